What follows belongs to an exercise in optimizing a design on an open flow for small area; a production flow would make more cautious choices. Where RTL was checked, it was by simulation tests only, not by an equivalence proof against the original. The runs stand in the order in which they began. Some may have run side by side, so a run need not build on the results above it, and the first need not be the original design. The series may have gaps, and a smaller design here may also do less where the tests do not look. Function not checked in runs 3 to 6: the RTL went through the layout flow alone.

[flow/map.dat]
1111111111111111111111111111111111111111111111111111111111111111
1111111111111111111111111111111111111111111111111111111111111111
1110000000000000000000000000000000000000000000000000000000000111
1110000000000000000000000000000000000000000000000000000000000111
1110000000000000000000000000000000000000000000000000000000000111
1110000000000000000000000000000000000000000000000000000000000111
1110000000000000000000000000000000000000000000000000000000000111
1110000000000000000000000000011111111111100000000000000000000111
1110000000000000000000000000011111111111100000000000000000000111
1110000000000000000000000000000000011111100000000000000000000111
1110000000000000000000000000000000011111100000000000000000000111
1110000000000000000000000000000000011111100000000000000000000111
1110000000000000000000000000000000011111100000000000000000000111
1110000000000000000000000000000000011111100000000000000000000111
1110000001111111111111100000000000011111111111111111100000000111
1110000001111111111111100000000000011111111111111111100000000111
1110000000000000000000000000000000000000000000000000000000000111
1110000000000000000000000000000000000000000000000000000000000111
1110000000000000000000000000000000000000000000000000000000000111
1110000000000000000000000000000000000000000000000000000000000111
1110000000000000000000000000000000000000000000000000000000000111
1110000000000000000000000000000000000000000000000000000000000111
1110000000000000000000000000000000000000000000000000000000000111
1110000001111111111111100000000000011111111111111111100000000111
1110000001111111111111100000000000011111111111111111100000000111
1110000000000000000000000000000000000000000000000000000000000111
1110000000000000000000000000000000000000000000000000000000000111
1110000000000000000000000000000000000000000000000000000000000111
1110000000000000000000000000000000000000000000000000000000000111
1110000000000000000000000000000000000000000000000000000000000111
1110000000000000000000000011111100000000000000000000000000000111
1110000000000000000000000011111100000000000000000000000000000111
1110000000000000000000000011111100000000000000000000000000000111
1110000000000000000000000011111100000000000000000000000000000111
1110000000000000000000000011111100000000000000000000000000000111
1110000000000000000000000011111111111100000000000000000000000111
1110000000000000000000000011111111111100000000000000000000000111
1110000000000000000000000000000000000000000000000000000000000111
1110000000000000000000000000000000000000000000000000000000000111
1110000000000000000000000000000000000000000000000000000000000111
1110000000000000000000000000000000000000000000000000000000000111
1110000000000000000000000000000000000000000000000000000000000111
1111111111111111111111111111111111111111111111111111111111111111
1111111111111111111111111111111111111111111111111111111111111111
[flow/run.sh]
#!/bin/bash
# synth_recipe.tcl (not shown) runs the flow's synth.tcl, then flattens the netlist and writes it again
# the make line also repeats each setting of config.mk as NAME=value (left out here)
make -C /OpenROAD-flow-scripts/flow DESIGN_CONFIG=/design/flow/config.mk WORK_HOME=/design/flow/orfs CLKGATE_MAP_FILE= SYNTH_SCRIPT=/design/flow/synth_recipe.tcl finish
[flow/config.mk]
export PLATFORM = sky130hd
export DESIGN_NAME = tank_game
export DESIGN_NICKNAME = tank_game
export VERILOG_FILES = /design/flow/design.v
export SDC_FILE = /design/flow/constraint.sdc
export NUM_CORES = 4
export LEC_CHECK = 0
export CAP_MARGIN = 20
export CORE_MARGIN = 2
export CORE_UTILIZATION = 35
export PLACE_DENSITY = 0.5
export SLEW_MARGIN = 20
[flow/constraint.sdc]
create_clock -name core_clock -period 40.0 [get_ports {clk}]
set_input_delay 8.0000 -clock core_clock [delete_from_list [all_inputs] [get_ports {clk}]]
set_output_delay 8.0000 -clock core_clock [all_outputs]
set_load 0.01 [all_outputs]
[flow/design.v]
module state(
    input clk,
    input rst_n,
    input press_up_1,    
    input press_down_1,
    input press_left_1,
    input press_right_1,
    input press_fire_1,
    input press_up_2,
    input press_down_2,
    input press_left_2,
    input press_right_2,
    input press_fire_2,
    input[5:0] tank_1_pos_x,
    input[5:0] tank_1_pos_y,
    input[5:0] tank_2_pos_x,
    input[5:0] tank_2_pos_y,
    input[1:0] tank_1_dir,
    input[1:0] tank_2_dir,
    input[2:0] tank_1_life,
    input[2:0] tank_2_life,
    output[5:0] o_init_tank_1_pos_x,
    output[5:0] o_init_tank_1_pos_y,
    output[5:0] o_init_tank_2_pos_x,
    output[5:0] o_init_tank_2_pos_y,
    output logic o_tank_1_hurt,
    output logic o_tank_2_hurt,
    input[4:0] i_valid_shell_1,    
    input[4:0] i_valid_shell_2,
    input[5:0] shell_1_0_pos_x,      
    input[5:0] shell_1_0_pos_y,
    input[5:0] shell_1_1_pos_x,      
    input[5:0] shell_1_1_pos_y,
    input[5:0] shell_1_2_pos_x,      
    input[5:0] shell_1_2_pos_y,
    input[5:0] shell_1_3_pos_x,      
    input[5:0] shell_1_3_pos_y, 
    input[5:0] shell_1_4_pos_x,      
    input[5:0] shell_1_4_pos_y,
    input[5:0] shell_2_0_pos_x,      
    input[5:0] shell_2_0_pos_y,
    input[5:0] shell_2_1_pos_x,      
    input[5:0] shell_2_1_pos_y,     
    input[5:0] shell_2_2_pos_x,      
    input[5:0] shell_2_2_pos_y,
    input[5:0] shell_2_3_pos_x,      
    input[5:0] shell_2_3_pos_y,
    input[5:0] shell_2_4_pos_x,      
    input[5:0] shell_2_4_pos_y,
    output[4:0] o_shell_vanish_1,      
    output[4:0] o_shell_vanish_2,
    output      o_valid_frame_1,   
    output      o_valid_frame_2,
    output[2:0] o_dir_1,       
    output[2:0] o_dir_2,       
    output o_fire_1,
    output o_fire_2,           
    input[5:0]  i_x_pos,   
    input[5:0]  i_y_pos, 
    input       i_busy,     
    output      o_is_map,      
    output[1:0] o_state,      
    output[1:0] o_who_wins     
);
    parameter START = 2'b00;
    parameter GAME = 2'b01;
    parameter END = 2'b10;
    reg   [63:0]   map_mem    [0:43];
    logic          valid_frame_1, next_valid_frame_1;
    logic          valid_frame_2, next_valid_frame_2;
    logic [2:0]    dir_1, next_dir_1;
    logic [2:0]    dir_2, next_dir_2;
    logic          fire_1, next_fire_1;
    logic          fire_2, next_fire_2;
    logic          save_fire_1, save_next_fire_1;
    logic          save_fire_2, save_next_fire_2;
    logic [4:0]    shell_vanish_1, next_shell_vanish_1;
    logic [4:0]    shell_vanish_2, next_shell_vanish_2;
    logic [4:0]    shell_hit_1, next_shell_hit_1;
    logic [4:0]    shell_hit_2, next_shell_hit_2;
    logic          next_tank_1_hurt, next_tank_2_hurt;
    logic          is_map, next_is_map;
    logic [1:0]    state, next_state;
    logic [1:0]    who_wins, next_who_wins;
    assign o_init_tank_1_pos_y = 6'd38;
    assign o_init_tank_1_pos_x = 6'd6;
    assign o_init_tank_2_pos_y = 6'd6;
    assign o_init_tank_2_pos_x = 6'd57;
    assign o_valid_frame_1 = valid_frame_1;
    assign o_valid_frame_2 = valid_frame_2;
    assign o_dir_1 = dir_1;
    assign o_dir_2 = dir_2;
    assign o_fire_1 = fire_1;
    assign o_fire_2 = fire_2;
    assign o_shell_vanish_1 = shell_vanish_1;
    assign o_shell_vanish_2 = shell_vanish_2;
    assign o_is_map = is_map;
    assign o_state = state;
    assign o_who_wins = who_wins;
    initial $readmemb ("map.dat",  map_mem);    
    always_comb begin
        next_tank_1_hurt = 1'b0;
        next_tank_2_hurt = 1'b0;
        case(state)
            default: begin
                next_state = state;
                next_valid_frame_1 = valid_frame_1;
                next_valid_frame_2 = valid_frame_2;
                next_dir_1 = dir_1;
                next_dir_2 = dir_2;
                next_fire_1 = fire_1;
                next_fire_2 = fire_2;
                next_shell_vanish_1 = shell_vanish_1;
                next_shell_vanish_2 = shell_vanish_2;
                next_shell_hit_1 = shell_hit_1;
                next_shell_hit_2 = shell_hit_2;
                next_is_map = is_map;
                next_who_wins = who_wins;
            end
            START: begin
                if( (~press_left_1)& (~press_left_2) ) next_state = GAME;
                else next_state = state;
                next_valid_frame_1  = 5'b0;
                next_valid_frame_2  = 5'b0;
                next_dir_1          = 3'b100;
                next_dir_2          = 3'b100;
                next_fire_1         = 1'b0;
                next_fire_2         = 1'b0;
                next_shell_vanish_1 = 5'b0;
                next_shell_vanish_2 = 5'b0;
                next_shell_hit_1    = 5'b0;
                next_shell_hit_2    = 5'b0;
                next_is_map         = 1'b0;
                next_who_wins       = 2'b00;
            end
            GAME: begin
                if( ~i_busy ) begin
                    next_valid_frame_1 = 1'b1;
                    next_valid_frame_2 = 1'b1;
                end
                else begin
                    next_valid_frame_1 = 1'b0;
                    next_valid_frame_2 = 1'b0;
                end
                if( ~fire_1 ) next_fire_1 = ~press_fire_1;
                else next_fire_1 = ~valid_frame_1;
                if( ~press_up_1 ) begin
                    if(tank_1_dir != 2'd0)next_dir_1 = 3'd0;
                    else if( tank_1_pos_y <= 2  
                      | map_mem[tank_1_pos_y - 3][63 - (tank_1_pos_x - 2)] 
                      | map_mem[tank_1_pos_y - 3][63 - (tank_1_pos_x - 1)]
                      | map_mem[tank_1_pos_y - 3][63 - (tank_1_pos_x)]
                      | map_mem[tank_1_pos_y - 3][63 - (tank_1_pos_x + 1)]
                      | map_mem[tank_1_pos_y - 3][63 - (tank_1_pos_x + 2)]      
                      | (( tank_1_pos_y < 7 + tank_2_pos_y )&&(tank_2_pos_y < tank_1_pos_y)
                        &&((tank_2_pos_x + 6 > tank_1_pos_x) && (tank_2_pos_x < tank_1_pos_x + 6))) )    
                        next_dir_1 = 3'b100;
                    else next_dir_1 = 3'b000;
                end
                else if( ~press_down_1 ) begin
                    if(tank_1_dir != 2'd1)next_dir_1 = 3'd1;
                    else if( tank_1_pos_y >= 41  
                      | map_mem[tank_1_pos_y + 3][63 - (tank_1_pos_x - 2)] 
                      | map_mem[tank_1_pos_y + 3][63 - (tank_1_pos_x - 1)]
                      | map_mem[tank_1_pos_y + 3][63 - (tank_1_pos_x)]
                      | map_mem[tank_1_pos_y + 3][63 - (tank_1_pos_x + 1)]
                      | map_mem[tank_1_pos_y + 3][63 - (tank_1_pos_x + 2)]      
                      | (( tank_2_pos_y < 7 + tank_1_pos_y)&&(tank_1_pos_y < tank_2_pos_y)
                     &&((tank_2_pos_x + 6> tank_1_pos_x) && (tank_2_pos_x < tank_1_pos_x + 6))) )    
                        next_dir_1 = 3'b100;
                    else next_dir_1 = 3'b001;
                end
                else if( ~press_left_1 ) begin
                    if(tank_1_dir != 2'd2)next_dir_1 = 3'd2;
                    else if( tank_1_pos_x <= 2  
                      | map_mem[tank_1_pos_y - 2][63 - (tank_1_pos_x - 3)]
                      | map_mem[tank_1_pos_y - 1][63 - (tank_1_pos_x - 3)]
                      | map_mem[tank_1_pos_y][63 - (tank_1_pos_x - 3)]
                      | map_mem[tank_1_pos_y + 1][63 - (tank_1_pos_x - 3)]
                      | map_mem[tank_1_pos_y + 2][63 - (tank_1_pos_x - 3)]     
                      | (( tank_1_pos_x < 7 + tank_2_pos_x )&&(tank_2_pos_x < tank_1_pos_x)
                        &&((tank_2_pos_y < tank_1_pos_y + 6) && (tank_2_pos_y + 6 > tank_1_pos_y))) )    
                        next_dir_1 = 3'b100;
                    else next_dir_1 = 3'b010;
                end
                else if( ~press_right_1 ) begin
                    if(tank_1_dir != 2'd3)next_dir_1 = 3'd3;
                    else if( tank_1_pos_x >= 61  
                      | map_mem[tank_1_pos_y - 2][63 - (tank_1_pos_x + 3)]
                      | map_mem[tank_1_pos_y - 1][63 - (tank_1_pos_x + 3)]
                      | map_mem[tank_1_pos_y][63 - (tank_1_pos_x + 3)]
                      | map_mem[tank_1_pos_y + 1][63 - (tank_1_pos_x + 3)]
                      | map_mem[tank_1_pos_y + 2][63 - (tank_1_pos_x + 3)]     
                      | (( tank_2_pos_x < 7 + tank_1_pos_x)&&(tank_1_pos_x < tank_2_pos_x)
                        &&((tank_2_pos_y < tank_1_pos_y + 6) && (tank_2_pos_y + 6 > tank_1_pos_y))) )    
                        next_dir_1 = 3'b100;
                    else next_dir_1 = 3'b011;
                end
                else begin
                    next_dir_1 = 3'b100;
                end
                if( ~fire_2 ) next_fire_2 = ~press_fire_2;
                else next_fire_2 = ~valid_frame_2;
                if( ~press_up_2 ) begin
                    if(tank_2_dir != 2'd0)next_dir_2 = 3'd0;
                    else if( tank_2_pos_y <= 2  
                      | map_mem[tank_2_pos_y - 3][63 - (tank_2_pos_x - 2)] 
                      | map_mem[tank_2_pos_y - 3][63 - (tank_2_pos_x - 1)]
                      | map_mem[tank_2_pos_y - 3][63 - (tank_2_pos_x)]
                      | map_mem[tank_2_pos_y - 3][63 - (tank_2_pos_x + 1)]
                      | map_mem[tank_2_pos_y - 3][63 - (tank_2_pos_x + 2)]     
                      | (( tank_2_pos_y  < 7 + tank_1_pos_y)&&(tank_1_pos_y < tank_2_pos_y)
                        &&((tank_1_pos_x +6 > tank_2_pos_x ) && (tank_1_pos_x < tank_2_pos_x + 6))) )    
                        next_dir_2 = 3'b100;
                    else next_dir_2 = 3'b000;
                end
                else if( ~press_down_2 ) begin
                    if(tank_2_dir != 2'd1)next_dir_2 = 3'd1;
                    else if( tank_2_pos_y >= 41  
                      | map_mem[tank_2_pos_y + 3][63 - (tank_2_pos_x - 2)] 
                      | map_mem[tank_2_pos_y + 3][63 - (tank_2_pos_x - 1)]
                      | map_mem[tank_2_pos_y + 3][63 - (tank_2_pos_x)]
                      | map_mem[tank_2_pos_y + 3][63 - (tank_2_pos_x + 1)]
                      | map_mem[tank_2_pos_y + 3][63 - (tank_2_pos_x + 2)]     
                      | (( tank_1_pos_y < 7 + tank_2_pos_y)&&(tank_2_pos_y < tank_1_pos_y)
                        &&((tank_1_pos_x +6 > tank_2_pos_x) && (tank_1_pos_x < tank_2_pos_x + 6))) )    
                        next_dir_2 = 3'b100;
                    else next_dir_2 = 3'b001;
                end
                else if( ~press_left_2 ) begin
                    if(tank_2_dir != 2'd2)next_dir_2 = 3'd2;
                    else if( tank_2_pos_x <= 2  
                      | map_mem[tank_2_pos_y - 2][63 - (tank_2_pos_x - 3)]
                      | map_mem[tank_2_pos_y - 1][63 - (tank_2_pos_x - 3)]
                      | map_mem[tank_2_pos_y][63 - (tank_2_pos_x - 3)]
                      | map_mem[tank_2_pos_y + 1][63 - (tank_2_pos_x - 3)]
                      | map_mem[tank_2_pos_y + 2][63 - (tank_2_pos_x - 3)]    
                      | (( tank_2_pos_x < 7 + tank_1_pos_x)&&(tank_1_pos_x < tank_2_pos_x)
                        &&((tank_1_pos_y < tank_2_pos_y + 6) && (tank_1_pos_y + 6 > tank_2_pos_y))) )    
                        next_dir_2 = 3'b100;
                    else next_dir_2 = 3'b010;
                end
                else if( ~press_right_2 ) begin
                    if(tank_2_dir != 2'd3)next_dir_2 = 3'd3;
                    else if( tank_2_pos_x >= 61  
                      | map_mem[tank_2_pos_y - 2][63 - (tank_2_pos_x + 3)]
                      | map_mem[tank_2_pos_y - 1][63 - (tank_2_pos_x + 3)]
                      | map_mem[tank_2_pos_y][63 - (tank_2_pos_x + 3)]
                      | map_mem[tank_2_pos_y + 1][63 - (tank_2_pos_x + 3)]
                      | map_mem[tank_2_pos_y + 2][63 - (tank_2_pos_x + 3)]     
                      | (( tank_1_pos_x < 7 + tank_2_pos_x)&&(tank_2_pos_x < tank_1_pos_x)
                        &&((tank_1_pos_y < tank_2_pos_y + 6) && (tank_1_pos_y + 6 > tank_2_pos_y))) )    
                        next_dir_2 = 3'b100;
                    else next_dir_2 = 3'b011;
                end
                else begin
                    next_dir_2 = 3'b100;
                end
                if( ~i_valid_shell_1[0] & ~shell_vanish_1[0]) begin
                    if( map_mem[shell_1_0_pos_y][63 - shell_1_0_pos_x] || 
                    shell_1_0_pos_x == 6'd0 || shell_1_0_pos_x == 6'd63 || 
                    shell_1_0_pos_y == 6'd0 || shell_1_0_pos_y == 6'd43) begin
                        next_shell_vanish_1[0] = 1'b1;
                    end 
                    else next_shell_vanish_1[0] = 1'b0;
                    if(( shell_1_0_pos_x >= (tank_2_pos_x - 2)
                      & shell_1_0_pos_x <= (tank_2_pos_x + 2)
                      & shell_1_0_pos_y >= tank_2_pos_y - 2
                      & shell_1_0_pos_y <= tank_2_pos_y + 2 )) begin
                        next_shell_hit_1[0] = 1'b1;
                        next_shell_vanish_1[0] = 1'b1;
                    end
                    else begin
                        next_shell_hit_1[0] = 1'b0;
                    end
                end
                else begin
                    next_shell_vanish_1[0] = 1'b0;
                    next_shell_hit_1[0] = 1'b0;
                end
                if( ~i_valid_shell_1[1] & ~shell_vanish_1[1]) begin
                    if( map_mem[shell_1_1_pos_y][63 - shell_1_1_pos_x] || 
                    shell_1_1_pos_x == 6'd0 || shell_1_1_pos_x == 6'd63 || 
                    shell_1_1_pos_y == 6'd0 || shell_1_1_pos_y == 6'd43 ) begin
                        next_shell_vanish_1[1] = 1'b1;
                    end 
                    else next_shell_vanish_1[1] = 1'b0;
                    if(( shell_1_1_pos_x >= (tank_2_pos_x - 2)
                      & shell_1_1_pos_x <= (tank_2_pos_x + 2)
                      & shell_1_1_pos_y >= tank_2_pos_y - 2
                      & shell_1_1_pos_y <= tank_2_pos_y + 2 )) begin
                        next_shell_hit_1[1] = 1'b1;
                        next_shell_vanish_1[1] = 1'b1;
                    end
                    else begin
                        next_shell_hit_1[1] = 1'b0;
                    end
                end
                else begin
                    next_shell_vanish_1[1] = 1'b0;
                    next_shell_hit_1[1] = 1'b0;
                end
                if( ~i_valid_shell_1[2] & ~shell_vanish_1[2]) begin
                    if( map_mem[shell_1_2_pos_y][63 - shell_1_2_pos_x] || 
                    shell_1_2_pos_x == 6'd0 || shell_1_2_pos_x == 6'd63 || 
                    shell_1_2_pos_y == 6'd0 || shell_1_2_pos_y == 6'd43 ) begin
                        next_shell_vanish_1[2] = 1'b1;
                    end
                    else next_shell_vanish_1[2] = 1'b0;
                    if(( shell_1_2_pos_x >= (tank_2_pos_x - 2)
                      & shell_1_2_pos_x <= (tank_2_pos_x + 2)
                      & shell_1_2_pos_y >= tank_2_pos_y - 2
                      & shell_1_2_pos_y <= tank_2_pos_y + 2 )) begin
                        next_shell_hit_1[2] = 1'b1;
                        next_shell_vanish_1[2] = 1'b1;
                    end
                    else begin
                        next_shell_hit_1[2] = 1'b0;
                    end
                end
                else begin
                    next_shell_vanish_1[2] = 1'b0;
                    next_shell_hit_1[2] = 1'b0;
                end
                if( ~i_valid_shell_1[3] & ~shell_vanish_1[3]) begin
                    if( map_mem[shell_1_3_pos_y][63 - shell_1_3_pos_x] || 
                    shell_1_3_pos_x == 6'd0 || shell_1_3_pos_x == 6'd63 || 
                    shell_1_3_pos_y == 6'd0 || shell_1_3_pos_y == 6'd43 ) begin
                        next_shell_vanish_1[3] = 1'b1;
                    end
                    else next_shell_vanish_1[3] = 1'b0;
                    if(( shell_1_3_pos_x >= (tank_2_pos_x - 2)
                      & shell_1_3_pos_x <= (tank_2_pos_x + 2)
                      & shell_1_3_pos_y >= tank_2_pos_y - 2
                      & shell_1_3_pos_y <= tank_2_pos_y + 2 )) begin
                        next_shell_hit_1[3] = 1'b1;
                        next_shell_vanish_1[3] = 1'b1;
                    end
                    else begin
                        next_shell_hit_1[3] = 1'b0;
                    end
                end
                else begin
                    next_shell_vanish_1[3] = 1'b0;
                    next_shell_hit_1[3] = 1'b0;
                end
                if( ~i_valid_shell_1[4] & ~shell_vanish_1[4]) begin
                    if( map_mem[shell_1_4_pos_y][63 - shell_1_4_pos_x] || 
                    shell_1_4_pos_x == 6'd0 || shell_1_4_pos_x == 6'd63 || 
                    shell_1_4_pos_y == 6'd0 || shell_1_4_pos_y == 6'd43 ) begin
                        next_shell_vanish_1[4] = 1'b1;
                    end
                    else next_shell_vanish_1[4] = 1'b0;
                    if(( shell_1_4_pos_x >= (tank_2_pos_x - 2)
                      & shell_1_4_pos_x <= (tank_2_pos_x + 2)
                      & shell_1_4_pos_y >= tank_2_pos_y - 2
                      & shell_1_4_pos_y <= tank_2_pos_y + 2 )) begin
                        next_shell_hit_1[4] = 1'b1;
                        next_shell_vanish_1[4] = 1'b1;
                    end
                    else begin
                        next_shell_hit_1[4] = 1'b0;
                    end
                end
                else begin
                    next_shell_vanish_1[4] = 1'b0;
                    next_shell_hit_1[4] = 1'b0;
                end
                if( ~i_valid_shell_2[0] & ~shell_vanish_2[0]) begin
                    if( map_mem[shell_2_0_pos_y][63 - shell_2_0_pos_x] || 
                    shell_2_0_pos_x == 6'd0 || shell_2_0_pos_x == 6'd63 || 
                    shell_2_0_pos_y == 6'd0 || shell_2_0_pos_y == 6'd43 ) begin
                        next_shell_vanish_2[0] = 1'b1;
                    end
                    else next_shell_vanish_2[0] = 1'b0;
                    if(( shell_2_0_pos_x >= (tank_1_pos_x - 2) 
                      & shell_2_0_pos_x <= (tank_1_pos_x + 2)  
                      & shell_2_0_pos_y >= tank_1_pos_y - 2
                      & shell_2_0_pos_y <= tank_1_pos_y + 2 )) begin
                        next_shell_hit_2[0] = 1'b1;
                        next_shell_vanish_2[0] = 1'b1;
                    end
                    else begin
                        next_shell_hit_2[0] = 1'b0;
                    end
                end
                else begin
                    next_shell_vanish_2[0] = 1'b0;
                    next_shell_hit_2[0] = 1'b0;
                end
                if( ~i_valid_shell_2[1] & ~shell_vanish_2[1]) begin
                    if( map_mem[shell_2_1_pos_y][63 - shell_2_1_pos_x] || 
                    shell_2_1_pos_x == 6'd0 || shell_2_1_pos_x == 6'd63 || 
                    shell_2_1_pos_y == 6'd0 || shell_2_1_pos_y == 6'd43 ) begin
                        next_shell_vanish_2[1] = 1'b1;
                    end
                    else next_shell_vanish_2[1] = 1'b0;
                    if(( shell_2_1_pos_x >= (tank_1_pos_x - 2) 
                      & shell_2_1_pos_x <= (tank_1_pos_x + 2)  
                      & shell_2_1_pos_y >= tank_1_pos_y - 2
                      & shell_2_1_pos_y <= tank_1_pos_y + 2 )) begin
                        next_shell_hit_2[1] = 1'b1;
                        next_shell_vanish_2[1] = 1'b1;
                    end
                    else begin
                        next_shell_hit_2[1] = 1'b0;
                    end
                end
                else begin
                    next_shell_vanish_2[1] = 1'b0;
                    next_shell_hit_2[1] = 1'b0;
                end
                if( ~i_valid_shell_2[2] & ~shell_vanish_2[2]) begin
                    if( map_mem[shell_2_2_pos_y][63 - shell_2_2_pos_x] || 
                    shell_2_2_pos_x == 6'd0 || shell_2_2_pos_x == 6'd63 || 
                    shell_2_2_pos_y == 6'd0 || shell_2_2_pos_y == 6'd43 ) begin
                        next_shell_vanish_2[2] = 1'b1;
                    end
                    else next_shell_vanish_2[2] = 1'b0;
                    if(( shell_2_2_pos_x >= (tank_1_pos_x - 2) 
                      & shell_2_2_pos_x <= (tank_1_pos_x + 2)  
                      & shell_2_2_pos_y >= tank_1_pos_y - 2
                      & shell_2_2_pos_y <= tank_1_pos_y + 2 )) begin
                        next_shell_hit_2[2] = 1'b1;
                        next_shell_vanish_2[2] = 1'b1;
                    end
                    else begin
                        next_shell_hit_2[2] = 1'b0;
                    end
                end
                else begin
                    next_shell_vanish_2[2] = 1'b0;
                    next_shell_hit_2[2] = 1'b0;
                end
                if( ~i_valid_shell_2[3] & ~shell_vanish_2[3]) begin
                    if( map_mem[shell_2_3_pos_y][63 - shell_2_3_pos_x] || 
                    shell_2_3_pos_x == 6'd0 || shell_2_3_pos_x == 6'd63 || 
                    shell_2_3_pos_y == 6'd0 || shell_2_3_pos_y == 6'd43 ) begin
                        next_shell_vanish_2[3] = 1'b1;
                    end
                    else next_shell_vanish_2[3] = 1'b0;
                    if(( shell_2_3_pos_x >= (tank_1_pos_x - 2) 
                      & shell_2_3_pos_x <= (tank_1_pos_x + 2)  
                      & shell_2_3_pos_y >= tank_1_pos_y - 2
                      & shell_2_3_pos_y <= tank_1_pos_y + 2 )) begin
                        next_shell_hit_2[3] = 1'b1;
                        next_shell_vanish_2[3] = 1'b1;
                    end
                    else begin
                        next_shell_hit_2[3] = 1'b0;
                    end
                end
                else begin
                    next_shell_vanish_2[3] = 1'b0;
                    next_shell_hit_2[3] = 1'b0;
                end
                if( ~i_valid_shell_2[4] & ~shell_vanish_2[4]) begin
                    if( map_mem[shell_2_4_pos_y][63 - shell_2_4_pos_x] || 
                    shell_2_4_pos_x == 6'd0 || shell_2_4_pos_x == 6'd63 || 
                    shell_2_4_pos_y == 6'd0 || shell_2_4_pos_y == 6'd43 ) begin
                        next_shell_vanish_2[4] = 1'b1;
                    end
                    else next_shell_vanish_2[4] = 1'b0;
                    if(( shell_2_4_pos_x >= (tank_1_pos_x - 2) 
                      & shell_2_4_pos_x <= (tank_1_pos_x + 2)  
                      & shell_2_4_pos_y >= tank_1_pos_y - 2
                      & shell_2_4_pos_y <= tank_1_pos_y + 2 )) begin
                        next_shell_hit_2[4] = 1'b1;
                        next_shell_vanish_2[4] = 1'b1;
                    end
                    else begin
                        next_shell_hit_2[4] = 1'b0;
                    end
                end
                else begin
                    next_shell_vanish_2[4] = 1'b0;
                    next_shell_hit_2[4] = 1'b0;
                end
                next_state = state;
                next_who_wins = 2'b00;
                if( shell_hit_1 ) begin
                    if(tank_2_life > 3'd1) next_tank_2_hurt = 1'b1;
                    else begin
                        next_state = END;
                        next_who_wins = 2'b01;
                    end
                end
                if( shell_hit_2 ) begin 
                    if(tank_1_life > 3'd1) next_tank_1_hurt = 1'b1;
                    else begin
                        next_state = END;
                        next_who_wins = 2'b10;
                    end
                end
                if( map_mem[i_y_pos][63 - i_x_pos] ) next_is_map = 1'b1;
                else next_is_map = 1'b0;
            end
            END: begin
                if( ~press_left_1 & ~press_left_2 ) next_state = GAME;
                else next_state = state;
                next_valid_frame_1  = 5'b0;
                next_valid_frame_2  = 5'b0;
                next_dir_1          = 3'b100;
                next_dir_2          = 3'b100;
                next_fire_1         = 1'b0;
                next_fire_2         = 1'b0;
                next_shell_vanish_1 = 5'b0;
                next_shell_vanish_2 = 5'b0;
                next_shell_hit_1    = 5'b0;
                next_shell_hit_2    = 5'b0;
                next_is_map         = 1'b0;
                next_who_wins       = who_wins;
            end
        endcase
    end
    always_ff@(posedge clk or negedge rst_n) begin
        if(~rst_n)begin
            valid_frame_1      <= 1'b0;
            valid_frame_2      <= 1'b0;
            dir_1            <= 3'b100;
            dir_2            <= 3'b100;
            fire_1           <= 1'b0;
            fire_2           <= 1'b0;
            shell_vanish_1   <= 5'b0;
            shell_vanish_2   <= 5'b0;
            shell_hit_1      <= 5'b0;
            shell_hit_2      <= 5'b0;
            o_tank_1_hurt    <= 1'b0;
            o_tank_2_hurt    <= 1'b0;
            is_map    <= 1'b0;
            state     <= START;
            who_wins  <= 2'b00;	
		end
		else begin
            valid_frame_1    <= next_valid_frame_1;
            valid_frame_2    <= next_valid_frame_2;
            dir_1          <= next_dir_1;
            dir_2          <= next_dir_2;
            fire_1         <= next_fire_1;
            fire_2         <= next_fire_2;
            shell_vanish_1 <= next_shell_vanish_1;
            shell_vanish_2 <= next_shell_vanish_2;
            shell_hit_1    <= next_shell_hit_1;
            shell_hit_2    <= next_shell_hit_2;
            o_tank_1_hurt    <= next_tank_1_hurt;
            o_tank_2_hurt    <= next_tank_2_hurt;
            is_map    <= next_is_map;
            state     <= next_state;
            who_wins  <= next_who_wins;	
		end
    end
endmodule
module tank(
	input clk,
	input rst_n,
    input [5:0] initial_x,
    input [5:0] initial_y,
    input [2:0] initial_direction,
    input [2:0] direction_in,  
    input valid_take_direction,
    input [1:0] game_state,
    input is_hurt,
    output logic [5:0] tank_x_pos, 
    output logic [5:0] tank_y_pos, 
    output logic [2:0] tank_life,
    output logic [1:0] direction_out
);
	localparam UP = 0;
	localparam DOWN = 1;
	localparam LEFT = 2;
	localparam RIGHT = 3;
	localparam STAND = 4;
	localparam STATE_0 = 0;
	localparam STATE_1 = 1;
	localparam STATE_2 = 2;
	localparam STATE_3 = 3;
	localparam STATE_4 = 4;
	localparam LIFE_MAX = 5;
	reg [2:0] state, state_n;
	reg [5:0] tank_x_pos_n, tank_y_pos_n;
	reg [2:0] direction_last, direction_last_n;  
	reg [1:0] direction_out_n;
	reg [2:0] tank_life_n;
	always_comb begin
		direction_out_n = direction_out;
		tank_life_n = is_hurt ? tank_life -3'd1 : tank_life;
		case(state)
			STATE_0: begin
				if (~valid_take_direction) begin
					state_n = state;
					tank_x_pos_n = tank_x_pos;
					tank_y_pos_n = tank_y_pos;
					direction_last_n = direction_last;
				end
				else begin
					if(direction_in != 3'd4)direction_out_n = direction_in[1:0];
					if (direction_last != direction_in) begin
						state_n = STATE_0;
						tank_x_pos_n = tank_x_pos;
						tank_y_pos_n = tank_y_pos;
						direction_last_n = direction_in;
					end
					else begin
						state_n = STATE_1;
						tank_x_pos_n = tank_x_pos;
						tank_y_pos_n = tank_y_pos;
						direction_last_n = direction_in;
					end
				end
			end
			STATE_1: begin
				if (~valid_take_direction) begin
					state_n = state;
					tank_x_pos_n = tank_x_pos;
					tank_y_pos_n = tank_y_pos;
					direction_last_n = direction_last;
				end
				else begin
					if (direction_last != direction_in) begin
						state_n = STATE_0;
						tank_x_pos_n = tank_x_pos;
						tank_y_pos_n = tank_y_pos;
						direction_last_n = direction_in;
					end
					else begin
						state_n = STATE_2;
						tank_x_pos_n = tank_x_pos;
						tank_y_pos_n = tank_y_pos;
						direction_last_n = direction_last;
					end
				end
			end
			STATE_2: begin
				if (~valid_take_direction) begin
					state_n = state;
					tank_x_pos_n = tank_x_pos;
					tank_y_pos_n = tank_y_pos;
					direction_last_n = direction_last;
				end
				else begin
					if (direction_last != direction_in) begin
						state_n = STATE_0;
						tank_x_pos_n = tank_x_pos;
						tank_y_pos_n = tank_y_pos;
						direction_last_n = direction_in;
					end
					else begin
						state_n = STATE_3;
						tank_x_pos_n = tank_x_pos;
						tank_y_pos_n = tank_y_pos;
						direction_last_n = direction_in;
					end
				end
			end
			STATE_3: begin
				if (~valid_take_direction) begin
					state_n = state;
					tank_x_pos_n = tank_x_pos;
					tank_y_pos_n = tank_y_pos;
					direction_last_n = direction_last;
				end
				else begin
					if (direction_last != direction_in) begin
						state_n = STATE_0;
						tank_x_pos_n = tank_x_pos;
						tank_y_pos_n = tank_y_pos;
						direction_last_n = direction_in;
					end
					else begin
						state_n = STATE_0;
						direction_last_n = direction_in;
						tank_x_pos_n = tank_x_pos;
						tank_y_pos_n = tank_y_pos;
						if (direction_last == UP) begin
							tank_y_pos_n = tank_y_pos - 1;
							direction_out_n = direction_last [1:0];
						end
						else if (direction_last == DOWN) begin
							tank_y_pos_n = tank_y_pos + 1;
							direction_out_n = direction_last [1:0];
						end
						else if (direction_last == LEFT) begin
							tank_x_pos_n = tank_x_pos - 1;
							direction_out_n = direction_last [1:0];
						end
						else if (direction_last == RIGHT) begin
							tank_x_pos_n = tank_x_pos + 1;
							direction_out_n = direction_last [1:0];
						end
					end
				end
			end
			default : begin
				state_n = state;
				tank_x_pos_n = tank_x_pos;
				tank_y_pos_n = tank_y_pos;
				direction_last_n = direction_last;
			end
		endcase  
		if (game_state == 2'b10) begin
			tank_x_pos_n = initial_x;
			tank_y_pos_n = initial_y;
			tank_life_n = LIFE_MAX;
		end
	end
	always_ff @(posedge clk or negedge rst_n) begin
		if (~rst_n) begin
			state <= STATE_0;
			tank_x_pos <= initial_x;
			tank_y_pos <= initial_y;
			direction_last <= STAND;
			direction_out <= initial_direction;
			tank_life <= LIFE_MAX;
		end
		else begin
			state <= state_n;
			tank_x_pos <= tank_x_pos_n;
			tank_y_pos <= tank_y_pos_n;
			direction_last <= direction_last_n;
			direction_out <= direction_out_n;
			tank_life <= tank_life_n;
		end
	end
endmodule  
module shell(
    input clk,
    input rst_n,
    input fire_1,
    input fire_2,
    input valid_give_shell_1,
    input valid_give_shell_2,
    input [4:0] vanish_1,
    input [4:0] vanish_2,
    input [1:0] game_state,
    input [1:0] direction_1_in,  
    input [1:0] direction_2_in,  
    input [5:0] tank_1_x_pos,
    input [5:0] tank_1_y_pos,
    input [5:0] tank_2_x_pos,
    input [5:0] tank_2_y_pos,
    output logic [5:0] shell_1_0_x_pos, 
    output logic [5:0] shell_1_0_y_pos, 
    output logic [5:0] shell_1_1_x_pos, 
    output logic [5:0] shell_1_1_y_pos, 
    output logic [5:0] shell_1_2_x_pos, 
    output logic [5:0] shell_1_2_y_pos, 
    output logic [5:0] shell_1_3_x_pos, 
    output logic [5:0] shell_1_3_y_pos, 
    output logic [5:0] shell_1_4_x_pos, 
    output logic [5:0] shell_1_4_y_pos, 
    output logic [5:0] shell_2_0_x_pos, 
    output logic [5:0] shell_2_0_y_pos, 
    output logic [5:0] shell_2_1_x_pos, 
    output logic [5:0] shell_2_1_y_pos, 
    output logic [5:0] shell_2_2_x_pos, 
    output logic [5:0] shell_2_2_y_pos, 
    output logic [5:0] shell_2_3_x_pos, 
    output logic [5:0] shell_2_3_y_pos, 
    output logic [5:0] shell_2_4_x_pos, 
    output logic [5:0] shell_2_4_y_pos, 
    output logic [4:0] valid_1_shell,  
    output logic [4:0] valid_2_shell  
    );
    logic [4:0] fire_1_out, fire_2_out;
    select_shell select_shell_1(.fire(fire_1), .valid_give_shell(valid_give_shell_1),
                                .valid_shell(valid_1_shell), .fire_out(fire_1_out));
    select_shell select_shell_2(.fire(fire_2), .valid_give_shell(valid_give_shell_2),
                                .valid_shell(valid_2_shell), .fire_out(fire_2_out));
    single_shell single_shell_1_0(.clk(clk), .rst_n(rst_n), .vanish(vanish_1[0]), 
                                  .fire(fire_1_out[0]), .direction_in(direction_1_in), 
                                  .tank_x_pos(tank_1_x_pos), .tank_y_pos(tank_1_y_pos),
                                  .game_state(game_state), 
                                  .shell_x_pos(shell_1_0_x_pos), .shell_y_pos(shell_1_0_y_pos), 
                                  .valid_shell(valid_1_shell[0]));
    single_shell single_shell_1_1(.clk(clk), .rst_n(rst_n), .vanish(vanish_1[1]), 
                                  .fire(fire_1_out[1]), .direction_in(direction_1_in), 
                                  .tank_x_pos(tank_1_x_pos), .tank_y_pos(tank_1_y_pos),
                                  .game_state(game_state), 
                                  .shell_x_pos(shell_1_1_x_pos), .shell_y_pos(shell_1_1_y_pos), 
                                  .valid_shell(valid_1_shell[1]));
    single_shell single_shell_1_2(.clk(clk), .rst_n(rst_n), .vanish(vanish_1[2]), 
                                  .fire(fire_1_out[2]), .direction_in(direction_1_in), 
                                  .tank_x_pos(tank_1_x_pos), .tank_y_pos(tank_1_y_pos),
                                  .game_state(game_state), 
                                  .shell_x_pos(shell_1_2_x_pos), .shell_y_pos(shell_1_2_y_pos), 
                                  .valid_shell(valid_1_shell[2]));
    single_shell single_shell_1_3(.clk(clk), .rst_n(rst_n), .vanish(vanish_1[3]), 
                                  .fire(fire_1_out[3]), .direction_in(direction_1_in), 
                                  .tank_x_pos(tank_1_x_pos), .tank_y_pos(tank_1_y_pos),
                                  .game_state(game_state), 
                                  .shell_x_pos(shell_1_3_x_pos), .shell_y_pos(shell_1_3_y_pos), 
                                  .valid_shell(valid_1_shell[3]));
    single_shell single_shell_1_4(.clk(clk), .rst_n(rst_n), .vanish(vanish_1[4]), 
                                  .fire(fire_1_out[4]), .direction_in(direction_1_in), 
                                  .tank_x_pos(tank_1_x_pos), .tank_y_pos(tank_1_y_pos),
                                  .game_state(game_state), 
                                  .shell_x_pos(shell_1_4_x_pos), .shell_y_pos(shell_1_4_y_pos), 
                                  .valid_shell(valid_1_shell[4]));
    single_shell single_shell_2_0(.clk(clk), .rst_n(rst_n), .vanish(vanish_2[0]), 
                                  .fire(fire_2_out[0]), .direction_in(direction_2_in), 
                                  .tank_x_pos(tank_2_x_pos), .tank_y_pos(tank_2_y_pos),
                                  .game_state(game_state), 
                                  .shell_x_pos(shell_2_0_x_pos), .shell_y_pos(shell_2_0_y_pos), 
                                  .valid_shell(valid_2_shell[0]));
    single_shell single_shell_2_1(.clk(clk), .rst_n(rst_n), .vanish(vanish_2[1]), 
                                  .fire(fire_2_out[1]), .direction_in(direction_2_in), 
                                  .tank_x_pos(tank_2_x_pos), .tank_y_pos(tank_2_y_pos),
                                  .game_state(game_state), 
                                  .shell_x_pos(shell_2_1_x_pos), .shell_y_pos(shell_2_1_y_pos), 
                                  .valid_shell(valid_2_shell[1]));
    single_shell single_shell_2_2(.clk(clk), .rst_n(rst_n), .vanish(vanish_2[2]), 
                                  .fire(fire_2_out[2]), .direction_in(direction_2_in), 
                                  .tank_x_pos(tank_2_x_pos), .tank_y_pos(tank_2_y_pos),
                                  .game_state(game_state), 
                                  .shell_x_pos(shell_2_2_x_pos), .shell_y_pos(shell_2_2_y_pos), 
                                  .valid_shell(valid_2_shell[2]));
    single_shell single_shell_2_3(.clk(clk), .rst_n(rst_n), .vanish(vanish_2[3]), 
                                  .fire(fire_2_out[3]), .direction_in(direction_2_in), 
                                  .tank_x_pos(tank_2_x_pos), .tank_y_pos(tank_2_y_pos),
                                  .game_state(game_state), 
                                  .shell_x_pos(shell_2_3_x_pos), .shell_y_pos(shell_2_3_y_pos), 
                                  .valid_shell(valid_2_shell[3]));
    single_shell single_shell_2_4(.clk(clk), .rst_n(rst_n), .vanish(vanish_2[4]), 
                                  .fire(fire_2_out[4]), .direction_in(direction_2_in), 
                                  .tank_x_pos(tank_2_x_pos), .tank_y_pos(tank_2_y_pos),
                                  .game_state(game_state), 
                                  .shell_x_pos(shell_2_4_x_pos), .shell_y_pos(shell_2_4_y_pos), 
                                  .valid_shell(valid_2_shell[4]));
endmodule
module select_shell(
    input fire,
    input valid_give_shell,
    input [4:0] valid_shell,
    output logic [4:0] fire_out 
    );
    assign fire_out = (fire == 0) ? 5'b00000 :
                      (valid_give_shell == 0) ? 5'b00000:
                      (valid_shell == 5'b11111) ? 5'b00001 :
                      (valid_shell == 5'b11110) ? 5'b00010 :
                      (valid_shell == 5'b11101) ? 5'b00001 :
                      (valid_shell == 5'b11100) ? 5'b00100 :
                      (valid_shell == 5'b11011) ? 5'b00001 :
                      (valid_shell == 5'b11010) ? 5'b00010 :
                      (valid_shell == 5'b11001) ? 5'b00001 :
                      (valid_shell == 5'b11000) ? 5'b01000 :
                      (valid_shell == 5'b10111) ? 5'b00001 :
                      (valid_shell == 5'b10110) ? 5'b00010 :
                      (valid_shell == 5'b10101) ? 5'b00001 :
                      (valid_shell == 5'b10100) ? 5'b00100 :
                      (valid_shell == 5'b10011) ? 5'b00001 :
                      (valid_shell == 5'b10010) ? 5'b00010 :
                      (valid_shell == 5'b10001) ? 5'b00001 :
                      (valid_shell == 5'b10000) ? 5'b10000 :
                      (valid_shell == 5'b01111) ? 5'b00001 :
                      (valid_shell == 5'b01110) ? 5'b00010 :
                      (valid_shell == 5'b01101) ? 5'b00001 :
                      (valid_shell == 5'b01100) ? 5'b00100 :
                      (valid_shell == 5'b01011) ? 5'b00001 :
                      (valid_shell == 5'b01010) ? 5'b00010 :
                      (valid_shell == 5'b01001) ? 5'b00001 :
                      (valid_shell == 5'b01000) ? 5'b01000 :
                      (valid_shell == 5'b00111) ? 5'b00001 :
                      (valid_shell == 5'b00110) ? 5'b00010 :
                      (valid_shell == 5'b00101) ? 5'b00001 :
                      (valid_shell == 5'b00100) ? 5'b00100 :
                      (valid_shell == 5'b00011) ? 5'b00001 :
                      (valid_shell == 5'b00010) ? 5'b00010 :
                      (valid_shell == 5'b00001) ? 5'b00001 :
                      (valid_shell == 5'b00000) ? 5'b00000 : 5'b00000;  
endmodule
module single_shell(
    input clk,
    input rst_n,
    input vanish,
    input fire,
    input [1:0] direction_in,  
    input [5:0] tank_x_pos,
    input [5:0] tank_y_pos,
    input [1:0] game_state,
    output logic [5:0] shell_x_pos, 
    output logic [5:0] shell_y_pos, 
    output logic valid_shell  
);
    reg [19:0] count;
    reg [19:0] count_n;
    reg state, state_n;
    reg [5:0] shell_x_pos_n, shell_y_pos_n;
    reg [2:0] record_direction, record_direction_n;
    localparam IDLE = 0;
    localparam SHOOT = 1;
    localparam UP = 0;
    localparam DOWN = 1;
    localparam LEFT = 2;
    localparam RIGHT = 3;
    localparam STAND = 4;
    always_comb begin
        case(state) 
            IDLE: begin
                count_n = 0;
                shell_x_pos_n = tank_x_pos; 
                shell_y_pos_n = tank_y_pos; 
                state_n = state;
                valid_shell = 1;
                record_direction_n = STAND;
                if (fire) begin
                    state_n = SHOOT;
                    valid_shell = 1; 
                    record_direction_n = direction_in;
                end
            end
            SHOOT: begin
                count_n = count + 1;
                shell_x_pos_n = shell_x_pos;
                shell_y_pos_n = shell_y_pos;
                state_n = SHOOT;
                valid_shell = 0;
                record_direction_n = record_direction;
                if (count == 20'd15) begin
                    count_n = 0;
                    if (record_direction == UP) begin
                        shell_y_pos_n = shell_y_pos - 1;
                    end
                    else if (record_direction == DOWN) begin
                        shell_y_pos_n = shell_y_pos + 1;
                    end
                    else if (record_direction == LEFT) begin
                        shell_x_pos_n = shell_x_pos - 1;
                    end
                    else if (record_direction == RIGHT) begin
                        shell_x_pos_n = shell_x_pos + 1;
                    end
                end
                if (vanish) begin
                    count_n = 0;
                    valid_shell = 1;
                    state_n = IDLE;
                end
            end
        endcase  
        if(game_state == 2'b10) begin
        valid_shell = 1;
        state_n = IDLE;
        count_n = 0;
        shell_x_pos_n = tank_x_pos;
        shell_y_pos_n = tank_y_pos;
      end
    end
    always_ff @(posedge clk) begin
        if (~rst_n) begin
            state <= IDLE;
            count <= 0;
            shell_x_pos <= tank_x_pos;
            shell_y_pos <= tank_y_pos;
            record_direction <= STAND;
        end
        else begin
            state <= state_n;
            count <= count_n;
            shell_x_pos <= shell_x_pos_n;
            shell_y_pos <= shell_y_pos_n;
            record_direction <= record_direction_n;
        end
    end
endmodule  
module tank_game(
    input        clk,
    input        rst_n,
    input        press_up_1,
    input        press_down_1,
    input        press_left_1,
    input        press_right_1,
    input        press_fire_1,
    input        press_up_2,
    input        press_down_2,
    input        press_left_2,
    input        press_right_2,
    input        press_fire_2,
    input        vga_busy,
    input  [5:0] vga_x,
    input  [5:0] vga_y,
    output       is_map,
    output [1:0] game_state,
    output [1:0] who_wins,
    output [5:0] tank_1_x,
    output [5:0] tank_1_y,
    output [1:0] tank_1_dir,
    output [2:0] tank_1_life,
    output [5:0] tank_2_x,
    output [5:0] tank_2_y,
    output [1:0] tank_2_dir,
    output [2:0] tank_2_life,
    output [4:0] valid_1_shell,
    output [4:0] valid_2_shell,
    output [5:0] shell_1_0_x, output [5:0] shell_1_0_y,
    output [5:0] shell_1_1_x, output [5:0] shell_1_1_y,
    output [5:0] shell_1_2_x, output [5:0] shell_1_2_y,
    output [5:0] shell_1_3_x, output [5:0] shell_1_3_y,
    output [5:0] shell_1_4_x, output [5:0] shell_1_4_y,
    output [5:0] shell_2_0_x, output [5:0] shell_2_0_y,
    output [5:0] shell_2_1_x, output [5:0] shell_2_1_y,
    output [5:0] shell_2_2_x, output [5:0] shell_2_2_y,
    output [5:0] shell_2_3_x, output [5:0] shell_2_3_y,
    output [5:0] shell_2_4_x, output [5:0] shell_2_4_y
);
logic tank_1_hurt, tank_2_hurt;
logic [5:0] init_1_x, init_1_y, init_2_x, init_2_y;
logic [4:0] shell_vanish_1, shell_vanish_2;
logic valid_frame_1, valid_frame_2;
logic [2:0] dir_1_cmd, dir_2_cmd;
logic fire_1, fire_2;
state state_1(.clk(clk), .rst_n(rst_n),
    .press_up_1(press_up_1), .press_down_1(press_down_1),
    .press_left_1(press_left_1), .press_right_1(press_right_1), .press_fire_1(press_fire_1),
    .press_up_2(press_up_2), .press_down_2(press_down_2),
    .press_left_2(press_left_2), .press_right_2(press_right_2), .press_fire_2(press_fire_2),
    .tank_1_pos_x(tank_1_x), .tank_1_pos_y(tank_1_y),
    .tank_2_pos_x(tank_2_x), .tank_2_pos_y(tank_2_y),
    .tank_1_dir(tank_1_dir), .tank_2_dir(tank_2_dir),
    .tank_1_life(tank_1_life), .tank_2_life(tank_2_life),
    .o_init_tank_1_pos_x(init_1_x), .o_init_tank_1_pos_y(init_1_y),
    .o_init_tank_2_pos_x(init_2_x), .o_init_tank_2_pos_y(init_2_y),
    .o_tank_1_hurt(tank_1_hurt), .o_tank_2_hurt(tank_2_hurt),
    .i_valid_shell_1(valid_1_shell), .i_valid_shell_2(valid_2_shell),
    .shell_1_0_pos_x(shell_1_0_x), .shell_1_0_pos_y(shell_1_0_y),
    .shell_1_1_pos_x(shell_1_1_x), .shell_1_1_pos_y(shell_1_1_y),
    .shell_1_2_pos_x(shell_1_2_x), .shell_1_2_pos_y(shell_1_2_y),
    .shell_1_3_pos_x(shell_1_3_x), .shell_1_3_pos_y(shell_1_3_y),
    .shell_1_4_pos_x(shell_1_4_x), .shell_1_4_pos_y(shell_1_4_y),
    .shell_2_0_pos_x(shell_2_0_x), .shell_2_0_pos_y(shell_2_0_y),
    .shell_2_1_pos_x(shell_2_1_x), .shell_2_1_pos_y(shell_2_1_y),
    .shell_2_2_pos_x(shell_2_2_x), .shell_2_2_pos_y(shell_2_2_y),
    .shell_2_3_pos_x(shell_2_3_x), .shell_2_3_pos_y(shell_2_3_y),
    .shell_2_4_pos_x(shell_2_4_x), .shell_2_4_pos_y(shell_2_4_y),
    .o_shell_vanish_1(shell_vanish_1), .o_shell_vanish_2(shell_vanish_2),
    .o_valid_frame_1(valid_frame_1), .o_valid_frame_2(valid_frame_2),
    .o_dir_1(dir_1_cmd), .o_dir_2(dir_2_cmd),
    .o_fire_1(fire_1), .o_fire_2(fire_2),
    .i_x_pos(vga_x), .i_y_pos(vga_y), .i_busy(vga_busy),
    .o_is_map(is_map), .o_state(game_state), .o_who_wins(who_wins));
shell shell_1(.clk(clk), .rst_n(rst_n), .fire_1(fire_1), .fire_2(fire_2),
    .valid_give_shell_1(valid_frame_1), .valid_give_shell_2(valid_frame_2),
    .vanish_1(shell_vanish_1), .vanish_2(shell_vanish_2),
    .game_state(game_state),
    .direction_1_in(tank_1_dir), .direction_2_in(tank_2_dir),
    .tank_1_x_pos(tank_1_x), .tank_1_y_pos(tank_1_y),
    .tank_2_x_pos(tank_2_x), .tank_2_y_pos(tank_2_y),
    .shell_1_0_x_pos(shell_1_0_x), .shell_1_0_y_pos(shell_1_0_y),
    .shell_1_1_x_pos(shell_1_1_x), .shell_1_1_y_pos(shell_1_1_y),
    .shell_1_2_x_pos(shell_1_2_x), .shell_1_2_y_pos(shell_1_2_y),
    .shell_1_3_x_pos(shell_1_3_x), .shell_1_3_y_pos(shell_1_3_y),
    .shell_1_4_x_pos(shell_1_4_x), .shell_1_4_y_pos(shell_1_4_y),
    .shell_2_0_x_pos(shell_2_0_x), .shell_2_0_y_pos(shell_2_0_y),
    .shell_2_1_x_pos(shell_2_1_x), .shell_2_1_y_pos(shell_2_1_y),
    .shell_2_2_x_pos(shell_2_2_x), .shell_2_2_y_pos(shell_2_2_y),
    .shell_2_3_x_pos(shell_2_3_x), .shell_2_3_y_pos(shell_2_3_y),
    .shell_2_4_x_pos(shell_2_4_x), .shell_2_4_y_pos(shell_2_4_y),
    .valid_1_shell(valid_1_shell), .valid_2_shell(valid_2_shell));
tank tank_1(.clk(clk), .rst_n(rst_n), .initial_x(init_1_x), .initial_y(init_1_y),
    .initial_direction(3'd3), .direction_in(dir_1_cmd), .valid_take_direction(valid_frame_1),
    .game_state(game_state), .is_hurt(tank_1_hurt),
    .tank_x_pos(tank_1_x), .tank_y_pos(tank_1_y), .tank_life(tank_1_life),
    .direction_out(tank_1_dir));
tank tank_2(.clk(clk), .rst_n(rst_n), .initial_x(init_2_x), .initial_y(init_2_y),
    .initial_direction(3'd2), .direction_in(dir_2_cmd), .valid_take_direction(valid_frame_2),
    .game_state(game_state), .is_hurt(tank_2_hurt),
    .tank_x_pos(tank_2_x), .tank_y_pos(tank_2_y), .tank_life(tank_2_life),
    .direction_out(tank_2_dir));
endmodule
==> reports/qor.csv, run 1 <==
stage;metric;value;unit
status;outcome;finished clean;
floorplanning;core area;137700;um2
setup_path;reg2reg setup slack;33.30;ns
setup_path;CP top delay family;buffers and inverters;
setup_path;WP data arrival;3.09;ns
finish;final-stage net count;6776;
setup_path;CP max stage delay;0.59;ns
synth;number of flops mapped to enable cells by yosys;120;
floorplanning;Core Rows;136;
setup_path;Setup crit start kind;register;
floorplanning;IO Count;194;
placed_design;I/O Buffers;193;
global_routing;initial antenna violation count;9;
hold_path;hold depth;1;
floorplanning;Initial Util;35.31;%
placed_design;Routability Congestion;0.9975;
clock_tree;number of CTS-inserted buffers;68;
finish;sequential cell area;11850;um2
detailed_routing;Vias;48720;
hold_path;Min-Delay Endpoint;shell_1.single_shell_1_4.count[0]$_SDFF_PP0_;
finish;synthesis-to-layout area growth;12.34;%
clock_tree;H-tree Lvls;3;
timing;RSZ-0062 raised after global routing;no;
setup_path;CP Cell Sequence;nand2b_2 > buf_4 > nand2_1 > clkdlybuf4s50_1;
timing;Fmax;90.20;MHz
global_routing;vias in the first global route;45660;
clock_tree;post_cts resized;0;
clock_tree;root buf cell;clkbuf_16;
setup_path;Slowest-stage cell, CP;clkdlybuf4s50_1;
timing;period utilisation layout;27.72;%
setup_path;crit-path max FO;22;
floorplanning;die area;141900;um2
setup_path;reg-to-reg endpoint;state_1.dir_1[1]$_DFFE_PN0P_;
clock_tree;clk buf depth;3;
clock_tree;CTS tree;done;
timing;worst clock skew;0.03376;ns
synth;FF+latch count, synth;510;
synth;Synth Warn #;6;
hold_path;Worst Hold Class;reg2reg;
detailed_routing;remaining antenna violation count after routing;0;
timing;max-slew violations;0;
finish;Fill cells;14140;
synth;mapped cell area;48610;um2
setup_path;crit path kind;reg2out;
run;# Max-Cap Violations;0;
detailed_routing;DR iter-0 viols;4771;
synth;post-synth net total;6751;
clock_tree;clock latency (worst-skew pair);0.68;ns
global_routing;Total Routing Usage GR;26.40;%
timing;Hold Violations, Final;0;
floorplanning;Die Y;376.7;um
synth;cells after synthesis;6285;
setup_path;WP buf/inv;2;
synth;Seq/Total Area, Yosys;24.35;%
clock_tree;Post-CTS Setup Inserts;0;
setup_path;CP Capture Type;output pin;
global_routing;largest net degree at the start of global routing;57;
setup_path;Reg2Reg Depth;18;
clock_tree;Clk pin slew, worst setup/hold paths;0.06;ns
timing;worst slew pin tran;1.184;ns
clock_tree;clock sink count;510;
timing;setup tns final;0;ns
timing;Slew headroom;21.04;%
placed_design;post-DP HPWL;139.7;mm
hold_path;min-delay src;shell_1.single_shell_1_4.count[0]$_SDFF_PP0_;
floorplanning;die span in x;376.7;um
setup_path;required time worst endpoint;32.00;ns
clock_tree;CTS Hold Buffers Added;0;
finish;share of layout cells above drive strength 1;6.505;%
detailed_routing;vias per cell;5.970;
timing;# setup viols final;0;
detailed_routing;residual DRC count;0;
finish;multi-input logic area;34580;um2
finish;final instance area;54610;um2
setup_path;reg2reg start;tank_1.tank_y_pos[2]$_DFFE_PN1P_;
synth;Synth cell types;112;
global_routing;global-route wire length before repair;289.9;mm
synth;top_reg_cell synth;dfxtp_1;
global_routing;GRT overflow;0;
detailed_routing;Total Routed Length;193.6;mm
synth;Syn Area/Cell;7.734;um2
synth;async set-reset flop share out of synthesis;15.69;%
placed_design;Placed Area;52240;um2
timing;crit path time final;11.09;ns
detailed_routing;wire length per cell;23.73;um
detailed_routing;Pre-antenna DRT Iters;8;
==> stage by stage <==
stage	hold WS, ns	setup slack (ns)	utilization [%]	std cells
floorplan	0.4130	29.70	-	6285
global placement	0.4285	28.46	37.94	8033
detailed placement	0.4323	28.47	37.95	8033
CTS	0.4405	28.89	39.65	8157
global route	0.4596	28.79	39.67	8158
finish	0.4383	28.91	39.67	8160
==> cell type report <==
type | instances | share of cell area, %
multi-input combinational | 5198 | 63.31
sequential | 510 | 21.71
timing repair buffer | 293 | 4.915
tap | 1794 | 4.110
clock buffer | 107 | 3.888
inverter | 239 | 1.643
clock inverter | 17 | 0.4147
antenna | 2 | 0.009165
==> cell families (layout without fill, tap and decap cells) <==
logic type,count (synthesis),after routing,synth area share [%]
and+or+nand+nor,2355,2355,23.55
AOI/OAI and AO/OA,1817,1817,24.02
buffers and inverters,577,656,4.703
DFF,510,510,24.35
adders and majority gates,442,442,11.68
xor gates and xnor gates,391,391,7.153
muxes,193,193,4.533
other,0,2,0
==> worst max-delay path by stage <==
| stage | slack [ns] | cells after the start | startpoint | end |
|---|---|---|---|---|
| floorplan | 29.70 | 10 | rst_n | register |
| global placement | 28.46 | 12 | rst_n | register |
| detailed placement | 28.47 | 12 | rst_n | register |
| CTS | 28.89 | 4 | state_1.state[1]$_DFFE_PN0P_ | valid_1_shell[1] |
| global route | 28.79 | 12 | rst_n | register |
| finish | 28.91 | 4 | state_1.state[1]$_DFFE_PN0P_ | valid_1_shell[1] |
==> routing by layer <==
| metal | vias up | track usage [%] | wire length, um |
|---|---|---|---|
| li1 | 23070 | - | - |
| met5 | - | 0 | 21 |
| met2 | 1990 | 39.72 | 82390 |
| met4 | 4 | 9.992 | 7075 |
| met3 | 344 | 5.429 | 16610 |
| met1 | 23320 | 36.87 | 87520 |
==> synthesized netlist by cell type (all sizes together), types with 25 or more instances <==
cell type  instances  area share, %
nand2b           139            1.8
nand2            588            4.5
inv              231            1.8
nor4              72           0.94
ha               421             11
a311oi            30           0.59
a21o              92            1.4
nand4            102            1.3
nor2             642            5.0
nor2b            143            1.8
nand3b            25           0.39
o21bai            36           0.56
dfrtp             58            3.0
and2              43           0.55
o31ai             47           0.82
o21ai            491            5.1
clkbuf           248            1.9
xnor2            229            4.2
o22ai             54           0.69
mux2              57            1.3
o21a              63           0.97
a211oi            59           0.91
or3               50           0.64
o221ai            35           0.64
nand3            242            2.5
dfxtp            310             13
mux2i            120            2.5
a31oi             60           0.80
xor2             162            2.9
a21oi            490            5.1
edfxtp           120            7.4
nor3             112            1.2
buf               90           0.94
o211ai            76            1.2
and3              90            1.2
a221oi            32           0.59
==> cell usage in the layout (no fill, tap or decap), drive strengths merged, types with 57 or more instances in the layout <==
cell and instances:
clkdlybuf4s50 192, mux2i 120, clkbuf 107, nand2b 139
dfrtp 58, nand4 102, ha 421, o21ai 491
nor2b 143, mux2 57, and3 90, xnor2 229
nor2 642, xor2 162, nand2 588, inv 235
nand3 242, buf 101, nor4 72, dfxtp 310
o21a 63, a31oi 60, nor3 112, edfxtp 120
a21oi 490, a211oi 59, a21o 92, o211ai 76
Power of run 1 is not shown: the default activity estimate is doubtful for this run.
==> inputs of run 2 (changes only) <==
==> flow/design.v (replaced) <==
module tg_wall(
    input  [5:0] x,
    input  [5:0] y,
    output       wall
);
    wire y_a = (y >= 6'd7)  & (y <= 6'd8);
    wire y_b = (y >= 6'd7)  & (y <= 6'd15);
    wire y_c = ((y >= 6'd14) & (y <= 6'd15)) | ((y >= 6'd23) & (y <= 6'd24));
    wire y_d = (y >= 6'd30) & (y <= 6'd36);
    wire y_e = (y >= 6'd35) & (y <= 6'd36);
    assign wall = (y <= 6'd1) | (y >= 6'd42) | (x <= 6'd2) | (x >= 6'd61)
                | (y_a & (x >= 6'd29) & (x <= 6'd40))
                | (y_b & (x >= 6'd35) & (x <= 6'd40))
                | (y_c & (((x >= 6'd9) & (x <= 6'd22)) | ((x >= 6'd35) & (x <= 6'd52))))
                | (y_d & (x >= 6'd26) & (x <= 6'd31))
                | (y_e & (x >= 6'd26) & (x <= 6'd37));
endmodule
module tg_strip_h #(parameter integer OFF = 3) (
    input  [5:0] tx,
    input  [5:0] ty,
    output       wall
);
    function automatic rin(input [5:0] v, input integer lo, input integer hi);
        integer t;
        begin
            t = v;
            rin = (t >= lo) && (t <= hi);
        end
    endfunction
    wire y_a = rin(ty, 7 - OFF, 8 - OFF);
    wire y_b = rin(ty, 7 - OFF, 15 - OFF);
    wire y_c = rin(ty, 14 - OFF, 15 - OFF) | rin(ty, 23 - OFF, 24 - OFF);
    wire y_d = rin(ty, 30 - OFF, 36 - OFF);
    wire y_e = rin(ty, 35 - OFF, 36 - OFF);
    assign wall = rin(ty, -64, 1 - OFF) | rin(ty, 42 - OFF, 127)
                | (tx <= 6'd4) | (tx >= 6'd59)
                | (y_a & rin(tx, 27, 42))
                | (y_b & rin(tx, 33, 42))
                | (y_c & (rin(tx, 7, 24) | rin(tx, 33, 54)))
                | (y_d & rin(tx, 24, 33))
                | (y_e & rin(tx, 24, 39));
endmodule
module tg_strip_v #(parameter integer OFF = 3) (
    input  [5:0] tx,
    input  [5:0] ty,
    output       wall
);
    function automatic rin(input [5:0] v, input integer lo, input integer hi);
        integer t;
        begin
            t = v;
            rin = (t >= lo) && (t <= hi);
        end
    endfunction
    wire x_a = rin(tx, 29 - OFF, 40 - OFF);
    wire x_b = rin(tx, 35 - OFF, 40 - OFF);
    wire x_c = rin(tx, 9 - OFF, 22 - OFF);
    wire x_d = rin(tx, 35 - OFF, 52 - OFF);
    wire x_e = rin(tx, 26 - OFF, 31 - OFF);
    wire x_f = rin(tx, 26 - OFF, 37 - OFF);
    assign wall = rin(tx, -64, 2 - OFF) | rin(tx, 61 - OFF, 127)
                | (ty <= 6'd3) | (ty >= 6'd40)
                | (x_a & rin(ty, 5, 10))
                | (x_b & rin(ty, 5, 17))
                | ((x_c | x_d) & (rin(ty, 12, 17) | rin(ty, 21, 26)))
                | (x_e & rin(ty, 28, 38))
                | (x_f & rin(ty, 33, 38));
endmodule
module tg_tank #(
    parameter [5:0] INIT_X = 6'd6,
    parameter [5:0] INIT_Y = 6'd38,
    parameter [1:0] INIT_DIR = 2'd3
) (
    input            clk,
    input            rst_n,
    input      [2:0] dir_in,       
    input            frame,
    input            end_screen,
    input            hurt,
    output reg [5:0] x,
    output reg [5:0] y,
    output reg [2:0] life,
    output reg [1:0] dir
);
    reg [1:0] cnt;
    reg [2:0] last;
    wire same = (last == dir_in);
    wire move = frame & same & (cnt == 2'd3) & ~last[2];
    wire turn = frame & ~dir_in[2] & ((cnt == 2'd0) | move);
    wire [5:0] c  = last[1] ? x : y;
    wire [5:0] cn = c + {{5{~last[0]}}, 1'b1};
    always @(posedge clk or negedge rst_n) begin
        if (~rst_n) begin
            cnt  <= 2'd0;
            last <= 3'd4;
            dir  <= INIT_DIR;
            x    <= INIT_X;
            y    <= INIT_Y;
            life <= 5;
        end else begin
            if (frame) begin
                cnt  <= same ? cnt + 2'd1 : 2'd0;
                last <= dir_in;
            end
            if (turn) dir <= dir_in[1:0];
            if (end_screen) begin
                x    <= INIT_X;
                y    <= INIT_Y;
                life <= 5;
            end else begin
                if (move &  last[1]) x <= cn;
                if (move & ~last[1]) y <= cn;
                if (hurt) life <= life - 3'd1;
            end
        end
    end
endmodule
module tg_shell(
    input            clk,
    input            rst_n,
    input            fire,
    input            game,         
    input            end_screen,
    input      [1:0] dir_in,
    input      [5:0] tank_x,       
    input      [5:0] tank_y,
    input      [5:0] hx,           
    input      [5:0] hy,
    output reg [5:0] x,
    output reg [5:0] y,
    output           valid,
    output           hit
);
    reg       fly;
    reg       vanish;
    reg [3:0] count;
    reg [1:0] rdir;
    wire wall;
    tg_wall u_wall(.x(x), .y(y), .wall(wall));
    wire [5:0] dx = x + hx;
    wire [5:0] dy = y + hy;
    wire in_x = (dx[5:3] == 3'd0) & ~(dx[2] & (dx[1] | dx[0]));
    wire in_y = (dy[5:3] == 3'd0) & ~(dy[2] & (dy[1] | dy[0]));
    wire live = fly & ~vanish;
    assign hit = live & in_x & in_y;
    assign valid = ~fly | vanish | end_screen;
    wire step = (count == 4'd15);
    wire [5:0] c  = rdir[1] ? x : y;
    wire [5:0] cn = c + {{5{~rdir[0]}}, 1'b1};
    wire load = ~fly | end_screen;
    always @(posedge clk) begin
        if (~rst_n) fly <= 1'b0;
        else if (end_screen) fly <= 1'b0;
        else if (fly) fly <= ~vanish;
        else fly <= fire;
        vanish <= game & live & (wall | in_x & in_y);
        count <= fly ? count + 4'd1 : 4'd0;
        if (~fly) rdir <= dir_in;
        if (load) begin
            x <= tank_x;
            y <= tank_y;
        end else if (step) begin
            if (rdir[1]) x <= cn;
            else y <= cn;
        end
    end
endmodule
module tank_game(
    input        clk,
    input        rst_n,
    input        press_up_1,
    input        press_down_1,
    input        press_left_1,
    input        press_right_1,
    input        press_fire_1,
    input        press_up_2,
    input        press_down_2,
    input        press_left_2,
    input        press_right_2,
    input        press_fire_2,
    input        vga_busy,
    input  [5:0] vga_x,
    input  [5:0] vga_y,
    output       is_map,
    output [1:0] game_state,
    output [1:0] who_wins,
    output [5:0] tank_1_x,
    output [5:0] tank_1_y,
    output [1:0] tank_1_dir,
    output [2:0] tank_1_life,
    output [5:0] tank_2_x,
    output [5:0] tank_2_y,
    output [1:0] tank_2_dir,
    output [2:0] tank_2_life,
    output [4:0] valid_1_shell,
    output [4:0] valid_2_shell,
    output [5:0] shell_1_0_x, output [5:0] shell_1_0_y,
    output [5:0] shell_1_1_x, output [5:0] shell_1_1_y,
    output [5:0] shell_1_2_x, output [5:0] shell_1_2_y,
    output [5:0] shell_1_3_x, output [5:0] shell_1_3_y,
    output [5:0] shell_1_4_x, output [5:0] shell_1_4_y,
    output [5:0] shell_2_0_x, output [5:0] shell_2_0_y,
    output [5:0] shell_2_1_x, output [5:0] shell_2_1_y,
    output [5:0] shell_2_2_x, output [5:0] shell_2_2_y,
    output [5:0] shell_2_3_x, output [5:0] shell_2_3_y,
    output [5:0] shell_2_4_x, output [5:0] shell_2_4_y
);
localparam [1:0] START = 2'd0, GAME = 2'd1, END = 2'd2;
reg  [1:0] state;
reg  [1:0] wins;
reg        map_q;
reg        frame;
reg  [2:0] cmd_1, cmd_2;
reg        fire_q_1, fire_q_2;
reg        hit_1, hit_2;           
reg        hurt_1, hurt_2;
wire game = (state == GAME);
wire end_screen = (state == END);
assign game_state = state;
assign who_wins = wins;
assign is_map = map_q;
tg_tank #(.INIT_X(6'd6), .INIT_Y(6'd38), .INIT_DIR(2'd3)) u_tank_1(
    .clk(clk), .rst_n(rst_n), .dir_in(cmd_1), .frame(frame), .end_screen(end_screen),
    .hurt(hurt_1), .x(tank_1_x), .y(tank_1_y), .life(tank_1_life), .dir(tank_1_dir));
tg_tank #(.INIT_X(6'd57), .INIT_Y(6'd6), .INIT_DIR(2'd2)) u_tank_2(
    .clk(clk), .rst_n(rst_n), .dir_in(cmd_2), .frame(frame), .end_screen(end_screen),
    .hurt(hurt_2), .x(tank_2_x), .y(tank_2_y), .life(tank_2_life), .dir(tank_2_dir));
wire [6:0] ddx = {1'b0, tank_1_x} - {1'b0, tank_2_x};
wire [6:0] ddy = {1'b0, tank_1_y} - {1'b0, tank_2_y};
wire dx_pos = ~ddx[6] & (ddx[5:0] != 6'd0) & (ddx[5:0] <= 6'd6);      
wire dx_neg = ddx[6] & (ddx[5:0] >= 6'd58);                           
wire dx_near = ~ddx[6] ? (ddx[5:0] <= 6'd5) : (ddx[5:0] >= 6'd59);     
wire dy_pos = ~ddy[6] & (ddy[5:0] != 6'd0) & (ddy[5:0] <= 6'd6);
wire dy_neg = ddy[6] & (ddy[5:0] >= 6'd58);
wire dy_near = ~ddy[6] ? (ddy[5:0] <= 6'd5) : (ddy[5:0] >= 6'd59);
wire wu_1, wd_1, wl_1, wr_1, wu_2, wd_2, wl_2, wr_2;
tg_strip_h #(.OFF(-3)) u_su_1(.tx(tank_1_x), .ty(tank_1_y), .wall(wu_1));
tg_strip_h #(.OFF(3))  u_sd_1(.tx(tank_1_x), .ty(tank_1_y), .wall(wd_1));
tg_strip_v #(.OFF(-3)) u_sl_1(.tx(tank_1_x), .ty(tank_1_y), .wall(wl_1));
tg_strip_v #(.OFF(3))  u_sr_1(.tx(tank_1_x), .ty(tank_1_y), .wall(wr_1));
tg_strip_h #(.OFF(-3)) u_su_2(.tx(tank_2_x), .ty(tank_2_y), .wall(wu_2));
tg_strip_h #(.OFF(3))  u_sd_2(.tx(tank_2_x), .ty(tank_2_y), .wall(wd_2));
tg_strip_v #(.OFF(-3)) u_sl_2(.tx(tank_2_x), .ty(tank_2_y), .wall(wl_2));
tg_strip_v #(.OFF(3))  u_sr_2(.tx(tank_2_x), .ty(tank_2_y), .wall(wr_2));
wire bu_1 = (tank_1_y <= 6'd2)  | wu_1 | (dy_pos & dx_near);
wire bd_1 = (tank_1_y >= 6'd41) | wd_1 | (dy_neg & dx_near);
wire bl_1 = (tank_1_x <= 6'd2)  | wl_1 | (dx_pos & dy_near);
wire br_1 = (tank_1_x >= 6'd61) | wr_1 | (dx_neg & dy_near);
wire bu_2 = (tank_2_y <= 6'd2)  | wu_2 | (dy_neg & dx_near);
wire bd_2 = (tank_2_y >= 6'd41) | wd_2 | (dy_pos & dx_near);
wire bl_2 = (tank_2_x <= 6'd2)  | wl_2 | (dx_neg & dy_near);
wire br_2 = (tank_2_x >= 6'd61) | wr_2 | (dx_pos & dy_near);
function automatic [2:0] command(input up, input down, input left, input right,
                                 input [1:0] facing,
                                 input bu, input bd, input bl, input br);
    reg [1:0] p;
    reg b;
    begin
        if (~up)         begin p = 2'd0; b = bu; end
        else if (~down)  begin p = 2'd1; b = bd; end
        else if (~left)  begin p = 2'd2; b = bl; end
        else             begin p = 2'd3; b = br; end
        if (up & down & left & right) command = 3'd4;
        else if (facing != p) command = {1'b0, p};
        else command = b ? 3'd4 : {1'b0, p};
    end
endfunction
wire [2:0] next_cmd_1 = command(press_up_1, press_down_1, press_left_1, press_right_1,
                                tank_1_dir, bu_1, bd_1, bl_1, br_1);
wire [2:0] next_cmd_2 = command(press_up_2, press_down_2, press_left_2, press_right_2,
                                tank_2_dir, bu_2, bd_2, bl_2, br_2);
wire [5:0] hx_1 = 6'd2 - tank_2_x, hy_1 = 6'd2 - tank_2_y;    
wire [5:0] hx_2 = 6'd2 - tank_1_x, hy_2 = 6'd2 - tank_1_y;
wire [4:0] shot_1 = frame & fire_q_1 ? valid_1_shell & (~valid_1_shell + 5'd1) : 5'd0;
wire [4:0] shot_2 = frame & fire_q_2 ? valid_2_shell & (~valid_2_shell + 5'd1) : 5'd0;
wire [4:0] sh_hit_1, sh_hit_2;
wire [5:0] sx_1 [0:4], sy_1 [0:4], sx_2 [0:4], sy_2 [0:4];
genvar k;
generate
    for (k = 0; k < 5; k = k + 1) begin : g_shell
        tg_shell u_1(.clk(clk), .rst_n(rst_n), .fire(shot_1[k]), .game(game),
            .end_screen(end_screen), .dir_in(tank_1_dir), .tank_x(tank_1_x), .tank_y(tank_1_y),
            .hx(hx_1), .hy(hy_1), .x(sx_1[k]), .y(sy_1[k]), .valid(valid_1_shell[k]),
            .hit(sh_hit_1[k]));
        tg_shell u_2(.clk(clk), .rst_n(rst_n), .fire(shot_2[k]), .game(game),
            .end_screen(end_screen), .dir_in(tank_2_dir), .tank_x(tank_2_x), .tank_y(tank_2_y),
            .hx(hx_2), .hy(hy_2), .x(sx_2[k]), .y(sy_2[k]), .valid(valid_2_shell[k]),
            .hit(sh_hit_2[k]));
    end
endgenerate
assign shell_1_0_x = sx_1[0]; assign shell_1_0_y = sy_1[0];
assign shell_1_1_x = sx_1[1]; assign shell_1_1_y = sy_1[1];
assign shell_1_2_x = sx_1[2]; assign shell_1_2_y = sy_1[2];
assign shell_1_3_x = sx_1[3]; assign shell_1_3_y = sy_1[3];
assign shell_1_4_x = sx_1[4]; assign shell_1_4_y = sy_1[4];
assign shell_2_0_x = sx_2[0]; assign shell_2_0_y = sy_2[0];
assign shell_2_1_x = sx_2[1]; assign shell_2_1_y = sy_2[1];
assign shell_2_2_x = sx_2[2]; assign shell_2_2_y = sy_2[2];
assign shell_2_3_x = sx_2[3]; assign shell_2_3_y = sy_2[3];
assign shell_2_4_x = sx_2[4]; assign shell_2_4_y = sy_2[4];
wire map_wall;
tg_wall u_map(.x(vga_x), .y(vga_y), .wall(map_wall));
wire start_press = ~press_left_1 & ~press_left_2;
wire lose_1 = hit_2 & (tank_1_life <= 3'd1);
wire lose_2 = hit_1 & (tank_2_life <= 3'd1);
always @(posedge clk or negedge rst_n) begin
    if (~rst_n) state <= START;
    else if (game) state <= (lose_1 | lose_2) ? END : GAME;
    else if (start_press) state <= GAME;
end
always @(posedge clk) begin
    wins     <= game ? (lose_1 ? 2'd2 : lose_2 ? 2'd1 : 2'd0) : (end_screen ? wins : 2'd0);
    map_q    <= game & map_wall;
    frame    <= game & ~vga_busy;
    fire_q_1 <= game & (fire_q_1 ? ~frame : ~press_fire_1);
    fire_q_2 <= game & (fire_q_2 ? ~frame : ~press_fire_2);
    cmd_1    <= game ? next_cmd_1 : 3'd4;
    cmd_2    <= game ? next_cmd_2 : 3'd4;
    hit_1    <= game & (|sh_hit_1);
    hit_2    <= game & (|sh_hit_2);
    hurt_1   <= game & hit_2 & ~lose_1;
    hurt_2   <= game & hit_1 & ~lose_2;
end
endmodule
removed: flow/map.dat
==> run 2 against run 1 <==
Effect of this change:
- critical endpoint is now valid_1_shell[3]
- still clean
- final cell count shrank 55%
- wire length shrank 58%
- critical path type unchanged
- sequential cell count shrank 248
- critical path depth is the same
- worst hold slack lost 0.0020 ns
- highest routed layer is now met4
- sequential share of layout area grew 4.1 points
- clock skew shrank 0.012 ns
- synthesized area shrank 52%
- setup slack gained 0.51 ns
- die area shrank 52%
- global-route usage shrank 3.0 points
==> reports/qor.csv, run 2 <==
stage;metric;value;unit;change
floorplanning;Core Rows;94;;was 136
synth;cells after synthesis;2703;;was 6285
placed_design;post-DP HPWL;58.68;mm;was 139.7 mm
setup_path;crit path kind;reg2out;;unchanged
synth;post-synth net total;2960;;was 6751
floorplanning;Initial Util;35.30;%;was 35.31%
detailed_routing;Vias;21080;;was 48720
clock_tree;Post-CTS Setup Inserts;0;;unchanged
synth;Synth cell types;89;;was 112
synth;top_reg_cell synth;edfxtp_1;;was dfxtp_1
finish;commonest non-fill, non-tap cell in the layout;o21ai_0;;was nor2_1
hold_path;hold depth;1;;unchanged
finish;Fill cells;6527;;was 14140
timing;period utilisation layout;26.44;%;was 27.72%
synth;mapped cell area;23170;um2;was 48610 um2
floorplanning;die area;68260;um2;was 141900 um2
synth;area leader, netlist;edfxtp_1;;was dfxtp_1
synth;FF+latch count, synth;262;;was 510
setup_path;required time worst endpoint;32.00;ns;about the same
synth;async set-reset flop share out of synthesis;17.56;%;was 15.69%
clock_tree;clock sink count;262;;was 510
timing;Slew headroom;21.35;%;was 21.04%
run;# Max-Cap Violations;0;;unchanged
synth;top-count cell post-synth;o21ai_0;;was nor2_1
clock_tree;post_cts resized;0;;unchanged
timing;worst slew pin tran;1.150;ns;was 1.184 ns
synth;Synth area leaders;edfxtp_1 (18%), ha_1 (11%), dfxtp_1 (6.4%), xnor2_1 (5.9%), o21ai_0 (5.1%);;was dfxtp_1 (13%), ha_1 (11%), edfxtp_1 (7.4%), a21oi_1 (5.0%), nor2_1 (5.0%)
finish;diode count;0;;was 2
finish;synthesis-to-layout area growth;15.77;%;was 12.34%
finish;share of layout cells above drive strength 1;6.636;%;was 6.505%
timing;RSZ-0062 raised after global routing;no;;unchanged
placed_design;I/O Buffers;193;;unchanged
finish;multi-input logic area;14980;um2;was 34580 um2
placed_design;Routability Congestion;0.8939;;was 0.9975
timing;crit path time final;10.58;ns;was 11.09 ns
timing;setup tns final;0;ns;unchanged
detailed_routing;vias per cell;5.725;;was 5.970
synth;post-synth top area share;18.41;%;was 12.77%
setup_path;crit-path max FO;48;;was 22
setup_path;WP data arrival;2.58;ns;was 3.09 ns
finish;final-stage net count;3051;;was 6776
global_routing;vias in the first global route;20050;;was 45660
clock_tree;Clk pin slew, worst setup/hold paths;0.06;ns;about the same
global_routing;global-route wire length before repair;123.2;mm;was 289.9 mm
floorplanning;Die Y;261.3;um;was 376.7 um
setup_path;reg-to-reg endpoint;g_shell[4].u_2.vanish$_DFF_P_;;was state_1.dir_1[1]$_DFFE_PN0P_
placed_design;post-placement cell count;3626;;was 8033
status;outcome;finished clean;;unchanged
detailed_routing;remaining antenna violation count after routing;0;;unchanged
setup_path;reg2reg setup slack;34.80;ns;was 33.30 ns
detailed_routing;DR iter-0 viols;1784;;was 4771
finish;most frequent cells in the layout;o21ai_0 (234), nand2_1 (214), nor2_1 (199);;was nor2_1 (640), nand2_1 (587), a21oi_1 (486)
global_routing;initial antenna violation count;1;;was 9
clock_tree;H-tree Lvls;1;;was 3
floorplanning;die span in x;261.3;um;was 376.7 um
clock_tree;CTS tree;done;;unchanged
setup_path;Setup crit start kind;register;;unchanged
detailed_routing;wire length per cell;22.17;um;was 23.73 um
clock_tree;CTS Hold Buffers Added;0;;unchanged
hold_path;Min-Delay Endpoint;g_shell[4].u_1.count[0]$_SDFF_PN0_;;was shell_1.single_shell_1_4.count[0]$_SDFF_PP0_
synth;Synth Warn #;8;;was 6
detailed_routing;Pre-antenna DRT Iters;6;;was 8
timing;Fmax;94.55;MHz;was 90.20 MHz
clock_tree;root buf cell;clkbuf_16;;unchanged
floorplanning;core area;65630;um2;was 137700 um2
synth;number of flops mapped to enable cells by yosys;142;;was 120
detailed_routing;Total Routed Length;81.62;mm;was 193.6 mm
timing;# setup viols final;0;;unchanged
timing;max-slew violations;0;;unchanged
floorplanning;IO Count;194;;unchanged
synth;Seq/Total Area, Yosys;29.88;%;was 24.35%
global_routing;largest net degree at the start of global routing;49;;was 57
hold_path;min-delay src;g_shell[4].u_1.count[0]$_SDFF_PN0_;;was shell_1.single_shell_1_4.count[0]$_SDFF_PP0_
timing;worst clock skew;0.02178;ns;was 0.03376 ns
setup_path;Reg2Reg Depth;12;;was 18
detailed_routing;residual DRC count;0;;unchanged
finish;fin cells;3682;;was 8160
timing;Hold Violations, Final;0;;unchanged
global_routing;GRT overflow;0;;unchanged
setup_path;CP Capture Type;output pin;;unchanged
clock_tree;number of CTS-inserted buffers;30;;was 68
finish;sequential cell area;6922;um2;was 11850 um2
hold_path;Worst Hold Class;reg2reg;;unchanged
setup_path;reg2reg start;u_tank_1.y[1]$_DFFE_PN1P_;;was tank_1.tank_y_pos[2]$_DFFE_PN1P_
global_routing;Total Routing Usage GR;23.40;%;was 26.40%
synth;Syn Area/Cell;8.570;um2;was 7.734 um2
clock_tree;clk buf depth;3;;unchanged
synth;top post-synthesis cells by count;o21ai_0 (235), nand2_1 (214), nor2_1 (199);;was nor2_1 (642), nand2_1 (587), a21oi_1 (486)
clock_tree;clock latency (worst-skew pair);0.59;ns;was 0.68 ns
## run 2: metal layers
layer  vias to the layer above  track usage (%)  part of all wire [%]  routed length [um]
li1                      10020                -                     -                   -
met5                         -                0                     0                   0
met4                         0            5.129                   2.0                1663
met2                       672            37.58                    45               36780
met1                     10290            33.95                    47               38620
met3                        89            2.265                   5.6                4556
## run 2: how the worst max path moves through the flow
stage | slack (ns) | depth (start not counted) | to | start
floorplan | 30.37 | 6 | valid_1_shell[2] | state[1]$_DFFE_PN0P_
global placement | 29.77 | 8 | cmd_1[2]$_SDFF_PP1_ | press_up_1
detailed placement | 29.65 | 8 | cmd_1[2]$_SDFF_PP1_ | press_up_1
CTS | 29.36 | 4 | valid_1_shell[3] | state[0]$_DFFE_PN0P_
global route | 29.32 | 4 | valid_1_shell[3] | state[1]$_DFFE_PN0P_
finish | 29.42 | 4 | valid_1_shell[3] | state[1]$_DFFE_PN0P_
## run 2: kinds of logic (layout without fill, tap and decap cells)
kind of cell | after synthesis | in the layout | synth area share [%]
adder cells (fa/ha/maj) | 238 | 238 | 13.89
XOR/XNOR | 200 | 200 | 7.561
AND/OR/NAND/NOR | 748 | 748 | 15.67
AO/OA/AOI/OAI | 840 | 840 | 23.46
buffers and inverters | 332 | 447 | 5.687
multiplexers | 83 | 83 | 3.856
flip-flops | 262 | 262 | 29.88
## run 2: worst max-delay path, stage by stage, from the launching register on
cell and delay (ns):
dfrtp_1 0.41, nor2b_4 0.16, buf_4 0.55, or3_1 0.28, clkdlybuf4s50_1 0.56
## run 2: final cells by class
class / count / share of cell area [%]
Clock buffer: 41 / 3.261
Clock inverter: 15 / 0.6112
Inverter: 164 / 2.295
Multi-Input combinational cell: 2109 / 55.86
Sequential cell: 262 / 25.81
Tap cell: 864 / 4.031
Timing Repair Buffer: 227 / 8.137
## run 2: per-stage QoR
stage / cell area, um2 / util, % / hold WS (ns) / setup WS, ns
2_1_floorplan: 23170 / - / 0.4021 / 30.37
3_3_place_gp: 25780 / 39.28 / 0.4141 / 29.77
3_5_place_dp: 25780 / 39.28 / 0.4252 / 29.65
4_1_cts: 26820 / 40.86 / 0.4390 / 29.36
5_1_grt: 26820 / 40.86 / 0.4584 / 29.32
6_report: 26820 / 40.86 / 0.4363 / 29.42
Power of run 2 is not shown: the default activity estimate is doubtful for this run.
==> inputs of run 3 (changes only) <==
--- a/flow/design.v
+++ b/flow/design.v
@@ -89,4 +89,17 @@
     wire turn = frame & ~dir_in[2] & ((cnt == 2'd0) | move);
+    function automatic [5:0] radd(input [5:0] a, input [5:0] b, input ci);
+        reg cy;
+        integer i;
+        begin
+            cy = ci;
+            for (i = 0; i < 6; i = i + 1) begin
+                radd[i] = a[i] ^ b[i] ^ cy;
+                cy = (a[i] & b[i]) | (cy & (a[i] ^ b[i]));
+            end
+        end
+    endfunction
     wire [5:0] c  = last[1] ? x : y;
-    wire [5:0] cn = c + {{5{~last[0]}}, 1'b1};
+    wire [5:0] cn = radd(c, {{5{~last[0]}}, 1'b1}, 1'b0);
+    wire [1:0] cnt_n = {cnt[1] ^ cnt[0], ~cnt[0]};
+    wire [2:0] life_n = {life[2] ^ (life[1:0] == 2'b00), life[1] ^ ~life[0], ~life[0]};
     always @(posedge clk or negedge rst_n) begin
@@ -101,3 +114,3 @@
             if (frame) begin
-                cnt  <= same ? cnt + 2'd1 : 2'd0;
+                cnt  <= same ? cnt_n : 2'd0;
                 last <= dir_in;
@@ -112,3 +125,3 @@
                 if (move & ~last[1]) y <= cn;
-                if (hurt) life <= life - 3'd1;
+                if (hurt) life <= life_n;
             end
@@ -139,4 +152,15 @@
     tg_wall u_wall(.x(x), .y(y), .wall(wall));
-    wire [5:0] dx = x + hx;
-    wire [5:0] dy = y + hy;
+    function automatic [5:0] radd(input [5:0] a, input [5:0] b, input ci);
+        reg cy;
+        integer i;
+        begin
+            cy = ci;
+            for (i = 0; i < 6; i = i + 1) begin
+                radd[i] = a[i] ^ b[i] ^ cy;
+                cy = (a[i] & b[i]) | (cy & (a[i] ^ b[i]));
+            end
+        end
+    endfunction
+    wire [5:0] dx = radd(x, hx, 1'b0);
+    wire [5:0] dy = radd(y, hy, 1'b0);
     wire in_x = (dx[5:3] == 3'd0) & ~(dx[2] & (dx[1] | dx[0]));
@@ -146,5 +170,7 @@
     assign valid = ~fly | vanish | end_screen;
-    wire step = (count == 4'd15);
+    wire fb = count[3] ^ count[2] ^ (count[2:0] == 3'b000);
+    wire [3:0] count_n = {count[2:0], fb};
+    wire step = (count == 4'b1000);
     wire [5:0] c  = rdir[1] ? x : y;
-    wire [5:0] cn = c + {{5{~rdir[0]}}, 1'b1};
+    wire [5:0] cn = radd(c, {{5{~rdir[0]}}, 1'b1}, 1'b0);
     wire load = ~fly | end_screen;
@@ -156,3 +182,3 @@
         vanish <= game & live & (wall | in_x & in_y);
-        count <= fly ? count + 4'd1 : 4'd0;
+        count <= fly ? count_n : 4'd0;
         if (~fly) rdir <= dir_in;
@@ -227,4 +253,16 @@
     .hurt(hurt_2), .x(tank_2_x), .y(tank_2_y), .life(tank_2_life), .dir(tank_2_dir));
-wire [6:0] ddx = {1'b0, tank_1_x} - {1'b0, tank_2_x};
-wire [6:0] ddy = {1'b0, tank_1_y} - {1'b0, tank_2_y};
+function automatic [6:0] rsub(input [5:0] a, input [5:0] b);
+    reg cy;
+    integer i;
+    begin
+        cy = 1'b1;
+        for (i = 0; i < 6; i = i + 1) begin
+            rsub[i] = a[i] ^ ~b[i] ^ cy;
+            cy = (a[i] & ~b[i]) | (cy & (a[i] ^ ~b[i]));
+        end
+        rsub[6] = ~cy;
+    end
+endfunction
+wire [6:0] ddx = rsub(tank_1_x, tank_2_x);
+wire [6:0] ddy = rsub(tank_1_y, tank_2_y);
 wire dx_pos = ~ddx[6] & (ddx[5:0] != 6'd0) & (ddx[5:0] <= 6'd6);      
@@ -252,15 +290,25 @@
 wire br_2 = (tank_2_x >= 6'd61) | wr_2 | (dx_pos & dy_near);
+reg blk_1, blk_2;
+always @* begin
+    case (tank_1_dir)
+        2'd0: blk_1 = bu_1;
+        2'd1: blk_1 = bd_1;
+        2'd2: blk_1 = bl_1;
+        default: blk_1 = br_1;
+    endcase
+    case (tank_2_dir)
+        2'd0: blk_2 = bu_2;
+        2'd1: blk_2 = bd_2;
+        2'd2: blk_2 = bl_2;
+        default: blk_2 = br_2;
+    endcase
+end
 function automatic [2:0] command(input up, input down, input left, input right,
-                                 input [1:0] facing,
-                                 input bu, input bd, input bl, input br);
+                                 input [1:0] facing, input blocked);
     reg [1:0] p;
-    reg b;
     begin
-        if (~up)         begin p = 2'd0; b = bu; end
-        else if (~down)  begin p = 2'd1; b = bd; end
-        else if (~left)  begin p = 2'd2; b = bl; end
-        else             begin p = 2'd3; b = br; end
+        p = ~up ? 2'd0 : ~down ? 2'd1 : ~left ? 2'd2 : 2'd3;
         if (up & down & left & right) command = 3'd4;
         else if (facing != p) command = {1'b0, p};
-        else command = b ? 3'd4 : {1'b0, p};
+        else command = blocked ? 3'd4 : {1'b0, p};
     end
@@ -268,9 +316,12 @@
 wire [2:0] next_cmd_1 = command(press_up_1, press_down_1, press_left_1, press_right_1,
-                                tank_1_dir, bu_1, bd_1, bl_1, br_1);
+                                tank_1_dir, blk_1);
 wire [2:0] next_cmd_2 = command(press_up_2, press_down_2, press_left_2, press_right_2,
-                                tank_2_dir, bu_2, bd_2, bl_2, br_2);
-wire [5:0] hx_1 = 6'd2 - tank_2_x, hy_1 = 6'd2 - tank_2_y;    
-wire [5:0] hx_2 = 6'd2 - tank_1_x, hy_2 = 6'd2 - tank_1_y;
-wire [4:0] shot_1 = frame & fire_q_1 ? valid_1_shell & (~valid_1_shell + 5'd1) : 5'd0;
-wire [4:0] shot_2 = frame & fire_q_2 ? valid_2_shell & (~valid_2_shell + 5'd1) : 5'd0;
+                                tank_2_dir, blk_2);
+wire [5:0] hx_1 = ~tank_2_x + 6'd3, hy_1 = ~tank_2_y + 6'd3;    
+wire [5:0] hx_2 = ~tank_1_x + 6'd3, hy_2 = ~tank_1_y + 6'd3;
+function automatic [4:0] lowest(input [4:0] v);
+    lowest = {v[4] & ~|v[3:0], v[3] & ~|v[2:0], v[2] & ~|v[1:0], v[1] & ~v[0], v[0]};
+endfunction
+wire [4:0] shot_1 = frame & fire_q_1 ? lowest(valid_1_shell) : 5'd0;
+wire [4:0] shot_2 = frame & fire_q_2 ? lowest(valid_2_shell) : 5'd0;
 wire [4:0] sh_hit_1, sh_hit_2;
==> flow/flow/run.sh (new file) <==
#!/bin/bash
# Layout: the standard ORFS flow, with the smallest buffer on the ports and
# no dummy loads in the clock tree.
set -euo pipefail
export BUFFER_PORTS_ARGS="-buffer_cell sky130_fd_sc_hd__buf_1"
export CTS_ARGS="-sink_clustering_enable -repair_clock_nets -dont_use_dummy_load"
bash standard.sh > standard.log 2>&1
==> flow/standard.sh (new file) <==
#!/bin/bash
# synth_recipe.tcl (not shown) runs the flow's synth.tcl, then flattens the netlist and writes it again
# the make line also repeats each setting of config.mk as NAME=value (left out here)
make -C /OpenROAD-flow-scripts/flow DESIGN_CONFIG=/design/flow/config.mk WORK_HOME=/design/flow/orfs CLKGATE_MAP_FILE= SYNTH_SCRIPT=/design/flow/synth_recipe.tcl "${@:-finish}"
removed: flow/run.sh
==> run 3 against run 2 <==
Effect of this change:
- via count is 15% lower
- synthesized cell count is 15% lower
- clock skew is 0.014 ns higher
- highest routed layer is now met5
- sequential cell count stayed put
- critical path depth stayed put
- largest cell class unchanged
- die area is 10% lower
- still clean
- first-iteration DRC count is 12% lower
- global-route usage is 0.50 points lower
- maximum frequency is 1.8% higher
- worst hold slack better by 0.021 ns
==> reports/qor.csv, run 3 <==
stage;metric;value;unit;change
floorplanning;die area;61320;um2;was 68260 um2
clock_tree;Clk pin slew, worst setup/hold paths;0.05;ns;was 0.06 ns
global_routing;GRT overflow;0;;unchanged
synth;number of flops mapped to enable cells by yosys;142;;unchanged
finish;fin cells;3164;;was 3682
timing;Hold Violations, Final;0;;unchanged
placed_design;post-DP HPWL;50.79;mm;was 58.68 mm
synth;FF+latch count, synth;262;;unchanged
hold_path;hold depth;2;;was 1
synth;post-synth top area share;20.53;%;was 18.41%
floorplanning;core area;58800;um2;was 65630 um2
floorplanning;die span in x;247.6;um;was 261.3 um
detailed_routing;residual DRC count;0;;unchanged
setup_path;Setup crit start kind;register;;unchanged
detailed_routing;Pre-antenna DRT Iters;5;;was 6
clock_tree;CTS tree;done;;unchanged
clock_tree;clk buf depth;3;;unchanged
synth;Synth cell types;92;;was 89
timing;setup tns final;0;ns;unchanged
clock_tree;clock sink count;262;;unchanged
floorplanning;Core Rows;89;;was 94
finish;commonest non-fill, non-tap cell in the layout;nor2_1;;was o21ai_0
clock_tree;root buf cell;clkbuf_16;;unchanged
global_routing;largest net degree at the start of global routing;48;;was 49
timing;# setup viols final;0;;unchanged
timing;max-slew violations;0;;unchanged
placed_design;Routability Congestion;0.9042;;was 0.8939
timing;Slew headroom;29.99;%;was 21.35%
synth;Seq/Total Area, Yosys;33.32;%;was 29.88%
clock_tree;CTS Hold Buffers Added;0;;unchanged
finish;share of layout cells above drive strength 1;5.941;%;was 6.636%
clock_tree;H-tree Lvls;1;;unchanged
synth;Synth Warn #;8;;unchanged
synth;area leader, netlist;edfxtp_1;;unchanged
floorplanning;IO Count;194;;unchanged
global_routing;Total Routing Usage GR;22.90;%;was 23.40%
detailed_routing;Vias;17900;;was 21080
synth;cells after synthesis;2291;;was 2703
detailed_routing;DR iter-0 viols;1578;;was 1784
timing;worst slew pin tran;1.039;ns;was 1.150 ns
setup_path;Slowest-stage cell, CP;nor2b_4;;was clkdlybuf4s50_1
synth;top post-synthesis cells by count;nor2_1 (243), inv_1 (170), a21oi_1 (169);;was o21ai_0 (235), nand2_1 (214), nor2_1 (199)
timing;crit path time final;10.39;ns;was 10.58 ns
placed_design;Placed Area;22150;um2;was 25780 um2
finish;final instance area;22910;um2;was 26820 um2
synth;Synth area leaders;edfxtp_1 (21%), fa_1 (13%), dfxtp_1 (7.1%), nor2_1 (4.4%), a21oi_1 (4.1%);;was edfxtp_1 (18%), ha_1 (11%), dfxtp_1 (6.4%), xnor2_1 (5.9%), o21ai_0 (5.1%)
setup_path;crit-path max FO;24;;was 48
timing;RSZ-0062 raised after global routing;no;;unchanged
clock_tree;Post-CTS Setup Inserts;0;;unchanged
setup_path;Reg2Reg Depth;17;;was 12
finish;synthesis-to-layout area growth;10.26;%;was 15.77%
global_routing;vias in the first global route;17200;;was 20050
run;# Max-Cap Violations;0;;unchanged
clock_tree;number of CTS-inserted buffers;30;;unchanged
timing;Hold WS;0.4572;ns;was 0.4363 ns
setup_path;CP Cell Sequence;nor2b_4 > buf_4 > or3_1 > buf_1;;was nor2b_4 > buf_4 > or3_1 > clkdlybuf4s50_1
setup_path;CP Capture Type;output pin;;unchanged
synth;Syn Area/Cell;9.068;um2;was 8.570 um2
detailed_routing;Total Routed Length;70.92;mm;was 81.62 mm
global_routing;initial antenna violation count;2;;was 1
detailed_routing;vias per cell;5.656;;was 5.725
floorplanning;Die Y;247.6;um;was 261.3 um
synth;mapped cell area;20770;um2;was 23170 um2
setup_path;crit path kind;reg2out;;unchanged
synth;post-synth net total;2507;;was 2960
hold_path;Worst Hold Class;reg2reg;;unchanged
clock_tree;clock latency (worst-skew pair);0.58;ns;was 0.59 ns
timing;worst clock skew;0.03614;ns;was 0.02178 ns
detailed_routing;wire length per cell;22.41;um;was 22.17 um
setup_path;required time worst endpoint;32.00;ns;about the same
synth;async set-reset flop share out of synthesis;17.56;%;unchanged
timing;period utilisation layout;25.98;%;was 26.44%
floorplanning;Initial Util;35.33;%;was 35.30%
setup_path;WP data arrival;2.39;ns;was 2.58 ns
finish;most frequent cells in the layout;nor2_1 (241), buf_1 (192), inv_1 (170);;was o21ai_0 (234), nand2_1 (214), nor2_1 (199)
finish;final-stage net count;2608;;was 3051
placed_design;I/O Buffers;193;;unchanged
clock_tree;post_cts resized;0;;unchanged
synth;top_reg_cell synth;edfxtp_1;;unchanged
detailed_routing;remaining antenna violation count after routing;0;;unchanged
setup_path;CP max stage delay;0.52;ns;was 0.56 ns
placed_design;post-placement cell count;3133;;was 3626
global_routing;global-route wire length before repair;106.7;mm;was 123.2 mm
timing;Fmax;96.23;MHz;was 94.55 MHz
synth;top-count cell post-synth;nor2_1;;was o21ai_0
status;outcome;finished clean;;unchanged
[run 3: cell families after synthesis]
| logic type | count (synthesis) | synth area share [%] |
|---|---|---|
| buffers and inverters | 339 | 6.469 |
| muxes | 79 | 3.885 |
| DFF | 262 | 33.32 |
| adders and majority gates | 199 | 16.88 |
| and+or+nand+nor | 721 | 16.63 |
| xor gates and xnor gates | 104 | 4.529 |
| AOI/OAI and AO/OA | 587 | 18.29 |
[run 3: layout make-up]
cell class | count | area [um2]
Fill cell | 5907 | 35890
Multi-Input combinational cell | 1690 | 12580
Sequential cell | 262 | 6922
Timing Repair Buffer | 232 | 1022
Tap cell | 773 | 967.2
Clock buffer | 30 | 750.7
Inverter | 176 | 660.6
Antenna cell | 1 | 2.502
[run 3: layer usage]
metal / GRT usage [%] / part of all wire [%]
met5: 0 / 0.0099
met4: 6.904 / 3.0
met3: 3.666 / 7.2
met2: 35.17 / 45
met1: 33.05 / 45
[run 3: critical path: cells and delay by family (launching register included)]
kind,cells,cell delay [ns]
AND/OR/NAND/NOR,2,0.78
buffers and inverters,2,0.63
flip-flops,1,0.42
[run 3: path summary, 6_finish.rpt]
kind                                                    start                                 end  slack [ns]
max                                      state[1]$_DFFE_PN0P_                    valid_1_shell[3]       29.61
min                        g_shell[0].u_1.count[2]$_SDFF_PN0_  g_shell[0].u_1.count[3]$_SDFF_PN0_        0.46
max reg2reg                         u_tank_1.x[0]$_DFFE_PN0P_                 cmd_2[0]$_SDFF_PP0_       34.53
min reg2reg                g_shell[0].u_1.count[2]$_SDFF_PN0_  g_shell[0].u_1.count[3]$_SDFF_PN0_        0.46
max in group asynchronous                               rst_n         u_tank_1.cnt[0]$_DFFE_PN0P_       32.05
min in group asynchronous                               rst_n           u_tank_2.y[3]$_DFFE_PN0P_        7.52
[run 3: per-stage QoR]
stage | worst slack [ns] | util (%)
2_1_floorplan | 30.54 | -
3_3_place_gp | 30.29 | 37.65
3_5_place_dp | 30.15 | 37.67
4_1_cts | 29.60 | 38.95
5_1_grt | 29.50 | 38.95
6_report | 29.61 | 38.96
Power of run 3 is not shown: the default activity estimate is doubtful for this run.
==> inputs of run 4 (changes only) <==
--- a/flow/design.v
+++ b/flow/design.v
@@ -17,6 +17,7 @@
 endmodule
-module tg_strip_h #(parameter integer OFF = 3) (
+module tg_wall_ahead(
     input  [5:0] tx,
     input  [5:0] ty,
-    output       wall
+    input  [1:0] facing,
+    output reg   wall
 );
@@ -29,40 +30,23 @@
     endfunction
-    wire y_a = rin(ty, 7 - OFF, 8 - OFF);
-    wire y_b = rin(ty, 7 - OFF, 15 - OFF);
-    wire y_c = rin(ty, 14 - OFF, 15 - OFF) | rin(ty, 23 - OFF, 24 - OFF);
-    wire y_d = rin(ty, 30 - OFF, 36 - OFF);
-    wire y_e = rin(ty, 35 - OFF, 36 - OFF);
-    assign wall = rin(ty, -64, 1 - OFF) | rin(ty, 42 - OFF, 127)
-                | (tx <= 6'd4) | (tx >= 6'd59)
-                | (y_a & rin(tx, 27, 42))
-                | (y_b & rin(tx, 33, 42))
-                | (y_c & (rin(tx, 7, 24) | rin(tx, 33, 54)))
-                | (y_d & rin(tx, 24, 33))
-                | (y_e & rin(tx, 24, 39));
-endmodule
-module tg_strip_v #(parameter integer OFF = 3) (
-    input  [5:0] tx,
-    input  [5:0] ty,
-    output       wall
-);
-    function automatic rin(input [5:0] v, input integer lo, input integer hi);
-        integer t;
-        begin
-            t = v;
-            rin = (t >= lo) && (t <= hi);
-        end
-    endfunction
-    wire x_a = rin(tx, 29 - OFF, 40 - OFF);
-    wire x_b = rin(tx, 35 - OFF, 40 - OFF);
-    wire x_c = rin(tx, 9 - OFF, 22 - OFF);
-    wire x_d = rin(tx, 35 - OFF, 52 - OFF);
-    wire x_e = rin(tx, 26 - OFF, 31 - OFF);
-    wire x_f = rin(tx, 26 - OFF, 37 - OFF);
-    assign wall = rin(tx, -64, 2 - OFF) | rin(tx, 61 - OFF, 127)
-                | (ty <= 6'd3) | (ty >= 6'd40)
-                | (x_a & rin(ty, 5, 10))
-                | (x_b & rin(ty, 5, 17))
-                | ((x_c | x_d) & (rin(ty, 12, 17) | rin(ty, 21, 26)))
-                | (x_e & rin(ty, 28, 38))
-                | (x_f & rin(ty, 33, 38));
+    wire xc = rin(tx, 7, 24) | rin(tx, 33, 54);
+    wire yc = rin(ty, 12, 17) | rin(ty, 21, 26);
+    wire up    = (ty == 6'd4) | (((ty == 6'd18) | (ty == 6'd27)) & xc)
+               | ((ty == 6'd11) & rin(tx, 27, 42)) | ((ty == 6'd39) & rin(tx, 24, 39));
+    wire down  = (ty == 6'd39) | ((ty == 6'd4) & rin(tx, 27, 42))
+               | (((ty == 6'd11) | (ty == 6'd20)) & xc)
+               | ((ty == 6'd27) & rin(tx, 24, 33)) | ((ty == 6'd32) & rin(tx, 24, 39));
+    wire left  = (tx == 6'd5) | ((tx == 6'd43) & rin(ty, 5, 17))
+               | (((tx == 6'd25) | (tx == 6'd55)) & yc)
+               | ((tx == 6'd34) & rin(ty, 28, 38)) | ((tx == 6'd40) & rin(ty, 33, 38));
+    wire right = (tx == 6'd58) | ((tx == 6'd26) & rin(ty, 5, 10))
+               | ((tx == 6'd32) & (rin(ty, 5, 17) | rin(ty, 21, 26)))
+               | ((tx == 6'd6) & yc) | ((tx == 6'd23) & rin(ty, 28, 38));
+    always @* begin
+        case (facing)
+            2'd0: wall = up;
+            2'd1: wall = down;
+            2'd2: wall = left;
+            default: wall = right;
+        endcase
+    end
 endmodule
@@ -273,34 +257,22 @@
 wire dy_near = ~ddy[6] ? (ddy[5:0] <= 6'd5) : (ddy[5:0] >= 6'd59);
-wire wu_1, wd_1, wl_1, wr_1, wu_2, wd_2, wl_2, wr_2;
-tg_strip_h #(.OFF(-3)) u_su_1(.tx(tank_1_x), .ty(tank_1_y), .wall(wu_1));
-tg_strip_h #(.OFF(3))  u_sd_1(.tx(tank_1_x), .ty(tank_1_y), .wall(wd_1));
-tg_strip_v #(.OFF(-3)) u_sl_1(.tx(tank_1_x), .ty(tank_1_y), .wall(wl_1));
-tg_strip_v #(.OFF(3))  u_sr_1(.tx(tank_1_x), .ty(tank_1_y), .wall(wr_1));
-tg_strip_h #(.OFF(-3)) u_su_2(.tx(tank_2_x), .ty(tank_2_y), .wall(wu_2));
-tg_strip_h #(.OFF(3))  u_sd_2(.tx(tank_2_x), .ty(tank_2_y), .wall(wd_2));
-tg_strip_v #(.OFF(-3)) u_sl_2(.tx(tank_2_x), .ty(tank_2_y), .wall(wl_2));
-tg_strip_v #(.OFF(3))  u_sr_2(.tx(tank_2_x), .ty(tank_2_y), .wall(wr_2));
-wire bu_1 = (tank_1_y <= 6'd2)  | wu_1 | (dy_pos & dx_near);
-wire bd_1 = (tank_1_y >= 6'd41) | wd_1 | (dy_neg & dx_near);
-wire bl_1 = (tank_1_x <= 6'd2)  | wl_1 | (dx_pos & dy_near);
-wire br_1 = (tank_1_x >= 6'd61) | wr_1 | (dx_neg & dy_near);
-wire bu_2 = (tank_2_y <= 6'd2)  | wu_2 | (dy_neg & dx_near);
-wire bd_2 = (tank_2_y >= 6'd41) | wd_2 | (dy_pos & dx_near);
-wire bl_2 = (tank_2_x <= 6'd2)  | wl_2 | (dx_neg & dy_near);
-wire br_2 = (tank_2_x >= 6'd61) | wr_2 | (dx_pos & dy_near);
-reg blk_1, blk_2;
+wire wa_1, wa_2;
+tg_wall_ahead u_wa_1(.tx(tank_1_x), .ty(tank_1_y), .facing(tank_1_dir), .wall(wa_1));
+tg_wall_ahead u_wa_2(.tx(tank_2_x), .ty(tank_2_y), .facing(tank_2_dir), .wall(wa_2));
+reg tk_1, tk_2;
 always @* begin
     case (tank_1_dir)
-        2'd0: blk_1 = bu_1;
-        2'd1: blk_1 = bd_1;
-        2'd2: blk_1 = bl_1;
-        default: blk_1 = br_1;
+        2'd0: tk_1 = dy_pos & dx_near;
+        2'd1: tk_1 = dy_neg & dx_near;
+        2'd2: tk_1 = dx_pos & dy_near;
+        default: tk_1 = dx_neg & dy_near;
     endcase
     case (tank_2_dir)
-        2'd0: blk_2 = bu_2;
-        2'd1: blk_2 = bd_2;
-        2'd2: blk_2 = bl_2;
-        default: blk_2 = br_2;
+        2'd0: tk_2 = dy_neg & dx_near;
+        2'd1: tk_2 = dy_pos & dx_near;
+        2'd2: tk_2 = dx_neg & dy_near;
+        default: tk_2 = dx_pos & dy_near;
     endcase
 end
+wire blk_1 = wa_1 | tk_1;
+wire blk_2 = wa_2 | tk_2;
 function automatic [2:0] command(input up, input down, input left, input right,
==> flow/flow/run.sh (replaced) <==
#!/bin/bash
# Layout: the standard ORFS flow, with the smallest buffer on the ports and
# no dummy loads in the clock tree.
set -euo pipefail
export BUFFER_PORTS_ARGS="-buffer_cell sky130_fd_sc_hd__buf_1"
export CTS_ARGS="-sink_clustering_enable -repair_clock_nets -dont_use_dummy_load -buf_list sky130_fd_sc_hd__clkbuf_8"
bash standard.sh > standard.log 2>&1
==> run 4 against run 3 <==
Effect of this change:
- still clean
- clock-buffer cell count is 18 higher
- critical path depth is 2 higher
- die area is 1.0% lower
- utilization is 0.083 points higher
- maximum frequency is 0.34% higher
- final cell count is 1.4% lower
- non-clock buffer count is 3 lower
==> reports/qor.csv, run 4 <==
stage;metric;value;unit;change
detailed_routing;vias per cell;5.582;;was 5.656
placed_design;Routability Congestion;0.9056;;was 0.9042
floorplanning;IO Count;194;;unchanged
finish;share of layout cells above drive strength 1;6.964;%;was 5.941%
synth;number of flops mapped to enable cells by yosys;142;;unchanged
run;# Max-Cap Violations;0;;unchanged
setup_path;CP Cell Sequence;nor2b_4 > buf_4 > nor2_1 > buf_4 > nand2_1 > buf_1;;was nor2b_4 > buf_4 > or3_1 > buf_1
synth;cells after synthesis;2220;;was 2291
global_routing;initial antenna violation count;5;;was 2
timing;max-slew violations;0;;unchanged
detailed_routing;Vias;17420;;was 17900
clock_tree;Clk pin slew, worst setup/hold paths;0.06;ns;was 0.05 ns
synth;Seq/Total Area, Yosys;33.67;%;was 33.32%
setup_path;CP Capture Type;output pin;;unchanged
finish;sequential cell area;6922;um2;unchanged
detailed_routing;remaining antenna violation count after routing;0;;unchanged
timing;worst slew pin tran;1.070;ns;was 1.039 ns
finish;multi-input logic area;12390;um2;was 12580 um2
hold_path;Worst Hold Class;reg2reg;;unchanged
clock_tree;clock sink count;262;;unchanged
clock_tree;clock latency (worst-skew pair);0.63;ns;was 0.58 ns
synth;FF+latch count, synth;262;;unchanged
setup_path;CP top delay family;buffers and inverters;;was simple AND/OR/NAND/NOR gates
floorplanning;core area;57920;um2;was 58800 um2
setup_path;crit-path most repeated cell;buf_4;;
clock_tree;CTS Hold Buffers Added;0;;unchanged
timing;worst clock skew;0.03106;ns;was 0.03614 ns
synth;Synth area leaders;edfxtp_1 (21%), fa_1 (13%), dfxtp_1 (7.2%), o21ai_0 (3.8%), a21oi_1 (3.7%);;was edfxtp_1 (21%), fa_1 (13%), dfxtp_1 (7.1%), nor2_1 (4.4%), a21oi_1 (4.1%)
timing;Fmax;96.56;MHz;was 96.23 MHz
synth;mapped cell area;20560;um2;was 20770 um2
synth;post-synth net total;2441;;was 2507
timing;Slew headroom;28.70;%;was 29.99%
synth;async set-reset flop share out of synthesis;17.56;%;unchanged
timing;# setup viols final;0;;unchanged
global_routing;Total Routing Usage GR;22.20;%;was 22.90%
global_routing;GRT overflow;0;;unchanged
global_routing;largest net degree at the start of global routing;48;;unchanged
placed_design;I/O Buffers;193;;unchanged
setup_path;reg2reg setup slack;34.15;ns;was 34.53 ns
floorplanning;Core Rows;88;;was 89
setup_path;Setup crit start kind;register;;unchanged
finish;synthesis-to-layout area growth;9.974;%;was 10.26%
finish;most frequent cells in the layout;nor2_1 (197), buf_1 (192), inv_1 (180);;was nor2_1 (241), buf_1 (192), inv_1 (170)
setup_path;WP buf/inv;3;;was 2
clock_tree;clk buf depth;3;;unchanged
finish;commonest non-fill, non-tap cell in the layout;nor2_1;;unchanged
synth;Synth cell types;99;;was 92
global_routing;vias in the first global route;16860;;was 17200
global_routing;global-route wire length before repair;102.1;mm;was 106.7 mm
floorplanning;Initial Util;35.50;%;was 35.33%
timing;period utilisation layout;25.89;%;was 25.98%
synth;top_reg_cell synth;edfxtp_1;;unchanged
synth;top post-synthesis cells by count;nor2_1 (199), inv_1 (180), nand2_1 (170);;was nor2_1 (243), inv_1 (170), a21oi_1 (169)
detailed_routing;wire length per cell;21.81;um;was 22.41 um
setup_path;Slowest-stage cell, CP;buf_4;;was nor2b_4
floorplanning;Die Y;246.4;um;was 247.6 um
finish;Fill cells;5924;;was 5907
clock_tree;H-tree Lvls;2;;was 1
detailed_routing;residual DRC count;0;;unchanged
clock_tree;post_cts resized;0;;unchanged
floorplanning;die area;60700;um2;was 61320 um2
synth;area leader, netlist;edfxtp_1;;unchanged
detailed_routing;Total Routed Length;68.07;mm;was 70.92 mm
clock_tree;Post-CTS Setup Inserts;0;;unchanged
finish;final-stage net count;2578;;was 2608
synth;Synth Warn #;5;;was 8
timing;RSZ-0062 raised after global routing;no;;unchanged
detailed_routing;Pre-antenna DRT Iters;6;;was 5
setup_path;CP max stage delay;0.49;ns;was 0.52 ns
clock_tree;CTS tree;done;;unchanged
setup_path;crit-path max FO;44;;was 24
placed_design;post-DP HPWL;48.44;mm;was 50.79 mm
clock_tree;root buf cell;clkbuf_8;;was clkbuf_16
setup_path;crit path kind;reg2out;;unchanged
detailed_routing;DR iter-0 viols;1460;;was 1578
timing;setup tns final;0;ns;unchanged
timing;Hold Violations, Final;0;;unchanged
status;outcome;finished clean;;unchanged
setup_path;WP data arrival;2.36;ns;was 2.39 ns
clock_tree;number of CTS-inserted buffers;48;;was 30
timing;crit path time final;10.36;ns;was 10.39 ns
setup_path;required time worst endpoint;32.00;ns;about the same
synth;top-count cell post-synth;nor2_1;;unchanged
synth;post-synth top area share;20.74;%;was 20.53%
floorplanning;die span in x;246.4;um;was 247.6 um
synth;Syn Area/Cell;9.261;um2;was 9.068 um2
[run 4: cell count changes after synthesis, sizes merged, moves of 11 or more]
cell | before | now
nor2 | 243 | 199
a21oi | 170 | 151
o21ai | 145 | 157
a2111oi | 15 | 29
clkbuf | 118 | 107
nand3 | 44 | 56
[run 4: cell families after synthesis]
| group | share of synthesized area [%] |
|---|---|
| AOI/OAI and AO/OA | 17.32 |
| xor gates and xnor gates | 4.704 |
| adders and majority gates | 17.45 |
| buffers and inverters | 6.317 |
| DFF | 33.67 |
| muxes | 3.822 |
| and+or+nand+nor | 16.72 |
[run 4: path summary, 6_finish.rpt]
path / from / to / cells after the start
setup / recovery: state[1]$_DFFE_PN0P_ / valid_2_shell[3] / 6
hold reg to reg: g_shell[1].u_2.count[2]$_SDFF_PN0_ / g_shell[1].u_2.count[3]$_SDFF_PN0_ / 2
hold / removal: g_shell[1].u_2.count[2]$_SDFF_PN0_ / g_shell[1].u_2.count[3]$_SDFF_PN0_ / 2
setup reg to reg: u_tank_1.x[0]$_DFFE_PN0P_ / cmd_2[1]$_SDFF_PP0_ / 16
max in group asynchronous: rst_n / u_tank_1.x[4]$_DFFE_PN0P_ / 2
min in group asynchronous: rst_n / u_tank_1.life[1]$_DFFE_PN0P_ / 2
[run 4: area by class of cell]
| type | instances | area share (%) |
|---|---|---|
| antenna | 1 | 0.01107 |
| inverter | 182 | 3.021 |
| tap | 765 | 4.233 |
| sequential | 262 | 30.61 |
| multi-input combinational | 1634 | 54.80 |
| timing repair buffer | 229 | 4.405 |
| clock buffer | 48 | 2.922 |
[run 4: worst register-to-register path, stage by stage (launching register included)]
cell and delay (ns):
dfrtp_1 0.48, buf_4 0.30, inv_1 0.52, ha_1 0.26
inv_1 0.05, fa_1 0.39, fa_1 0.41, fa_1 0.40
fa_1 0.40, fa_1 0.46, nor4b_1 0.42, nand2_1 0.13
a21oi_1 0.51, a2111oi_0 0.15, a31o_1 0.30, a2111oi_4 0.44
a2111oi_2 0.09
[run 4: metal layers]
layer  share of wire, %  up-vias  track usage (%)  wire length [um]
li1                   -     8119                -                 -
met1                 46     8613            31.37             31020
met2                 46      586            35.10             31090
met3                6.6      100            3.987              4475
met4                2.1        4            5.439              1459
met5              0.035        -                0                24
[run 4: metrics by stage]
step                hold slack, ns  cell area [um2]  setup WS [ns]  util [%]  std cells
global placement            0.4411            21940          30.34     37.88       3072
global route                0.4905            22610          29.51     39.04       3121
CTS                         0.4604            22600          29.63     39.02       3120
detailed placement          0.4530            21940          30.32     37.88       3072
finish                      0.4581            22610          29.64     39.04       3121
floorplan                   0.4308            20560          30.47         -       2220
Power of run 4 is not shown: the default activity estimate is doubtful for this run.
==> inputs of run 5 (changes only) <==
==> flow/flow/run.sh (replaced) <==
#!/bin/bash
# Layout: the standard ORFS flow, with the smallest buffer on the ports and
# no dummy loads in the clock tree.
set -euo pipefail
export BUFFER_PORTS_ARGS="-buffer_cell sky130_fd_sc_hd__buf_1"
export CTS_ARGS="-sink_clustering_enable -repair_clock_nets -dont_use_dummy_load -buf_list sky130_fd_sc_hd__clkbuf_4"
bash standard.sh > standard.log 2>&1
==> run 5 against run 4 <==
Effect of this change:
- still clean on timing, DRC and antenna
- non-clock buffer count unchanged
- sequential share of layout area up 0.11 points
- die area unchanged
- synthesized area unchanged
- via count up 1.1%
- clock-buffer cell count up 29
- worst hold slack worse by 0.060 ns
- first-iteration DRC count down 4.5%
- wire length about the same
- critical path type unchanged
- critical endpoint unchanged
==> reports/qor.csv, run 5 <==
stage;metric;value;unit;change
placed_design;I/O Buffers;193;;unchanged
synth;Synth cell types;99;;unchanged
setup_path;crit-path max FO;44;;unchanged
placed_design;Placed Area;21940;um2;unchanged
synth;mux cell area share after synthesis;3.822;%;unchanged
clock_tree;Clk pin slew, worst setup/hold paths;0.06;ns;about the same
synth;largest family of logic cells by synthesized area;adder cells;;unchanged
global_routing;GRT busiest layer;met2;;unchanged
finish;sequential cell area;6922;um2;unchanged
timing;RSZ-0062 raised after global routing;no;;unchanged
detailed_routing;remaining antenna violation count after routing;0;;unchanged
finish;final instance area;22530;um2;was 22610 um2
synth;Seq/Total Area, Yosys;33.67;%;unchanged
clock_tree;Post-CTS Setup Inserts;0;;unchanged
timing;max-slew violations;0;;unchanged
run;# Max-Cap Violations;0;;unchanged
clock_tree;post_cts resized;0;;unchanged
detailed_routing;Total Routed Length;68.09;mm;was 68.07 mm
synth;number of flops mapped to enable cells by yosys;142;;unchanged
clock_tree;clk buf depth;3;;unchanged
floorplanning;Core Rows;88;;unchanged
setup_path;CP top delay family;buffers and inverters;;unchanged
setup_path;Crit path depth;6;;unchanged
synth;post-synth net total;2441;;unchanged
clock_tree;CTS Hold Buffers Added;0;;unchanged
finish;commonest non-fill, non-tap cell in the layout;nor2_1;;unchanged
synth;async set-reset flop share out of synthesis;17.56;%;unchanged
setup_path;CP Capture Type;output pin;;unchanged
clock_tree;CTS tree;done;;unchanged
placed_design;post-DP HPWL;48.44;mm;unchanged
clock_tree;clock latency (worst-skew pair);0.81;ns;was 0.63 ns
finish;Fill cells;5974;;was 5924
floorplanning;core area;57920;um2;unchanged
setup_path;Setup crit start kind;register;;unchanged
timing;Hold Violations, Final;0;;unchanged
hold_path;min-delay src;g_shell[0].u_1.count[2]$_SDFF_PN0_;;was g_shell[1].u_2.count[2]$_SDFF_PN0_
clock_tree;clock sink count;262;;unchanged
synth;mapped cell area;20560;um2;unchanged
global_routing;GRT overflow;0;;unchanged
timing;period utilisation layout;26.31;%;was 25.89%
setup_path;crit path kind;reg2out;;unchanged
floorplanning;IO Count;194;;unchanged
synth;Post-Synth XOR/XNOR Area;4.704;%;unchanged
placed_design;Routability Congestion;0.9056;;unchanged
setup_path;CP Cell Sequence;nor2b_4 > buf_4 > nor2_1 > buf_4 > nand2_1 > buf_1;;unchanged
finish;share of layout cells above drive strength 1;8.096;%;was 6.964%
floorplanning;die area;60700;um2;unchanged
setup_path;Slowest-stage cell, CP;buf_4;;unchanged
detailed_routing;Vias;17620;;was 17420
setup_path;reg2reg setup slack;34.22;ns;was 34.15 ns
clock_tree;H-tree Lvls;3;;was 2
setup_path;Reg2Reg Depth;16;;unchanged
synth;Synth area leaders;edfxtp_1 (21%), fa_1 (13%), dfxtp_1 (7.2%), o21ai_0 (3.8%), a21oi_1 (3.7%);;unchanged
synth;Syn Area/Cell;9.261;um2;unchanged
global_routing;largest net degree at the start of global routing;48;;unchanged
detailed_routing;residual DRC count;0;;unchanged
finish;synthesis-to-layout area growth;9.573;%;was 9.974%
status;outcome;finished clean;;unchanged
detailed_routing;wire length per cell;21.62;um;was 21.81 um
timing;Fmax;95.02;MHz;was 96.56 MHz
setup_path;crit path launch;state[1]$_DFFE_PN0P_;;unchanged
synth;post-synth top area share;20.74;%;unchanged
global_routing;global-route wire length before repair;102.8;mm;was 102.1 mm
setup_path;crit-path most repeated cell;buf_4;;unchanged
synth;FF+latch count, synth;262;;unchanged
setup_path;reg-to-reg endpoint;cmd_2[1]$_SDFF_PP0_;;unchanged
global_routing;initial antenna violation count;5;;unchanged
global_routing;Global Route met2 Usage;35.34;%;was 35.10%
setup_path;WP buf/inv;3;;unchanged
finish;most frequent cells in the layout;nor2_1 (197), buf_1 (192), inv_1 (180);;unchanged
floorplanning;Initial Util;35.50;%;unchanged
finish;multi-input logic area;12390;um2;unchanged
hold_path;Worst Hold Class;reg2reg;;unchanged
timing;crit path time final;10.52;ns;was 10.36 ns
timing;# setup viols final;0;;unchanged
timing;worst clock skew;0.09407;ns;was 0.03106 ns
setup_path;required time worst endpoint;32.00;ns;about the same
global_routing;Total Routing Usage GR;22.39;%;was 22.20%
detailed_routing;DR iter-0 viols;1395;;was 1460
placed_design;post-placement cell count;3072;;unchanged
setup_path;reg2reg start;u_tank_1.x[0]$_DFFE_PN0P_;;unchanged
detailed_routing;vias per cell;5.594;;was 5.582
synth;top post-synthesis cells by count;nor2_1 (199), inv_1 (180), nand2_1 (170);;unchanged
timing;Slew headroom;28.60;%;was 28.70%
timing;worst slew pin tran;1.071;ns;was 1.070 ns
floorplanning;Die Y;246.4;um;unchanged
finish;fin cells;3150;;was 3121
clock_tree;number of CTS-inserted buffers;77;;was 48
hold_path;hold depth;2;;unchanged
setup_path;Worst Setup EP;valid_2_shell[3];;unchanged
synth;top_reg_cell synth;edfxtp_1;;unchanged
clock_tree;root buf cell;clkbuf_4;;was clkbuf_8
finish;final-stage net count;2607;;was 2578
synth;top-count cell post-synth;nor2_1;;unchanged
setup_path;CP max stage delay;0.49;ns;about the same
timing;setup tns final;0;ns;unchanged
floorplanning;die span in x;246.4;um;unchanged
synth;Post-Synth Simple-Gate Area;16.72;%;unchanged
setup_path;WP data arrival;2.52;ns;was 2.36 ns
detailed_routing;Pre-antenna DRT Iters;6;;unchanged
synth;area leader, netlist;edfxtp_1;;unchanged
synth;Synth Area in Compound Gates;17.32;%;unchanged
global_routing;met1 track utilization from global routing;31.24;%;was 31.37%
global_routing;vias in the first global route;17080;;was 16860
global_routing;met3 Usage GRT;4.183;%;was 3.987%
synth;cells after synthesis;2220;;unchanged
synth;adder-cell area share of the yosys netlist;17.45;%;unchanged
synth;Synth Warn #;5;;unchanged
[run 5: changes by cell type in the layout (fill, tap and decap cells not counted), sizes merged]
cell / before / now
clkbuf: 49 / 78
[run 5: metrics by stage]
step / hold WS (ns) / setup slack [ns] / util, %
6_report: 0.3981 / 29.48 / 38.90
5_1_grt: 0.4307 / 29.32 / 38.90
4_1_cts: 0.4167 / 29.44 / 38.88
3_5_place_dp: 0.4530 / 30.32 / 37.88
3_3_place_gp: 0.4411 / 30.34 / 37.88
2_1_floorplan: 0.4308 / 30.47 / -
[run 5: area by class of cell]
type / instances / share of cell area (%)
inverter: 182 / 3.032
timing repair buffer: 229 / 4.421
tap: 765 / 4.249
multi-input combinational: 1634 / 55.00
sequential: 262 / 30.72
clock buffer: 77 / 2.566
antenna: 1 / 0.01111
[run 5: logic make-up (layout without fill, tap and decap cells)]
family / count (synthesis) / count (layout)
mux: 76 / 76
flops: 262 / 262
simple gates: 700 / 700
other cells: 0 / 1
fa+ha+maj: 206 / 206
xor+xnor: 107 / 107
buf+inv: 324 / 488
compound gates: 545 / 545
[run 5: layer usage]
| metal | wire [um] | part of all wire (%) | up-vias |
|---|---|---|---|
| met2 | 31350 | 46 | 576 |
| met4 | 1402 | 2.1 | 4 |
| met5 | 23 | 0.034 | - |
| met1 | 30650 | 45 | 8748 |
| li1 | - | - | 8191 |
| met3 | 4671 | 6.9 | 102 |
[run 5: how the worst min path moves through the flow]
stage	endpoint
3_3_place_gp	g_shell[1].u_2.count[3]$_SDFF_PN0_
2_1_floorplan	g_shell[0].u_1.count[3]$_SDFF_PN0_
6_report	g_shell[0].u_1.count[3]$_SDFF_PN0_
5_1_grt	g_shell[0].u_1.count[3]$_SDFF_PN0_
4_1_cts	g_shell[0].u_1.count[3]$_SDFF_PN0_
3_5_place_dp	g_shell[0].u_2.count[3]$_SDFF_PN0_
[run 5: worst reg2reg max path, stage by stage, from the launching register on]
cell,delay (ns)
dfrtp_1,0.49
buf_4,0.30
inv_1,0.51
ha_1,0.26
inv_1,0.05
fa_1,0.38
fa_1,0.41
fa_1,0.41
fa_1,0.40
fa_1,0.46
nor4b_1,0.42
nand2_1,0.14
a21oi_1,0.48
a2111oi_0,0.15
a31o_1,0.30
a2111oi_4,0.45
a2111oi_2,0.09
Power of run 5 is not shown: the default activity estimate is doubtful for this run.
==> inputs of run 6 (changes only) <==
--- a/flow/design.v
+++ b/flow/design.v
@@ -88,2 +88,13 @@
     wire [2:0] life_n = {life[2] ^ (life[1:0] == 2'b00), life[1] ^ ~life[0], ~life[0]};
+    always @(posedge clk) begin
+        if (~rst_n | end_screen) begin
+            x    <= INIT_X;
+            y    <= INIT_Y;
+            life <= 5;
+        end else begin
+            if (move &  last[1]) x <= cn;
+            if (move & ~last[1]) y <= cn;
+            if (hurt) life <= life_n;
+        end
+    end
     always @(posedge clk or negedge rst_n) begin
@@ -93,5 +104,2 @@
             dir  <= INIT_DIR;
-            x    <= INIT_X;
-            y    <= INIT_Y;
-            life <= 5;
         end else begin
@@ -102,11 +110,2 @@
             if (turn) dir <= dir_in[1:0];
-            if (end_screen) begin
-                x    <= INIT_X;
-                y    <= INIT_Y;
-                life <= 5;
-            end else begin
-                if (move &  last[1]) x <= cn;
-                if (move & ~last[1]) y <= cn;
-                if (hurt) life <= life_n;
-            end
         end
==> flow/flow/run.sh (replaced) <==
#!/bin/bash
# Layout: the standard ORFS flow, except that
#  - the standard synthesis's logic between the registers is re-mapped by ABC
#    for area (registers untouched: same cells, same names);
#  - the ports get the smallest buffer;
#  - the clock tree uses clkbuf_4 in clusters of at most 8 sinks, no dummy loads.
set -euo pipefail
W=$PWD
R=$W/orfs/results/$FLOW_PLATFORM/tank_game/base
LIB=$FLOW_HOME/platforms/$FLOW_PLATFORM/lib/sky130_fd_sc_hd__tt_025C_1v80.lib
export BUFFER_PORTS_ARGS="-buffer_cell sky130_fd_sc_hd__buf_1"
export CTS_ARGS="-sink_clustering_enable -repair_clock_nets -dont_use_dummy_load -buf_list sky130_fd_sc_hd__clkbuf_4 -sink_clustering_size 8 -sink_clustering_max_diameter 50"

bash standard.sh $R/1_2_yosys.v > $W/synth.log 2>&1
cp $R/1_2_yosys.v $W/standard_synth.v
sed -e "s#{LIB}#$LIB#g" -e "s#{IN}#$W/standard_synth.v#" -e "s#{OUT}#$W/remapped.v#" \
    -e "s#{TOP}#$FLOW_TOP#" -e "s#{ABC}#$W/flow/area.abc#" $W/flow/remap.ys > $W/remap.ys
yosys -q -l $W/remap.log -s $W/remap.ys > /dev/null
cp $W/remapped.v $R/1_2_yosys.v
touch $R/1_2_yosys.v $R/1_2_yosys.sdc
bash standard.sh > $W/layout.log 2>&1
==> flow/flow/area.abc (new file) <==
&get -n
&st
&b
&dc2
&dch -f
&nf -R 1000
&st
&b
&dc2
&dch -f
&nf -R 1000
&st
&b
&dc2
&dch -f
&nf -R 1000
&st
&b
&dc2
&dch -f
&nf -R 1000
&put
topo
==> flow/flow/remap.ys (new file) <==
# Re-map the standard synthesis's logic for area. The registers are kept as
# they are (same cells, same names): only the cells between them are re-mapped.
read_liberty -ignore_miss_func -ignore_miss_dir {LIB}
blackbox sky130_fd_sc_hd__df* sky130_fd_sc_hd__edf* sky130_fd_sc_hd__sdf* sky130_fd_sc_hd__sedf* sky130_fd_sc_hd__dl* sky130_fd_sc_hd__lpflow_inputisolatch_1
read_verilog {IN}
hierarchy -top {TOP}
flatten
opt_clean
techmap
opt -fast
abc -liberty {LIB} -script {ABC} -dont_use sky130_fd_sc_hd__probe_p_8 -dont_use sky130_fd_sc_hd__probec_p_8 -dont_use sky130_fd_sc_hd__lpflow_*
read_liberty -lib -ignore_redef {LIB}
opt_clean -purge
setundef -zero
hilomap -singleton -hicell sky130_fd_sc_hd__conb_1 HI -locell sky130_fd_sc_hd__conb_1 LO
stat -liberty {LIB}
check -assert
write_verilog -noattr -nohex -nodec {OUT}
==> run 6 against run 5 <==
Effect of this change:
- clock skew increased by 0.029 ns
- setup slack got worse by 0.46 ns
- sequential cell count unchanged
- global-route usage increased by 2.7 points
- first-iteration DRC count increased by 25%
- final area decreased by 6.7%
- final cell count increased by 3.8%
- synthesized area decreased by 9.2%
- worst hold slack got worse by 0.0064 ns
- sequential share of layout area increased by 1.4 points
- register-to-register slack improved by 0.93 ns
- maximum frequency decreased by 4.2%
- critical path type unchanged
- critical endpoint is now valid_1_shell[3]
- highest routed layer is now met4
==> reports/qor.csv, run 6 <==
stage;metric;value;unit;change
floorplanning;Core Rows;84;;was 88
detailed_routing;met2 WL;32.35;mm;was 31.35 mm
setup_path;reg2reg setup slack;35.15;ns;was 34.22 ns
clock_tree;number of CTS-inserted buffers;47;;was 77
detailed_routing;WL met3;4.561;mm;was 4.671 mm
clock_tree;post_cts resized;0;;unchanged
timing;RSZ-0062 raised after global routing;no;;unchanged
floorplanning;core area;52660;um2;was 57920 um2
timing;period utilisation layout;27.47;%;was 26.31%
timing;Hold Violations, Final;0;;unchanged
setup_path;crit path kind;reg2out;;unchanged
global_routing;initial antenna violation count;3;;was 5
setup_path;Slowest-stage cell, CP;and2_0;;was buf_4
timing;# setup viols final;0;;unchanged
setup_path;crit-path max FO;18;;was 44
setup_path;CP Cell Sequence;nand2b_2 > buf_4 > and2_0 > nand2b_1 > buf_1;;was nor2b_4 > buf_4 > nor2_1 > buf_4 > nand2_1 > buf_1
floorplanning;die span in x;234.9;um;was 246.4 um
hold_path;Min-Delay Endpoint;g_shell[2].u_1.count[1]$_SDFF_PN0_;;was g_shell[0].u_1.count[3]$_SDFF_PN0_
finish;final-stage net count;2607;;unchanged
clock_tree;H-tree Lvls;2;;was 3
setup_path;WP data arrival;2.99;ns;was 2.52 ns
clock_tree;clk buf depth;3;;unchanged
global_routing;GRT overflow;0;;unchanged
placed_design;post-DP HPWL;49.48;mm;was 48.44 mm
detailed_routing;Vias;19520;;was 17620
placed_design;Routability Congestion;0.9020;;was 0.9056
floorplanning;Die Y;234.9;um;was 246.4 um
timing;Hold WS;0.3917;ns;was 0.3981 ns
synth;Syn Area/Cell;8.149;um2;was 9.261 um2
detailed_routing;residual DRC count;0;;unchanged
clock_tree;root buf cell;clkbuf_4;;unchanged
timing;Final Worst Setup Slack;29.01;ns;was 29.48 ns
timing;Slew headroom;26.69;%;was 28.60%
detailed_routing;vias per cell;5.972;;was 5.594
setup_path;Reg2Reg Depth;14;;was 16
placed_design;pre-CTS setup slack;29.80;ns;was 30.32 ns
timing;crit path time final;10.99;ns;was 10.52 ns
run;# Max-Cap Violations;0;;unchanged
clock_tree;CTS Hold Buffers Added;0;;unchanged
placed_design;I/O Buffers;193;;unchanged
detailed_routing;remaining antenna violation count after routing;0;;unchanged
finish;most frequent cells in the layout;nand2_1 (269), nor2_1 (247), o21ai_0 (220);;was nor2_1 (197), buf_1 (192), inv_1 (180)
detailed_routing;DR iter-0 viols;1738;;was 1395
setup_path;CP max stage delay;0.56;ns;was 0.49 ns
finish;commonest non-fill, non-tap cell in the layout;nand2_1;;was nor2_1
detailed_routing;wire length per cell;22.10;um;was 21.62 um
detailed_routing;top routing layer used;met4;;was met5
status;outcome;finished clean;;unchanged
setup_path;CP Capture Type;output pin;;unchanged
synth;post-synth net total;2315;;was 2441
setup_path;reg-to-reg endpoint;cmd_2[1]$_SDFF_PP0_;;unchanged
hold_path;hold depth;1;;was 2
setup_path;reg2reg start;u_tank_2.x[1]$_SDFFE_PP0P_;;was u_tank_1.x[0]$_DFFE_PN0P_
setup_path;Setup crit start kind;register;;unchanged
floorplanning;Initial Util;35.44;%;was 35.50%
clock_tree;clock sink count;262;;unchanged
timing;worst clock skew;0.1226;ns;was 0.09407 ns
timing;worst slew pin tran;1.096;ns;was 1.071 ns
clock_tree;clock latency (worst-skew pair);0.81;ns;about the same
floorplanning;die area;55180;um2;was 60700 um2
synth;cells after synthesis;2290;;was 2220
global_routing;global-route wire length before repair;108.2;mm;was 102.8 mm
clock_tree;CTS tree;done;;unchanged
finish;synthesis-to-layout area growth;12.65;%;was 9.573%
finish;share of layout cells above drive strength 1;4.341;%;was 8.096%
placed_design;post-placement cell count;3220;;was 3072
synth;mapped cell area;18660;um2;was 20560 um2
setup_path;required time worst endpoint;32.00;ns;about the same
hold_path;Worst Hold Class;reg2reg;;unchanged
synth;Synth Warn #;5;;unchanged
timing;setup tns final;0;ns;unchanged
detailed_routing;metal1 wirelength;32.50;mm;was 30.65 mm
global_routing;Total Routing Usage GR;25.10;%;was 22.39%
clock_tree;Clk pin slew, worst setup/hold paths;0.10;ns;was 0.06 ns
global_routing;largest net degree at the start of global routing;30;;was 48
floorplanning;IO Count;194;;unchanged
finish;fin cells;3269;;was 3150
global_routing;vias in the first global route;17810;;was 17080
hold_path;min-delay src;g_shell[2].u_1.count[0]$_SDFF_PN0_;;was g_shell[0].u_1.count[2]$_SDFF_PN0_
clock_tree;Post-CTS Setup Inserts;0;;unchanged
timing;max-slew violations;0;;unchanged
detailed_routing;Total Routed Length;72.23;mm;was 68.09 mm
detailed_routing;Pre-antenna DRT Iters;8;;was 6
finish;Fill cells;5398;;was 5974
timing;Fmax;91.02;MHz;was 95.02 MHz
==> run 6: area by class of cell <==
type	instances	area [um2]	share of cell area (%)
Multi-Input combinational cell	1973	11750	55.89
Antenna cell	1	2.502	0.01190
Tap cell	688	860.8	4.095
Inverter	55	206.4	0.9820
Clock buffer	47	352.8	1.678
Sequential cell	262	6753	32.12
Timing Repair Buffer	243	1097	5.220
==> run 6: through the flow <==
stage	area (um2)	utilization [%]
4_1_cts	20980	39.84
2_1_floorplan	18660	-
3_3_place_gp	20630	39.17
3_5_place_dp	20630	39.17
6_report	21020	39.92
5_1_grt	21020	39.92
==> run 6: layer usage <==
metal | global-route usage (%) | vias up
li1 | - | 9161
met1 | 34.55 | 9430
met2 | 39.82 | 797
met3 | 3.102 | 136
met4 | 10.26 | 0
met5 | 0 | -
==> run 6: critical path: cells and delay by family, from the launching register on <==
kind          cells  cell delay (ns)
flops             1             0.40
buf+inv           2             0.57
simple gates      3             1.25
==> run 6: how the worst max path moves through the flow <==
| stage | start | end | slack, ns | depth (start not counted) |
|---|---|---|---|---|
| finish | state[0]$_DFFE_PN0P_ | valid_1_shell[3] | 29.01 | 5 |
| global route | state[0]$_DFFE_PN0P_ | valid_1_shell[3] | 28.83 | 5 |
| CTS | state[0]$_DFFE_PN0P_ | valid_1_shell[3] | 28.96 | 5 |
| detailed placement | state[0]$_DFFE_PN0P_ | valid_1_shell[3] | 29.80 | 5 |
| global placement | state[0]$_DFFE_PN0P_ | valid_1_shell[3] | 29.88 | 5 |
| floorplan | state[0]$_DFFE_PN0P_ | valid_1_shell[3] | 30.27 | 3 |
Power of run 6 is not shown: the default activity estimate is doubtful for this run.
==> inputs of run 7 (changes only) <==
--- a/flow/design.v
+++ b/flow/design.v
@@ -122,3 +122,5 @@
     input      [5:0] tank_y,
-    input      [5:0] hx,           
+    input      [5:0] lx,           
+    input      [5:0] hx,
+    input      [5:0] ly,
     input      [5:0] hy,
@@ -146,6 +148,14 @@
     endfunction
-    wire [5:0] dx = radd(x, hx, 1'b0);
-    wire [5:0] dy = radd(y, hy, 1'b0);
-    wire in_x = (dx[5:3] == 3'd0) & ~(dx[2] & (dx[1] | dx[0]));
-    wire in_y = (dy[5:3] == 3'd0) & ~(dy[2] & (dy[1] | dy[0]));
+    function automatic ge(input [5:0] a, input [5:0] b);
+        reg cy;
+        integer i;
+        begin
+            cy = 1'b1;
+            for (i = 0; i < 6; i = i + 1)
+                cy = (a[i] & ~b[i]) | (cy & (a[i] | ~b[i]));
+            ge = cy;
+        end
+    endfunction
+    wire in_x = ge(x, lx) & ge(hx, x);
+    wire in_y = ge(y, ly) & ge(hy, y);
     wire live = fly & ~vanish;
@@ -290,4 +300,6 @@
                                 tank_2_dir, blk_2);
-wire [5:0] hx_1 = ~tank_2_x + 6'd3, hy_1 = ~tank_2_y + 6'd3;    
-wire [5:0] hx_2 = ~tank_1_x + 6'd3, hy_2 = ~tank_1_y + 6'd3;
+wire [5:0] lx_1 = tank_2_x - 6'd2, hx_1 = tank_2_x + 6'd2;    
+wire [5:0] ly_1 = tank_2_y - 6'd2, hy_1 = tank_2_y + 6'd2;
+wire [5:0] lx_2 = tank_1_x - 6'd2, hx_2 = tank_1_x + 6'd2;
+wire [5:0] ly_2 = tank_1_y - 6'd2, hy_2 = tank_1_y + 6'd2;
 function automatic [4:0] lowest(input [4:0] v);
@@ -304,3 +316,3 @@
             .end_screen(end_screen), .dir_in(tank_1_dir), .tank_x(tank_1_x), .tank_y(tank_1_y),
-            .hx(hx_1), .hy(hy_1), .x(sx_1[k]), .y(sy_1[k]), .valid(valid_1_shell[k]),
+            .lx(lx_1), .hx(hx_1), .ly(ly_1), .hy(hy_1), .x(sx_1[k]), .y(sy_1[k]), .valid(valid_1_shell[k]),
             .hit(sh_hit_1[k]));
@@ -308,3 +320,3 @@
             .end_screen(end_screen), .dir_in(tank_2_dir), .tank_x(tank_2_x), .tank_y(tank_2_y),
-            .hx(hx_2), .hy(hy_2), .x(sx_2[k]), .y(sy_2[k]), .valid(valid_2_shell[k]),
+            .lx(lx_2), .hx(hx_2), .ly(ly_2), .hy(hy_2), .x(sx_2[k]), .y(sy_2[k]), .valid(valid_2_shell[k]),
             .hit(sh_hit_2[k]));
--- a/flow/config.mk
+++ b/flow/config.mk
@@ -7,3 +7,3 @@
 export LEC_CHECK = 0
-export CAP_MARGIN = 20
+export CAP_MARGIN = 0
 export CORE_MARGIN = 2
@@ -11,2 +11,2 @@
 export PLACE_DENSITY = 0.5
-export SLEW_MARGIN = 20
+export SLEW_MARGIN = 0
==> run 7 against run 6 <==
Effect of this change:
- setup slack better by 0.77 ns
- clock-buffer cell count is 3 lower
- synthesized area is 0.66% lower
- maximum frequency is 7.5% higher
- utilization is 0.28 points lower
- clock skew is 0.032 ns lower
- global-route usage is 1.5 points higher
- die area is 0.65% lower
- sequential share of layout area is 0.38 points higher
- largest cell class unchanged
- highest routed layer unchanged
==> reports/qor.csv, run 7 <==
stage;metric;value;unit;change
status;outcome;finished clean;;unchanged
clock_tree;clock latency (worst-skew pair);0.81;ns;about the same
setup_path;Setup crit start kind;register;;unchanged
detailed_routing;Total Routed Length;74.75;mm;was 72.23 mm
placed_design;Routability Congestion;0.8918;;was 0.9020
timing;RSZ-0062 raised after global routing;no;;unchanged
clock_tree;Clk pin slew, worst setup/hold paths;0.09;ns;was 0.10 ns
synth;Synth Warn #;5;;unchanged
timing;setup tns final;0;ns;unchanged
timing;worst clock skew;0.09100;ns;was 0.1226 ns
global_routing;initial antenna violation count;2;;was 3
finish;final-stage net count;2599;;was 2607
setup_path;reg2reg start;u_tank_2.y[0]$_SDFFE_PP0P_;;was u_tank_2.x[1]$_SDFFE_PP0P_
clock_tree;post_cts resized;0;;unchanged
timing;Hold Violations, Final;0;;unchanged
detailed_routing;Vias;20190;;was 19520
clock_tree;Post-CTS Setup Inserts;0;;unchanged
synth;post-synth net total;2318;;was 2315
global_routing;Total Routing Usage GR;26.55;%;was 25.10%
run;# Max-Cap Violations;0;;unchanged
setup_path;WP data arrival;2.22;ns;was 2.99 ns
floorplanning;Die Y;234.2;um;was 234.9 um
detailed_routing;Pre-antenna DRT Iters;5;;was 8
clock_tree;clock sink count;262;;unchanged
timing;Slew headroom;17.88;%;was 26.69%
detailed_routing;residual DRC count;0;;unchanged
detailed_routing;DR iter-0 viols;2239;;was 1738
hold_path;min-delay src;hit_1$_DFF_P_;;was g_shell[2].u_1.count[0]$_SDFF_PN0_
hold_path;Worst Hold Class;reg2reg;;unchanged
timing;max-slew violations;0;;unchanged
timing;Fmax;97.86;MHz;was 91.02 MHz
timing;crit path time final;10.22;ns;was 10.99 ns
setup_path;reg-to-reg endpoint;cmd_2[1]$_SDFF_PP0_;;unchanged
setup_path;required time worst endpoint;32.00;ns;about the same
setup_path;CP Capture Type;output pin;;unchanged
placed_design;I/O Buffers;193;;unchanged
global_routing;GRT overflow;0;;unchanged
floorplanning;IO Count;194;;unchanged
clock_tree;CTS Hold Buffers Added;0;;unchanged
finish;commonest non-fill, non-tap cell in the layout;nand2_1;;unchanged
setup_path;Reg2Reg Depth;17;;was 14
finish;fin cells;3265;;was 3269
setup_path;crit path kind;reg2out;;unchanged
detailed_routing;remaining antenna violation count after routing;0;;unchanged
floorplanning;Initial Util;35.35;%;was 35.44%
synth;mapped cell area;18540;um2;was 18660 um2
detailed_routing;vias per cell;6.182;;was 5.972
clock_tree;number of CTS-inserted buffers;44;;was 47
global_routing;vias in the first global route;17850;;was 17810
finish;most frequent cells in the layout;nand2_1 (288), o21ai_0 (238), nor2_1 (229);;was nand2_1 (269), nor2_1 (247), o21ai_0 (220)
setup_path;reg2reg setup slack;35.26;ns;was 35.15 ns
synth;cells after synthesis;2293;;was 2290
global_routing;largest net degree at the start of global routing;42;;was 30
hold_path;Min-Delay Endpoint;hurt_2$_DFF_P_;;was g_shell[2].u_1.count[1]$_SDFF_PN0_
setup_path;crit-path max FO;34;;was 18
synth;Syn Area/Cell;8.085;um2;was 8.149 um2
clock_tree;CTS tree;done;;unchanged
floorplanning;core area;52450;um2;was 52660 um2
placed_design;post-placement cell count;3216;;was 3220
placed_design;post-DP HPWL;51.02;mm;was 49.48 mm
detailed_routing;wire length per cell;22.90;um;was 22.10 um
global_routing;global-route wire length before repair;110.3;mm;was 108.2 mm
timing;period utilisation layout;25.55;%;was 27.47%
timing;worst slew pin tran;1.223;ns;was 1.096 ns
finish;synthesis-to-layout area growth;12.15;%;was 12.65%
clock_tree;root buf cell;clkbuf_4;;unchanged
floorplanning;die area;54830;um2;was 55180 um2
floorplanning;die span in x;234.2;um;was 234.9 um
floorplanning;Core Rows;84;;unchanged
finish;Fill cells;5440;;was 5398
timing;# setup viols final;0;;unchanged
finish;share of layout cells above drive strength 1;3.733;%;was 4.341%
clock_tree;H-tree Lvls;2;;unchanged
clock_tree;clk buf depth;3;;unchanged
hold_path;hold depth;2;;was 1
run 7: routing by layer:
layer	part of all wire (%)	GRT usage, %	up-vias
li1	-	-	9408
met4	2.6	7.694	0
met2	44	40.59	941
met5	0	0	-
met1	45	37.93	9702
met3	8.9	5.022	134
run 7: worst max path at each step:
stage | startpoint | to | slack, ns
after CTS | state[0]$_DFFE_PN0P_ | valid_1_shell[2] | 29.72
after floorplan | state[0]$_DFFE_PN0P_ | valid_2_shell[0] | 30.71
after detailed placement | rst_n | u_tank_2.x[2]$_SDFFE_PP0P_ | 29.93
after global placement | rst_n | u_tank_1.y[0]$_SDFFE_PP0P_ | 29.94
final | state[0]$_DFFE_PN0P_ | valid_1_shell[2] | 29.78
after global routing | state[0]$_DFFE_PN0P_ | valid_1_shell[2] | 29.66
run 7: cell type report:
type / instances / area (um2) / share of cell area (%)
antenna: 5 / 12.51 / 0.06018
clock buffer: 44 / 330.3 / 1.589
inverter: 66 / 247.7 / 1.192
multi-input combinational: 1965 / 11540 / 55.52
sequential: 262 / 6756 / 32.50
tap: 688 / 860.8 / 4.140
timing repair buffer: 235 / 1040 / 5.001
run 7: stage by stage:
| step | utilization [%] | hold WS [ns] | worst slack (ns) | area [um2] |
|---|---|---|---|---|
| 3_3_place_gp | 38.99 | 0.4178 | 29.94 | 20450 |
| 6_report | 39.64 | 0.4321 | 29.78 | 20790 |
| 3_5_place_dp | 38.99 | 0.4258 | 29.93 | 20450 |
| 2_1_floorplan | - | 0.4049 | 30.71 | 18540 |
| 5_1_grt | 39.63 | 0.4549 | 29.66 | 20780 |
| 4_1_cts | 39.62 | 0.4346 | 29.72 | 20780 |
run 7: worst max-delay path: stages (launching register included):
cell,delay (ns)
dfrtp_1,0.40
nand2b_2,0.13
buf_4,0.46
nand2_1,0.22
buf_1,0.19
Power of run 7 is not shown: the default activity estimate is doubtful for this run.
==> inputs of run 8 (changes only) <==
--- a/flow/config.mk
+++ b/flow/config.mk
@@ -10,2 +10,3 @@
 export CORE_UTILIZATION = 35
+export GPL_TIMING_DRIVEN = 0
 export PLACE_DENSITY = 0.5
==> run 8 against run 7 <==
Effect of this change:
- register-to-register slack lost 1.1 ns
- critical path depth unchanged
- final cell count shrank 1.2%
- clock skew grew 0.0026 ns
- utilization fell by 0.36 points
- highest routed layer unchanged
==> reports/qor.csv, run 8 <==
stage;metric;value;unit;change
timing;Hold WS;0.4212;ns;was 0.4321 ns
synth;post-synth net total;2318;;unchanged
finish;commonest non-fill, non-tap cell in the layout;nand2_1;;unchanged
detailed_routing;DR iter-0 viols;2210;;was 2239
clock_tree;CTS tree;done;;unchanged
clock_tree;Post-CTS Setup Inserts;0;;unchanged
timing;# setup viols final;0;;unchanged
detailed_routing;remaining antenna violation count after routing;0;;unchanged
floorplanning;die area;54830;um2;unchanged
floorplanning;Core Rows;84;;unchanged
floorplanning;Die Y;234.2;um;unchanged
setup_path;CP top delay family;simple AND/OR/NAND/NOR gates;;was buffers and inverters
clock_tree;number of CTS-inserted buffers;45;;was 44
clock_tree;post_cts resized;0;;unchanged
timing;max-slew violations;0;;unchanged
clock_tree;clk buf depth;3;;unchanged
setup_path;WP buf/inv;2;;unchanged
timing;Fmax;97.13;MHz;was 97.86 MHz
setup_path;reg2reg start;u_tank_2.x[0]$_SDFFE_PP1P_;;was u_tank_2.y[0]$_SDFFE_PP0P_
setup_path;crit path kind;reg2out;;unchanged
global_routing;global-route wire length before repair;106.5;mm;was 110.3 mm
setup_path;Reg2Reg Depth;17;;unchanged
timing;worst clock skew;0.09360;ns;was 0.09100 ns
finish;final-stage net count;2565;;was 2599
finish;Fill cells;5420;;was 5440
setup_path;WP data arrival;2.30;ns;was 2.22 ns
detailed_routing;residual DRC count;0;;unchanged
timing;period utilisation layout;25.74;%;was 25.55%
floorplanning;die span in x;234.2;um;unchanged
setup_path;required time worst endpoint;32.00;ns;about the same
hold_path;Min-Delay Endpoint;g_shell[1].u_1.count[2]$_SDFF_PN0_;;was hurt_2$_DFF_P_
timing;RSZ-0062 raised after global routing;no;;unchanged
global_routing;GRT overflow;0;;unchanged
setup_path;reg2reg setup slack;34.16;ns;was 35.26 ns
floorplanning;Initial Util;35.35;%;unchanged
hold_path;min-delay src;g_shell[1].u_1.count[1]$_SDFF_PN0_;;was hit_1$_DFF_P_
timing;Slew headroom;6.823;%;was 17.88%
setup_path;CP Cell Sequence;nand2b_2 > buf_12 > nand2_1 > buf_1;;was nand2b_2 > buf_4 > nand2_1 > buf_1
clock_tree;CTS Hold Buffers Added;0;;unchanged
run;# Max-Cap Violations;0;;unchanged
global_routing;initial antenna violation count;2;;unchanged
hold_path;Worst Hold Class;reg2reg;;unchanged
setup_path;Setup crit start kind;register;;unchanged
timing;Hold Violations, Final;0;;unchanged
clock_tree;clock latency (worst-skew pair);0.79;ns;was 0.81 ns
finish;synthesis-to-layout area growth;11.14;%;was 12.15%
clock_tree;root buf cell;clkbuf_4;;unchanged
placed_design;post-DP HPWL;48.41;mm;was 51.02 mm
floorplanning;core area;52450;um2;unchanged
clock_tree;Clk pin slew, worst setup/hold paths;0.09;ns;about the same
detailed_routing;Vias;19710;;was 20190
synth;cells after synthesis;2293;;unchanged
setup_path;CP max stage delay;0.42;ns;was 0.46 ns
timing;crit path time final;10.30;ns;was 10.22 ns
synth;mapped cell area;18540;um2;unchanged
detailed_routing;Pre-antenna DRT Iters;6;;was 5
placed_design;I/O Buffers;193;;unchanged
finish;share of layout cells above drive strength 1;2.640;%;was 3.733%
clock_tree;clock sink count;262;;unchanged
floorplanning;IO Count;194;;unchanged
detailed_routing;vias per cell;6.107;;was 6.182
timing;Final Worst Setup Slack;29.70;ns;was 29.78 ns
status;outcome;finished clean;;unchanged
finish;final instance area;20600;um2;was 20790 um2
detailed_routing;wire length per cell;22.04;um;was 22.90 um
setup_path;crit-path max FO;22;;was 34
setup_path;CP Capture Type;output pin;;unchanged
clock_tree;H-tree Lvls;2;;unchanged
setup_path;Slowest-stage cell, CP;dfrtp_1;;was buf_4
timing;worst slew pin tran;1.396;ns;was 1.223 ns
placed_design;pre-CTS setup slack;29.48;ns;was 29.93 ns
global_routing;Total Routing Usage GR;25.33;%;was 26.55%
finish;most frequent cells in the layout;nand2_1 (288), o21ai_0 (238), nor2_1 (229);;unchanged
global_routing;vias in the first global route;17710;;was 17850
detailed_routing;Total Routed Length;71.11;mm;was 74.75 mm
synth;Synth Warn #;5;;unchanged
synth;Syn Area/Cell;8.085;um2;unchanged
timing;setup tns final;0;ns;unchanged
placed_design;Routability Congestion;0.8460;;was 0.8918
setup_path;reg-to-reg endpoint;cmd_2[1]$_SDFF_PP0_;;unchanged
placed_design;Placed Area;20260;um2;was 20450 um2
hold_path;hold depth;1;;was 2
global_routing;largest net degree at the start of global routing;38;;was 42
run 8: changes by cell type in the layout (fill, tap and decap cells not counted), sizes merged:
| cell | delta |
|---|---|
| diode | -4 |
| clkbuf | +2 |
| buf | -36 |
run 8: final cells by class:
cell class | instances | area [um2] | area share, %
multi-input cells | 1965 | 11550 | 56.05
flip-flops and latches | 262 | 6761 | 32.82
repair buffers | 200 | 844.6 | 4.099
clock buffers | 45 | 337.8 | 1.640
well taps | 688 | 860.8 | 4.178
inverters | 66 | 247.7 | 1.202
diodes | 1 | 2.502 | 0.01214
run 8: worst register-to-register path, cell delays in order (launching register included):
cell and delay (ns):
dfxtp_1 0.78, clkinv_1 1.12, nor2_1 0.65, a21o_1 0.12, o21ai_0 0.12, o21ai_0 0.32
a21o_1 0.12, o21ai_0 0.11, o21ai_0 0.36, o21ai_0 0.16, nor3_1 0.20, a21boi_0 0.28
a21oi_1 0.12, nor2b_1 0.18, nor4_1 0.09, o32a_1 0.41, o311a_1 0.41, and3_1 0.19
run 8: metal layers:
layer	global-route usage, %	up-vias	routed length (um)
met4	8.228	0	2253
met1	36.32	9420	32230
met2	38.88	831	31170
li1	-	9313	-
met3	3.806	142	5452
met5	0	-	0
run 8: how the worst max path moves through the flow:
stage / from / endpoint / slack, ns / cells past startpoint
CTS: u_tank_2.x[3]$_SDFFE_PP1P_ / tank_2_x[3] / 29.61 / 1
global route: state[0]$_DFFE_PN0P_ / valid_1_shell[2] / 29.61 / 4
floorplan: state[0]$_DFFE_PN0P_ / valid_2_shell[0] / 30.71 / 2
detailed placement: rst_n / u_tank_2.y[2]$_SDFFE_PP1P_ / 29.48 / 4
global placement: rst_n / u_tank_2.y[2]$_SDFFE_PP1P_ / 29.40 / 4
finish: state[0]$_DFFE_PN0P_ / valid_1_shell[2] / 29.70 / 4
run 8: stage by stage:
step | cells | utilization [%]
5_1_grt | 3227 | 39.29
3_5_place_dp | 3180 | 38.62
3_3_place_gp | 3174 | 38.37
6_report | 3227 | 39.29
4_1_cts | 3225 | 39.27
2_1_floorplan | 2293 | -
Power of run 8 is not shown: the default activity estimate is doubtful for this run.
==> inputs of run 9 (changes only) <==
--- a/flow/design.v
+++ b/flow/design.v
@@ -117,3 +117,2 @@
     input            fire,
-    input            game,         
     input            end_screen,
@@ -122,6 +121,6 @@
     input      [5:0] tank_y,
-    input      [5:0] lx,           
-    input      [5:0] hx,
-    input      [5:0] ly,
-    input      [5:0] hy,
+    input      [5:0] nlx,          
+    input      [5:0] nhx,          
+    input      [5:0] nly,
+    input      [5:0] nhy,
     output reg [5:0] x,
@@ -148,3 +147,3 @@
     endfunction
-    function automatic ge(input [5:0] a, input [5:0] b);
+    function automatic cout(input [5:0] a, input [5:0] b, input ci);
         reg cy;
@@ -152,10 +151,10 @@
         begin
-            cy = 1'b1;
+            cy = ci;
             for (i = 0; i < 6; i = i + 1)
-                cy = (a[i] & ~b[i]) | (cy & (a[i] | ~b[i]));
-            ge = cy;
+                cy = (a[i] & b[i]) | (cy & (a[i] | b[i]));
+            cout = cy;
         end
     endfunction
-    wire in_x = ge(x, lx) & ge(hx, x);
-    wire in_y = ge(y, ly) & ge(hy, y);
+    wire in_x = cout(x, nlx, 1'b1) & ~cout(x, nhx, 1'b0);
+    wire in_y = cout(y, nly, 1'b1) & ~cout(y, nhy, 1'b0);
     wire live = fly & ~vanish;
@@ -174,3 +173,3 @@
         else fly <= fire;
-        vanish <= game & live & (wall | in_x & in_y);
+        vanish <= live & (wall | in_x & in_y);
         count <= fly ? count_n : 4'd0;
@@ -314,9 +313,9 @@
     for (k = 0; k < 5; k = k + 1) begin : g_shell
-        tg_shell u_1(.clk(clk), .rst_n(rst_n), .fire(shot_1[k]), .game(game),
+        tg_shell u_1(.clk(clk), .rst_n(rst_n), .fire(shot_1[k]),
             .end_screen(end_screen), .dir_in(tank_1_dir), .tank_x(tank_1_x), .tank_y(tank_1_y),
-            .lx(lx_1), .hx(hx_1), .ly(ly_1), .hy(hy_1), .x(sx_1[k]), .y(sy_1[k]), .valid(valid_1_shell[k]),
+            .nlx(~lx_1), .nhx(~hx_1), .nly(~ly_1), .nhy(~hy_1), .x(sx_1[k]), .y(sy_1[k]), .valid(valid_1_shell[k]),
             .hit(sh_hit_1[k]));
-        tg_shell u_2(.clk(clk), .rst_n(rst_n), .fire(shot_2[k]), .game(game),
+        tg_shell u_2(.clk(clk), .rst_n(rst_n), .fire(shot_2[k]),
             .end_screen(end_screen), .dir_in(tank_2_dir), .tank_x(tank_2_x), .tank_y(tank_2_y),
-            .lx(lx_2), .hx(hx_2), .ly(ly_2), .hy(hy_2), .x(sx_2[k]), .y(sy_2[k]), .valid(valid_2_shell[k]),
+            .nlx(~lx_2), .nhx(~hx_2), .nly(~ly_2), .nhy(~hy_2), .x(sx_2[k]), .y(sy_2[k]), .valid(valid_2_shell[k]),
             .hit(sh_hit_2[k]));
--- a/flow/flow/run.sh
+++ b/flow/flow/run.sh
@@ -3,3 +3,4 @@
 #  - the standard synthesis's logic between the registers is re-mapped by ABC
-#    for area (registers untouched: same cells, same names);
+#    for area with a few scripts, keeping the smallest result (registers
+#    untouched: same cells, same names);
 #  - the ports get the smallest buffer;
@@ -15,6 +16,18 @@
 cp $R/1_2_yosys.v $W/standard_synth.v
-sed -e "s#{LIB}#$LIB#g" -e "s#{IN}#$W/standard_synth.v#" -e "s#{OUT}#$W/remapped.v#" \
-    -e "s#{TOP}#$FLOW_TOP#" -e "s#{ABC}#$W/flow/area.abc#" $W/flow/remap.ys > $W/remap.ys
-yosys -q -l $W/remap.log -s $W/remap.ys > /dev/null
-cp $W/remapped.v $R/1_2_yosys.v
+
+best=""
+best_area=""
+for s in $W/flow/area*.abc; do
+  n=$(basename $s .abc)
+  sed -e "s#{LIB}#$LIB#g" -e "s#{IN}#$W/standard_synth.v#" -e "s#{OUT}#$W/remap_$n.v#" \
+      -e "s#{TOP}#$FLOW_TOP#" -e "s#{ABC}#$s#" $W/flow/remap.ys > $W/remap_$n.ys
+  yosys -q -l $W/remap_$n.log -s $W/remap_$n.ys > /dev/null
+  a=$(grep "Chip area" $W/remap_$n.log | tail -1 | awk '{print $NF}')
+  echo "$n $a" >> $W/remap_areas.txt
+  if [[ -z "$best" ]] || awk -v a="$a" -v b="$best_area" 'BEGIN{exit !(a < b)}'; then
+    best=$n; best_area=$a
+  fi
+done
+echo "chosen $best $best_area" >> $W/remap_areas.txt
+cp $W/remap_$best.v $R/1_2_yosys.v
 touch $R/1_2_yosys.v $R/1_2_yosys.sdc
==> flow/flow/area1.abc (new file) <==
&get -n
&st
&b
&dc2
&dch -f
&nf -R 1000
&st
&b
&dc2
&dch -f
&nf -R 1000
&st
&b
&dc2
&dch -f
&nf -R 1000
&st
&b
&dc2
&dch -f
&nf -R 1000
&put
topo
==> flow/flow/area2.abc (new file) <==
&get -n
&st
&b
&dc2
&dch -f
&nf -R 1000
&st
&b
&dc2
&dch -f
&nf -R 1000
&st
&b
&dc2
&dch -f
&nf -R 1000
&st
&b
&dc2
&dch -f
&nf -R 1000
&put
&get -n
&st
&dch -f
&nf -R 1000 -p
&put
topo
==> flow/flow/area3.abc (new file) <==
&get -n
&st
&dc2
&dch -f
&nf -R 1000
&st
&dc2
&dch -f
&nf -R 1000
&st
&dc2
&dch -f
&nf -R 1000
&st
&dc2
&dch -f
&nf -R 1000
&put
topo
==> flow/flow/area4.abc (new file) <==
&get -n
&st
&dc2
&dch -f
&nf -R 1000
&st
&dc2
&dch -f
&nf -R 1000
&st
&dc2
&dch -f
&nf -R 1000
&st
&dc2
&dch -f
&nf -R 1000
&st
&dc2
&dch -f
&nf -R 1000
&st
&dc2
&dch -f
&nf -R 1000
&st
&dc2
&dch -f
&nf -R 1000
&st
&dc2
&dch -f
&nf -R 1000
&put
topo
==> run 9 against run 8 <==
Effect of this change:
- worst hold slack better by 0.027 ns
- still clean on timing, DRC and antenna
- sequential share of layout area increased by 0.26 points
- final area is 0.80% lower
==> reports/qor.csv, run 9 <==
stage;metric;value;unit;change
synth;Synth Warn #;5;;unchanged
synth;mapped cell area;18460;um2;was 18540 um2
timing;RSZ-0062 raised after global routing;no;;unchanged
clock_tree;Clk pin slew, worst setup/hold paths;0.08;ns;was 0.09 ns
setup_path;crit path kind;reg2out;;unchanged
setup_path;CP Capture Type;output pin;;unchanged
setup_path;crit-path max FO;20;;was 22
setup_path;CP Cell Sequence;nand2b_2 > buf_16 > nand2b_1 > buf_1;;was nand2b_2 > buf_12 > nand2_1 > buf_1
timing;Final Worst Setup Slack;29.69;ns;was 29.70 ns
floorplanning;core area;52340;um2;was 52450 um2
timing;worst slew pin tran;1.427;ns;was 1.396 ns
floorplanning;Core Rows;84;;unchanged
finish;most frequent cells in the layout;nand2_1 (267), o21ai_0 (249), nor2_1 (223);;was nand2_1 (288), o21ai_0 (238), nor2_1 (229)
detailed_routing;vias per cell;6.124;;was 6.107
setup_path;WP data arrival;2.31;ns;was 2.30 ns
clock_tree;CTS tree;done;;unchanged
timing;crit path time final;10.31;ns;was 10.30 ns
clock_tree;Post-CTS Setup Inserts;0;;unchanged
finish;commonest non-fill, non-tap cell in the layout;nand2_1;;unchanged
status;outcome;finished clean;;unchanged
global_routing;initial antenna violation count;3;;was 2
synth;Syn Area/Cell;8.171;um2;was 8.085 um2
setup_path;CP max stage delay;0.46;ns;was 0.42 ns
detailed_routing;residual DRC count;0;;unchanged
global_routing;GRT overflow;0;;unchanged
global_routing;vias in the first global route;17670;;was 17710
setup_path;required time worst endpoint;32.00;ns;about the same
clock_tree;clk buf depth;3;;unchanged
clock_tree;root buf cell;clkbuf_4;;unchanged
global_routing;global-route wire length before repair;105.8;mm;was 106.5 mm
detailed_routing;Pre-antenna DRT Iters;5;;was 6
floorplanning;Die Y;233.6;um;was 234.2 um
global_routing;Total Routing Usage GR;25.21;%;was 25.33%
timing;# setup viols final;0;;unchanged
synth;post-synth net total;2284;;was 2318
finish;share of layout cells above drive strength 1;2.323;%;was 2.640%
floorplanning;die area;54590;um2;was 54830 um2
clock_tree;number of CTS-inserted buffers;43;;was 45
hold_path;Worst Hold Class;reg2reg;;unchanged
setup_path;Slowest-stage cell, CP;nand2b_2;;was dfrtp_1
timing;period utilisation layout;25.79;%;was 25.74%
timing;max-slew violations;0;;unchanged
floorplanning;IO Count;194;;unchanged
synth;cells after synthesis;2259;;was 2293
clock_tree;clock latency (worst-skew pair);0.79;ns;about the same
timing;Hold Violations, Final;0;;unchanged
clock_tree;clock sink count;262;;unchanged
clock_tree;H-tree Lvls;2;;unchanged
run;# Max-Cap Violations;0;;unchanged
finish;final-stage net count;2524;;was 2565
placed_design;pre-CTS setup slack;29.28;ns;was 29.48 ns
setup_path;WP buf/inv;2;;unchanged
placed_design;Routability Congestion;0.8780;;was 0.8460
timing;Slew headroom;4.727;%;was 6.823%
setup_path;CP top delay family;simple AND/OR/NAND/NOR gates;;unchanged
floorplanning;die span in x;233.6;um;was 234.2 um
detailed_routing;remaining antenna violation count after routing;0;;unchanged
finish;synthesis-to-layout area growth;10.74;%;was 11.14%
timing;worst clock skew;0.07602;ns;was 0.09360 ns
detailed_routing;Total Routed Length;70.29;mm;was 71.11 mm
detailed_routing;DR iter-0 viols;1787;;was 2210
clock_tree;CTS Hold Buffers Added;0;;unchanged
clock_tree;post_cts resized;0;;unchanged
detailed_routing;Vias;19530;;was 19710
setup_path;Setup crit start kind;register;;unchanged
detailed_routing;wire length per cell;22.04;um;about the same
placed_design;I/O Buffers;193;;unchanged
timing;setup tns final;0;ns;unchanged
placed_design;post-DP HPWL;48.03;mm;was 48.41 mm
timing;Fmax;96.95;MHz;was 97.13 MHz
floorplanning;Initial Util;35.26;%;was 35.35%
global_routing;largest net degree at the start of global routing;36;;was 38
[run 9: cell types whose count changed in the layout (fill, tap and decap cells not counted), moves of 14 or more]
cell	change
nand2b_1	+14
o221ai_1	+16
nand2_1	-21
a21o_1	-16
o22ai_1	-15
[run 9: per-layer routing]
| layer | vias up | track usage, % | part of all wire [%] |
|---|---|---|---|
| li1 | 9203 | - | - |
| met1 | 9436 | 34.11 | 45 |
| met2 | 759 | 41.77 | 47 |
| met3 | 133 | 3.687 | 6.1 |
| met4 | 0 | 6.922 | 2.6 |
| met5 | - | 0 | 0 |
[run 9: path summary, 6_finish.rpt]
check	slack, ns	to	cells past startpoint	from
max	29.69	valid_1_shell[0]	4	state[0]$_DFFE_PN0P_
min	0.45	g_shell[0].u_2.count[2]$_SDFF_PN0_	1	g_shell[0].u_2.count[1]$_SDFF_PN0_
max reg2reg	34.52	cmd_2[0]$_SDFF_PP0_	15	u_tank_2.y[2]$_SDFFE_PP1P_
min reg2reg	0.45	g_shell[0].u_2.count[2]$_SDFF_PN0_	1	g_shell[0].u_2.count[1]$_SDFF_PN0_
max in group asynchronous	31.95	u_tank_2.cnt[0]$_DFFE_PN0P_	1	rst_n
min in group asynchronous	7.39	u_tank_1.last[0]$_DFFE_PN0P_	1	rst_n
[run 9: per-stage QoR]
step | cell area (um2) | hold slack [ns] | util [%] | std cells
final | 20440 | 0.4482 | 39.05 | 3189
after CTS | 20420 | 0.4559 | 39.02 | 3185
after floorplan | 18460 | 0.4099 | - | 2259
after detailed placement | 20100 | 0.4437 | 38.40 | 3142
after global placement | 20040 | 0.4345 | 38.29 | 3140
after global routing | 20440 | 0.4733 | 39.05 | 3189
[run 9: area by class of cell]
type | count | area (um2)
fill | 5440 | 31900
multi-input combinational | 1942 | 11510
sequential | 262 | 6760
tap | 688 | 860.8
timing repair buffer | 195 | 772.0
clock buffer | 43 | 322.8
inverter | 55 | 206.4
antenna | 4 | 10.01
Power of run 9 is not shown: the default activity estimate is doubtful for this run.
==> inputs of run 10 (changes only) <==
removed: flow/flow/area.abc
==> run 10 against run 9 <==
Effect of this change:
- clock-buffer cell count unchanged
- wire length unchanged
- critical endpoint unchanged
- global-route usage unchanged
- die area unchanged
- final cell count unchanged
- via count unchanged
- worst hold slack unchanged
- synthesized area unchanged
==> reports/qor.csv, run 10 <==
stage;metric;value;unit;change
status;outcome;finished clean;;unchanged
detailed_routing;vias per cell;6.124;;unchanged
synth;Synth Warn #;5;;unchanged
finish;final instance area;20440;um2;unchanged
detailed_routing;met2 WL;32.82;mm;unchanged
detailed_routing;Total Routed Length;70.29;mm;unchanged
global_routing;initial antenna violation count;3;;unchanged
floorplanning;die area;54590;um2;unchanged
setup_path;Crit path depth;4;;unchanged
timing;max-slew violations;0;;unchanged
clock_tree;clock latency (worst-skew pair);0.79;ns;about the same
global_routing;global-route wire length before repair;105.8;mm;unchanged
setup_path;CP top delay family;simple AND/OR/NAND/NOR gates;;unchanged
floorplanning;Core Rows;84;;unchanged
setup_path;CP Capture Type;output pin;;unchanged
clock_tree;Clk pin slew, worst setup/hold paths;0.08;ns;about the same
finish;multi-input logic area;11510;um2;unchanged
floorplanning;Die Y;233.6;um;unchanged
synth;Syn Area/Cell;8.171;um2;unchanged
timing;# setup viols final;0;;unchanged
finish;synthesis-to-layout area growth;10.74;%;unchanged
detailed_routing;top routing layer used;met4;;unchanged
setup_path;Slowest-stage cell, CP;nand2b_2;;unchanged
finish;sequential cell area;6760;um2;unchanged
setup_path;crit-path max FO;20;;unchanged
setup_path;required time worst endpoint;32.00;ns;about the same
floorplanning;die span in x;233.6;um;unchanged
timing;Hold Violations, Final;0;;unchanged
clock_tree;root buf cell;clkbuf_4;;unchanged
finish;most frequent cells in the layout;nand2_1 (267), o21ai_0 (249), nor2_1 (223);;unchanged
detailed_routing;WL met3;4.261;mm;unchanged
placed_design;Placed Area;20100;um2;unchanged
timing;period utilisation layout;25.79;%;unchanged
timing;worst clock skew;0.07602;ns;unchanged
clock_tree;Post-CTS Setup Inserts;0;;unchanged
finish;share of layout cells above drive strength 1;2.323;%;unchanged
clock_tree;CTS Hold Buffers Added;0;;unchanged
detailed_routing;remaining antenna violation count after routing;0;;unchanged
floorplanning;core area;52340;um2;unchanged
timing;Slew headroom;4.727;%;unchanged
timing;RSZ-0062 raised after global routing;no;;unchanged
finish;final-stage net count;2524;;unchanged
global_routing;Total Routing Usage GR;25.21;%;unchanged
hold_path;Worst Hold Class;reg2reg;;unchanged
clock_tree;clock sink count;262;;unchanged
setup_path;Setup crit start kind;register;;unchanged
synth;post-synth net total;2284;;unchanged
detailed_routing;metal1 wirelength;31.36;mm;unchanged
detailed_routing;residual DRC count;0;;unchanged
timing;Fmax;96.95;MHz;unchanged
timing;worst slew pin tran;1.427;ns;unchanged
synth;cells after synthesis;2259;;unchanged
placed_design;I/O Buffers;193;;unchanged
setup_path;WP data arrival;2.31;ns;about the same
global_routing;vias in the first global route;17670;;unchanged
floorplanning;IO Count;194;;unchanged
floorplanning;Initial Util;35.26;%;unchanged
clock_tree;clk buf depth;3;;unchanged
clock_tree;CTS tree;done;;unchanged
hold_path;hold depth;1;;unchanged
placed_design;pre-CTS setup slack;29.28;ns;unchanged
detailed_routing;DR iter-0 viols;1787;;unchanged
clock_tree;post_cts resized;0;;unchanged
timing;setup tns final;0;ns;unchanged
detailed_routing;Vias;19530;;unchanged
timing;Final Worst Setup Slack;29.69;ns;unchanged
setup_path;WP buf/inv;2;;unchanged
finish;Fill cells;5440;;unchanged
setup_path;CP Cell Sequence;nand2b_2 > buf_16 > nand2b_1 > buf_1;;unchanged
placed_design;Routability Congestion;0.8780;;unchanged
global_routing;largest net degree at the start of global routing;36;;unchanged
placed_design;post-DP HPWL;48.03;mm;unchanged
clock_tree;number of CTS-inserted buffers;43;;unchanged
global_routing;GRT overflow;0;;unchanged
setup_path;crit path kind;reg2out;;unchanged
setup_path;Reg2Reg Depth;15;;unchanged
setup_path;CP max stage delay;0.46;ns;about the same
timing;crit path time final;10.31;ns;unchanged
run;# Max-Cap Violations;0;;unchanged
detailed_routing;wire length per cell;22.04;um;unchanged
synth;mapped cell area;18460;um2;unchanged
clock_tree;H-tree Lvls;2;;unchanged
finish;commonest non-fill, non-tap cell in the layout;nand2_1;;unchanged
detailed_routing;Pre-antenna DRT Iters;5;;unchanged
## run 10: cell counts in the layout (fill, tap and decap cells not counted)
No cell type changed its count.
## run 10: metrics by stage
| stage | utilization [%] | hold WS, ns | cells |
|---|---|---|---|
| global placement | 38.29 | 0.4345 | 3140 |
| floorplan | - | 0.4099 | 2259 |
| CTS | 39.02 | 0.4559 | 3185 |
| global route | 39.05 | 0.4733 | 3189 |
| finish | 39.05 | 0.4482 | 3189 |
| detailed placement | 38.40 | 0.4437 | 3142 |
## run 10: area by class of cell
type,instances,share of cell area [%]
multi-input combinational,1942,56.30
inverter,55,1.010
clock buffer,43,1.579
timing repair buffer,195,3.777
tap,688,4.212
sequential,262,33.07
antenna,4,0.04897
## run 10: worst paths after layout
kind	from	to	slack, ns
max reg2reg	u_tank_2.y[2]$_SDFFE_PP1P_	cmd_2[0]$_SDFF_PP0_	34.52
max in group asynchronous	rst_n	u_tank_2.cnt[0]$_DFFE_PN0P_	31.95
min in group asynchronous	rst_n	u_tank_1.last[0]$_DFFE_PN0P_	7.39
min	g_shell[0].u_2.count[1]$_SDFF_PN0_	g_shell[0].u_2.count[2]$_SDFF_PN0_	0.45
min reg2reg	g_shell[0].u_2.count[1]$_SDFF_PN0_	g_shell[0].u_2.count[2]$_SDFF_PN0_	0.45
max	state[0]$_DFFE_PN0P_	valid_1_shell[0]	29.69
## run 10: metal layers
layer	global-route usage, %	vias up
met5	0	-
met4	6.922	0
met3	3.687	133
met2	41.77	759
met1	34.11	9436
li1	-	9203
Power of run 10 is not shown: the default activity estimate is doubtful for this run.
==> inputs of run 11 (changes only) <==
==> flow/flow/run.sh (replaced) <==
#!/bin/bash
# Layout: the standard ORFS flow, except that
#  - the standard synthesis's logic between the registers is re-mapped by ABC
#    for area: a few scripts, each run on the smallest netlist so far, for up
#    to three rounds (registers untouched: same cells, same names);
#  - the ports get the smallest buffer;
#  - the clock tree uses clkbuf_4 in clusters of at most 8 sinks, no dummy loads.
set -euo pipefail
W=$PWD
R=$W/orfs/results/$FLOW_PLATFORM/tank_game/base
LIB=$FLOW_HOME/platforms/$FLOW_PLATFORM/lib/sky130_fd_sc_hd__tt_025C_1v80.lib
export BUFFER_PORTS_ARGS="-buffer_cell sky130_fd_sc_hd__buf_1"
export CTS_ARGS="-sink_clustering_enable -repair_clock_nets -dont_use_dummy_load -buf_list sky130_fd_sc_hd__clkbuf_4 -sink_clustering_size 8 -sink_clustering_max_diameter 50"

bash standard.sh $R/1_2_yosys.v > $W/synth.log 2>&1
cp $R/1_2_yosys.v $W/standard_synth.v

area() { grep "Chip area" "$1" | tail -1 | awk '{print $NF}'; }
smaller() { awk -v a="$1" -v b="$2" 'BEGIN { exit !(a < b) }'; }

best=$W/standard_synth.v
best_area=1e12
for round in 1 2 3; do
  pids=()
  for s in $W/flow/s*.abc; do
    n=r${round}_$(basename $s .abc)
    sed -e "s#{LIB}#$LIB#g" -e "s#{IN}#$best#" -e "s#{OUT}#$W/$n.v#" \
        -e "s#{TOP}#$FLOW_TOP#" -e "s#{ABC}#$s#" $W/flow/remap.ys > $W/$n.ys
    yosys -q -l $W/$n.log -s $W/$n.ys > /dev/null 2>&1 &
    pids+=($!)
  done
  for p in "${pids[@]}"; do wait $p; done
  improved=0
  for s in $W/flow/s*.abc; do
    n=r${round}_$(basename $s .abc)
    a=$(area $W/$n.log)
    echo "$n $a" >> $W/remap_areas.txt
    if smaller "$a" "$best_area"; then best=$W/$n.v; best_area=$a; improved=1; fi
  done
  echo "round $round best $best $best_area" >> $W/remap_areas.txt
  [[ $improved == 1 ]] || break
done
cp $best $R/1_2_yosys.v
touch $R/1_2_yosys.v $R/1_2_yosys.sdc
bash standard.sh > $W/layout.log 2>&1
==> flow/flow/s1.abc (new file) <==
&get -n
&st
&b
&dc2
&dch -f
&nf -R 1000
&st
&b
&dc2
&dch -f
&nf -R 1000
&st
&b
&dc2
&dch -f
&nf -R 1000
&st
&b
&dc2
&dch -f
&nf -R 1000
&put
topo
==> flow/flow/s2.abc (new file) <==
&get -n
&st
&b
&dc2
&dch -f
&nf -R 1000
&st
&b
&dc2
&dch -f
&nf -R 1000
&st
&b
&dc2
&dch -f
&nf -R 1000
&st
&b
&dc2
&dch -f
&nf -R 1000
&put
&get -n
&st
&dch -f
&nf -R 1000 -p
&put
topo
==> flow/flow/s3.abc (new file) <==
&get -n
&st
&dc2
&dch -f
&nf -R 1000
&st
&dc2
&dch -f
&nf -R 1000
&st
&dc2
&dch -f
&nf -R 1000
&st
&dc2
&dch -f
&nf -R 1000
&put
topo
==> flow/flow/s4.abc (new file) <==
&get -n
&st
&deepsyn -T 60
&dch -f
&nf -R 1000
&st
&b
&dc2
&dch -f
&nf -R 1000
&st
&b
&dc2
&dch -f
&nf -R 1000
&put
topo
removed: flow/flow/area1.abc
removed: flow/flow/area2.abc
removed: flow/flow/area3.abc
removed: flow/flow/area4.abc
==> run 11 against run 10 <==
Effect of this change:
- still clean
- final cell count fell by 1.1%
- final area fell by 1.7%
- first-iteration DRC count rose by 0.11%
- die area fell by 1.8%
- non-clock buffer count rose by 1
- synthesized area fell by 1.9%
- synthesized cell count fell by 1.4%
- sequential share of layout area rose by 0.56 points
- setup slack got worse by 0.12 ns
==> reports/qor.csv, run 11 <==
stage;metric;value;unit;change
clock_tree;clock sink count;262;;unchanged
setup_path;WP data arrival;2.44;ns;was 2.31 ns
global_routing;global-route wire length before repair;102.6;mm;was 105.8 mm
timing;max-slew violations;0;;unchanged
timing;Slew headroom;7.788;%;was 4.727%
detailed_routing;wire length per cell;21.96;um;was 22.04 um
synth;Synth Warn #;5;;unchanged
clock_tree;CTS Hold Buffers Added;0;;unchanged
floorplanning;Initial Util;35.38;%;was 35.26%
clock_tree;post_cts resized;0;;unchanged
timing;setup tns final;0;ns;unchanged
setup_path;Slowest-stage cell, CP;nand2b_2;;unchanged
synth;Syn Area/Cell;8.130;um2;was 8.171 um2
detailed_routing;Pre-antenna DRT Iters;7;;was 5
finish;final instance area;20090;um2;was 20440 um2
setup_path;CP Cell Sequence;nand2b_2 > buf_12 > nand2_1 > buf_1;;was nand2b_2 > buf_16 > nand2b_1 > buf_1
floorplanning;IO Count;194;;unchanged
hold_path;Worst Hold Class;reg2reg;;unchanged
synth;post-synth net total;2253;;was 2284
global_routing;initial antenna violation count;3;;unchanged
timing;# setup viols final;0;;unchanged
hold_path;hold depth;2;;was 1
global_routing;vias in the first global route;17090;;was 17670
setup_path;Setup crit start kind;register;;unchanged
timing;crit path time final;10.44;ns;was 10.31 ns
placed_design;Placed Area;19720;um2;was 20100 um2
placed_design;I/O Buffers;193;;unchanged
global_routing;Total Routing Usage GR;24.91;%;was 25.21%
finish;commonest non-fill, non-tap cell in the layout;nand2_1;;unchanged
clock_tree;Clk pin slew, worst setup/hold paths;0.09;ns;was 0.08 ns
floorplanning;core area;51200;um2;was 52340 um2
clock_tree;H-tree Lvls;2;;unchanged
placed_design;Routability Congestion;0.8885;;was 0.8780
floorplanning;die area;53590;um2;was 54590 um2
global_routing;largest net degree at the start of global routing;38;;was 36
detailed_routing;remaining antenna violation count after routing;0;;unchanged
placed_design;pre-CTS setup slack;29.53;ns;was 29.28 ns
timing;Hold WS;0.4179;ns;was 0.4482 ns
detailed_routing;DR iter-0 viols;1789;;was 1787
clock_tree;root buf cell;clkbuf_4;;unchanged
finish;synthesis-to-layout area growth;10.92;%;was 10.74%
finish;final-stage net count;2499;;was 2524
timing;Fmax;95.82;MHz;was 96.95 MHz
floorplanning;Core Rows;83;;was 84
clock_tree;clk buf depth;3;;unchanged
timing;Final Worst Setup Slack;29.56;ns;was 29.69 ns
detailed_routing;Vias;19180;;was 19530
finish;share of layout cells above drive strength 1;2.508;%;was 2.323%
timing;worst clock skew;0.1001;ns;was 0.07602 ns
setup_path;crit path kind;reg2out;;unchanged
detailed_routing;residual DRC count;0;;unchanged
floorplanning;die span in x;231.5;um;was 233.6 um
setup_path;CP max stage delay;0.54;ns;was 0.46 ns
synth;mapped cell area;18110;um2;was 18460 um2
setup_path;crit-path max FO;21;;was 20
timing;period utilisation layout;26.09;%;was 25.79%
synth;cells after synthesis;2228;;was 2259
detailed_routing;Total Routed Length;69.23;mm;was 70.29 mm
setup_path;CP Capture Type;output pin;;unchanged
status;outcome;finished clean;;unchanged
setup_path;required time worst endpoint;32.00;ns;about the same
placed_design;post-DP HPWL;47.34;mm;was 48.03 mm
timing;Hold Violations, Final;0;;unchanged
clock_tree;clock latency (worst-skew pair);0.81;ns;was 0.79 ns
floorplanning;Die Y;231.5;um;was 233.6 um
finish;most frequent cells in the layout;nand2_1 (271), nor2_1 (266), o21ai_0 (237);;was nand2_1 (267), o21ai_0 (249), nor2_1 (223)
setup_path;Reg2Reg Depth;12;;was 15
global_routing;GRT overflow;0;;unchanged
clock_tree;CTS tree;done;;unchanged
timing;worst slew pin tran;1.381;ns;was 1.427 ns
detailed_routing;vias per cell;6.084;;was 6.124
run;# Max-Cap Violations;0;;unchanged
clock_tree;Post-CTS Setup Inserts;0;;unchanged
timing;RSZ-0062 raised after global routing;no;;unchanged
clock_tree;number of CTS-inserted buffers;48;;was 43
[run 11: cell types whose count changed in the layout (fill, tap and decap cells not counted), moves of 13 or more]
cell      delta
nand2b_1    -39
nor2_1      +43
or3_1       +13
a21boi_0    -21
[run 11: area by class of cell]
type,count,area (um2)
clock buffers,48,360.3
inverters,66,247.7
diodes,1,2.502
flip-flops and latches,262,6758
repair buffers,196,754.5
well taps,680,850.8
multi-input cells,1900,11120
fillers,5328,31110
[run 11: worst paths after layout]
kind,startpoint,to,slack [ns]
worst max-delay path,state[0]$_DFFE_PN0P_,valid_2_shell[0],29.56
min in group asynchronous,rst_n,u_tank_1.cnt[1]$_DFFE_PN0P_,7.43
worst max register to register,u_tank_1.x[2]$_SDFFE_PP1P_,hit_2$_DFF_P_,34.53
worst min register to register,hit_2$_DFF_P_,hurt_1$_DFF_P_,0.42
max in group asynchronous,rst_n,u_tank_2.last[0]$_DFFE_PN0P_,31.92
worst min-delay path,hit_2$_DFF_P_,hurt_1$_DFF_P_,0.42
[run 11: critical path: cells and delay by family (launching register included)]
family | cells | cell delay (ns)
buf+inv | 2 | 0.53
flops | 1 | 0.43
simple gates | 2 | 0.73
[run 11: per-layer routing]
metal | global-route usage, % | vias up | routed length, um
li1 | - | 9017 | -
met1 | 34.59 | 9105 | 30430
met2 | 37.88 | 896 | 30430
met3 | 4.331 | 164 | 5685
met4 | 10.79 | 0 | 2687
met5 | 0 | - | 0
[run 11: per-stage QoR]
step	util, %	std cells
4_1_cts	39.23	3151
3_3_place_gp	38.46	3101
5_1_grt	39.24	3153
6_report	39.24	3153
3_5_place_dp	38.52	3103
2_1_floorplan	-	2228
Power of run 11 is not shown: the default activity estimate is doubtful for this run.
==> inputs of run 12 (changes only) <==
--- a/flow/flow/run.sh
+++ b/flow/flow/run.sh
@@ -4,3 +4,3 @@
 #    for area: a few scripts, each run on the smallest netlist so far, for up
-#    to three rounds (registers untouched: same cells, same names);
+#    to eight rounds, until a round gains less than 0.1% (registers untouched: same cells, same names);
 #  - the ports get the smallest buffer;
@@ -22,3 +22,4 @@
 best_area=1e12
-for round in 1 2 3; do
+for round in 1 2 3 4 5 6 7 8; do
+  prev_area=$best_area
   pids=()
@@ -41,2 +42,3 @@
   [[ $improved == 1 ]] || break
+  awk -v a="$best_area" -v b="$prev_area" 'BEGIN { exit !(a < 0.999 * b) }' || break
 done
==> run 12 against run 11 <==
Effect of this change:
- clock-buffer cell count down 4
- final area up 0.22%
- via count fell by 0.78%
- die area is essentially flat
- sequential cell count unchanged
- non-clock buffer count rose by 5
- first-iteration DRC count is 1.3% higher
- sequential share of layout area fell by 0.057 points
- maximum frequency is essentially flat
- register-to-register slack got worse by 0.21 ns
- final cell count fell by 0.76%
- critical path depth stayed put
- critical endpoint is now valid_2_shell[1]
==> reports/qor.csv, run 12 <==
stage;metric;value;unit;change
status;outcome;finished clean;;unchanged
setup_path;CP top delay family;simple AND/OR/NAND/NOR gates;;unchanged
floorplanning;core area;51200;um2;unchanged
hold_path;Worst Hold Class;reg2reg;;unchanged
finish;share of layout cells above drive strength 1;2.696;%;was 2.508%
floorplanning;Initial Util;35.36;%;was 35.38%
floorplanning;die area;53560;um2;was 53590 um2
timing;Hold Violations, Final;0;;unchanged
floorplanning;die span in x;231.4;um;was 231.5 um
setup_path;Setup crit start kind;register;;unchanged
setup_path;crit path kind;reg2out;;unchanged
finish;most frequent cells in the layout;nand2_1 (268), nor2_1 (240), o21ai_0 (208);;was nand2_1 (271), nor2_1 (266), o21ai_0 (237)
run;# Max-Cap Violations;0;;unchanged
detailed_routing;residual DRC count;0;;unchanged
detailed_routing;Pre-antenna DRT Iters;6;;was 7
timing;Fmax;95.79;MHz;was 95.82 MHz
synth;Syn Area/Cell;8.218;um2;was 8.130 um2
timing;Hold WS;0.4404;ns;was 0.4179 ns
synth;Synth Warn #;5;;unchanged
global_routing;global-route wire length before repair;104.9;mm;was 102.6 mm
setup_path;reg2reg start;u_tank_1.x[0]$_SDFFE_PP0P_;;was u_tank_1.x[2]$_SDFFE_PP1P_
detailed_routing;DR iter-0 viols;1812;;was 1789
finish;final-stage net count;2475;;was 2499
setup_path;Reg2Reg Depth;15;;was 12
synth;cells after synthesis;2203;;was 2228
global_routing;GRT overflow;0;;unchanged
clock_tree;post_cts resized;0;;unchanged
timing;worst clock skew;0.05768;ns;was 0.1001 ns
detailed_routing;Vias;19030;;was 19180
detailed_routing;Total Routed Length;69.57;mm;was 69.23 mm
global_routing;largest net degree at the start of global routing;34;;was 38
floorplanning;Core Rows;83;;unchanged
hold_path;hold depth;1;;was 2
clock_tree;clock latency (worst-skew pair);0.80;ns;was 0.81 ns
global_routing;Total Routing Usage GR;25.30;%;was 24.91%
clock_tree;H-tree Lvls;2;;unchanged
clock_tree;root buf cell;clkbuf_4;;unchanged
timing;# setup viols final;0;;unchanged
floorplanning;IO Count;194;;unchanged
placed_design;Routability Congestion;0.8991;;was 0.8885
timing;worst slew pin tran;1.367;ns;was 1.381 ns
setup_path;Slowest-stage cell, CP;nor2_1;;was nand2b_2
setup_path;CP Capture Type;output pin;;unchanged
global_routing;vias in the first global route;17260;;was 17090
finish;synthesis-to-layout area growth;11.22;%;was 10.92%
synth;post-synth net total;2228;;was 2253
setup_path;CP max stage delay;0.54;ns;about the same
placed_design;post-DP HPWL;46.75;mm;was 47.34 mm
timing;crit path time final;10.44;ns;about the same
clock_tree;CTS Hold Buffers Added;0;;unchanged
detailed_routing;wire length per cell;22.23;um;was 21.96 um
finish;sequential cell area;6761;um2;was 6758 um2
hold_path;min-delay src;g_shell[3].u_2.count[1]$_SDFF_PN0_;;was hit_2$_DFF_P_
hold_path;Min-Delay Endpoint;g_shell[3].u_2.count[2]$_SDFF_PN0_;;was hurt_1$_DFF_P_
setup_path;WP buf/inv;2;;unchanged
clock_tree;number of CTS-inserted buffers;44;;was 48
timing;RSZ-0062 raised after global routing;no;;unchanged
clock_tree;Clk pin slew, worst setup/hold paths;0.10;ns;was 0.09 ns
finish;multi-input logic area;11170;um2;was 11120 um2
setup_path;reg-to-reg endpoint;cmd_2[0]$_SDFF_PP0_;;was hit_2$_DFF_P_
global_routing;initial antenna violation count;1;;was 3
timing;setup tns final;0;ns;unchanged
synth;mapped cell area;18100;um2;was 18110 um2
clock_tree;clock sink count;262;;unchanged
finish;commonest non-fill, non-tap cell in the layout;nand2_1;;unchanged
clock_tree;CTS tree;done;;unchanged
setup_path;CP Cell Sequence;clkinv_1 > nor2_1 > nand2_1 > buf_1;;was nand2b_2 > buf_12 > nand2_1 > buf_1
timing;period utilisation layout;26.10;%;was 26.09%
floorplanning;Die Y;231.4;um;was 231.5 um
setup_path;crit-path max FO;7;;was 21
clock_tree;Post-CTS Setup Inserts;0;;unchanged
detailed_routing;vias per cell;6.082;;was 6.084
detailed_routing;remaining antenna violation count after routing;0;;unchanged
setup_path;WP data arrival;2.44;ns;about the same
clock_tree;clk buf depth;3;;unchanged
finish;fin util;39.33;%;was 39.24%
finish;Fill cells;5297;;was 5328
timing;max-slew violations;0;;unchanged
placed_design;I/O Buffers;193;;unchanged
setup_path;required time worst endpoint;32.00;ns;about the same
setup_path;reg2reg setup slack;34.32;ns;was 34.53 ns
timing;Slew headroom;8.203;%;was 7.788%
-- run 12: final cells by class --
type	count	share of cell area [%]
Antenna cell	1	0.01243
Clock buffer	44	1.640
Inverter	50	0.9320
Multi-Input combinational cell	1891	55.49
Sequential cell	262	33.58
Tap cell	680	4.225
Timing Repair Buffer	201	4.120
-- run 12: metal layers --
layer,wire length [um],share of wire (%),global-route usage [%],vias up
li1,-,-,-,8964
met1,31260,45,34.66,9149
met2,31240,45,39.85,792
met3,4659,6.7,3.999,127
met4,2410,3.5,9.859,0
met5,0,0,0,-
-- run 12: how the worst max path moves through the flow --
stage                                             start                    endpoint  slack, ns  depth (start not counted)
final                     g_shell[1].u_2.fly$_SDFF_PP0_            valid_2_shell[1]      29.56                          4
after global routing      g_shell[1].u_2.fly$_SDFF_PP0_            valid_2_shell[1]      29.46                          4
after CTS                 g_shell[1].u_2.fly$_SDFF_PP0_            valid_2_shell[1]      29.48                          4
after detailed placement                          rst_n  u_tank_1.y[0]$_SDFFE_PP0P_      29.02                          5
after global placement                            rst_n  u_tank_1.y[0]$_SDFFE_PP0P_      28.97                          5
after floorplan                    state[0]$_DFFE_PN0P_            valid_2_shell[0]      30.67                          2
-- run 12: per-stage QoR --
stage / worst slack [ns] / instances / instance area, um2
6_report: 29.56 / 3129 / 20140
4_1_cts: 29.48 / 3128 / 20130
3_3_place_gp: 28.97 / 3076 / 19680
3_5_place_dp: 29.02 / 3084 / 19800
5_1_grt: 29.46 / 3129 / 20140
2_1_floorplan: 30.67 / 2203 / 18100
Power of run 12 is not shown: the default activity estimate is doubtful for this run.
==> inputs of run 13 (changes only) <==
==> flow/flow/s5.abc (new file) <==
&get -n
&st
&dch -f
&nf -R 1000 -E 100
&put
topo
==> flow/flow/s6.abc (new file) <==
&get -n
&st
&dch -f
&nf -R 1000 -a -A 4
&put
topo
==> run 13 against run 12 <==
Effect of this change:
- still clean on timing, DRC and antenna
- wire length grew 0.81%
- sequential cell count unchanged
- die area grew 0.27%
- synthesized cell count is 0.54% lower
- sequential share of layout area hardly changed
- register-to-register slack improved by 0.08 ns
- clock-buffer cell count grew 1
- final area about the same
- clock skew increased by 0.036 ns
- synthesized area up 0.28%
- first-iteration DRC count fell by 8.6%
- final cell count down 0.51%
- critical path type unchanged
- largest cell class unchanged
- highest routed layer unchanged
==> reports/qor.csv, run 13 <==
stage;metric;value;unit;change
setup_path;crit-path max FO;15;;was 7
clock_tree;Post-CTS Setup Inserts;0;;unchanged
timing;crit path time final;10.91;ns;was 10.44 ns
detailed_routing;remaining antenna violation count after routing;0;;unchanged
floorplanning;die area;53710;um2;was 53560 um2
timing;worst clock skew;0.09324;ns;was 0.05768 ns
run;# Max-Cap Violations;0;;unchanged
floorplanning;die span in x;231.8;um;was 231.4 um
synth;mapped cell area;18150;um2;was 18100 um2
clock_tree;Clk pin slew, worst setup/hold paths;0.09;ns;was 0.10 ns
clock_tree;post_cts resized;0;;unchanged
global_routing;global-route wire length before repair;105.3;mm;was 104.9 mm
setup_path;reg2reg start;u_tank_2.x[1]$_SDFFE_PP0P_;;was u_tank_1.x[0]$_SDFFE_PP0P_
setup_path;CP Capture Type;output pin;;unchanged
setup_path;CP max stage delay;0.49;ns;was 0.54 ns
global_routing;vias in the first global route;17550;;was 17260
finish;final instance area;20120;um2;was 20140 um2
timing;Hold WS;0.4407;ns;was 0.4404 ns
clock_tree;number of CTS-inserted buffers;45;;was 44
timing;Slew headroom;4.096;%;was 8.203%
setup_path;Worst Setup EP;valid_2_shell[0];;was valid_2_shell[1]
clock_tree;clock sink count;262;;unchanged
hold_path;Worst Hold Class;reg2reg;;unchanged
setup_path;crit path kind;reg2out;;unchanged
global_routing;largest net degree at the start of global routing;37;;was 34
placed_design;I/O Buffers;193;;unchanged
finish;final-stage net count;2458;;was 2475
setup_path;Setup crit start kind;register;;unchanged
finish;share of layout cells above drive strength 1;2.427;%;was 2.696%
status;outcome;finished clean;;unchanged
clock_tree;CTS tree;done;;unchanged
timing;# setup viols final;0;;unchanged
detailed_routing;Total Routed Length;70.13;mm;was 69.57 mm
clock_tree;clock latency (worst-skew pair);0.82;ns;was 0.80 ns
detailed_routing;vias per cell;6.119;;was 6.082
finish;most frequent cells in the layout;nand2_1 (261), o21ai_0 (223), nor2_1 (219);;was nand2_1 (268), nor2_1 (240), o21ai_0 (208)
setup_path;Slowest-stage cell, CP;nand2b_2;;was nor2_1
floorplanning;Initial Util;35.39;%;was 35.36%
setup_path;required time worst endpoint;32.00;ns;about the same
setup_path;reg-to-reg endpoint;cmd_2[0]$_SDFF_PP0_;;unchanged
synth;cells after synthesis;2191;;was 2203
hold_path;hold depth;2;;was 1
finish;synthesis-to-layout area growth;10.84;%;was 11.22%
floorplanning;IO Count;194;;unchanged
floorplanning;core area;51300;um2;was 51200 um2
placed_design;Placed Area;19780;um2;was 19800 um2
setup_path;reg2reg setup slack;34.40;ns;was 34.32 ns
detailed_routing;residual DRC count;0;;unchanged
timing;period utilisation layout;27.27;%;was 26.10%
global_routing;GRT overflow;0;;unchanged
setup_path;CP Cell Sequence;nand2b_2 > nand2_1 > nor2_1 > clkinv_1 > buf_1;;was clkinv_1 > nor2_1 > nand2_1 > buf_1
timing;Hold Violations, Final;0;;unchanged
timing;RSZ-0062 raised after global routing;no;;unchanged
setup_path;Reg2Reg Depth;15;;unchanged
synth;Syn Area/Cell;8.286;um2;was 8.218 um2
setup_path;WP data arrival;2.91;ns;was 2.44 ns
detailed_routing;DR iter-0 viols;1656;;was 1812
placed_design;Routability Congestion;0.8729;;was 0.8991
synth;post-synth net total;2216;;was 2228
setup_path;crit path launch;state[0]$_DFFE_PN0P_;;was g_shell[1].u_2.fly$_SDFF_PP0_
global_routing;Total Routing Usage GR;25.48;%;was 25.30%
timing;max-slew violations;0;;unchanged
placed_design;pre-CTS setup slack;29.25;ns;was 29.02 ns
timing;Final Worst Setup Slack;29.09;ns;was 29.56 ns
synth;Synth Warn #;5;;unchanged
clock_tree;CTS Hold Buffers Added;0;;unchanged
finish;commonest non-fill, non-tap cell in the layout;nand2_1;;unchanged
floorplanning;Die Y;231.8;um;was 231.4 um
detailed_routing;Pre-antenna DRT Iters;8;;was 6
timing;worst slew pin tran;1.437;ns;was 1.367 ns
placed_design;post-DP HPWL;47.33;mm;was 46.75 mm
floorplanning;Core Rows;83;;unchanged
detailed_routing;wire length per cell;22.53;um;was 22.23 um
global_routing;initial antenna violation count;2;;was 1
detailed_routing;Vias;19050;;was 19030
timing;setup tns final;0;ns;unchanged
clock_tree;H-tree Lvls;2;;unchanged
clock_tree;root buf cell;clkbuf_4;;unchanged
clock_tree;clk buf depth;3;;unchanged
timing;Fmax;91.69;MHz;was 95.79 MHz
-- run 13: cell types whose count changed in the layout (fill, tap and decap cells not counted), sizes merged, moves of 9 or more --
| cell | previous run | this run |
|---|---|---|
| o21ai | 209 | 223 |
| and3 | 6 | 15 |
| nor2 | 240 | 219 |
| a21oi | 203 | 183 |
| nor2b | 44 | 35 |
| a211oi | 13 | 22 |
| xnor2 | 69 | 56 |
-- run 13: metal layers --
metal	part of all wire, %	vias up	track usage, %
met2	46	767	41.14
met5	0	-	0
met1	43	9162	34.40
met4	3.8	0	10.30
met3	7.0	155	3.352
li1	-	8964	-
-- run 13: layout make-up --
class	instances	area [um2]
fill	5338	31180
multi-input combinational	1873	11190
sequential	262	6760
tap	680	850.8
timing repair buffer	195	764.5
clock buffer	45	337.8
inverter	56	210.2
antenna	2	5.005
-- run 13: worst min path at each step --
stage,start,end,slack (ns)
5_1_grt,g_shell[2].u_2.count[0]$_SDFF_PN0_,g_shell[2].u_2.count[1]$_SDFF_PN0_,0.47
6_report,cmd_2[1]$_SDFF_PP0_,u_tank_2.dir[1]$_DFFE_PN1P_,0.44
2_1_floorplan,cmd_2[1]$_SDFF_PP0_,u_tank_2.dir[1]$_DFFE_PN1P_,0.41
4_1_cts,cmd_2[1]$_SDFF_PP0_,u_tank_2.dir[1]$_DFFE_PN1P_,0.44
3_5_place_dp,cmd_2[1]$_SDFF_PP0_,u_tank_2.dir[1]$_DFFE_PN1P_,0.44
3_3_place_gp,cmd_2[1]$_SDFF_PP0_,u_tank_2.dir[1]$_DFFE_PN1P_,0.43
-- run 13: worst max-delay path, delay by kind of cell (launching register included) --
kind / cells / cell delay [ns]
buf+inv: 2 / 0.38
flops: 1 / 0.41
simple gates: 3 / 1.30
-- run 13: metrics by stage --
step                utilization (%)  std cells
floorplan                         -       2191
global placement              38.46       3064
detailed placement            38.56       3066
CTS                           39.22       3111
global route                  39.22       3113
finish                        39.22       3113
Power of run 13 is not shown: the default activity estimate is doubtful for this run.
==> inputs of run 14 (changes only) <==
==> flow/flow/run.sh (replaced) <==
#!/bin/bash
# Layout: the standard ORFS flow, except that
#  - the standard synthesis's logic between the registers is re-mapped by ABC
#    for area (registers untouched: same cells, same names): in each round
#    every script s*.abc runs on each of the two smallest netlists so far,
#    for up to six rounds, until the smallest gains less than 0.05%;
#  - the ports get the smallest buffer;
#  - the clock tree uses clkbuf_4 in clusters of at most 8 sinks, no dummy loads.
set -euo pipefail
W=$PWD
R=$W/orfs/results/$FLOW_PLATFORM/tank_game/base
LIB=$FLOW_HOME/platforms/$FLOW_PLATFORM/lib/sky130_fd_sc_hd__tt_025C_1v80.lib
export BUFFER_PORTS_ARGS="-buffer_cell sky130_fd_sc_hd__buf_1"
export CTS_ARGS="-sink_clustering_enable -repair_clock_nets -dont_use_dummy_load -buf_list sky130_fd_sc_hd__clkbuf_4 -sink_clustering_size 8 -sink_clustering_max_diameter 50"

bash standard.sh $R/1_2_yosys.v > $W/synth.log 2>&1
cp $R/1_2_yosys.v $W/standard_synth.v

area() { grep "Chip area" "$1" | tail -1 | awk '{print $NF}'; }

# candidates: "area netlist" lines, smallest first
echo "1e12 $W/standard_synth.v" > $W/cands.txt
for round in 1 2 3 4 5 6; do
  prev=$(head -1 $W/cands.txt | awk '{print $1}')
  k=0
  for c in $(head -2 $W/cands.txt | awk '{print $2}'); do
    k=$((k + 1))
    pids=()
    for s in $W/flow/s*.abc; do
      n=r${round}_c${k}_$(basename $s .abc)
      sed -e "s#{LIB}#$LIB#g" -e "s#{IN}#$c#" -e "s#{OUT}#$W/$n.v#" \
          -e "s#{TOP}#$FLOW_TOP#" -e "s#{ABC}#$s#" $W/flow/remap.ys > $W/$n.ys
      yosys -q -l $W/$n.log -s $W/$n.ys > /dev/null 2>&1 &
      pids+=($!)
    done
    for p in "${pids[@]}"; do wait $p; done
    for s in $W/flow/s*.abc; do
      n=r${round}_c${k}_$(basename $s .abc)
      echo "$(area $W/$n.log) $W/$n.v" >> $W/cands.txt
      echo "$n $(area $W/$n.log)" >> $W/remap_areas.txt
    done
  done
  sort -g $W/cands.txt | awk '!seen[$1]++' > $W/cands.tmp && mv $W/cands.tmp $W/cands.txt
  best=$(head -1 $W/cands.txt | awk '{print $1}')
  echo "round $round best $(head -1 $W/cands.txt)" >> $W/remap_areas.txt
  awk -v a="$best" -v b="$prev" 'BEGIN { exit !(a < 0.9995 * b) }' || break
done
cp $(head -1 $W/cands.txt | awk '{print $2}') $R/1_2_yosys.v
touch $R/1_2_yosys.v $R/1_2_yosys.sdc
bash standard.sh > $W/layout.log 2>&1
==> run 14 against run 13 <==
Effect of this change:
- setup slack improved by 0.56 ns
- critical path depth decreased by 1
- wire length down 1.5%
- maximum frequency up 5.4%
- synthesized area decreased by 0.95%
- critical path type unchanged
- critical endpoint is now valid_1_shell[2]
- largest cell class unchanged
- highest routed layer unchanged
==> reports/qor.csv, run 14 <==
stage;metric;value;unit;change
status;outcome;finished clean;;unchanged
clock_tree;CTS Hold Buffers Added;0;;unchanged
clock_tree;CTS tree;done;;unchanged
floorplanning;die span in x;230.7;um;was 231.8 um
detailed_routing;Total Routed Length;69.09;mm;was 70.13 mm
clock_tree;number of CTS-inserted buffers;41;;was 45
setup_path;crit path kind;reg2out;;unchanged
timing;Fmax;96.63;MHz;was 91.69 MHz
global_routing;Total Routing Usage GR;25.22;%;was 25.48%
clock_tree;root buf cell;clkbuf_4;;unchanged
global_routing;initial antenna violation count;1;;was 2
clock_tree;post_cts resized;0;;unchanged
clock_tree;H-tree Lvls;2;;unchanged
timing;worst slew pin tran;1.410;ns;was 1.437 ns
detailed_routing;DR iter-0 viols;1749;;was 1656
setup_path;CP max stage delay;0.49;ns;about the same
floorplanning;Core Rows;83;;unchanged
clock_tree;clock sink count;262;;unchanged
global_routing;vias in the first global route;17130;;was 17550
clock_tree;Post-CTS Setup Inserts;0;;unchanged
setup_path;CP Cell Sequence;nand2b_2 > buf_12 > nand2_1 > buf_1;;was nand2b_2 > nand2_1 > nor2_1 > clkinv_1 > buf_1
detailed_routing;vias per cell;6.127;;was 6.119
timing;Hold Violations, Final;0;;unchanged
timing;Slew headroom;5.850;%;was 4.096%
floorplanning;Die Y;230.7;um;was 231.8 um
global_routing;global-route wire length before repair;104.1;mm;was 105.3 mm
timing;# setup viols final;0;;unchanged
floorplanning;core area;51090;um2;was 51300 um2
setup_path;WP data arrival;2.35;ns;was 2.91 ns
setup_path;Setup crit start kind;register;;unchanged
finish;share of layout cells above drive strength 1;2.237;%;was 2.427%
finish;commonest non-fill, non-tap cell in the layout;nand2_1;;unchanged
placed_design;post-DP HPWL;47.03;mm;was 47.33 mm
detailed_routing;residual DRC count;0;;unchanged
timing;worst clock skew;0.05258;ns;was 0.09324 ns
run;# Max-Cap Violations;0;;unchanged
setup_path;Slowest-stage cell, CP;nand2b_2;;unchanged
finish;synthesis-to-layout area growth;10.76;%;was 10.84%
detailed_routing;remaining antenna violation count after routing;0;;unchanged
hold_path;Worst Hold Class;reg2reg;;unchanged
placed_design;I/O Buffers;193;;unchanged
global_routing;GRT overflow;0;;unchanged
clock_tree;Clk pin slew, worst setup/hold paths;0.10;ns;was 0.09 ns
setup_path;crit-path max FO;19;;was 15
floorplanning;IO Count;194;;unchanged
detailed_routing;wire length per cell;22.32;um;was 22.53 um
timing;RSZ-0062 raised after global routing;no;;unchanged
floorplanning;Initial Util;35.19;%;was 35.39%
placed_design;Routability Congestion;0.8820;;was 0.8729
synth;cells after synthesis;2178;;was 2191
synth;mapped cell area;17980;um2;was 18150 um2
detailed_routing;Pre-antenna DRT Iters;6;;was 8
setup_path;required time worst endpoint;32.00;ns;about the same
clock_tree;clk buf depth;3;;unchanged
floorplanning;die area;53210;um2;was 53710 um2
setup_path;CP Capture Type;output pin;;unchanged
synth;post-synth net total;2203;;was 2216
global_routing;largest net degree at the start of global routing;37;;unchanged
timing;max-slew violations;0;;unchanged
clock_tree;clock latency (worst-skew pair);0.77;ns;was 0.82 ns
detailed_routing;Vias;18960;;was 19050
finish;most frequent cells in the layout;nand2_1 (253), nor2_1 (251), o21ai_0 (226);;was nand2_1 (261), o21ai_0 (223), nor2_1 (219)
timing;period utilisation layout;25.87;%;was 27.27%
synth;Syn Area/Cell;8.256;um2;was 8.286 um2
timing;crit path time final;10.35;ns;was 10.91 ns
timing;setup tns final;0;ns;unchanged
synth;Synth Warn #;5;;unchanged
finish;final-stage net count;2441;;was 2458
-- run 14: changes by cell type in the layout (fill, tap and decap cells not counted), sizes merged, moves of 10 or more --
cell and delta:
a22oi -14, xnor2 +12, a31oi +12, nor2 +32, nor2b -20, nand2b -28, clkinv +18, o22ai +15
a221o +10
-- run 14: layer usage --
metal  up-vias  track usage, %  routed length (um)
met5         -               0                   0
met4         0           7.863                1749
met3       130           2.927                4783
met2       771           40.80               31730
met1      9146           35.17               30830
li1       8916               -                   -
-- run 14: path summary, 6_finish.rpt --
kind	from	to	slack, ns	cells past startpoint
max	state[0]$_DFFE_PN0P_	valid_1_shell[2]	29.65	4
max reg2reg	u_tank_2.x[0]$_SDFFE_PP1P_	cmd_2[0]$_SDFF_PP0_	34.22	18
max in group asynchronous	rst_n	u_tank_1.cnt[1]$_DFFE_PN0P_	31.96	1
min reg2reg	g_shell[0].u_1.count[0]$_SDFF_PN0_	g_shell[0].u_1.count[1]$_SDFF_PN0_	0.44	1
min	g_shell[0].u_1.count[0]$_SDFF_PN0_	g_shell[0].u_1.count[1]$_SDFF_PN0_	0.44	1
min in group asynchronous	rst_n	u_tank_2.dir[0]$_DFFE_PN0P_	7.41	1
-- run 14: area by class of cell --
cell class                 count  area (um2)
multi-input combinational   1842       10960
clock buffer                  41       307.8
fill                        5398       31180
antenna                        1       2.502
timing repair buffer         195       764.5
inverter                      74       277.8
sequential                   262        6758
tap                          680       850.8
-- run 14: metrics by stage --
| step | setup WS [ns] | instances | hold slack, ns | instance area (um2) | util [%] |
|---|---|---|---|---|---|
| after floorplan | 30.69 | 2178 | 0.4109 | 17980 | - |
| after global routing | 29.54 | 3095 | 0.4791 | 19920 | 38.98 |
| after global placement | 28.76 | 3051 | 0.4322 | 19560 | 38.28 |
| after detailed placement | 29.34 | 3053 | 0.4393 | 19610 | 38.38 |
| after CTS | 29.58 | 3094 | 0.4469 | 19920 | 38.98 |
| final | 29.65 | 3095 | 0.4373 | 19920 | 38.98 |
-- run 14: critical path: cells and delay by family (launching register included) --
family / cells / cell delay, ns
DFF: 1 / 0.42
buffers and inverters: 2 / 0.49
and+or+nand+nor: 2 / 0.68
Power of run 14 is not shown: the default activity estimate is doubtful for this run.
==> inputs of run 15 (changes only) <==
--- a/flow/config.mk
+++ b/flow/config.mk
@@ -9,5 +9,5 @@
 export CORE_MARGIN = 2
-export CORE_UTILIZATION = 35
+export CORE_UTILIZATION = 45
 export GPL_TIMING_DRIVEN = 0
-export PLACE_DENSITY = 0.5
+export PLACE_DENSITY = 0.6
 export SLEW_MARGIN = 0
==> run 15 against run 14 <==
Effect of this change:
- final cell count shrank 4.8%
- still clean on timing, DRC and antenna
- wire length shrank 5.7%
- die area shrank 22%
- critical path type unchanged
==> reports/qor.csv, run 15 <==
stage;metric;value;unit;change
floorplanning;core area;39550;um2;was 51090 um2
setup_path;Worst Setup EP;valid_1_shell[2];;unchanged
timing;Hold WS;0.4480;ns;was 0.4373 ns
clock_tree;clk buf depth;3;;unchanged
floorplanning;Die Y;203.9;um;was 230.7 um
finish;fin cells;2945;;was 3095
global_routing;global-route wire length before repair;98.60;mm;was 104.1 mm
timing;# setup viols final;0;;unchanged
finish;commonest non-fill, non-tap cell in the layout;nand2_1;;unchanged
timing;crit path time final;10.33;ns;was 10.35 ns
finish;synthesis-to-layout area growth;9.908;%;was 10.76%
detailed_routing;remaining antenna violation count after routing;0;;unchanged
detailed_routing;Total Routed Length;65.18;mm;was 69.09 mm
setup_path;crit-path max FO;19;;unchanged
clock_tree;H-tree Lvls;2;;unchanged
global_routing;Total Routing Usage GR;30.59;%;was 25.22%
timing;setup tns final;0;ns;unchanged
setup_path;reg2reg setup slack;33.94;ns;was 34.22 ns
setup_path;Setup crit start kind;register;;unchanged
clock_tree;post_cts resized;0;;unchanged
clock_tree;root buf cell;clkbuf_4;;unchanged
setup_path;crit path launch;state[0]$_DFFE_PN0P_;;unchanged
setup_path;reg-to-reg endpoint;cmd_2[0]$_SDFF_PP0_;;unchanged
synth;post-synth net total;2203;;unchanged
synth;Syn Area/Cell;8.256;um2;unchanged
floorplanning;die span in x;203.9;um;was 230.7 um
timing;max-slew violations;0;;unchanged
clock_tree;CTS Hold Buffers Added;0;;unchanged
setup_path;required time worst endpoint;32.00;ns;about the same
timing;RSZ-0062 raised after global routing;no;;unchanged
placed_design;post-DP HPWL;43.84;mm;was 47.03 mm
timing;worst slew pin tran;1.391;ns;was 1.410 ns
placed_design;post-placement cell count;2897;;was 3053
detailed_routing;Pre-antenna DRT Iters;6;;unchanged
clock_tree;Clk pin slew, worst setup/hold paths;0.08;ns;was 0.10 ns
clock_tree;Post-CTS Setup Inserts;0;;unchanged
detailed_routing;wire length per cell;22.13;um;was 22.32 um
timing;Slew headroom;7.145;%;was 5.850%
setup_path;Slowest-stage cell, CP;nand2b_2;;unchanged
global_routing;GRT overflow;0;;unchanged
floorplanning;Core Rows;73;;was 83
global_routing;vias in the first global route;17110;;was 17130
finish;share of layout cells above drive strength 1;2.317;%;was 2.237%
setup_path;Crit path depth;4;;unchanged
timing;Hold Violations, Final;0;;unchanged
floorplanning;die area;41580;um2;was 53210 um2
timing;worst clock skew;0.06888;ns;was 0.05258 ns
clock_tree;clock latency (worst-skew pair);0.78;ns;was 0.77 ns
detailed_routing;DR iter-0 viols;2219;;was 1749
finish;final-stage net count;2444;;was 2441
setup_path;WP buf/inv;2;;unchanged
global_routing;largest net degree at the start of global routing;37;;unchanged
synth;cells after synthesis;2178;;unchanged
floorplanning;IO Count;194;;unchanged
finish;most frequent cells in the layout;nand2_1 (254), nor2_1 (251), o21ai_0 (226);;was nand2_1 (253), nor2_1 (251), o21ai_0 (226)
detailed_routing;Vias;19130;;was 18960
detailed_routing;vias per cell;6.497;;was 6.127
synth;mapped cell area;17980;um2;unchanged
status;outcome;finished clean;;unchanged
run;# Max-Cap Violations;0;;unchanged
placed_design;Routability Congestion;0.9529;;was 0.8820
setup_path;WP data arrival;2.33;ns;was 2.35 ns
setup_path;CP Capture Type;output pin;;unchanged
setup_path;Reg2Reg Depth;18;;unchanged
hold_path;Worst Hold Class;reg2reg;;unchanged
global_routing;initial antenna violation count;3;;was 1
detailed_routing;residual DRC count;0;;unchanged
clock_tree;number of CTS-inserted buffers;44;;was 41
clock_tree;clock sink count;262;;unchanged
setup_path;CP max stage delay;0.49;ns;about the same
finish;fin util;49.97;%;was 38.98%
clock_tree;CTS tree;done;;unchanged
synth;Synth Warn #;5;;unchanged
setup_path;CP Cell Sequence;nand2b_2 > buf_16 > nand2_1 > buf_1;;was nand2b_2 > buf_12 > nand2_1 > buf_1
setup_path;crit path kind;reg2out;;unchanged
finish;Fill cells;3882;;was 5398
timing;Fmax;96.79;MHz;was 96.63 MHz
floorplanning;Initial Util;45.47;%;was 35.19%
setup_path;reg2reg start;u_tank_2.x[0]$_SDFFE_PP1P_;;unchanged
timing;period utilisation layout;25.83;%;was 25.87%
placed_design;I/O Buffers;193;;unchanged
setup_path;CP top delay family;simple AND/OR/NAND/NOR gates;;unchanged
==> run 15: worst min path at each step <==
stage | start | endpoint | slack (ns) | depth (start not counted)
6_report | g_shell[0].u_2.count[1]$_SDFF_PN0_ | g_shell[0].u_2.count[2]$_SDFF_PN0_ | 0.45 | 1
3_3_place_gp | cmd_1[2]$_SDFF_PP1_ | u_tank_1.last[2]$_DFFE_PN1P_ | 0.43 | 2
5_1_grt | g_shell[1].u_2.count[1]$_SDFF_PN0_ | g_shell[1].u_2.count[2]$_SDFF_PN0_ | 0.48 | 1
2_1_floorplan | cmd_1[2]$_SDFF_PP1_ | u_tank_1.last[2]$_DFFE_PN1P_ | 0.41 | 2
4_1_cts | g_shell[1].u_2.count[1]$_SDFF_PN0_ | g_shell[1].u_2.count[2]$_SDFF_PN0_ | 0.45 | 1
3_5_place_dp | cmd_1[2]$_SDFF_PP1_ | u_tank_1.last[2]$_DFFE_PN1P_ | 0.44 | 2
==> run 15: layer usage <==
| layer | track usage, % | part of all wire [%] | up-vias | wire length [um] |
|---|---|---|---|---|
| met3 | 5.134 | 8.9 | 171 | 5797 |
| met2 | 47.30 | 44 | 959 | 28980 |
| met1 | 42.13 | 43 | 9099 | 27990 |
| met5 | 0 | 0 | - | 0 |
| met4 | 13.24 | 3.7 | 0 | 2410 |
| li1 | - | - | 8905 | - |
==> run 15: layout make-up <==
type,count,area (um2),share of cell area (%)
Antenna cell,3,7.507,0.03798
Timing Repair Buffer,195,779.5,3.944
Clock buffer,44,330.3,1.671
Inverter,74,277.8,1.405
Multi-Input combinational cell,1842,10950,55.43
Tap cell,525,656.9,3.324
Sequential cell,262,6758,34.19
==> run 15: metrics by stage <==
stage	instance area [um2]	setup slack [ns]
after floorplan	17980	30.69
after global placement	19360	28.98
after detailed placement	19400	28.92
final	19760	29.67
after CTS	19730	29.60
after global routing	19760	29.58
Power of run 15 is not shown: the default activity estimate is doubtful for this run.
==> inputs of run 16 (changes only) <==
--- a/flow/config.mk
+++ b/flow/config.mk
@@ -9,5 +9,5 @@
 export CORE_MARGIN = 2
-export CORE_UTILIZATION = 45
+export CORE_UTILIZATION = 35
 export GPL_TIMING_DRIVEN = 0
-export PLACE_DENSITY = 0.6
+export PLACE_DENSITY = 0.65
 export SLEW_MARGIN = 0
==> run 16 against run 15 <==
Effect of this change:
- still clean on timing, DRC and antenna
- via count up 1.5%
- global-route usage decreased by 6.7 points
- critical path depth did not move
- sequential cell count stayed put
- sequential share of layout area decreased by 0.29 points
- wire length grew 1.8%
- first-iteration DRC count grew 1.4%
- non-clock buffer count stayed put
- final area increased by 0.85%
- setup slack better by 0.035 ns
- clock-buffer cell count decreased by 3
- critical endpoint is now valid_2_shell[0]
- highest routed layer is now met5
==> reports/qor.csv, run 16 <==
stage;metric;value;unit;change
run;# Max-Cap Violations;0;;unchanged
placed_design;I/O Buffers;193;;unchanged
floorplanning;Core Rows;83;;was 73
placed_design;post-placement cell count;3052;;was 2897
setup_path;Setup crit start kind;register;;unchanged
floorplanning;die area;53210;um2;was 41580 um2
setup_path;crit-path max FO;21;;was 19
finish;most frequent cells in the layout;nand2_1 (254), nor2_1 (251), o21ai_0 (226);;unchanged
global_routing;initial antenna violation count;3;;unchanged
global_routing;vias in the first global route;17360;;was 17110
setup_path;required time worst endpoint;32.00;ns;about the same
floorplanning;Die Y;230.7;um;was 203.9 um
timing;Fmax;97.12;MHz;was 96.79 MHz
clock_tree;Clk pin slew, worst setup/hold paths;0.09;ns;was 0.08 ns
setup_path;CP Capture Type;output pin;;unchanged
clock_tree;clk buf depth;3;;unchanged
status;outcome;finished clean;;unchanged
finish;share of layout cells above drive strength 1;2.196;%;was 2.317%
floorplanning;die span in x;230.7;um;was 203.9 um
placed_design;Placed Area;19590;um2;was 19400 um2
timing;crit path time final;10.30;ns;was 10.33 ns
clock_tree;number of CTS-inserted buffers;41;;was 44
floorplanning;Initial Util;35.19;%;was 45.47%
hold_path;Worst Hold Class;reg2reg;;unchanged
finish;commonest non-fill, non-tap cell in the layout;nand2_1;;unchanged
timing;max-slew violations;0;;unchanged
clock_tree;Post-CTS Setup Inserts;0;;unchanged
setup_path;reg2reg setup slack;33.86;ns;was 33.94 ns
timing;setup tns final;0;ns;unchanged
finish;fin cells;3096;;was 2945
placed_design;post-DP HPWL;44.91;mm;was 43.84 mm
detailed_routing;Total Routed Length;66.35;mm;was 65.18 mm
clock_tree;root buf cell;clkbuf_4;;unchanged
clock_tree;H-tree Lvls;2;;unchanged
setup_path;Slowest-stage cell, CP;nand2b_2;;unchanged
setup_path;CP max stage delay;0.47;ns;was 0.49 ns
global_routing;GRT overflow;0;;unchanged
timing;# setup viols final;0;;unchanged
clock_tree;clock sink count;262;;unchanged
timing;worst clock skew;0.04812;ns;was 0.06888 ns
global_routing;Total Routing Usage GR;23.88;%;was 30.59%
detailed_routing;wire length per cell;21.43;um;was 22.13 um
timing;RSZ-0062 raised after global routing;no;;unchanged
global_routing;global-route wire length before repair;99.94;mm;was 98.60 mm
synth;post-synth net total;2203;;unchanged
timing;Slew headroom;9.440;%;was 7.145%
clock_tree;post_cts resized;0;;unchanged
clock_tree;CTS Hold Buffers Added;0;;unchanged
finish;synthesis-to-layout area growth;10.85;%;was 9.908%
setup_path;CP Cell Sequence;nand2b_2 > buf_16 > nand2_1 > buf_1;;unchanged
finish;final-stage net count;2441;;was 2444
finish;Fill cells;5228;;was 3882
detailed_routing;DR iter-0 viols;2251;;was 2219
detailed_routing;residual DRC count;0;;unchanged
synth;Syn Area/Cell;8.256;um2;unchanged
global_routing;largest net degree at the start of global routing;37;;unchanged
detailed_routing;Pre-antenna DRT Iters;8;;was 6
synth;Synth Warn #;5;;unchanged
detailed_routing;remaining antenna violation count after routing;0;;unchanged
synth;cells after synthesis;2178;;unchanged
floorplanning;core area;51090;um2;was 39550 um2
finish;final instance area;19930;um2;was 19760 um2
setup_path;WP data arrival;2.30;ns;was 2.33 ns
detailed_routing;Vias;19420;;was 19130
synth;mapped cell area;17980;um2;unchanged
setup_path;crit path kind;reg2out;;unchanged
timing;period utilisation layout;25.74;%;was 25.83%
floorplanning;IO Count;194;;unchanged
timing;worst slew pin tran;1.357;ns;was 1.391 ns
clock_tree;clock latency (worst-skew pair);0.75;ns;was 0.78 ns
placed_design;Routability Congestion;0.9253;;was 0.9529
detailed_routing;vias per cell;6.271;;was 6.497
clock_tree;CTS tree;done;;unchanged
timing;Hold Violations, Final;0;;unchanged
==> run 16: per-layer routing <==
layer	up-vias	track usage [%]	wire [um]
met3	205	4.027	6624
met5	-	0	9
met4	2	10.69	2839
met1	9186	30.80	26530
met2	1133	39.19	30340
li1	8890	-	-
==> run 16: path summary, 6_finish.rpt <==
path,cells after the start,startpoint,to
setup / recovery,4,state[0]$_DFFE_PN0P_,valid_2_shell[0]
hold / removal,1,hurt_2$_DFF_P_,u_tank_2.life[0]$_SDFFE_PP1P_
setup reg to reg,18,u_tank_2.x[0]$_SDFFE_PP1P_,cmd_2[0]$_SDFF_PP0_
hold reg to reg,1,hurt_2$_DFF_P_,u_tank_2.life[0]$_SDFFE_PP1P_
max in group asynchronous,1,rst_n,u_tank_2.last[1]$_DFFE_PN0P_
min in group asynchronous,1,rst_n,u_tank_2.last[0]$_DFFE_PN0P_
==> run 16: area by class of cell <==
cell class | count | area, um2 | share of cell area [%]
multi-input combinational | 1842 | 10950 | 54.96
sequential | 262 | 6758 | 33.90
tap | 680 | 850.8 | 4.268
timing repair buffer | 195 | 779.5 | 3.911
clock buffer | 41 | 307.8 | 1.544
inverter | 74 | 277.8 | 1.394
antenna | 2 | 5.005 | 0.02511
==> run 16: per-stage QoR <==
step                      setup slack, ns  hold WS (ns)  utilization [%]
after global placement              28.98        0.4271            38.28
after global routing                29.61        0.4593            39.01
final                               29.70        0.4431            39.01
after floorplan                     30.69        0.4109                -
after detailed placement            28.97        0.4346            38.35
after CTS                           29.62        0.4397            38.95
==> run 16: critical path: cells and delay by family (launching register included) <==
| kind | cells | cell delay [ns] |
|---|---|---|
| and+or+nand+nor | 2 | 0.65 |
| buffers and inverters | 2 | 0.48 |
| DFF | 1 | 0.42 |
Power of run 16 is not shown: the default activity estimate is doubtful for this run.

## static timing again, ports no longer ideal
In the flow no input, the clock included, has a driving cell. The finished layouts below were timed again as built, in two steps.
Step 1 sets driving cells, clkbuf_16 on the clock port and buf_2 on the other inputs (assumed; they add their load-dependent delay and slew).
Step 2 moves the port delays by t, midway between the first and last clock arrival at a register: inputs arrive t later, outputs are due t later. That takes back most of the time a late clock gives input paths.
Three values: no drivers, after step 1, after step 2; two values: the first two.
run | t (ns) | setup WS [ns] | worst setup path at the end | worst register clock-pin slew, ns | cell pins on the clock port's net
run 1 | 0.745 | 28.913 / 28.836 / 28.380 | input to register | 0.08 / 0.08 | 1
run 2 | 0.633 | 29.424 / 29.368 / 29.637 | input to register | 0.07 / 0.07 | 1
run 3 | 0.622 | 29.609 / 29.550 / 30.172 | register to output | 0.07 / 0.07 | 1
run 4 | 0.658 | 29.644 / 29.592 / 30.250 | register to output | 0.07 / 0.07 | 1
run 5 | 0.816 | 29.476 / 29.426 / 30.242 | register to output | 0.07 / 0.07 | 1
run 6 | 0.803 | 29.013 / 28.962 / 29.765 | register to output | 0.10 / 0.10 | 1
run 7 | 0.815 | 29.781 / 29.728 / 30.001 | input to register | 0.11 / 0.11 | 1
run 8 | 0.800 | 29.704 / 29.652 / 29.517 | input to register | 0.10 / 0.10 | 1
run 9 | 0.805 | 29.685 / 29.633 / 29.458 | input to register | 0.11 / 0.11 | 1
run 10 | 0.805 | 29.685 / 29.633 / 29.458 | input to register | 0.11 / 0.11 | 1
run 11 | 0.818 | 29.564 / 29.507 / 29.689 | input to register | 0.10 / 0.10 | 1
run 12 | 0.811 | 29.561 / 29.512 / 29.092 | input to register | 0.10 / 0.10 | 1
run 13 | 0.830 | 29.094 / 29.040 / 29.300 | input to register | 0.10 / 0.10 | 1
run 14 | 0.796 | 29.652 / 29.596 / 29.375 | input to register | 0.10 / 0.10 | 1
run 15 | 0.797 | 29.668 / 29.619 / 29.327 | input to register | 0.11 / 0.11 | 1
run 16 | 0.779 | 29.704 / 29.650 / 29.454 | input to register | 0.10 / 0.10 | 1
After both steps setup and hold are still met in every run listed. The setup slack of run 1, which loses most, moves by -0.077 ns with the drivers and by -0.533 ns with both steps.
